What follows belongs to an exercise in optimizing a design on an open flow for small area; a production flow would make more cautious choices. The RTL was checked by simulation tests, not by an equivalence proof against the original design. Runs are listed by start time; runs that overlapped did not see each other's results, and the first one shown may already differ from the original design. The series may have gaps, and a smaller design here may also do less where the tests do not look. Power is estimated from default activity; no workload was simulated.

<file path="design/flow/run.sh">
#!/bin/bash
# synth_recipe.tcl (not shown) runs the flow's synth.tcl, then flattens the netlist and writes it again
# the make line also repeats each setting of config.mk as NAME=value (left out here)
make -C /OpenROAD-flow-scripts/flow DESIGN_CONFIG=/design/flow/config.mk WORK_HOME=/design/flow/orfs CLKGATE_MAP_FILE= SYNTH_SCRIPT=/design/flow/synth_recipe.tcl finish
</file>
<file path="design/flow/design.v">
`timescale 1ns/100ps
module cmn_uart #(
    parameter BAUD_RATE       = 115200,
    parameter CLOCK_FREQUENCY = 100000000
)(
    input               CLOCK,
    input               RESET,
    input               uart_active,
    input       [7:0]   DATA_STREAM_IN,
    input               DATA_STREAM_IN_STB,
    output              DATA_STREAM_IN_ACK,
    output              next_command_ready,
    output      [7:0]   DATA_STREAM_OUT,
    output              DATA_STREAM_OUT_STB,
    input               DATA_STREAM_OUT_ACK,
    output              TX,
    input               RX,
    output      [1:0]   debug_uart_phy
);
    localparam OVS_STEPS = CLOCK_FREQUENCY / (16 * BAUD_RATE) - 1;
    localparam OVS_BITS  = $clog2(OVS_STEPS);
    localparam TX_IDLE          = 3'd0;
    localparam TX_WAIT_FOR_TICK = 3'd1;
    localparam TX_START_BIT     = 3'd2;
    localparam TX_DATA          = 3'd3;
    localparam TX_STOP_BIT      = 3'd4;
    localparam RX_WAIT_START    = 2'd0;
    localparam RX_GET_START_BIT = 2'd1;
    localparam RX_GET_DATA      = 2'd2;
    localparam RX_GET_STOP_BIT  = 2'd3;
    reg [OVS_BITS-1:0] oversample_baud_counter;
    reg                oversample_baud_tick;
    reg [3:0]          baud_counter;
    wire               baud_tick;
    wire               uart_rx_sample_tick;
    reg [2:0]          uart_tx_state;
    reg [7:0]          uart_tx_data_block;
    reg                uart_tx_data;
    reg [2:0]          uart_tx_count;
    reg                uart_rx_data_in_ack;
    reg [1:0]          uart_rx_state;
    reg                uart_rx_bit;
    reg [7:0]          uart_rx_data_block;
    reg [1:0]          uart_rx_filter;
    reg [2:0]          uart_rx_count;
    reg                uart_rx_data_out_stb;
    reg [3:0]          uart_rx_sync_clock;
    reg                next_command_ready_r;
    assign TX = uart_tx_data;
    always @(posedge CLOCK or posedge RESET) begin
        if (RESET) begin
            baud_counter <= 4'hf;
        end else if (oversample_baud_tick) begin
            if (baud_counter == 4'd0)
                baud_counter <= 4'hf;
            else
                baud_counter <= baud_counter - 4'd1;
        end
    end
    assign baud_tick = ~RESET & oversample_baud_tick & (baud_counter == 4'd0);
    always @(posedge CLOCK or posedge RESET) begin
        if (RESET) begin
            uart_tx_data        <= 1'b1;
            uart_tx_data_block  <= 8'h00;
            uart_tx_count       <= 3'd0;
            uart_tx_state       <= TX_IDLE;
            uart_rx_data_in_ack <= 1'b0;
        end else begin
            uart_rx_data_in_ack <= 1'b0;
            case (uart_tx_state)
                TX_IDLE: begin
                    if (DATA_STREAM_IN_STB) begin
                        uart_tx_data_block  <= DATA_STREAM_IN;
                        uart_rx_data_in_ack <= 1'b1;
                        uart_tx_state       <= TX_WAIT_FOR_TICK;
                    end
                end
                TX_WAIT_FOR_TICK: begin
                    if (baud_tick)
                        uart_tx_state <= TX_START_BIT;
                end
                TX_START_BIT: begin
                    if (baud_tick) begin
                        uart_tx_data  <= 1'b0;
                        uart_tx_state <= TX_DATA;
                    end
                end
                TX_DATA: begin
                    if (baud_tick) begin
                        uart_tx_data       <= uart_tx_data_block[0];
                        uart_tx_data_block <= {1'b0, uart_tx_data_block[7:1]};
                        if (uart_tx_count == 3'd7) begin
                            uart_tx_state <= TX_STOP_BIT;
                            uart_tx_count <= 3'd0;
                        end else begin
                            uart_tx_state <= TX_DATA;
                            uart_tx_count <= uart_tx_count + 3'd1;
                        end
                    end
                end
                TX_STOP_BIT: begin
                    if (baud_tick) begin
                        uart_tx_data  <= 1'b1;
                        uart_tx_state <= TX_IDLE;
                    end
                end
                default: begin
                    uart_tx_data  <= 1'b1;
                    uart_tx_state <= TX_IDLE;
                end
            endcase
        end
    end
    assign DATA_STREAM_IN_ACK  = uart_rx_data_in_ack;
    assign DATA_STREAM_OUT     = uart_rx_data_block;
    assign DATA_STREAM_OUT_STB = uart_rx_data_out_stb;
    always @(posedge CLOCK or posedge RESET) begin
        if (RESET) begin
            oversample_baud_counter <= OVS_STEPS;
            oversample_baud_tick    <= 1'b0;
        end else begin
            if (oversample_baud_counter == 0) begin
                oversample_baud_counter <= OVS_STEPS;
                oversample_baud_tick    <= 1'b1;
            end else begin
                oversample_baud_counter <= oversample_baud_counter - 1'b1;
                oversample_baud_tick    <= 1'b0;
            end
        end
    end
    assign uart_rx_sample_tick = ~RESET & oversample_baud_tick & (uart_rx_sync_clock == baud_counter);
    always @(posedge CLOCK or posedge RESET) begin
        if (RESET) begin
            uart_rx_filter <= 2'b11;
            uart_rx_bit    <= 1'b1;
        end else if (oversample_baud_tick) begin
            if (RX && uart_rx_filter < 2'd3)
                uart_rx_filter <= uart_rx_filter + 2'd1;
            else if (!RX && uart_rx_filter > 2'd0)
                uart_rx_filter <= uart_rx_filter - 2'd1;
            if (uart_rx_filter == 2'd3)
                uart_rx_bit <= 1'b1;
            else if (uart_rx_filter == 2'd0)
                uart_rx_bit <= 1'b0;
        end
    end
    always @(posedge CLOCK or posedge RESET) begin
        if (RESET) begin
            uart_rx_state        <= RX_WAIT_START;
            uart_rx_data_block   <= 8'h00;
            uart_rx_count        <= 3'd0;
            uart_rx_data_out_stb <= 1'b0;
            uart_rx_sync_clock   <= 4'h0;
        end else begin
            case (uart_rx_state)
                RX_WAIT_START: begin
                    if (DATA_STREAM_OUT_ACK)
                        uart_rx_data_out_stb <= 1'b0;
                    if (oversample_baud_tick && !uart_rx_bit) begin
                        uart_rx_state      <= RX_GET_START_BIT;
                        uart_rx_sync_clock <= {~baud_counter[3], baud_counter[2:0]};
                    end
                end
                RX_GET_START_BIT: begin
                    if (DATA_STREAM_OUT_ACK)
                        uart_rx_data_out_stb <= 1'b0;
                    if (uart_rx_sample_tick) begin
                        if (!uart_rx_bit) begin
                            uart_rx_state        <= RX_GET_DATA;
                            uart_rx_data_out_stb <= 1'b0;
                        end else begin
                            uart_rx_state <= RX_WAIT_START;
                        end
                    end
                end
                RX_GET_DATA: begin
                    if (uart_rx_sample_tick) begin
                        uart_rx_data_block <= {uart_rx_bit, uart_rx_data_block[7:1]};
                        if (uart_rx_count == 3'd7) begin
                            uart_rx_state <= RX_GET_STOP_BIT;
                            uart_rx_count <= 3'd0;
                        end else begin
                            uart_rx_state <= RX_GET_DATA;
                            uart_rx_count <= uart_rx_count + 3'd1;
                        end
                    end
                end
                RX_GET_STOP_BIT: begin
                    if (uart_rx_sample_tick) begin
                        if (uart_rx_bit)
                            uart_rx_data_out_stb <= 1'b1;
                        uart_rx_state <= RX_WAIT_START;
                    end
                end
            endcase
        end
    end
    always @(posedge CLOCK or posedge RESET) begin
        if (RESET)
            next_command_ready_r <= 1'b0;
        else
            next_command_ready_r <= (uart_tx_state == TX_STOP_BIT) && baud_tick;
    end
    assign next_command_ready = next_command_ready_r;
    assign debug_uart_phy     = {uart_rx_sample_tick, baud_tick};
endmodule
`timescale 1ns / 100ps
module afifo #(
    parameter DSIZE = 16,
    parameter ASIZE = 8
)
(
    input               i_wclk,
    input               i_wrst_n,
    input               i_wr,
    input [DSIZE-1:0]   i_wdata,
    output reg          o_wfull,
    input               i_rclk,
    input               i_rrst_n,
    input               i_rd,
    output [DSIZE-1:0]  o_rdata,
    output reg          o_rempty
);
	localparam DW = DSIZE;
	localparam AW = ASIZE;
	wire	[AW-1:0]	waddr, raddr;
	wire			wfull_next, rempty_next;
	reg	[AW:0]		wgray, wbin, wq2_rgray, wq1_rgray,
				rgray, rbin, rq2_wgray, rq1_wgray;
	wire	[AW:0]		wgraynext, wbinnext;
	wire	[AW:0]		rgraynext, rbinnext;
	reg	[DW-1:0]	mem	[0:((1<<AW)-1)];
	always @(posedge i_wclk or negedge i_wrst_n)
	if (!i_wrst_n)
		{ wq2_rgray, wq1_rgray } <= 0;
	else
		{ wq2_rgray, wq1_rgray } <= { wq1_rgray, rgray };
	assign	wbinnext  = wbin + { {(AW){1'b0}}, ((i_wr) && (!o_wfull)) };
	assign	wgraynext = (wbinnext >> 1) ^ wbinnext;
	assign	waddr = wbin[AW-1:0];
	always @(posedge i_wclk or negedge i_wrst_n)
	if (!i_wrst_n)
		{ wbin, wgray } <= 0;
	else
		{ wbin, wgray } <= { wbinnext, wgraynext };
	assign	wfull_next = (wgraynext == { ~wq2_rgray[AW:AW-1],
				wq2_rgray[AW-2:0] });
	always @(posedge i_wclk or negedge i_wrst_n)
	if (!i_wrst_n)
		o_wfull <= 1'b0;
	else
		o_wfull <= wfull_next;
	always @(posedge i_wclk)
	if ((i_wr)&&(!o_wfull))
		mem[waddr] <= i_wdata;
	always @(posedge i_rclk or negedge i_rrst_n)
	if (!i_rrst_n)
		{ rq2_wgray, rq1_wgray } <= 0;
	else
		{ rq2_wgray, rq1_wgray } <= { rq1_wgray, wgray };
	assign	rbinnext  = rbin + { {(AW){1'b0}}, ((i_rd)&&(!o_rempty)) };
	assign	rgraynext = (rbinnext >> 1) ^ rbinnext;
	always @(posedge i_rclk or negedge i_rrst_n)
	if (!i_rrst_n)
		{ rbin, rgray } <= 0;
	else
		{ rbin, rgray } <= { rbinnext, rgraynext };
	assign	raddr = rbin[AW-1:0];
	assign	rempty_next = (rgraynext == rq2_wgray);
	always @(posedge i_rclk or negedge i_rrst_n)
	if (!i_rrst_n)
		o_rempty <= 1'b1;
	else
		o_rempty <= rempty_next;
	assign	o_rdata = mem[raddr];
endmodule
`timescale 1ns/100ps
module msg_buffer
(
    input           OPB_CLK,
    input           OPB_RST,
    input   [7:0]   DATA_STREAM_OUT,
    input           DATA_STREAM_OUT_STB,
    output  reg     DATA_STREAM_OUT_ACK,
    output  [7:0]   DATA_STREAM_IN,
    output          DATA_STREAM_IN_STB,
    input           DATA_STREAM_IN_ACK,
    input           RX_FIFO_RD,
    output  [7:0]   RX_FIFO_DATA,
    output          RX_FIFO_EMPTY,
    input           TX_FIFO_WR,
    input   [7:0]   TX_FIFO_DATA,
    output          TX_FIFO_FULL
);
    wire            rx_fifo_wr;
    wire            rx_fifo_full;
    wire            tx_fifo_empty;
    wire            tx_fifo_rd;
    afifo #(
        .DSIZE(8),
        .ASIZE(4)
    )rx_fifo_inst(
        .i_wclk(OPB_CLK),
        .i_wrst_n(~OPB_RST),
        .i_wr(rx_fifo_wr),
        .i_wdata(DATA_STREAM_OUT),
        .o_wfull(rx_fifo_full),
		.i_rclk(OPB_CLK),
        .i_rrst_n(~OPB_RST),
        .i_rd(RX_FIFO_RD),
        .o_rdata(RX_FIFO_DATA),
        .o_rempty(RX_FIFO_EMPTY)
    );
    assign rx_fifo_wr = DATA_STREAM_OUT_STB && DATA_STREAM_OUT_ACK;
    always @(posedge OPB_CLK or posedge OPB_RST) begin
        if (OPB_RST) begin
            DATA_STREAM_OUT_ACK <= 1'b0;
        end else if (DATA_STREAM_OUT_STB && (~rx_fifo_full)) begin
            DATA_STREAM_OUT_ACK <= 1'b1;
        end else begin
            DATA_STREAM_OUT_ACK <= 1'b0;
        end
    end
    afifo #(
        .DSIZE(8),
        .ASIZE(4)
    )tx_fifo_inst(
        .i_wclk(OPB_CLK),
        .i_wrst_n(~OPB_RST),
        .i_wr(TX_FIFO_WR),
        .i_wdata(TX_FIFO_DATA),
        .o_wfull(TX_FIFO_FULL),
		.i_rclk(OPB_CLK),
        .i_rrst_n(~OPB_RST),
        .i_rd(tx_fifo_rd),
        .o_rdata(DATA_STREAM_IN),
        .o_rempty(tx_fifo_empty)
    );
    assign DATA_STREAM_IN_STB = ~tx_fifo_empty; 
    assign tx_fifo_rd = DATA_STREAM_IN_ACK && (~tx_fifo_empty);
endmodule
`timescale 1ns / 1ps
module CLOCK_DIV_EN(
	CLK_DIV,
	CLK_IN,
	CLK_EN,
	CLK_OUT,
    RST
);
	input   [15:0]  CLK_DIV;		 
	input           CLK_IN;
	input           CLK_EN;
    input           RST;
	output          CLK_OUT;
	reg             clkout;
	reg     [15:0]  cntr;
	always@(posedge CLK_IN or posedge RST) begin
        if(RST) begin
            cntr    <= 1;
            clkout  <= 1'b0;
        end
		else if(CLK_EN) begin
            if(CLK_DIV > 0) begin
                if(cntr >= CLK_DIV) begin
                    cntr    <= 1;
                    clkout  <= ~clkout;
                end
                else
                    cntr    <= cntr + 1;
            end
            else begin
                cntr    <= 1;
                clkout  <= 1'b0;
            end
        end
	end
	assign CLK_OUT = clkout;
endmodule
`timescale 1ns/1ps
module msg_read(
    input               OPB_CLK,
    input               OPB_RST,
    input               PULSE_2KHZ,
    output              RX_FIFO_RD,
    input       [7:0]   RX_FIFO_DATA,
    input               RX_FIFO_EMPTY,
    output  reg [31:0]  OPB_DO,
    output  reg [31:0]  OPB_ADDR,
    output  reg         OPB_RE,
    output  reg         OPB_WE,
    output              error_flag
);
    parameter IDLE = 8'h00;  
    parameter HEAD = 8'h01;  
    parameter ADDR = 8'h02;  
    parameter DATA = 8'h03;  
    parameter TAIL = 8'h04;  
    parameter DONE = 8'h05;  
    parameter ERROR = 8'h06;  
    reg [7:0]   state;  
    reg [7:0]   next_state;  
    reg [3:0]   byte_cnt;  
    reg [15:0]   timeout_cnt;  
    parameter TIMEOUT_LIMIT = 16'd200;  
    parameter ERROR_NONE = 8'h00;  
    parameter ERROR_TAIL = 8'h01;  
    parameter ERROR_TIMEOUT = 8'h02;  
    reg [7:0] byte_header;  
    reg [7:0] byte_tail;  
    always @(posedge OPB_CLK or posedge OPB_RST) begin
        if (OPB_RST) begin
            state <= IDLE;
        end else begin
            state <= next_state;
        end
    end
    always @(*) begin
        case(state)
            IDLE: begin
                if (byte_cnt > 0) begin
                    next_state = HEAD;  
                end else begin
                    next_state = IDLE;  
                end
            end
            HEAD: begin
                if( timeout_cnt < TIMEOUT_LIMIT) begin
                    if (byte_header == 8'h5A || byte_header == 8'h5B) begin
                        next_state = ADDR;  
                    end else begin
                        next_state = HEAD;  
                    end
                end else begin
                    next_state = ERROR;  
                end
            end
            ADDR: begin
                if (timeout_cnt < TIMEOUT_LIMIT) begin
                    if(byte_cnt == 4'd5) begin
                        next_state = DATA;  
                    end else begin
                        next_state = ADDR;  
                    end
                end else begin
                    next_state = ERROR;  
                end
            end
            DATA: begin
                if (timeout_cnt < TIMEOUT_LIMIT) begin
                    if(byte_cnt == 4'd9) begin
                        next_state = TAIL;  
                    end else begin
                        next_state = DATA;  
                    end
                end else begin
                    next_state = ERROR;  
                end
            end
            TAIL: begin
                if(timeout_cnt < TIMEOUT_LIMIT) begin
                    if (byte_cnt == 4'd10)begin
                        if(byte_tail == ~byte_header)begin
                            next_state = DONE;  
                        end else begin
                            next_state = ERROR;  
                        end
                    end else begin
                        next_state = TAIL;  
                    end
                end else begin
                    next_state = ERROR;  
                end
            end
            DONE: begin 
                next_state = IDLE;  
            end
            ERROR: begin 
                next_state = IDLE;  
            end
            default: begin 
                next_state = IDLE;  
            end 
        endcase 
    end
    assign RX_FIFO_RD = (state == IDLE || state == HEAD || state == ADDR || state == DATA || state == TAIL) ? (!RX_FIFO_EMPTY) : 1'b0;  
    always @(posedge OPB_CLK or posedge OPB_RST) begin
        if (OPB_RST) begin
            byte_cnt <= 4'b0000;  
        end else begin
            if(RX_FIFO_RD) begin
                byte_cnt <= byte_cnt + 1;  
            end else if(state == DONE || state == ERROR) begin
                byte_cnt <= 4'b0000;  
            end
        end
    end
    always @(posedge OPB_CLK or posedge OPB_RST) begin
        if (OPB_RST) begin
            timeout_cnt <= 16'd0;  
        end else if (PULSE_2KHZ) begin  
            if (state == IDLE) begin
                timeout_cnt <= 16'd0;  
            end else if (state == HEAD || state == ADDR || state == DATA || state == TAIL) begin
                if (timeout_cnt < TIMEOUT_LIMIT) begin
                    timeout_cnt <= timeout_cnt + 1;  
                end
            end else begin
                timeout_cnt <= timeout_cnt;  
            end
        end
    end
    assign error_flag = (state == ERROR);  
    always @(posedge OPB_CLK or posedge OPB_RST) begin
        if (OPB_RST) begin
            byte_header <= 8'b0;  
        end else begin
            if ((state == IDLE) && (byte_cnt == 0) && RX_FIFO_RD) begin
                byte_header <= RX_FIFO_DATA;  
            end else if(state == DONE || state == ERROR) begin
                    byte_header <= 8'b0;  
            end
        end
    end
    always @(posedge OPB_CLK or posedge OPB_RST) begin
        if (OPB_RST) begin
            byte_tail <= 8'b0;  
        end else begin
            if (byte_cnt == 9) begin
                byte_tail <= RX_FIFO_DATA;  
            end else if(state == DONE || state == ERROR) begin
                byte_tail <= 8'b0;  
            end
        end
    end
    always @(posedge OPB_CLK or posedge OPB_RST) begin
        if (OPB_RST) begin
            OPB_DO <= 32'b0;  
        end else begin
            if (byte_cnt == 8'd5) begin
                OPB_DO[31:24] <= RX_FIFO_DATA;
            end else if (byte_cnt == 8'd6) begin
                OPB_DO[23:16] <= RX_FIFO_DATA;
            end else if (byte_cnt == 8'd7) begin
                OPB_DO[15:8] <= RX_FIFO_DATA;
            end else if (byte_cnt == 8'd8) begin
                OPB_DO[7:0] <= RX_FIFO_DATA;
            end else if (state == IDLE) begin
                OPB_DO <= 32'b0;  
            end 
        end
    end
    always @(posedge OPB_CLK or posedge OPB_RST) begin
        if (OPB_RST) begin
            OPB_ADDR <= 32'b0;  
        end else begin
            if (byte_cnt == 8'd1) begin
                OPB_ADDR[31:24] <= RX_FIFO_DATA;
            end else if (byte_cnt == 8'd2) begin
                OPB_ADDR[23:16] <= RX_FIFO_DATA;
            end else if (byte_cnt == 8'd3) begin
                OPB_ADDR[15:8] <= RX_FIFO_DATA;
            end else if (byte_cnt == 8'd4) begin
                OPB_ADDR[7:0] <= RX_FIFO_DATA;
            end else if (state == IDLE) begin
                OPB_ADDR <= 32'b0;  
            end 
        end
    end
    always @(posedge OPB_CLK or posedge OPB_RST) begin
        if (OPB_RST) begin
            OPB_RE <= 1'b0;  
            OPB_WE <= 1'b0;  
        end else begin
            if (next_state == DONE) begin
                OPB_WE <= (byte_header == 8'h5A) ? 1'b1 : 1'b0;  
                OPB_RE <= (byte_header == 8'h5B) ? 1'b1 : 1'b0;  
            end else begin
                OPB_RE <= 1'b0;  
                OPB_WE <= 1'b0;  
            end 
        end
    end
endmodule
`timescale 1ns/1ps
module msg_write(
    input               OPB_CLK,
    input               OPB_RST,
    input               PULSE_2KHZ,
    output  reg         TX_FIFO_WR,
    output  reg [7:0]   TX_FIFO_DATA,
    input               TX_FIFO_FULL,
    input       [31:0]  OPB_DI,
    input       [31:0]  OPB_DO,
    input       [31:0]  OPB_ADDR,
    input               OPB_RE,
    input               OPB_WE,
    output              error_flag
);
    parameter IDLE_STATE = 8'h00;  
    parameter HEAD_STATE = 8'h01;  
    parameter ADDR_STATE = 8'h02;  
    parameter DATA_STATE = 8'h03;  
    parameter TAIL_STATE = 8'h04;  
    parameter DONE_STATE = 8'h05;  
    parameter ERROR_STATE = 8'h06; 
    reg [7:0] state;  
    reg [7:0] next_state;  
    reg [7:0] tx_header;  
    reg [7:0] tx_tail;  
    reg [31:0] tx_addr;  
    reg [31:0] tx_data;  
    reg [3:0] byte_cnt;  
    reg [15:0] timeout_cnt;  
    parameter TIMEOUT_LIMIT = 16'd200;  
    wire timeout_flag;  
    always @(posedge OPB_CLK or posedge OPB_RST) begin
        if (OPB_RST) begin
            state <= IDLE_STATE;
        end else begin
            state <= next_state;
        end
    end
    always @(*) begin
        case(state)
            IDLE_STATE: begin
                if (OPB_RE||OPB_WE) begin
                    next_state = HEAD_STATE;
                end else begin
                    next_state = IDLE_STATE;
                end
            end
            HEAD_STATE: begin
                if(timeout_flag) begin
                    next_state = ERROR_STATE;  
                end else if (!TX_FIFO_FULL) begin
                    next_state = ADDR_STATE;
                end else begin
                    next_state = HEAD_STATE;
                end
            end
            ADDR_STATE: begin
                if(timeout_flag) begin
                    next_state = ERROR_STATE;  
                end else if (!TX_FIFO_FULL && (byte_cnt == 4)) begin
                    next_state = DATA_STATE;
                end else begin
                    next_state = ADDR_STATE;
                end
            end
            DATA_STATE: begin
                if(timeout_flag) begin
                    next_state = ERROR_STATE;  
                end else if (!TX_FIFO_FULL && (byte_cnt == 8)) begin
                    next_state = TAIL_STATE;
                end else begin
                    next_state = DATA_STATE;
                end
            end
            TAIL_STATE: begin
                next_state = DONE_STATE;
            end
            DONE_STATE: begin
                next_state = IDLE_STATE;
            end
            ERROR_STATE: begin
                next_state = IDLE_STATE;
            end
            default: begin
                next_state = ERROR_STATE;
            end
        endcase
    end
    always @(posedge OPB_CLK or posedge OPB_RST) begin
        if (OPB_RST) begin
            byte_cnt <= 0;
        end else begin
            if (state == HEAD_STATE || state == ADDR_STATE || state == DATA_STATE || state == TAIL_STATE) begin
                if(!TX_FIFO_FULL) begin
                    byte_cnt <= byte_cnt + 1;  
                end else begin
                    byte_cnt <= byte_cnt;  
                end
            end else begin
                byte_cnt <= 0;
            end
        end
    end
    always @(posedge OPB_CLK or posedge OPB_RST) begin
        if (OPB_RST) begin
            tx_header <= 8'h5A;  
            tx_tail <= 8'hA5;  
        end else begin
            if(OPB_WE) begin
                tx_header <= 8'h5A;  
                tx_tail <= 8'hA5;  
            end else if (OPB_RE) begin
                tx_header <= 8'h5B;  
                tx_tail <= 8'hA4;  
            end else begin
                tx_header <= tx_header;  
                tx_tail <= tx_tail;  
            end
        end
    end
    always @(posedge OPB_CLK or posedge OPB_RST) begin
        if (OPB_RST) begin
            tx_addr <= 32'b0;  
        end else begin
            if(OPB_WE || OPB_RE) begin
                tx_addr <= OPB_ADDR;  
            end else if (state == ADDR_STATE) begin
                tx_addr <= {tx_addr[23:0], 8'h00};  
            end else begin
                tx_addr <= tx_addr;  
            end
        end
    end
    always @(posedge OPB_CLK or posedge OPB_RST) begin
        if (OPB_RST) begin
            tx_data <= 32'b0;  
        end else begin
            if(OPB_WE) begin
                tx_data <= OPB_DO;  
            end else if (OPB_RE) begin
                tx_data <= OPB_DI;  
            end else if (state == DATA_STATE) begin
                tx_data <= {tx_data[23:0], 8'h00};  
            end else begin
                tx_data <= tx_data;  
            end
        end
    end
    always @(posedge OPB_CLK or posedge OPB_RST) begin
        if (OPB_RST) begin
            TX_FIFO_DATA <= 8'h00;  
        end else begin
            if (state == HEAD_STATE) begin
                TX_FIFO_DATA <= tx_header;  
            end else if (state == ADDR_STATE) begin
                TX_FIFO_DATA <= tx_addr[31:24];  
            end else if (state == DATA_STATE) begin
                TX_FIFO_DATA <= tx_data[31:24];  
            end else if (state == TAIL_STATE) begin
                TX_FIFO_DATA <= tx_tail;  
            end else begin
                TX_FIFO_DATA <= 8'h00;  
            end
        end
    end
    always @(posedge OPB_CLK or posedge OPB_RST) begin
        if (OPB_RST) begin
            TX_FIFO_WR <= 1'b0;  
        end else begin
            if (state == HEAD_STATE || state == ADDR_STATE || state == DATA_STATE || state == TAIL_STATE) begin
                TX_FIFO_WR <= (!TX_FIFO_FULL) ? 1'b1 : 1'b0;  
            end else begin
                TX_FIFO_WR <= 1'b0;  
            end
        end
    end
    always @(posedge OPB_CLK or posedge OPB_RST) begin
        if (OPB_RST) begin
            timeout_cnt <= 16'b0;  
        end else if (PULSE_2KHZ) begin  
            if (state == IDLE_STATE) begin
                timeout_cnt <= 16'b0;  
            end else if (state == HEAD_STATE || state == ADDR_STATE || state == DATA_STATE || state == TAIL_STATE) begin
                if (timeout_cnt < TIMEOUT_LIMIT) begin
                    timeout_cnt <= timeout_cnt + 1;  
                end
            end else begin
                timeout_cnt <= timeout_cnt;  
            end
        end
    end
    assign timeout_flag = (timeout_cnt >= TIMEOUT_LIMIT) ? 1'b1 : 1'b0;  
    assign error_flag = (state == ERROR_STATE) ? 1'b1 : 1'b0;  
endmodule
`timescale 1ns/100ps
module opb_emu_target(
    input               SYS_CLK,
    input               SYS_RST,
    input               PULSE_2KHZ,
    output              RX_FIFO_RD,
    input       [7:0]   RX_FIFO_DATA,
    input               RX_FIFO_EMPTY,
    output              TX_FIFO_WR,
    output      [7:0]   TX_FIFO_DATA,
    input               TX_FIFO_FULL,
    output              OPB_CLK,
    output              OPB_RST,
    input       [31:0]  OPB_DI,
    output      [31:0]  OPB_DO,
    output      [31:0]  OPB_ADDR,
    output              OPB_RE,
    output              OPB_WE,
    output              error_flag
);
    parameter PING_LENGTH = 10;
    parameter IDLE = 2'h0;
    parameter PING = 2'h1;
    parameter OPB = 2'h2;
    reg     [1:0] state;
    reg     ping_mode;
    reg     [3:0] ping_counter;
    wire    trigger_per1s;  
    wire    PULSE_1HZ;
    reg     pulse_1hz_r;
    wire    TX_FIFO_WR_FROM_OPB;
    wire    [7:0] TX_FIFO_DATA_FROM_OPB;
    reg     OPB_RE_d1;  
    wire    error_flag_msg_read;
    wire    error_flag_msg_write;
    assign error_flag = error_flag_msg_read | error_flag_msg_write;
    assign OPB_CLK = SYS_CLK;
    assign OPB_RST = SYS_RST;
    msg_read msg_read_inst(
        .OPB_CLK(SYS_CLK),
        .OPB_RST(SYS_RST),
        .PULSE_2KHZ(PULSE_2KHZ),
        .RX_FIFO_RD(RX_FIFO_RD),
        .RX_FIFO_DATA(RX_FIFO_DATA),
        .RX_FIFO_EMPTY(RX_FIFO_EMPTY),
        .OPB_DO(OPB_DO),
        .OPB_ADDR(OPB_ADDR),
        .OPB_RE(OPB_RE),
        .OPB_WE(OPB_WE),
        .error_flag(error_flag_msg_read)
    );
    msg_write msg_write_inst(
        .OPB_CLK(SYS_CLK),
        .OPB_RST(SYS_RST),
        .PULSE_2KHZ(PULSE_2KHZ),
        .TX_FIFO_WR(TX_FIFO_WR_FROM_OPB),
        .TX_FIFO_DATA(TX_FIFO_DATA_FROM_OPB),
        .TX_FIFO_FULL(TX_FIFO_FULL),
        .OPB_DI(OPB_DI),
        .OPB_DO(OPB_DO),
        .OPB_ADDR(OPB_ADDR),
        .OPB_RE(OPB_RE_d1),
        .OPB_WE(OPB_WE),
        .error_flag(error_flag_msg_write)
    );
    always @(posedge SYS_CLK or posedge SYS_RST) begin
        if(SYS_RST) begin
            OPB_RE_d1 <= 1'b0;
        end else begin
            OPB_RE_d1 <= OPB_RE;
        end
    end
    always @(posedge SYS_CLK or posedge SYS_RST) begin
        if(SYS_RST) begin
            ping_mode <= 1'b1;
        end else if(OPB_WE || OPB_RE) begin
            ping_mode <= 1'b0;
        end
    end
	CLOCK_DIV_EN clkgen_1hz(
		.CLK_DIV(16'd250),
		.CLK_IN(SYS_CLK),
		.CLK_EN(PULSE_2KHZ),
        .RST(SYS_RST),
		.CLK_OUT(PULSE_1HZ)
	);
    always @(posedge SYS_CLK) begin
        pulse_1hz_r <= PULSE_1HZ;
    end
    assign trigger_per1s = PULSE_1HZ && ~pulse_1hz_r;
    always @(posedge SYS_CLK or posedge SYS_RST) begin
        if(SYS_RST) begin
            state <= IDLE;
        end else begin
            case(state)
                IDLE: begin
                    if(ping_mode) begin
                        if(trigger_per1s) begin
                            state <= PING;
                        end else begin
                            state <= IDLE;
                        end
                    end else begin
                        state <= OPB;
                    end
                end
                PING: begin  
                    if(ping_counter < PING_LENGTH+1) begin
                        state <= PING;
                    end else begin
                        state <= IDLE;
                    end
                end
                OPB: begin
                    state <= OPB;
                end
            endcase
        end
    end
    always @(posedge SYS_CLK or posedge SYS_RST) begin
        if (SYS_RST) begin
            ping_counter <= 0;
        end else if(state == PING) begin
            if (ping_counter < PING_LENGTH+1) begin
                ping_counter <= ping_counter + 1;
            end else begin
                ping_counter <= 0;
            end
        end
    end
    assign TX_FIFO_WR   =   (ping_counter > 0 && ping_counter < 11) ? 1: TX_FIFO_WR_FROM_OPB;
    assign TX_FIFO_DATA =   (ping_counter == 1) ? 8'h5A :
                            (ping_counter == 2) ? 8'hAA :
                            (ping_counter == 3) ? 8'hBB :
                            (ping_counter == 4) ? 8'hCC :
                            (ping_counter == 5) ? 8'hDD :
                            (ping_counter == 6) ? 8'h11 :
                            (ping_counter == 7) ? 8'h22 :
                            (ping_counter == 8) ? 8'h33 :
                            (ping_counter == 9) ? 8'h44 :
                            (ping_counter == 10) ? 8'hA5 : TX_FIFO_DATA_FROM_OPB;
endmodule
`timescale 1ns/100ps
module cmd_server(
    input               SYS_CLK,
    input               SYS_RST,
    input               PULSE_2KHZ,
    input       [31:0]  OPB_DI,
    output      [31:0]  OPB_DO,
    output      [31:0]  OPB_ADDR,
    output              OPB_RE,
    output              OPB_WE,
    output              UART_TXD,
    input               UART_RXD
);
    parameter BAUD_RATE = 115200;  
    parameter CLOCK_FREQUENCY = 100000000;  
    wire       [7:0]    DATA_STREAM_OUT;
    wire                DATA_STREAM_OUT_STB;
    wire                DATA_STREAM_OUT_ACK;
    wire       [7:0]    DATA_STREAM_IN;
    wire                DATA_STREAM_IN_STB;
    wire                DATA_STREAM_IN_ACK;
    wire                rx_fifo_rd;
    wire        [7:0]   rx_fifo_data;
    wire                rx_fifo_empty;
    wire                tx_fifo_wr;
    wire        [7:0]   tx_fifo_data;
    wire                tx_fifo_full;
    reg                 pulse_2khz_q;
    wire                pulse_2khz_tick;
    always @(posedge SYS_CLK or posedge SYS_RST) begin
        if (SYS_RST) begin
            pulse_2khz_q <= 1'b1;
        end else begin
            pulse_2khz_q <= PULSE_2KHZ;
        end
    end
    assign pulse_2khz_tick = PULSE_2KHZ & ~pulse_2khz_q;
    cmn_uart #(
        .BAUD_RATE(BAUD_RATE),
        .CLOCK_FREQUENCY(CLOCK_FREQUENCY)
    ) cmn_uart_inst (
        .CLOCK(SYS_CLK),
        .RESET(SYS_RST),
        .uart_active(1'b1),
        .DATA_STREAM_IN(DATA_STREAM_IN),
        .DATA_STREAM_IN_STB(DATA_STREAM_IN_STB),
        .DATA_STREAM_IN_ACK(DATA_STREAM_IN_ACK),
        .next_command_ready(),
        .DATA_STREAM_OUT(DATA_STREAM_OUT),
        .DATA_STREAM_OUT_STB(DATA_STREAM_OUT_STB),
        .DATA_STREAM_OUT_ACK(DATA_STREAM_OUT_ACK),
        .TX(UART_TXD),
        .RX(UART_RXD),
        .debug_uart_phy()
    );
    msg_buffer msg_buffer_inst(
        .OPB_CLK(SYS_CLK),
        .OPB_RST(SYS_RST),
        .DATA_STREAM_OUT(DATA_STREAM_OUT),
        .DATA_STREAM_OUT_STB(DATA_STREAM_OUT_STB),
        .DATA_STREAM_OUT_ACK(DATA_STREAM_OUT_ACK),
        .DATA_STREAM_IN(DATA_STREAM_IN),
        .DATA_STREAM_IN_STB(DATA_STREAM_IN_STB),
        .DATA_STREAM_IN_ACK(DATA_STREAM_IN_ACK),
        .RX_FIFO_RD(rx_fifo_rd),
        .RX_FIFO_DATA(rx_fifo_data),
        .RX_FIFO_EMPTY(rx_fifo_empty),
        .TX_FIFO_WR(tx_fifo_wr),
        .TX_FIFO_DATA(tx_fifo_data),
        .TX_FIFO_FULL(tx_fifo_full)
    );
    opb_emu_target opb_emu_target_inst(
        .SYS_CLK(SYS_CLK),
        .SYS_RST(SYS_RST),
        .PULSE_2KHZ(pulse_2khz_tick),
        .RX_FIFO_RD(rx_fifo_rd),
        .RX_FIFO_DATA(rx_fifo_data),
        .RX_FIFO_EMPTY(rx_fifo_empty),
        .TX_FIFO_WR(tx_fifo_wr),
        .TX_FIFO_DATA(tx_fifo_data),
        .TX_FIFO_FULL(tx_fifo_full),
        .OPB_CLK(),
        .OPB_RST(),
        .OPB_DI(OPB_DI),
        .OPB_DO(OPB_DO),
        .OPB_ADDR(OPB_ADDR),
        .OPB_RE(OPB_RE),
        .OPB_WE(OPB_WE),
        .error_flag()
    );
endmodule
</file>
<file path="design/flow/constraint.sdc">
create_clock -name core_clock -period 10.0 [get_ports {SYS_CLK}]
set_input_delay 2.0000 -clock core_clock [delete_from_list [all_inputs] [get_ports {SYS_CLK}]]
set_output_delay 2.0000 -clock core_clock [all_outputs]
set_load 0.01 [all_outputs]
</file>
<file path="design/flow/config.mk">
export PLATFORM = sky130hd
export DESIGN_NAME = cmd_server
export DESIGN_NICKNAME = cmd_server
export VERILOG_FILES = /design/flow/design.v
export SDC_FILE = /design/flow/constraint.sdc
export NUM_CORES = 4
export LEC_CHECK = 0
export CAP_MARGIN = 20
export CORE_MARGIN = 2
export CORE_UTILIZATION = 40
export SLEW_MARGIN = 20
</file>
==> impl_metrics.env, run 1 <==
export IMPL_outcome="finished clean"
export IMPL_drc_errors=0
export IMPL_setup_ws_ps=6130
export IMPL_fin_util_pct=47.0
export IMPL_yosysUniqueCellTypes=76
export IMPL_die_area_sq_um=67600
export IMPL_worst_slew_pin_slew_ps=996
export IMPL_grt_max_degree=187
export IMPL_place_area_sq_um=28100
export IMPL_n_antenna_cell=0
export IMPL_cp_end_kind="primary output"
export IMPL_htreeDepth=3
export IMPL_yosysSeqAreaShare_pct=63.7
export IMPL_cp_slowest_cell="clkdlybuf4s50_1"
export IMPL_finalMaxSlewViolations=0
export IMPL_synthCells=2021
export IMPL_routed_wl_um=62500
export IMPL_reg2reg_depth=12
export IMPL_clkLatencyLatePin_ps=620
export IMPL_vdd_drop_max_mv=0.168
export IMPL_synth_ff_type="dfrtp_1"
export IMPL_ant_nets=0
export IMPL_fin_area_sq_um=30400
export IMPL_drive_gt1_share_pct=12.9
export IMPL_cts_resized_gates=0
export IMPL_num_rows=93
export IMPL_firstDrtPassIters=5
export IMPL_clockBufferDepth=3
export IMPL_min_path_cells=0
export IMPL_clockRootBuffer="clkbuf_16"
export IMPL_critPathMaxFanout=3
export IMPL_path_class="reg -> out"
export IMPL_power_density_nw_per_um2=227
export IMPL_coreArea_sq_um=64600
export IMPL_dpl_worst_slack_ps=5170
export IMPL_worst_clock_skew_ps=26.5
export IMPL_die_w_um=260
export IMPL_rsz0062_at_grt="false"
export IMPL_hold_path_class="reg -> reg"
export IMPL_required_ps=8000
export IMPL_ios=103
export IMPL_nets=2192
export IMPL_grt_usage_pct=18.7
export IMPL_path_clk_slew_ps=60
export IMPL_worst_path_buf_inv=1
export IMPL_critPathLaunchType="flip-flop"
export IMPL_syn2layout_area_growth_pct=15.9
export IMPL_grt_pass1_wl_um=97100
export IMPL_drtIter0Drc=1564
export IMPL_port_buffers=102
export IMPL_die_height_um=260
export IMPL_grt_pass1_vias=16270
export IMPL_maxCapViolations=0
export IMPL_cpLargestDelayFamily="buffers and inverters"
export IMPL_avgSynthCellArea_sq_um=13.0
export IMPL_antenna_found_initial=0
export IMPL_initial_utilization_pct=40.6
export IMPL_slew_limit_headroom_pct=33.5
export IMPL_fin_crit_ps=3870
export IMPL_final_hold_violation_count=0
export IMPL_ys_async_sr_fraction_pct=58.2
export IMPL_fmax_mhz=258
export IMPL_cp_depth=1
export IMPL_synth_cell_area_sq_um=26200
export IMPL_cts_inserted_buffers=66
export IMPL_viasPerCell=5.43
export IMPL_place_congestion=0.845
export IMPL_path_cells="clkdlybuf4s50_1"
export IMPL_tritoncts="yes"
export IMPL_final_setup_tns_ps=0
export IMPL_synth_seq_cells=615
export IMPL_wl_per_cell_um=20.7
export IMPL_dp_final_hpwl_um=41800
export IMPL_setup_viol=0
export IMPL_syn_num_nets=2096
export IMPL_cts_sinks=615
export IMPL_period_share_pct=38.7
export IMPL_p_leak_uw=0.0120
export IMPL_overflow=0
export IMPL_vias=16440
export IMPL_hold_buffers=0
export IMPL_yosysWarnings=8
export IMPL_hold_ws_ps=333
export IMPL_synth_edf_count=256
export IMPL_cpPeakStageDelay_ps=640
export IMPL_worstPathArrival_ps=1870
export IMPL_cts_setup_buffers=0
-- state kept, by name (all words and copies together) (netlist names), 32 cells and up, named ones only --
name and count:
msg_buffer_inst.tx_fifo_inst.mem 128, opb_emu_target_inst.msg_write_inst.tx_addr 32, opb_emu_target_inst.msg_write_inst.tx_data 32, opb_emu_target_inst.msg_read_inst.OPB_DO 32, opb_emu_target_inst.msg_read_inst.OPB_ADDR 32, msg_buffer_inst.rx_fifo_inst.mem 128
-- report_power, final --
part | internal (uW) | switching [uW]
sequential | 2850 | 377
combinational | 574 | 596
clock | 1470 | 1030
total | 4890 | 2000
-- metal layers --
| layer | GRT usage, % | wire (um) | vias up |
|---|---|---|---|
| met4 | 5.11 | 1290 | 0 |
| met5 | 0 | 0 | - |
| met3 | 2.78 | 2880 | 89 |
| li1 | - | - | 7550 |
| met2 | 29.4 | 29300 | 402 |
| met1 | 27.2 | 29000 | 8399 |
-- cell usage after synthesis (all sizes together), types with 24 or more instances --
cell    instances  share of area (%)
edfxtp        256                 29
and2           24               0.57
o21ai         141                2.7
mux2i          64                2.4
nor3           35               0.69
nand2         242                3.5
mux2           33                1.4
nor2          125                1.8
xor2           45                1.5
xnor2          38                1.3
nand3          34               0.67
a22oi          36                1.0
mux4           65                5.6
buf            30               0.66
ha             39                1.9
a21oi          69                1.3
nor2b          34               0.81
dfrtp         340                 32
inv            74                1.1
clkbuf         69               0.99
-- through the flow --
step	instances	total power, uW
2_1_floorplan	2021	3900
3_3_place_gp	2901	4410
3_5_place_dp	2901	4430
4_1_cts	3023	6950
5_1_grt	3026	7190
6_report	3026	6890
-- area by class of cell --
class / instances / area, sq um
fill: 5689 / 34200
sequential: 615 / 16700
multi-input combinational: 1233 / 8810
clock buffer: 90 / 1840
timing repair buffer: 127 / 1270
tap: 855 / 1070
clock inverter: 32 / 407
inverter: 74 / 282
-- path summary, 6_finish.rpt --
check	startpoint	to	slack [ps]
max in group asynchronous	SYS_RST	opb_emu_target_inst.msg_read_inst.OPB_ADDR[23]	6220
worst min-delay path	msg_buffer_inst.tx_fifo_inst.rq1_wgray[4]	msg_buffer_inst.tx_fifo_inst.rq2_wgray[4]	330
worst max register to register	opb_emu_target_inst.ping_counter[0]	msg_buffer_inst.tx_fifo_inst.o_wfull	6670
worst max-delay path	opb_emu_target_inst.msg_read_inst.OPB_DO[4]	OPB_DO[4]	6130
worst min register to register	msg_buffer_inst.tx_fifo_inst.rq1_wgray[4]	msg_buffer_inst.tx_fifo_inst.rq2_wgray[4]	330
min in group asynchronous	SYS_RST	cmn_uart_inst.oversample_baud_counter[3]	1910
-- layout by cell type (no fill, tap or decap), types with 8 or more instances in the layout --
cell type,n
inv_1,66
nand2b_1,16
edfxtp_1,256
nand4_1,8
clkbuf_16,66
dfstp_2,18
clkdlybuf4s50_1,102
a211oi_1,17
clkinv_2,13
o21ai_0,138
nand2_1,242
a21oi_1,69
nor3_1,34
clkbuf_1,14
mux4_2,65
xor2_1,45
mux2_2,33
a221o_1,9
and2_1,24
a21o_1,10
buf_4,20
nand3_1,33
nor4_1,8
ha_1,39
mux2i_1,64
o221ai_1,10
xnor2_1,38
nor2b_1,34
a222oi_1,17
a22oi_1,36
dfrtp_1,333
nor2_1,124
clkbuf_8,9
-- cells by family (layout without fill, tap and decap cells) --
logic type | count (synthesis) | after routing | synth area share (%)
AO/OA/AOI/OAI | 369 | 369 | 9.01
XOR/XNOR | 83 | 83 | 2.77
adder cells (fa/ha/maj) | 40 | 40 | 1.91
buffers and inverters | 173 | 323 | 2.71
flip-flops | 615 | 615 | 63.7
multiplexers | 162 | 162 | 9.45
AND/OR/NAND/NOR | 579 | 579 | 10.5
==> run 2: changes to the inputs <==
==> design/flow/design.v (replaced) <==
`timescale 1ns/100ps
module cmd_server(
    input               SYS_CLK,
    input               SYS_RST,
    input               PULSE_2KHZ,
    input       [31:0]  OPB_DI,
    output      [31:0]  OPB_DO,
    output      [31:0]  OPB_ADDR,
    output              OPB_RE,
    output              OPB_WE,
    output              UART_TXD,
    input               UART_RXD
);
    reg  [4:0]  c_lo;
    reg  [4:0]  c_hi;
    wire        lo_end  = &c_lo;
    wire        hi_last = c_hi[4] & c_hi[3] & c_hi[1];      
    wire        bit_end = lo_end & hi_last;
    always @(posedge SYS_CLK or posedge SYS_RST) begin
        if (SYS_RST) begin
            c_lo <= 5'd0;
            c_hi <= 5'd0;
        end else begin
            c_lo <= c_lo + 5'd1;
            if (lo_end)
                c_hi <= hi_last ? 5'd0 : c_hi + 5'd1;
        end
    end
    reg         pulse_q;
    always @(posedge SYS_CLK)
        pulse_q <= PULSE_2KHZ;
    wire        tick = PULSE_2KHZ & ~pulse_q;
    reg  [3:0]  rx_ph;
    reg  [3:0]  rx_byte;
    reg         rx_sel;
    reg         typ;             
    reg         bad;
    reg  [7:0]  tcnt;
    wire        rx_idle  = (rx_ph == 4'd14);
    wire        rx_data  = ~rx_ph[3];
    wire        win      = rx_sel ? (c_hi == 5'd0) : (c_hi == 5'd13);
    wire        win_end  = win & lo_end;
    wire        in_hdr   = (rx_byte == 4'd15);
    wire        in_tail  = (rx_byte == 4'd8);
    wire [7:0]  HDR      = 8'h5A;
    wire        mism     = (rx_ph[2:0] == 3'd0) ? (in_tail & (UART_RXD == typ))
                                                : (UART_RXD ^ HDR[rx_ph[2:0]] ^ in_tail);
    wire        bad_now  = bad | ((in_hdr | in_tail) & mism);
    wire        byte_end = win_end & (rx_ph == 4'd7);
    wire        tmo      = tcnt[7] & tcnt[6] & tcnt[3];     
    wire        fire     = byte_end & in_tail & ~bad_now;
    always @(posedge SYS_CLK or posedge SYS_RST) begin
        if (SYS_RST) begin
            rx_ph   <= 4'd14;
            rx_byte <= 4'd15;
        end else begin
            if (rx_idle) begin
                if (!UART_RXD)
                    rx_ph <= 4'd15;
            end else if (win_end) begin
                rx_ph <= (rx_ph == 4'd8) ? 4'd14 : rx_ph + 4'd1;
            end
            if (tmo)
                rx_byte <= 4'd15;
            else if (byte_end) begin
                if (in_hdr)
                    rx_byte <= bad_now ? 4'd14 : 4'd0;
                else if (in_tail)
                    rx_byte <= 4'd15;
                else if (rx_byte != 4'd14)
                    rx_byte <= rx_byte + 4'd1;
            end
        end
    end
    always @(posedge SYS_CLK) begin
        if (rx_idle && !UART_RXD)
            rx_sel <= (c_hi >= 5'd7) && (c_hi <= 5'd20);
        if (win_end) begin
            if (rx_ph == 4'd15)
                bad <= 1'b0;
            else if (rx_data)
                bad <= bad_now;
            if (in_hdr && rx_ph == 4'd0)
                typ <= UART_RXD;
        end
        if (in_hdr)
            tcnt <= 8'd0;
        else if (tick)
            tcnt <= tcnt + 8'd1;
    end
    assign OPB_WE = fire & ~typ;
    assign OPB_RE = fire & typ;
    reg         re_d;
    always @(posedge SYS_CLK)
        re_d <= OPB_RE;
    reg  [3:0]  tx_byte;
    reg  [3:0]  tx_ph;
    reg  [31:0] ra;
    reg  [31:0] rd;
    wire [4:0]  j   = in_hdr ? {tx_byte[1:0], tx_ph[2:0]} : {rx_byte[1:0], rx_ph[2:0]};
    wire        jm  = (c_lo == j);
    wire        wr  = win & jm & rx_data & ~rx_byte[3];
    wire [31:0] a_out;
    wire [31:0] d_out;
    wire [31:0] di_ring;
    genvar g;
    generate
        for (g = 0; g < 32; g = g + 1) begin : map
            localparam integer JO = (62 - g) % 32;
            localparam integer JL = (32 - g) % 32;
            assign a_out[8 * (3 - JO / 8) + JO % 8]   = ra[g];
            assign d_out[8 * (3 - JO / 8) + JO % 8]   = rd[g];
            assign di_ring[g] = OPB_DI[8 * (3 - JL / 8) + JL % 8];
        end
    endgenerate
    assign OPB_ADDR = a_out;
    assign OPB_DO   = d_out;
    always @(posedge SYS_CLK) begin
        ra <= {ra[30:0], (wr & ~rx_byte[2]) ? UART_RXD : ra[31]};
        rd <= {rd[30:0], (wr & rx_byte[2]) ? (UART_RXD & ~typ) : rd[31]} | (di_ring & {32{re_d}});
    end
    reg  [8:0]  pcnt;
    reg         ping_mode;
    reg         ping_pend;
    reg         ans_pend;
    wire        ping_due = tick & ping_mode & (pcnt[7:0] == 8'd249);
    always @(posedge SYS_CLK or posedge SYS_RST) begin
        if (SYS_RST) begin
            pcnt      <= 9'd0;
            ping_mode <= 1'b1;
        end else begin
            if (tick)
                pcnt <= (pcnt == 9'd499) ? 9'd0 : pcnt + 9'd1;
            if (fire)
                ping_mode <= 1'b0;
        end
    end
    reg         src_ping;
    reg         txd;
    reg         pf;
    wire        tx_idle = (tx_byte == 4'd9);
    wire [2:0]  k       = tx_ph[2:0];
    wire        eff_typ = typ & ~src_ping;
    wire [7:0]  TAIL    = 8'hA5;
    reg  [7:0]  ping_b;
    always @(*) begin
        case (tx_byte[2:0])
            3'd0:    ping_b = 8'hAA;
            3'd1:    ping_b = 8'hBB;
            3'd2:    ping_b = 8'hCC;
            3'd3:    ping_b = 8'hDD;
            3'd4:    ping_b = 8'h11;
            3'd5:    ping_b = 8'h22;
            3'd6:    ping_b = 8'h33;
            default: ping_b = 8'h44;
        endcase
    end
    wire        dbit = (tx_byte == 4'd15) ? (HDR[k] | ((k == 3'd0) & eff_typ)) :
                       (tx_byte == 4'd8)  ? (TAIL[k] & ~((k == 3'd0) & eff_typ)) :
                       src_ping           ? ping_b[k] : pf;
    wire        nbit = (tx_ph == 4'd15) ? 1'b0 : tx_ph[3] ? 1'b1 : dbit;
    always @(posedge SYS_CLK)
        if (jm)
            pf <= tx_byte[2] ? rd[31] : ra[31];
    always @(posedge SYS_CLK or posedge SYS_RST) begin
        if (SYS_RST) begin
            tx_byte   <= 4'd9;
            tx_ph     <= 4'd15;
            txd       <= 1'b1;
            ping_pend <= 1'b0;
            ans_pend  <= 1'b0;
        end else begin
            if (ping_due)
                ping_pend <= 1'b1;
            if (fire)
                ans_pend <= 1'b1;
            if (bit_end) begin
                if (tx_idle) begin
                    if (ping_pend || ans_pend) begin
                        tx_byte <= 4'd15;
                        if (ping_pend)
                            ping_pend <= 1'b0;
                        else
                            ans_pend <= 1'b0;
                    end
                end else begin
                    txd <= nbit;
                    if (tx_ph == 4'd8) begin
                        tx_ph   <= 4'd15;
                        tx_byte <= (tx_byte == 4'd8) ? 4'd9 : tx_byte + 4'd1;
                    end else begin
                        tx_ph <= tx_ph + 4'd1;
                    end
                end
            end
        end
    end
    always @(posedge SYS_CLK)
        if (bit_end && tx_idle && (ping_pend || ans_pend))
            src_ping <= ping_pend;
    assign UART_TXD = txd;
endmodule
==> run 2 against run 1 <==
  * First-iteration DRC count fell by 88%
  * Core utilization rose by 7.9 points
  * Via count fell by 77%
  * Clock skew fell by 21 ps
  * Maximum frequency fell by 39%
  * Critical path depth rose by 6
  * Critical path type is now in -> out
==> impl_metrics.env, run 2 <==
export IMPL_synth_area_leaders="dfxtp_1, dfrtp_1, dfstp_2, ha_1, a21o_1"
export IMPL_r2r_start="c_lo[1]"
export IMPL_finalMaxSlewViolations=0
export IMPL_avgSynthCellArea_sq_um=10.4
export IMPL_grt_usage_pct=17.6
export IMPL_fin_area_sq_um=6540
export IMPL_routed_wl_um=10800
export IMPL_critPathMaxFanout=7
export IMPL_coreArea_sq_um=11900
export IMPL_r2r_end="rx_byte[1]"
export IMPL_die_area_sq_um=13000
export IMPL_initial_utilization_pct=40.5
export IMPL_cts_sinks=118
export IMPL_grt_max_degree=40
export IMPL_antenna_found_initial=0
export IMPL_final_cell_mix="clkdlybuf4s50_1, dfxtp_1, nor2_1"
export IMPL_clockBufferDepth=2
export IMPL_worst_slew_pin_slew_ps=863
export IMPL_fmax_mhz=157
export IMPL_startpoint="UART_RXD"
export IMPL_place_congestion=0.852
export IMPL_viasPerCell=5.08
export IMPL_ant_nets=0
export IMPL_synth_top_area_cell="dfxtp_1"
export IMPL_die_w_um=114
export IMPL_outcome="finished clean"
export IMPL_cts_setup_buffers=0
export IMPL_fin_crit_ps=6370
export IMPL_final_common_cell="clkdlybuf4s50_1"
export IMPL_drive_gt1_share_pct=10.8
export IMPL_path_class="in -> out"
export IMPL_final_hold_violation_count=0
export IMPL_cts_inserted_buffers=17
export IMPL_final_cells=729
export IMPL_grt_pass1_vias=3710
export IMPL_port_buffers=102
export IMPL_worstPathArrival_ps=4370
export IMPL_r2r_slack_ps=7260
export IMPL_syn2layout_area_growth_pct=35.5
export IMPL_drtIter0Drc=185
export IMPL_syn_num_nets=521
export IMPL_ios=103
export IMPL_synth_edf_count=5
export IMPL_hp_start="ra[29]"
export IMPL_required_ps=8000
export IMPL_setup_ws_ps=3630
export IMPL_nets=628
export IMPL_tritoncts="yes"
export IMPL_drc_errors=0
export IMPL_power_density_nw_per_um2=180
export IMPL_n_antenna_cell=0
export IMPL_rsz0062_at_grt="false"
export IMPL_synthCells=462
export IMPL_fillers=1052
export IMPL_dpl_worst_slack_ps=3660
export IMPL_vias=3703
export IMPL_dp_final_hpwl_um=7790
export IMPL_min_path_cells=0
export IMPL_endpoint="OPB_RE"
export IMPL_hold_path_class="reg -> reg"
export IMPL_worst_clock_skew_ps=5.28
export IMPL_synth_ff_type="dfxtp_1"
export IMPL_num_rows=40
export IMPL_yosysTopAreaCellShare_pct=30.7
export IMPL_hold_buffers=0
export IMPL_synthTopCellsByCount="dfxtp_1, nor2_1, a21o_1"
export IMPL_largestRegisters="ra (32), rd (32), pcnt (9)"
export IMPL_clockRootBuffer="clkbuf_16"
export IMPL_path_clk_slew_ps=50
export IMPL_place_area_sq_um=5970
export IMPL_yosysUniqueCellTypes=57
export IMPL_period_share_pct=63.7
export IMPL_die_height_um=114
export IMPL_yosysWarnings=1
export IMPL_wl_per_cell_um=14.8
export IMPL_yosysSeqAreaShare_pct=54.4
export IMPL_placedCellCount=697
export IMPL_reg2reg_depth=8
export IMPL_overflow=0
export IMPL_p_leak_uw=0.00280
export IMPL_firstDrtPassIters=4
export IMPL_clkLatencyLatePin_ps=410
export IMPL_slew_limit_headroom_pct=42.0
export IMPL_final_setup_tns_ps=0
export IMPL_synth_cell_area_sq_um=4830
export IMPL_ys_async_sr_fraction_pct=33.1
export IMPL_cp_end_kind="primary output"
export IMPL_critPathLaunchType="primary input"
export IMPL_maxCapViolations=0
export IMPL_htreeDepth=4
export IMPL_setup_viol=0
export IMPL_yosysMostFrequentCell="dfxtp_1"
export IMPL_cts_resized_gates=0
export IMPL_vdd_drop_max_mv=0.128
export IMPL_grt_pass1_wl_um=17900
export IMPL_synth_seq_cells=118
run 2: cell types whose count changed after synthesis, moves of 73 or more:
cell and delta:
dfrtp_1 -316, edfxtp_1 -251, nand2_1 -214, o21ai_0 -116, nor2_1 -89, dfxtp_1 +73
run 2: how the worst min path moves through the flow:
stage              to
2_1_floorplan  ra[10]
3_3_place_gp   ra[11]
3_5_place_dp   ra[30]
4_1_cts        ra[30]
5_1_grt        ra[13]
6_report       ra[30]
run 2: kinds of logic (layout without fill, tap and decap cells):
kind of cell,count (synthesis),count (layout),share of synthesized area [%]
buffers and inverters,39,159,3.29
XOR/XNOR,21,21,3.81
AND/OR/NAND/NOR,141,141,15.1
flip-flops,118,118,54.4
AO/OA/AOI/OAI,110,110,15.2
adder cells (fa/ha/maj),23,23,5.96
multiplexers,10,10,2.20
run 2: critical path: stages:
cell and delay, ps:
clkdlybuf4s50_1 550, xnor2_1 190, o21a_1 170, o21ai_0 400
a21oi_1 220, nor3_1 250, clkdlybuf4s50_1 600
run 2: layout make-up:
| type | instances | area (sq um) | area share [%] |
|---|---|---|---|
| clock inverters | 13 | 111 | 1.70 |
| multi-input cells | 305 | 2040 | 31.2 |
| flip-flops and latches | 118 | 2630 | 40.2 |
| well taps | 147 | 184 | 2.81 |
| repair buffers | 104 | 1040 | 15.8 |
| inverters | 23 | 86.3 | 1.32 |
| clock buffers | 19 | 454 | 6.94 |
run 2: power by group:
part           total, uW  switching (uW)  internal [uW]  leakage [uW]
clock network        570             230            339      0.000279
registers            529            26.4            503       0.00111
logic               77.3            31.4           45.9       0.00141
run 2: layer usage:
layer	up-vias	global-route usage [%]	routed length [um]
li1	1855	-	-
met1	1771	20.9	4800
met2	62	29.4	5400
met3	15	6.11	428
met4	0	6.50	191
met5	-	0	0
run 2: through the flow:
step / utilization (%) / total power, uW / hold slack, ps
finish: 54.9 / 1180 / 346
global route: 54.9 / 1230 / 351
CTS: 54.9 / 1190 / 348
detailed placement: 50.1 / 616 / 335
global placement: 50.1 / 613 / 334
floorplan: - / 574 / 382
==> run 3: changes to the inputs <==
--- a/design/flow/config.mk
+++ b/design/flow/config.mk
@@ -7,5 +7,9 @@
 export LEC_CHECK = 0
 export CAP_MARGIN = 20
 export CORE_MARGIN = 2
-export CORE_UTILIZATION = 40
+export CORE_UTILIZATION = 75
+export CTS_BUF_LIST = sky130_fd_sc_hd__clkbuf_4
+export CTS_CLUSTER_DIAMETER = 100
+export CTS_CLUSTER_SIZE = 40
+export PLACE_DENSITY = 0.85
 export SLEW_MARGIN = 20
==> run 3 against run 2 <==
  * Synthesized cell count did not move
  * The flow now stops in global placement
  * Synthesized area stayed put
==> impl_metrics.env, run 3 <==
export IMPL_synth_edf_count=5
export IMPL_synth_top_area_cell="dfxtp_1"
export IMPL_stop_error="[ERROR GPL-0301] Utilization 100.202 % exceeds 100%."
export IMPL_failing_step="global placement"
export IMPL_synth_xor_area_share_pct=3.81
export IMPL_ys_async_sr_fraction_pct=33.1
export IMPL_ios=103
export IMPL_die_height_um=84.2
export IMPL_synth_simple_area_share_pct=15.1
export IMPL_synth_cell_area_sq_um=4830
export IMPL_yosysMostFrequentCell="dfxtp_1"
export IMPL_syn_num_nets=521
export IMPL_synth_compound_area_share_pct=15.2
export IMPL_yosysTopAreaCellShare_pct=30.7
export IMPL_synth_seq_cells=118
export IMPL_yosysWarnings=1
export IMPL_initial_utilization_pct=76.9
export IMPL_synthTopCellsByCount="dfxtp_1, nor2_1, a21o_1"
export IMPL_synth_ff_type="dfxtp_1"
export IMPL_num_rows=29
export IMPL_outcome="aborted with a tool error"
export IMPL_synthCells=462
export IMPL_yosysUniqueCellTypes=57
export IMPL_die_w_um=84.2
export IMPL_yosysSeqAreaShare_pct=54.4
export IMPL_avgSynthCellArea_sq_um=10.4
export IMPL_synth_area_leaders="dfxtp_1, dfrtp_1, dfstp_2, ha_1, a21o_1"
export IMPL_port_buffers=102
export IMPL_synthMuxAreaShare_pct=2.20
export IMPL_synth_top_family_by_area="compound AO/OA/AOI/OAI gates"
export IMPL_synth_fa_ha_area_share_pct=5.96
run 3: cell counts after synthesis:
Identical to the previous run, type by type.
run 3: cell families after synthesis:
| kind of cell | after synthesis |
|---|---|
| flip-flops | 118 |
| AND/OR/NAND/NOR | 141 |
| XOR/XNOR | 21 |
| adder cells (fa/ha/maj) | 23 |
| buffers and inverters | 39 |
| multiplexers | 10 |
| AO/OA/AOI/OAI | 110 |
==> run 4: changes to the inputs <==
--- a/design/flow/config.mk
+++ b/design/flow/config.mk
@@ -7,9 +7,6 @@
 export LEC_CHECK = 0
 export CAP_MARGIN = 20
 export CORE_MARGIN = 2
-export CORE_UTILIZATION = 75
+export CORE_UTILIZATION = 60
 export CTS_BUF_LIST = sky130_fd_sc_hd__clkbuf_4
-export CTS_CLUSTER_DIAMETER = 100
-export CTS_CLUSTER_SIZE = 40
-export PLACE_DENSITY = 0.85
 export SLEW_MARGIN = 20
==> run 4 against run 3 <==
  * Now clean on timing, DRC and antenna
  * Synthesized area did not move
  * Synthesized cell count did not move
==> impl_metrics.env, run 4 <==
export IMPL_outcome="finished clean"
export IMPL_nets=627
export IMPL_slew_limit_headroom_pct=40.6
export IMPL_final_common_cell="clkdlybuf4s50_1"
export IMPL_grt_max_degree=34
export IMPL_synth_seq_cells=118
export IMPL_critPathLaunchType="primary input"
export IMPL_worst_path_buf_inv=2
export IMPL_power_density_nw_per_um2=150
export IMPL_yosysMostFrequentCell="dfxtp_1"
export IMPL_antenna_found_initial=0
export IMPL_coreArea_sq_um=7770
export IMPL_tritoncts="yes"
export IMPL_path_class="in -> out"
export IMPL_routed_wl_um=10200
export IMPL_fin_util_pct=79.5
export IMPL_final_cell_mix="clkdlybuf4s50_1, dfxtp_1, nor2_1"
export IMPL_synthCells=462
export IMPL_rsz0062_at_grt="false"
export IMPL_grt_pass1_vias=3653
export IMPL_wl_per_cell_um=15.0
export IMPL_synth_xor_area_share_pct=3.81
export IMPL_placedCellCount=651
export IMPL_overflow=0
export IMPL_hold_buffers=0
export IMPL_num_rows=32
export IMPL_syn2layout_area_growth_pct=27.9
export IMPL_yosysTopAreaCellShare_pct=30.7
export IMPL_synthTopCellsByCount="dfxtp_1, nor2_1, a21o_1"
export IMPL_die_w_um=93.7
export IMPL_cts_resized_gates=0
export IMPL_largestRegisters="ra (32), rd (32), pcnt (9)"
export IMPL_synthMuxAreaShare_pct=2.20
export IMPL_grt_usage_pct=24.1
export IMPL_synth_top_family_by_area="compound AO/OA/AOI/OAI gates"
export IMPL_critPathMostFrequentCell="clkdlybuf4s50_1"
export IMPL_clockBufferDepth=2
export IMPL_place_congestion=0.881
export IMPL_avgSynthCellArea_sq_um=10.4
export IMPL_syn_num_nets=521
export IMPL_worst_clock_skew_ps=24.4
export IMPL_yosysUniqueCellTypes=57
export IMPL_synth_ff_type="dfxtp_1"
export IMPL_port_buffers=102
export IMPL_worstPathArrival_ps=4330
export IMPL_synth_fa_ha_area_share_pct=5.96
export IMPL_cp_slowest_cell="clkdlybuf4s50_1"
export IMPL_die_area_sq_um=8780
export IMPL_cts_setup_buffers=0
export IMPL_grt_pass1_wl_um=16600
export IMPL_path_clk_slew_ps=120
export IMPL_p_leak_uw=0.00265
export IMPL_worst_slew_pin_slew_ps=889
export IMPL_finalMaxSlewViolations=0
export IMPL_firstDrtPassIters=4
export IMPL_ant_nets=0
export IMPL_drtIter0Drc=250
export IMPL_maxCapViolations=0
export IMPL_critPathMaxFanout=7
export IMPL_vdd_drop_max_mv=0.108
export IMPL_synth_cell_area_sq_um=4830
export IMPL_initial_utilization_pct=62.1
export IMPL_setup_viol=0
export IMPL_fin_crit_ps=6330
export IMPL_yosysSeqAreaShare_pct=54.4
export IMPL_ios=103
export IMPL_cpPeakStageDelay_ps=580
export IMPL_cts_sinks=118
export IMPL_htreeDepth=4
export IMPL_yosysWarnings=1
export IMPL_synth_edf_count=5
export IMPL_clockRootBuffer="clkbuf_4"
export IMPL_period_share_pct=63.3
export IMPL_vias=3755
export IMPL_ys_async_sr_fraction_pct=33.1
export IMPL_final_cells=683
export IMPL_cts_inserted_buffers=17
export IMPL_required_ps=8000
export IMPL_cp_end_kind="primary output"
export IMPL_synth_top_area_cell="dfxtp_1"
export IMPL_fmax_mhz=158
export IMPL_drc_errors=0
export IMPL_n_antenna_cell=0
export IMPL_drive_gt1_share_pct=10.5
export IMPL_final_hold_violation_count=0
export IMPL_cpLargestDelayFamily="buffers and inverters"
export IMPL_clkLatencyLatePin_ps=520
export IMPL_die_height_um=93.7
export IMPL_synth_compound_area_share_pct=15.2
export IMPL_dp_final_hpwl_um=7450
export IMPL_synth_area_leaders="dfxtp_1, dfrtp_1, dfstp_2, ha_1, a21o_1"
export IMPL_path_cells="clkdlybuf4s50_1, xnor2_1, o21a_1, o21ai_0, a21oi_1, nor3_1, clkdlybuf4s50_1"
export IMPL_synth_simple_area_share_pct=15.1
export IMPL_viasPerCell=5.50
export IMPL_hold_path_class="reg -> reg"
export IMPL_final_setup_tns_ps=0
-- run 4: cell counts after synthesis --
Identical to the previous run, type by type.
-- run 4: cell families after synthesis --
family	count (synthesis)
AOI/OAI and AO/OA	110
buffers and inverters	39
adders and majority gates	23
muxes	10
xor gates and xnor gates	21
DFF	118
and+or+nand+nor	141
-- run 4: worst paths after layout --
path	to	cells past startpoint	slack, ps	startpoint
max in group asynchronous	ping_mode	3	7380	SYS_RST
max	OPB_RE	7	3670	UART_RXD
min in group asynchronous	c_hi[0]	2	1820	SYS_RST
max reg2reg	rx_byte[1]	8	7240	c_lo[1]
min reg2reg	ra[24]	0	340	ra[23]
min	ra[24]	0	340	ra[23]
-- run 4: routing by layer --
| layer | wire length [um] | up-vias | global-route usage, % |
|---|---|---|---|
| met5 | 0 | - | 0 |
| met4 | 135 | 0 | 8.45 |
| met3 | 641 | 14 | 7.38 |
| met2 | 4970 | 106 | 39.4 |
| met1 | 4470 | 1785 | 30.3 |
| li1 | - | 1850 | - |
-- run 4: where the power goes --
part / leakage (uW) / internal, uW / switching [uW]
logic: 0.00141 / 45.7 / 30.7
registers: 0.00111 / 502 / 25.7
clock network: 0.000139 / 128 / 191
total: 0.00265 / 676 / 247
-- run 4: final cells by class --
class / count / area, sq um
inverter: 23 / 86.3
clock inverter: 14 / 128
tap: 102 / 128
clock buffer: 18 / 135
sequential: 118 / 2630
multi-input combinational: 305 / 2040
timing repair buffer: 103 / 1030
fill: 531 / 1590
-- run 4: metrics by stage --
stage	hold WS (ps)	instance area [sq um]	setup WS, ps	total power, uW
2_1_floorplan	382	4830	4930	574
3_3_place_gp	333	5910	3760	610
3_5_place_dp	338	5910	3700	613
4_1_cts	345	6170	3690	929
5_1_grt	363	6170	3540	962
6_report	343	6170	3670	923
==> run 5: changes to the inputs <==
--- a/design/flow/config.mk
+++ b/design/flow/config.mk
@@ -7,6 +7,6 @@
 export LEC_CHECK = 0
 export CAP_MARGIN = 20
 export CORE_MARGIN = 2
-export CORE_UTILIZATION = 60
-export CTS_BUF_LIST = sky130_fd_sc_hd__clkbuf_4
+export CORE_UTILIZATION = 65
+export CTS_BUF_LIST = sky130_fd_sc_hd__clkbuf_8
 export SLEW_MARGIN = 20
==> run 5 against run 4 <==
  * Final area grew 2.8%
  * Combinational power up 6.0%
  * Largest cell class unchanged
  * Wire length grew 30%
  * Maximum frequency fell by 1.7%
  * First-iteration DRC count up 33%
  * Critical endpoint unchanged
  * Die area fell by 7.4%
  * Power up 19%
==> impl_metrics.env, run 5 <==
export IMPL_critPathLaunchType="primary input"
export IMPL_grtUsageMet3_pct=11.9
export IMPL_place_congestion=0.882
export IMPL_synth_edf_count=5
export IMPL_fin_crit_ps=6440
export IMPL_clkLatencyLatePin_ps=430
export IMPL_cp_end_kind="primary output"
export IMPL_synth_ff_type="dfxtp_1"
export IMPL_synth_compound_area_share_pct=15.2
export IMPL_routed_wl_um=13300
export IMPL_dp_final_hpwl_um=8280
export IMPL_synth_area_leaders="dfxtp_1, dfrtp_1, dfstp_2, ha_1, a21o_1"
export IMPL_synth_seq_cells=118
export IMPL_tritoncts="yes"
export IMPL_fillers=328
export IMPL_avgSynthCellArea_sq_um=10.4
export IMPL_period_share_pct=64.4
export IMPL_finalMaxSlewViolations=0
export IMPL_synth_top_family_by_area="compound AO/OA/AOI/OAI gates"
export IMPL_syn2layout_area_growth_pct=31.6
export IMPL_ant_nets=0
export IMPL_die_height_um=90.2
export IMPL_synth_xor_area_share_pct=3.81
export IMPL_worst_clock_skew_ps=11.0
export IMPL_synthTopCellsByCount="dfxtp_1, nor2_1, a21o_1"
export IMPL_top_usage_layer="met2"
export IMPL_yosysUniqueCellTypes=57
export IMPL_synth_fa_ha_area_share_pct=5.96
export IMPL_final_common_cell="clkdlybuf4s50_1"
export IMPL_die_w_um=90.2
export IMPL_hold_buffers=0
export IMPL_syn_num_nets=521
export IMPL_rsz0062_at_grt="false"
export IMPL_outcome="finished clean"
export IMPL_grt_max_degree=40
export IMPL_ios=103
export IMPL_synthCells=462
export IMPL_overflow=0
export IMPL_wl_per_cell_um=19.6
export IMPL_slew_limit_headroom_pct=37.1
export IMPL_cts_inserted_buffers=17
export IMPL_required_ps=8000
export IMPL_critPathMaxFanout=7
export IMPL_vdd_drop_max_mv=0.126
export IMPL_power_density_nw_per_um2=173
export IMPL_worst_slew_pin_slew_ps=941
export IMPL_synth_cell_area_sq_um=4830
export IMPL_die_area_sq_um=8130
export IMPL_clockBufferDepth=2
export IMPL_grt_pass1_vias=4192
export IMPL_dpl_worst_slack_ps=3580
export IMPL_firstDrtPassIters=5
export IMPL_clockRootBuffer="clkbuf_8"
export IMPL_vias=3978
export IMPL_hold_ws_ps=346
export IMPL_cts_resized_gates=0
export IMPL_seq_area_sq_um=2630
export IMPL_cts_sinks=118
export IMPL_final_cell_mix="clkdlybuf4s50_1, dfxtp_1, nor2_1"
export IMPL_synth_top_area_cell="dfxtp_1"
export IMPL_setup_ws_ps=3560
export IMPL_ys_async_sr_fraction_pct=33.1
export IMPL_yosysMostFrequentCell="dfxtp_1"
export IMPL_largestRegisters="ra (32), rd (32), pcnt (9)"
export IMPL_initial_utilization_pct=66.9
export IMPL_coreArea_sq_um=7210
export IMPL_placedCellCount=648
export IMPL_yosysTopAreaCellShare_pct=30.7
export IMPL_path_class="in -> out"
export IMPL_yosysWarnings=1
export IMPL_final_cells=680
export IMPL_final_hold_violation_count=0
export IMPL_synth_simple_area_share_pct=15.1
export IMPL_multiInputGateArea_sq_um=2040
export IMPL_grt_met2_usage_pct=57.2
export IMPL_grt_pass1_wl_um=21500
export IMPL_viasPerCell=5.85
export IMPL_worstPathArrival_ps=4440
export IMPL_nets=627
export IMPL_yosysSeqAreaShare_pct=54.4
export IMPL_path_clk_slew_ps=80
export IMPL_maxCapViolations=0
export IMPL_port_buffers=102
export IMPL_drc_errors=0
export IMPL_final_setup_tns_ps=0
export IMPL_num_rows=31
export IMPL_setup_viol=0
export IMPL_drive_gt1_share_pct=10.5
export IMPL_antenna_found_initial=0
export IMPL_htreeDepth=4
export IMPL_p_leak_uw=0.00274
export IMPL_synthMuxAreaShare_pct=2.20
export IMPL_drtIter0Drc=332
export IMPL_cts_setup_buffers=0
export IMPL_hold_path_class="reg -> reg"
export IMPL_use_met1_pct=39.3
export IMPL_grt_usage_pct=33.6
export IMPL_fmax_mhz=155
export IMPL_n_antenna_cell=0
==> run 5: cell counts after synthesis <==
Identical to the previous run, type by type.
==> run 5: critical path, stage by stage <==
cell	delay, ps
clkdlybuf4s50_1	540
xnor2_1	180
o21a_1	170
o21ai_0	490
a21oi_1	240
nor3_1	240
clkdlybuf4s50_1	580
==> run 5: cell families (layout without fill, tap and decap cells) <==
| group | count (synthesis) | count (layout) |
|---|---|---|
| AO/OA/AOI/OAI | 110 | 110 |
| XOR/XNOR | 21 | 21 |
| adder cells (fa/ha/maj) | 23 | 23 |
| buffers and inverters | 39 | 158 |
| flip-flops | 118 | 118 |
| multiplexers | 10 | 10 |
| AND/OR/NAND/NOR | 141 | 141 |
==> run 5: where the power goes <==
part	internal [uW]	leakage [uW]	switching [uW]
Clock	284	0.000229	202
Sequential	502	0.00111	28.9
Combinational	46.0	0.00141	35.0
Total	832	0.00274	266
==> run 5: metrics by stage <==
stage / cell area (sq um) / power (uW) / util, %
after global placement: 5910 / 610 / 81.9
final: 6350 / 1100 / 88.0
after CTS: 6350 / 1100 / 88.0
after global routing: 6350 / 1140 / 88.0
after detailed placement: 5910 / 617 / 81.9
after floorplan: 4830 / 574 / -
==> run 5: area by class of cell <==
class	instances	share of cell area (%)
flip-flops and latches	118	41.4
multi-input cells	305	32.1
repair buffers	103	16.2
clock buffers	19	4.12
clock inverters	13	2.84
well taps	99	1.95
inverters	23	1.36
==> run 5: path summary, 6_finish.rpt <==
check	from	endpoint	slack [ps]	cells after the start
max	UART_RXD	OPB_RE	3560	7
min	ra[30]	ra[31]	350	0
max reg2reg	rx_byte[1]	ra[0]	7230	6
min reg2reg	ra[30]	ra[31]	350	0
max in group asynchronous	SYS_RST	txd	7620	3
min in group asynchronous	SYS_RST	pcnt[5]	2000	3
==> run 5: per-layer routing <==
| layer | vias to the layer above | part of all wire [%] |
|---|---|---|
| li1 | 1848 | - |
| met1 | 1902 | 39 |
| met2 | 199 | 50 |
| met3 | 29 | 8.8 |
| met4 | 0 | 2.1 |
| met5 | - | 0 |
==> run 6: changes to the inputs <==
==> design/flow/flow/run.sh (new file) <==
#!/bin/bash
# Own layout flow: the standard flow (standard.sh, unchanged synthesis), with
# - port buffers of the smallest buffer cell (buf_1) instead of the default pick;
# - a clock tree of clkbuf_4 buffers without dummy loads.
# Each tool's full output is in the ORFS logs under orfs/logs; make's own output in flow_make.log.
set -euo pipefail
bash standard.sh \
  "BUFFER_PORTS_ARGS=-buffer_cell sky130_fd_sc_hd__buf_1" \
  "CTS_ARGS=-sink_clustering_enable -repair_clock_nets -buf_list sky130_fd_sc_hd__clkbuf_4 -dont_use_dummy_load" \
  finish > flow_make.log 2>&1
==> design/flow/standard.sh (new file) <==
#!/bin/bash
# synth_recipe.tcl (not shown) runs the flow's synth.tcl, then flattens the netlist and writes it again
# the make line also repeats each setting of config.mk as NAME=value (left out here)
make -C /OpenROAD-flow-scripts/flow DESIGN_CONFIG=/design/flow/config.mk WORK_HOME=/design/flow/orfs CLKGATE_MAP_FILE= SYNTH_SCRIPT=/design/flow/synth_recipe.tcl "${@:-finish}"
--- a/design/flow/config.mk
+++ b/design/flow/config.mk
@@ -7,6 +7,5 @@
 export LEC_CHECK = 0
 export CAP_MARGIN = 20
 export CORE_MARGIN = 2
-export CORE_UTILIZATION = 65
-export CTS_BUF_LIST = sky130_fd_sc_hd__clkbuf_8
+export CORE_UTILIZATION = 60
 export SLEW_MARGIN = 20
removed: design/flow/run.sh
==> run 6 against run 5 <==
  * Non-clock buffer count unchanged
  * Clock-buffer cell count is 2 lower
  * Synthesized area is the same
  * Setup slack improved by 850 ps
  * First-iteration DRC count down 29%
  * Critical path depth is the same
  * Sequential power hardly changed
  * Synthesized cell count unchanged
  * Register-to-register slack better by 30 ps
  * Largest cell class unchanged
==> impl_metrics.env, run 6 <==
export IMPL_outcome="finished clean"
export IMPL_wl_per_cell_um=14.2
export IMPL_place_area_sq_um=5270
export IMPL_firstDrtPassIters=4
export IMPL_cts_setup_buffers=0
export IMPL_worst_clock_skew_ps=38.7
export IMPL_synth_fa_ha_area_share_pct=5.96
export IMPL_port_buffers=102
export IMPL_fin_util_pct=69.5
export IMPL_dp_final_hpwl_um=6950
export IMPL_synth_top_area_cell="dfxtp_1"
export IMPL_n_antenna_cell=0
export IMPL_grt_pass1_vias=3385
export IMPL_overflow=0
export IMPL_total_power_uw=804
export IMPL_final_hold_violation_count=0
export IMPL_path_class="in -> out"
export IMPL_ant_nets=0
export IMPL_antenna_found_initial=0
export IMPL_syn_num_nets=521
export IMPL_rsz0062_at_grt="false"
export IMPL_nets=627
export IMPL_die_area_sq_um=8780
export IMPL_power_density_nw_per_um2=149
export IMPL_p_leak_uw=0.00234
export IMPL_grt_max_degree=34
export IMPL_period_share_pct=55.8
export IMPL_final_setup_tns_ps=0
export IMPL_yosysWarnings=1
export IMPL_worst_slew_pin_slew_ps=928
export IMPL_ys_async_sr_fraction_pct=33.1
export IMPL_hold_path_class="reg -> reg"
export IMPL_vias=3701
export IMPL_ios=103
export IMPL_htreeDepth=4
export IMPL_synth_top_family_by_area="compound AO/OA/AOI/OAI gates"
export IMPL_vdd_drop_max_mv=0.121
export IMPL_drive_gt1_share_pct=8.48
export IMPL_final_cell_mix="buf_1, dfxtp_1, nor2_1"
export IMPL_dpl_worst_slack_ps=4440
export IMPL_synthCells=462
export IMPL_die_w_um=93.7
export IMPL_fmax_mhz=179
export IMPL_routed_wl_um=9510
export IMPL_slew_limit_headroom_pct=37.6
export IMPL_grt_usage_pct=22.4
export IMPL_synth_ff_type="dfxtp_1"
export IMPL_setup_ws_ps=4420
export IMPL_yosysSeqAreaShare_pct=54.4
export IMPL_worstPathArrival_ps=3580
export IMPL_synth_simple_area_share_pct=15.1
export IMPL_synthMuxAreaShare_pct=2.20
export IMPL_tritoncts="yes"
export IMPL_avgSynthCellArea_sq_um=10.4
export IMPL_clockRootBuffer="clkbuf_4"
export IMPL_viasPerCell=5.54
export IMPL_hold_buffers=0
export IMPL_grt_pass1_wl_um=15400
export IMPL_synth_cell_area_sq_um=4830
export IMPL_synth_seq_cells=118
export IMPL_synth_edf_count=5
export IMPL_synth_compound_area_share_pct=15.2
export IMPL_cts_resized_gates=0
export IMPL_finalMaxSlewViolations=0
export IMPL_final_common_cell="buf_1"
export IMPL_fin_area_sq_um=5400
export IMPL_critPathMaxFanout=7
export IMPL_coreArea_sq_um=7770
export IMPL_cts_sinks=118
export IMPL_yosysTopAreaCellShare_pct=30.7
export IMPL_maxCapViolations=0
export IMPL_drc_errors=0
export IMPL_num_rows=32
export IMPL_largestRegisters="ra (32), rd (32), pcnt (9)"
export IMPL_syn2layout_area_growth_pct=11.9
export IMPL_yosysMostFrequentCell="dfxtp_1"
export IMPL_place_congestion=0.916
export IMPL_critPathLaunchType="primary input"
export IMPL_clkLatencyLatePin_ps=500
export IMPL_yosysUniqueCellTypes=57
export IMPL_cts_inserted_buffers=17
export IMPL_clockBufferDepth=2
export IMPL_required_ps=8000
export IMPL_synth_xor_area_share_pct=3.81
export IMPL_synth_area_leaders="dfxtp_1, dfrtp_1, dfstp_2, ha_1, a21o_1"
export IMPL_die_height_um=93.7
export IMPL_path_clk_slew_ps=120
export IMPL_fin_crit_ps=5580
export IMPL_cp_end_kind="primary output"
export IMPL_fillers=633
export IMPL_drtIter0Drc=237
export IMPL_setup_viol=0
export IMPL_initial_utilization_pct=62.1
export IMPL_synthTopCellsByCount="dfxtp_1, nor2_1, a21o_1"
## run 6: worst paths after layout
| check | to | start | depth (start not counted) | slack (ps) |
|---|---|---|---|---|
| hold / removal | ra[22] | ra[21] | 0 | 330 |
| setup / recovery | OPB_RE | UART_RXD | 7 | 4420 |
| min in group asynchronous | tx_byte[2] | SYS_RST | 2 | 1490 |
| setup reg to reg | rx_byte[1] | c_lo[1] | 8 | 7260 |
| hold reg to reg | ra[22] | ra[21] | 0 | 330 |
| max in group asynchronous | rx_ph[2] | SYS_RST | 3 | 7720 |
## run 6: cells by family (layout without fill, tap and decap cells)
kind of cell / count (synthesis) / in the layout
flip-flops: 118 / 118
AND/OR/NAND/NOR: 141 / 141
AO/OA/AOI/OAI: 110 / 110
buffers and inverters: 39 / 143
XOR/XNOR: 21 / 21
adder cells (fa/ha/maj): 23 / 23
multiplexers: 10 / 10
## run 6: layer usage
metal / part of all wire, % / global-route usage (%) / vias up
li1: - / - / 1835
met1: 46 / 29.4 / 1749
met2: 48 / 35.4 / 106
met3: 5.3 / 6.98 / 11
met4: 1.2 / 7.73 / 0
met5: 0 / 0 / -
## run 6: report_power, final
part	switching [uW]	leakage, uW	total (uW)	internal, uW
sequential	26.3	0.00111	528	502
combinational	31.1	0.00115	59.8	28.7
clock	139	0.0000782	216	77.6
## run 6: final cells by class
cell class | count | area, sq um | share of cell area [%]
repair buffers | 103 | 390 | 7.23
clock buffers | 17 | 128 | 2.36
inverters | 23 | 86.3 | 1.60
well taps | 102 | 128 | 2.36
flip-flops and latches | 118 | 2630 | 48.7
multi-input cells | 305 | 2040 | 37.8
## run 6: critical path, cell delays in order
cell	delay, ps
buf_1	270
xnor2_1	110
o21a_1	170
o21ai_0	400
a21oi_1	230
nor3_1	230
buf_1	180
## run 6: metrics by stage
step                hold WS (ps)  instances
floorplan                    382        462
detailed placement           335        651
finish                       328        668
global placement             333        651
CTS                          326        668
global route                 340        668
==> run 7: changes to the inputs <==
--- a/design/flow/flow/run.sh
+++ b/design/flow/flow/run.sh
@@ -6,5 +6,5 @@
 set -euo pipefail
 bash standard.sh \
   "BUFFER_PORTS_ARGS=-buffer_cell sky130_fd_sc_hd__buf_1" \
-  "CTS_ARGS=-sink_clustering_enable -repair_clock_nets -buf_list sky130_fd_sc_hd__clkbuf_4 -dont_use_dummy_load" \
+  "CTS_ARGS=-sink_clustering_enable -repair_clock_nets -buf_list sky130_fd_sc_hd__clkbuf_8 -sink_clustering_size 40 -sink_clustering_max_diameter 150 -dont_use_dummy_load" \
   finish > flow_make.log 2>&1
==> run 7 against run 6 <==
  * Maximum frequency shrank 0.26%
  * Combinational power barely moved
  * Via count rose by 0.22%
  * Critical path type unchanged
  * Non-clock buffer count unchanged
  * Die area unchanged
  * Clock-buffer cell count stayed put
  * Critical path depth is the same
  * Core utilization is 1.4 points higher
  * Power up 10%
  * Largest cell class unchanged
  * Largest power group unchanged
  * Hold slack better by 8.0 ps
  * Synthesized area is the same
==> impl_metrics.env, run 7 <==
export IMPL_fmax_mhz=179
export IMPL_final_cell_mix="buf_1, dfxtp_1, nor2_1"
export IMPL_cts_setup_buffers=0
export IMPL_grt_max_degree=34
export IMPL_yosysUniqueCellTypes=57
export IMPL_period_share_pct=56.0
export IMPL_cp_slowest_cell="o21ai_0"
export IMPL_grt_pass1_wl_um=15400
export IMPL_placedCellCount=651
export IMPL_critPathMaxFanout=7
export IMPL_path_class="in -> out"
export IMPL_syn_num_nets=521
export IMPL_setup_viol=0
export IMPL_ys_async_sr_fraction_pct=33.1
export IMPL_drc_errors=0
export IMPL_maxCapViolations=0
export IMPL_num_rows=32
export IMPL_syn2layout_area_growth_pct=14.1
export IMPL_ios=103
export IMPL_vias=3709
export IMPL_antenna_found_initial=0
export IMPL_hold_buffers=0
export IMPL_fin_crit_ps=5600
export IMPL_grt_usage_pct=22.6
export IMPL_finalMaxSlewViolations=0
export IMPL_place_congestion=0.916
export IMPL_required_ps=8000
export IMPL_outcome="finished clean"
export IMPL_coreArea_sq_um=7770
export IMPL_synth_seq_cells=118
export IMPL_worst_path_buf_inv=2
export IMPL_yosysSeqAreaShare_pct=54.4
export IMPL_rsz0062_at_grt="false"
export IMPL_n_antenna_cell=0
export IMPL_drtIter0Drc=218
export IMPL_synthTopCellsByCount="dfxtp_1, nor2_1, a21o_1"
export IMPL_path_cells="buf_1, xnor2_1, o21a_1, o21ai_0, a21oi_1, nor3_1, buf_1"
export IMPL_nets=627
export IMPL_cp_end_kind="primary output"
export IMPL_worst_clock_skew_ps=24.2
export IMPL_yosysTopAreaCellShare_pct=30.7
export IMPL_clockBufferDepth=2
export IMPL_final_hold_violation_count=0
export IMPL_synth_ff_type="dfxtp_1"
export IMPL_tritoncts="yes"
export IMPL_final_setup_tns_ps=0
export IMPL_clockRootBuffer="clkbuf_8"
export IMPL_synth_cell_area_sq_um=4830
export IMPL_routed_wl_um=9630
export IMPL_yosysWarnings=1
export IMPL_final_common_cell="buf_1"
export IMPL_die_w_um=93.7
export IMPL_total_power_uw=886
export IMPL_port_buffers=102
export IMPL_yosysMostFrequentCell="dfxtp_1"
export IMPL_fin_util_pct=70.9
export IMPL_largestRegisters="ra (32), rd (32), pcnt (9)"
export IMPL_grt_pass1_vias=3388
export IMPL_synth_edf_count=5
export IMPL_worstPathArrival_ps=3600
export IMPL_dp_final_hpwl_um=6950
export IMPL_cts_inserted_buffers=17
export IMPL_critPathMostFrequentCell="buf_1"
export IMPL_die_height_um=93.7
export IMPL_cpPeakStageDelay_ps=400
export IMPL_final_cells=668
export IMPL_clkLatencyLatePin_ps=410
export IMPL_cts_resized_gates=0
export IMPL_slew_limit_headroom_pct=37.3
export IMPL_cpLargestDelayFamily="compound AO/OA/AOI/OAI gates"
export IMPL_hold_ws_ps=336
export IMPL_path_clk_slew_ps=60
export IMPL_synth_area_leaders="dfxtp_1, dfrtp_1, dfstp_2, ha_1, a21o_1"
export IMPL_wl_per_cell_um=14.4
export IMPL_critPathLaunchType="primary input"
export IMPL_avgSynthCellArea_sq_um=10.4
export IMPL_worst_slew_pin_slew_ps=933
export IMPL_drive_gt1_share_pct=8.48
export IMPL_p_leak_uw=0.00239
export IMPL_synthCells=462
export IMPL_vdd_drop_max_mv=0.140
export IMPL_die_area_sq_um=8780
export IMPL_viasPerCell=5.55
export IMPL_cts_sinks=118
export IMPL_synth_top_area_cell="dfxtp_1"
export IMPL_ant_nets=0
export IMPL_firstDrtPassIters=5
export IMPL_power_density_nw_per_um2=161
export IMPL_initial_utilization_pct=62.1
export IMPL_hold_path_class="reg -> reg"
export IMPL_overflow=0
export IMPL_htreeDepth=4
## run 7: per-stage QoR
step | worst slack (ps) | area [sq um]
floorplan | 4930 | 4830
global route | 4190 | 5510
finish | 4400 | 5510
CTS | 4430 | 5510
global placement | 4510 | 5270
detailed placement | 4440 | 5270
## run 7: area by class of cell
type,instances,area [sq um]
fillers,613,2260
inverters,23,86.3
clock buffers,17,234
flip-flops and latches,118,2630
well taps,102,128
multi-input cells,305,2040
repair buffers,103,390
## run 7: power by group
group          total, uW  leakage [uW]  switching [uW]  internal (uW)
clock                297      0.000122             149            149
combinational       60.0       0.00115            31.2           28.7
sequential           529       0.00111            26.1            503
## run 7: cell families (layout without fill, tap and decap cells)
group           after synthesis  after routing  share of synthesized area, %
simple gates                141            141                          15.1
flops                       118            118                          54.4
fa+ha+maj                    23             23                          5.96
buf+inv                      39            143                          3.29
compound gates              110            110                          15.2
mux                          10             10                          2.20
xor+xnor                     21             21                          3.81
## run 7: final timing paths
check	start	to	cells after the start	slack [ps]
min in group asynchronous	SYS_RST	tx_byte[2]	2	1580
setup reg to reg	c_lo[1]	rx_byte[3]	7	7290
hold reg to reg	ra[29]	ra[30]	0	340
setup / recovery	UART_RXD	OPB_RE	7	4400
max in group asynchronous	SYS_RST	rx_ph[2]	3	7640
hold / removal	ra[29]	ra[30]	0	340
## run 7: metal layers
metal	vias to the layer above	track usage [%]	wire [um]
li1	1832	-	-
met1	1752	29.5	4440
met2	110	35.8	4560
met3	15	6.66	501
met4	0	8.09	127
met5	-	0	0
==> run 8: changes to the inputs <==
--- a/design/flow/flow/run.sh
+++ b/design/flow/flow/run.sh
@@ -6,5 +6,5 @@
 set -euo pipefail
 bash standard.sh \
   "BUFFER_PORTS_ARGS=-buffer_cell sky130_fd_sc_hd__buf_1" \
-  "CTS_ARGS=-sink_clustering_enable -repair_clock_nets -buf_list sky130_fd_sc_hd__clkbuf_8 -sink_clustering_size 40 -sink_clustering_max_diameter 150 -dont_use_dummy_load" \
+  "CTS_ARGS=-sink_clustering_enable -repair_clock_nets -buf_list sky130_fd_sc_hd__clkbuf_4 -sink_clustering_size 25 -sink_clustering_max_diameter 100 -dont_use_dummy_load" \
   finish > flow_make.log 2>&1
--- a/design/flow/config.mk
+++ b/design/flow/config.mk
@@ -7,5 +7,5 @@
 export LEC_CHECK = 0
 export CAP_MARGIN = 20
 export CORE_MARGIN = 2
-export CORE_UTILIZATION = 60
+export CORE_UTILIZATION = 75
 export SLEW_MARGIN = 20
==> run 8 against run 7 <==
  * Still clean
  * Wire length rose by 20%
  * Core utilization is 15 points higher
  * Clock skew up 27 ps
  * Synthesized area unchanged
==> impl_metrics.env, run 8 <==
export IMPL_outcome="finished clean"
export IMPL_path_clk_slew_ps=100
export IMPL_syn_num_nets=521
export IMPL_worst_path_buf_inv=2
export IMPL_drtIter0Drc=257
export IMPL_setup_ws_ps=4470
export IMPL_avgSynthCellArea_sq_um=10.4
export IMPL_synth_ff_type="dfxtp_1"
export IMPL_worst_clock_skew_ps=51.5
export IMPL_min_path_cells=0
export IMPL_setup_viol=0
export IMPL_initial_utilization_pct=76.9
export IMPL_ant_nets=0
export IMPL_tritoncts="yes"
export IMPL_required_ps=8000
export IMPL_hold_end="ra[3]"
export IMPL_p_leak_uw=0.00234
export IMPL_synthTopCellsByCount="dfxtp_1, nor2_1, a21o_1"
export IMPL_yosysMostFrequentCell="dfxtp_1"
export IMPL_synth_seq_cells=118
export IMPL_synthCells=462
export IMPL_finalMaxSlewViolations=0
export IMPL_path_cells="buf_1, xnor2_1, o21a_1, o21ai_0, a21oi_1, nor3_1, buf_1"
export IMPL_final_cell_mix="buf_1, dfxtp_1, nor2_1"
export IMPL_hp_start="ra[2]"
export IMPL_r2r_slack_ps=7180
export IMPL_dp_final_hpwl_um=8180
export IMPL_drive_gt1_share_pct=8.48
export IMPL_ys_async_sr_fraction_pct=33.1
export IMPL_cp_depth=7
export IMPL_clkLatencyLatePin_ps=520
export IMPL_die_height_um=84.2
export IMPL_htreeDepth=4
export IMPL_viasPerCell=6.10
export IMPL_place_congestion=0.901
export IMPL_final_common_cell="buf_1"
export IMPL_rsz0062_at_grt="false"
export IMPL_port_buffers=102
export IMPL_reg2reg_depth=8
export IMPL_num_rows=29
export IMPL_coreArea_sq_um=6280
export IMPL_critPathLaunchType="primary input"
export IMPL_synth_area_leaders="dfxtp_1, dfrtp_1, dfstp_2, ha_1, a21o_1"
export IMPL_grt_pass1_wl_um=18400
export IMPL_overflow=0
export IMPL_clockRootBuffer="clkbuf_4"
export IMPL_yosysSeqAreaShare_pct=54.4
export IMPL_largestRegisters="ra (32), rd (32), pcnt (9)"
export IMPL_firstDrtPassIters=5
export IMPL_hold_buffers=0
export IMPL_fin_crit_ps=5530
export IMPL_cts_setup_buffers=0
export IMPL_final_hold_violation_count=0
export IMPL_worst_slew_pin_slew_ps=943
export IMPL_fin_area_sq_um=5370
export IMPL_cts_inserted_buffers=17
export IMPL_r2r_start="c_lo[1]"
export IMPL_critPathMaxFanout=7
export IMPL_vias=3921
export IMPL_synth_cell_area_sq_um=4830
export IMPL_hold_path_class="reg -> reg"
export IMPL_routed_wl_um=11500
export IMPL_vdd_drop_max_mv=0.151
export IMPL_cts_resized_gates=0
export IMPL_clockBufferDepth=2
export IMPL_r2r_end="rx_byte[1]"
export IMPL_cts_sinks=118
export IMPL_final_setup_tns_ps=0
export IMPL_die_w_um=84.2
export IMPL_cp_end_kind="primary output"
export IMPL_die_area_sq_um=7090
export IMPL_ios=103
export IMPL_path_class="in -> out"
export IMPL_cp_slowest_cell="o21ai_0"
export IMPL_slew_limit_headroom_pct=36.7
export IMPL_yosysTopAreaCellShare_pct=30.7
export IMPL_dpl_worst_slack_ps=4520
export IMPL_grt_max_degree=34
export IMPL_grt_usage_pct=33.2
export IMPL_antenna_found_initial=0
export IMPL_nets=627
export IMPL_maxCapViolations=0
export IMPL_cpLargestDelayFamily="compound AO/OA/AOI/OAI gates"
export IMPL_wl_per_cell_um=17.9
export IMPL_critPathMostFrequentCell="buf_1"
export IMPL_worstPathArrival_ps=3530
export IMPL_period_share_pct=55.3
export IMPL_yosysWarnings=1
export IMPL_place_area_sq_um=5240
export IMPL_synth_top_area_cell="dfxtp_1"
export IMPL_synth_edf_count=5
export IMPL_fmax_mhz=181
export IMPL_yosysUniqueCellTypes=57
export IMPL_cpPeakStageDelay_ps=380
export IMPL_drc_errors=0
export IMPL_syn2layout_area_growth_pct=11.3
export IMPL_power_density_nw_per_um2=151
export IMPL_grt_pass1_vias=3930
export IMPL_fillers=342
export IMPL_n_antenna_cell=0
## run 8: changes by cell type in the layout (fill, tap and decap cells not counted)
cell / previous run / this run
clkbuf_4: 0 / 17
clkbuf_8: 17 / 0
## run 8: cell families after synthesis
| group | Yosys count | synth area share [%] |
|---|---|---|
| muxes | 10 | 2.20 |
| AOI/OAI and AO/OA | 110 | 15.2 |
| and+or+nand+nor | 141 | 15.1 |
| xor gates and xnor gates | 21 | 3.81 |
| adders and majority gates | 23 | 5.96 |
| DFF | 118 | 54.4 |
| buffers and inverters | 39 | 3.29 |
## run 8: worst max path at each step
stage	startpoint	end	slack [ps]
5_1_grt	UART_RXD	OPB_RE	4260
3_5_place_dp	UART_RXD	OPB_RE	4520
3_3_place_gp	UART_RXD	OPB_RE	4590
4_1_cts	UART_RXD	OPB_RE	4500
6_report	UART_RXD	OPB_RE	4470
2_1_floorplan	UART_RXD	OPB_RE	4930
## run 8: metrics by stage
stage / instances / total power (uW) / hold slack, ps / util [%]
3_3_place_gp: 626 / 592 / 335 / 83.5
4_1_cts: 643 / 810 / 321 / 85.5
3_5_place_dp: 626 / 598 / 334 / 83.5
2_1_floorplan: 462 / 574 / 382 / -
6_report: 643 / 810 / 321 / 85.5
5_1_grt: 643 / 844 / 318 / 85.5
## run 8: cell type report
cell class              instances  area (sq um)  share of cell area (%)
clock buffers                  17           128                    2.38
inverters                      23          86.3                    1.61
multi-input cells             305          2040                    38.0
flip-flops and latches        118          2630                    48.9
well taps                      77          96.3                    1.79
repair buffers                103           390                    7.27
## run 8: routing by layer
layer / GRT usage [%] / share of wire, % / up-vias
li1: - / - / 1845
met1: 40.1 / 40 / 1861
met2: 56.2 / 50 / 189
met3: 10.1 / 7.7 / 26
met4: 12.8 / 2.2 / 0
met5: 0 / 0 / -
## run 8: report_power, final
group / switching [uW] / leakage [uW] / total, uW / internal, uW
Clock: 142 / 0.0000782 / 220 / 77.5
Combinational: 33.5 / 0.00115 / 62.0 / 28.5
Sequential: 26.5 / 0.00111 / 528 / 502
==> run 9: changes to the inputs <==
--- a/design/flow/design.v
+++ b/design/flow/design.v
@@ -35,10 +35,10 @@
     reg         rx_sel;
     reg         typ;             
     reg         bad;
-    reg  [7:0]  tcnt;
+    reg  [7:0]  tcnt;            
     wire        rx_idle  = (rx_ph == 4'd14);
     wire        rx_data  = ~rx_ph[3];
-    wire        win      = rx_sel ? (c_hi == 5'd0) : (c_hi == 5'd13);
+    wire        win      = (c_hi[3:0] == 4'd5) & (c_hi[4] ^ rx_sel);    
     wire        win_end  = win & lo_end;
     wire        in_hdr   = (rx_byte == 4'd15);
     wire        in_tail  = (rx_byte == 4'd8);
@@ -47,7 +47,7 @@
                                                 : (UART_RXD ^ HDR[rx_ph[2:0]] ^ in_tail);
     wire        bad_now  = bad | ((in_hdr | in_tail) & mism);
     wire        byte_end = win_end & (rx_ph == 4'd7);
-    wire        tmo      = tcnt[7] & tcnt[6] & tcnt[3];     
+    wire        tmo      = (tcnt == 8'd11);     
     wire        fire     = byte_end & in_tail & ~bad_now;
     always @(posedge SYS_CLK or posedge SYS_RST) begin
         if (SYS_RST) begin
@@ -74,7 +74,7 @@
     end
     always @(posedge SYS_CLK) begin
         if (rx_idle && !UART_RXD)
-            rx_sel <= (c_hi >= 5'd7) && (c_hi <= 5'd20);
+            rx_sel <= c_hi[4];
         if (win_end) begin
             if (rx_ph == 4'd15)
                 bad <= 1'b0;
@@ -86,7 +86,7 @@
         if (in_hdr)
             tcnt <= 8'd0;
         else if (tick)
-            tcnt <= tcnt + 8'd1;
+            tcnt <= {tcnt[6:0], ~(tcnt[7] ^ tcnt[5] ^ tcnt[4] ^ tcnt[3])};
     end
     assign OPB_WE = fire & ~typ;
     assign OPB_RE = fire & typ;
@@ -123,14 +123,15 @@
     reg         ping_mode;
     reg         ping_pend;
     reg         ans_pend;
-    wire        ping_due = tick & ping_mode & (pcnt[7:0] == 8'd249);
-    always @(posedge SYS_CLK or posedge SYS_RST) begin
-        if (SYS_RST) begin
-            pcnt      <= 9'd0;
+    wire        ptrig    = (pcnt == 9'd33);
+    wire        ping_due = tick & ping_mode & ptrig;
+    always @(posedge SYS_CLK or posedge SYS_RST) begin
+        if (SYS_RST) begin
+            pcnt      <= 9'd358;
             ping_mode <= 1'b1;
         end else begin
             if (tick)
-                pcnt <= (pcnt == 9'd499) ? 9'd0 : pcnt + 9'd1;
+                pcnt <= ptrig ? 9'd0 : {pcnt[7:0], ~(pcnt[8] ^ pcnt[4])};
             if (fire)
                 ping_mode <= 1'b0;
         end
--- a/design/flow/flow/run.sh
+++ b/design/flow/flow/run.sh
@@ -6,5 +6,5 @@
 set -euo pipefail
 bash standard.sh \
   "BUFFER_PORTS_ARGS=-buffer_cell sky130_fd_sc_hd__buf_1" \
-  "CTS_ARGS=-sink_clustering_enable -repair_clock_nets -buf_list sky130_fd_sc_hd__clkbuf_4 -sink_clustering_size 25 -sink_clustering_max_diameter 100 -dont_use_dummy_load" \
+  "CTS_ARGS=-sink_clustering_enable -repair_clock_nets -buf_list sky130_fd_sc_hd__clkbuf_4 -dont_use_dummy_load" \
   finish > flow_make.log 2>&1
--- a/design/flow/config.mk
+++ b/design/flow/config.mk
@@ -7,5 +7,5 @@
 export LEC_CHECK = 0
 export CAP_MARGIN = 20
 export CORE_MARGIN = 2
-export CORE_UTILIZATION = 75
+export CORE_UTILIZATION = 70
 export SLEW_MARGIN = 20
==> run 9 against run 8 <==
  * Core utilization fell by 4.3 points
  * Clock-buffer cell count did not move
  * Die area rose by 2.2%
  * Combinational power rose by 54%
  * Final cell count fell by 3.9%
  * Synthesized cell count fell by 5.6%
  * Critical path type unchanged
  * Largest power group unchanged
==> impl_metrics.env, run 9 <==
export IMPL_die_area_sq_um=7250
export IMPL_yosysWarnings=1
export IMPL_vias=3557
export IMPL_n_antenna_cell=0
export IMPL_synth_edf_count=5
export IMPL_coreArea_sq_um=6350
export IMPL_min_path_cells=0
export IMPL_finalMaxSlewViolations=0
export IMPL_seq_area_sq_um=2630
export IMPL_yosysMostFrequentCell="dfxtp_1"
export IMPL_routed_wl_um=9450
export IMPL_total_power_uw=833
export IMPL_hold_buffers=0
export IMPL_final_cell_mix="buf_1, dfxtp_1, nand2_1"
export IMPL_wl_per_cell_um=15.3
export IMPL_final_hold_violation_count=0
export IMPL_htreeDepth=4
export IMPL_multiInputGateArea_sq_um=1850
export IMPL_die_height_um=85.1
export IMPL_clockBufferDepth=2
export IMPL_yosysTopAreaCellShare_pct=32.1
export IMPL_setup_viol=0
export IMPL_port_buffers=102
export IMPL_cts_resized_gates=0
export IMPL_initial_utilization_pct=72.6
export IMPL_synthMuxAreaShare_pct=2.69
export IMPL_synth_compound_area_share_pct=14.8
export IMPL_avgSynthCellArea_sq_um=10.6
export IMPL_rsz0062_at_grt="false"
export IMPL_worst_clock_skew_ps=47.5
export IMPL_fin_crit_ps=5780
export IMPL_tritoncts="yes"
export IMPL_required_ps=8000
export IMPL_largestRegisters="ra (32), rd (32), pcnt (9)"
export IMPL_synthCells=436
export IMPL_grt_pass1_vias=3582
export IMPL_ys_async_sr_fraction_pct=33.1
export IMPL_clockRootBuffer="clkbuf_4"
export IMPL_nets=598
export IMPL_ios=103
export IMPL_p_leak_uw=0.00230
export IMPL_fin_util_pct=81.2
export IMPL_ant_nets=0
export IMPL_worstPathArrival_ps=3780
export IMPL_yosysUniqueCellTypes=54
export IMPL_cts_setup_buffers=0
export IMPL_num_rows=29
export IMPL_yosysSeqAreaShare_pct=57.1
export IMPL_fmax_mhz=173
export IMPL_dp_final_hpwl_um=6930
export IMPL_synth_ff_type="dfxtp_1"
export IMPL_synth_cell_area_sq_um=4610
export IMPL_synth_top_area_cell="dfxtp_1"
export IMPL_drtIter0Drc=188
export IMPL_synthTopCellsByCount="dfxtp_1, nand2_1, a21o_1"
export IMPL_drive_gt1_share_pct=8.69
export IMPL_cts_sinks=118
export IMPL_drc_errors=0
export IMPL_outcome="finished clean"
export IMPL_grt_max_degree=34
export IMPL_antenna_found_initial=0
export IMPL_grt_pass1_wl_um=15800
export IMPL_synth_fa_ha_area_share_pct=5.16
export IMPL_synth_seq_cells=118
export IMPL_overflow=0
export IMPL_syn_num_nets=491
export IMPL_final_common_cell="buf_1"
export IMPL_fillers=415
export IMPL_die_w_um=85.1
export IMPL_period_share_pct=57.8
export IMPL_place_congestion=0.910
export IMPL_synth_simple_area_share_pct=14.0
export IMPL_vdd_drop_max_mv=0.195
export IMPL_firstDrtPassIters=5
export IMPL_maxCapViolations=0
export IMPL_grt_usage_pct=27.9
export IMPL_synth_xor_area_share_pct=3.39
export IMPL_slew_limit_headroom_pct=34.4
export IMPL_power_density_nw_per_um2=162
export IMPL_cts_inserted_buffers=17
export IMPL_synth_top_family_by_area="compound AO/OA/AOI/OAI gates"
export IMPL_final_setup_tns_ps=0
export IMPL_path_class="in -> out"
export IMPL_reg2reg_depth=7
export IMPL_critPathLaunchType="primary input"
export IMPL_hold_path_class="reg -> reg"
export IMPL_viasPerCell=5.76
export IMPL_cp_end_kind="primary output"
export IMPL_clkLatencyLatePin_ps=500
export IMPL_worst_slew_pin_slew_ps=982
export IMPL_syn2layout_area_growth_pct=11.9
export IMPL_critPathMaxFanout=8
export IMPL_path_clk_slew_ps=110
export IMPL_synth_area_leaders="dfxtp_1, dfstp_2, dfrtp_1, a21o_1, ha_1"
## run 9: logic make-up (layout without fill, tap and decap cells)
kind of cell | Yosys count | count (layout)
xor gates and xnor gates | 17 | 17
AOI/OAI and AO/OA | 102 | 102
muxes | 12 | 12
adders and majority gates | 19 | 19
and+or+nand+nor | 136 | 136
DFF | 118 | 118
buffers and inverters | 32 | 137
## run 9: worst paths after layout
kind / startpoint / to / slack, ps
worst min-delay path: ra[0] / ra[1] / 340
worst min register to register: ra[0] / ra[1] / 340
worst max-delay path: UART_RXD / OPB_RE / 4220
worst max register to register: rx_byte[1] / rd[0] / 7160
min in group asynchronous: SYS_RST / pcnt[0] / 1430
max in group asynchronous: SYS_RST / ping_mode / 7810
## run 9: per-layer routing
layer | vias up | part of all wire [%] | global-route usage (%)
met5 | - | 0 | 0
met4 | 0 | 2.0 | 11.4
met3 | 17 | 6.4 | 10.6
met2 | 111 | 51 | 47.4
met1 | 1702 | 41 | 31.7
li1 | 1727 | - | -
## run 9: metrics by stage
step / area [sq um] / worst slack (ps) / hold WS, ps / cells
after detailed placement: 5030 / 4230 / 337 / 601
final: 5160 / 4220 / 336 / 618
after global routing: 5160 / 3940 / 342 / 618
after global placement: 5030 / 4340 / 332 / 601
after CTS: 5160 / 4230 / 327 / 618
after floorplan: 4610 / 4820 / 382 / 436
## run 9: layout make-up
| class | count | share of cell area (%) |
|---|---|---|
| timing repair buffer | 103 | 7.57 |
| tap | 77 | 1.87 |
| clock buffer | 17 | 2.47 |
| multi-input combinational | 286 | 35.8 |
| inverter | 17 | 1.24 |
| sequential | 118 | 51.1 |
## run 9: report_power, final
| group | leakage [uW] | switching [uW] | internal, uW |
|---|---|---|---|
| combinational | 0.00113 | 53.3 | 42.0 |
| sequential | 0.00110 | 20.3 | 505 |
| clock | 0.0000782 | 135 | 77.5 |
| total | 0.00230 | 209 | 625 |
## run 9: worst max-delay path: stages
cell     delay [ps]
buf_1           290
xnor2_1         110
o21a_1          170
o21ai_0         390
nand2_1         120
a211o_1         370
nor2_1          160
buf_1           170
==> run 10: changes to the inputs <==
--- a/design/flow/design.v
+++ b/design/flow/design.v
@@ -35,10 +35,10 @@
     reg         rx_sel;
     reg         typ;             
     reg         bad;
-    reg  [7:0]  tcnt;            
+    reg  [7:0]  tcnt;
     wire        rx_idle  = (rx_ph == 4'd14);
     wire        rx_data  = ~rx_ph[3];
-    wire        win      = (c_hi[3:0] == 4'd5) & (c_hi[4] ^ rx_sel);    
+    wire        win      = rx_sel ? (c_hi == 5'd0) : (c_hi == 5'd13);
     wire        win_end  = win & lo_end;
     wire        in_hdr   = (rx_byte == 4'd15);
     wire        in_tail  = (rx_byte == 4'd8);
@@ -47,7 +47,7 @@
                                                 : (UART_RXD ^ HDR[rx_ph[2:0]] ^ in_tail);
     wire        bad_now  = bad | ((in_hdr | in_tail) & mism);
     wire        byte_end = win_end & (rx_ph == 4'd7);
-    wire        tmo      = (tcnt == 8'd11);     
+    wire        tmo      = tcnt[7] & tcnt[6] & tcnt[3];     
     wire        fire     = byte_end & in_tail & ~bad_now;
     always @(posedge SYS_CLK or posedge SYS_RST) begin
         if (SYS_RST) begin
@@ -74,7 +74,7 @@
     end
     always @(posedge SYS_CLK) begin
         if (rx_idle && !UART_RXD)
-            rx_sel <= c_hi[4];
+            rx_sel <= (c_hi >= 5'd7) && (c_hi <= 5'd20);
         if (win_end) begin
             if (rx_ph == 4'd15)
                 bad <= 1'b0;
@@ -86,7 +86,7 @@
         if (in_hdr)
             tcnt <= 8'd0;
         else if (tick)
-            tcnt <= {tcnt[6:0], ~(tcnt[7] ^ tcnt[5] ^ tcnt[4] ^ tcnt[3])};
+            tcnt <= tcnt + 8'd1;
     end
     assign OPB_WE = fire & ~typ;
     assign OPB_RE = fire & typ;
@@ -123,15 +123,14 @@
     reg         ping_mode;
     reg         ping_pend;
     reg         ans_pend;
-    wire        ptrig    = (pcnt == 9'd33);
-    wire        ping_due = tick & ping_mode & ptrig;
-    always @(posedge SYS_CLK or posedge SYS_RST) begin
-        if (SYS_RST) begin
-            pcnt      <= 9'd358;
+    wire        ping_due = tick & ping_mode & (pcnt[7:0] == 8'd249);
+    always @(posedge SYS_CLK or posedge SYS_RST) begin
+        if (SYS_RST) begin
+            pcnt      <= 9'd0;
             ping_mode <= 1'b1;
         end else begin
             if (tick)
-                pcnt <= ptrig ? 9'd0 : {pcnt[7:0], ~(pcnt[8] ^ pcnt[4])};
+                pcnt <= (pcnt == 9'd499) ? 9'd0 : pcnt + 9'd1;
             if (fire)
                 ping_mode <= 1'b0;
         end
--- a/design/flow/flow/run.sh
+++ b/design/flow/flow/run.sh
@@ -6,5 +6,5 @@
 set -euo pipefail
 bash standard.sh \
   "BUFFER_PORTS_ARGS=-buffer_cell sky130_fd_sc_hd__buf_1" \
-  "CTS_ARGS=-sink_clustering_enable -repair_clock_nets -buf_list sky130_fd_sc_hd__clkbuf_4 -dont_use_dummy_load" \
+  "CTS_ARGS=-repair_clock_nets -buf_list sky130_fd_sc_hd__clkbuf_8 -dont_use_dummy_load" \
   finish > flow_make.log 2>&1
--- a/design/flow/config.mk
+++ b/design/flow/config.mk
@@ -7,5 +7,5 @@
 export LEC_CHECK = 0
 export CAP_MARGIN = 20
 export CORE_MARGIN = 2
-export CORE_UTILIZATION = 70
+export CORE_UTILIZATION = 60
 export SLEW_MARGIN = 20
==> run 10 against run 9 <==
  * Synthesized cell count up 6.0%
  * Global-route usage down 5.4 points
  * Clock power grew about 40%
  * First-iteration DRC count rose by 16%
  * Via count rose by 4.3%
  * Combinational power fell by 37%
  * Die area increased by 21%
  * Critical endpoint unchanged
  * Critical path depth is 1 lower
  * Sequential cell count did not move
  * Largest power group unchanged
  * Setup slack improved by 180 ps
  * Sequential share of layout area decreased by 3.4 points
==> impl_metrics.env, run 10 <==
export IMPL_outcome="finished clean"
export IMPL_worstPathArrival_ps=3600
export IMPL_hold_buffers=0
export IMPL_clkLatencyLatePin_ps=410
export IMPL_die_w_um=93.7
export IMPL_synth_edf_count=5
export IMPL_yosysMostFrequentCell="dfxtp_1"
export IMPL_period_share_pct=56.0
export IMPL_n_antenna_cell=0
export IMPL_required_ps=8000
export IMPL_coreArea_sq_um=7770
export IMPL_final_hold_violation_count=0
export IMPL_synth_ff_type="dfxtp_1"
export IMPL_final_cell_mix="buf_1, dfxtp_1, nor2_1"
export IMPL_vias=3709
export IMPL_endpoint="OPB_RE"
export IMPL_synth_cell_area_sq_um=4830
export IMPL_r2r_start="c_lo[1]"
export IMPL_ys_async_sr_fraction_pct=33.1
export IMPL_r2r_end="rx_byte[3]"
export IMPL_synthCells=462
export IMPL_drtIter0Drc=218
export IMPL_critPathLaunchType="primary input"
export IMPL_port_buffers=102
export IMPL_synth_fa_ha_area_share_pct=5.96
export IMPL_power_net_switching_uw=206
export IMPL_reg2reg_depth=7
export IMPL_power_density_nw_per_um2=161
export IMPL_placedCellCount=651
export IMPL_place_congestion=0.916
export IMPL_num_rows=32
export IMPL_routed_wl_um=9630
export IMPL_final_cells=668
export IMPL_yosysTopAreaCellShare_pct=30.7
export IMPL_cts_resized_gates=0
export IMPL_p_leak_uw=0.00239
export IMPL_cts_inserted_buffers=17
export IMPL_maxCapViolations=0
export IMPL_synth_xor_area_share_pct=3.81
export IMPL_initial_utilization_pct=62.1
export IMPL_grt_pass1_wl_um=15400
export IMPL_antenna_found_initial=0
export IMPL_startpoint="UART_RXD"
export IMPL_drc_errors=0
export IMPL_cts_setup_buffers=0
export IMPL_die_area_sq_um=8780
export IMPL_dpl_worst_slack_ps=4440
export IMPL_clockBufferDepth=2
export IMPL_synth_top_family_by_area="compound AO/OA/AOI/OAI gates"
export IMPL_yosysSeqAreaShare_pct=54.4
export IMPL_synth_simple_area_share_pct=15.1
export IMPL_wl_per_cell_um=14.4
export IMPL_critPathMaxFanout=7
export IMPL_rsz0062_at_grt="false"
export IMPL_path_class="in -> out"
export IMPL_viasPerCell=5.55
export IMPL_worst_clock_skew_ps=24.2
export IMPL_yosysUniqueCellTypes=57
export IMPL_syn_num_nets=521
export IMPL_synth_compound_area_share_pct=15.2
export IMPL_yosysWarnings=1
export IMPL_hold_path_class="reg -> reg"
export IMPL_final_common_cell="buf_1"
export IMPL_htreeDepth=4
export IMPL_clkPwrFrac_pct=33.6
export IMPL_grt_max_degree=34
export IMPL_grt_usage_pct=22.6
export IMPL_clockRootBuffer="clkbuf_8"
export IMPL_largestRegisters="ra (32), rd (32), pcnt (9)"
export IMPL_setup_ws_ps=4400
export IMPL_r2r_slack_ps=7290
export IMPL_sw_frac_of_total_pct=23.2
export IMPL_tritoncts="yes"
export IMPL_synth_area_leaders="dfxtp_1, dfrtp_1, dfstp_2, ha_1, a21o_1"
export IMPL_drive_gt1_share_pct=8.48
export IMPL_synthTopCellsByCount="dfxtp_1, nor2_1, a21o_1"
export IMPL_final_setup_tns_ps=0
export IMPL_ant_nets=0
export IMPL_setup_viol=0
export IMPL_overflow=0
export IMPL_p_int_uw=680
export IMPL_fin_crit_ps=5600
export IMPL_grt_pass1_vias=3388
export IMPL_vdd_drop_max_mv=0.140
export IMPL_ios=103
export IMPL_finalMaxSlewViolations=0
export IMPL_die_height_um=93.7
export IMPL_slew_limit_headroom_pct=37.3
export IMPL_syn2layout_area_growth_pct=14.1
export IMPL_cp_end_kind="primary output"
export IMPL_dp_final_hpwl_um=6950
export IMPL_worst_slew_pin_slew_ps=933
export IMPL_cts_sinks=118
export IMPL_nets=627
export IMPL_path_clk_slew_ps=60
export IMPL_synth_top_area_cell="dfxtp_1"
export IMPL_firstDrtPassIters=5
export IMPL_synth_seq_cells=118
export IMPL_fillers=613
export IMPL_comb_power_share_pct=6.8
export IMPL_avgSynthCellArea_sq_um=10.4
export IMPL_fmax_mhz=179
export IMPL_p_seq_share_pct=59.7
export IMPL_synthMuxAreaShare_pct=2.20
-- run 10: cell count changes in the layout (fill, tap and decap cells not counted), moves of 4 or more --
cell	delta
nand2_1	-33
o21a_1	+4
mux2i_1	-4
dfrtp_1	+5
ha_1	+4
clkbuf_8	+17
clkbuf_4	-17
nor2_1	+14
xor2_1	+5
dfstp_2	-5
nand4_1	+7
inv_1	+6
-- run 10: area by class of cell --
class	count	area, sq um	area share [%]
Multi-Input combinational cell	305	2040	37.1
Inverter	23	86.3	1.57
Timing Repair Buffer	103	390	7.09
Clock buffer	17	234	4.25
Tap cell	102	128	2.32
Sequential cell	118	2630	47.7
-- run 10: how the worst min path moves through the flow --
stage	slack, ps	start	endpoint	depth (start not counted)
after global placement	330	ra[12]	ra[13]	0
after global routing	340	ra[2]	ra[3]	0
after CTS	340	ra[24]	ra[25]	0
after detailed placement	340	ra[12]	ra[13]	0
after floorplan	380	ra[9]	ra[10]	0
final	340	ra[29]	ra[30]	0
-- run 10: logic make-up (layout without fill, tap and decap cells) --
kind of cell,count (synthesis),after routing
compound gates,110,110
xor+xnor,21,21
fa+ha+maj,23,23
buf+inv,39,143
flops,118,118
mux,10,10
simple gates,141,141
-- run 10: stage by stage --
| stage | instance area [sq um] | power (uW) | util, % | hold slack [ps] |
|---|---|---|---|---|
| 2_1_floorplan | 4830 | 574 | - | 382 |
| 3_3_place_gp | 5270 | 593 | 67.9 | 333 |
| 3_5_place_dp | 5270 | 598 | 67.9 | 335 |
| 4_1_cts | 5510 | 895 | 70.9 | 337 |
| 5_1_grt | 5510 | 925 | 70.9 | 342 |
| 6_report | 5510 | 886 | 70.9 | 336 |
-- run 10: routing by layer --
metal	share of wire, %	global-route usage, %	wire [um]	up-vias
met4	1.3	8.09	127	0
met5	0	0	0	-
li1	-	-	-	1832
met1	46	29.5	4440	1752
met3	5.2	6.66	501	15
met2	47	35.8	4560	110
-- run 10: worst max-delay path: stages --
cell and delay (ps):
buf_1 270, xnor2_1 110, o21a_1 170, o21ai_0 400
a21oi_1 230, nor3_1 230, buf_1 180
-- run 10: power groups by stage --
stage               clock network [uW]  registers, uW  logic [uW]
floorplan                            0            535        38.4
global placement                     0            536        57.2
detailed placement                   0            537        60.8
CTS                                305            528        61.1
global route                       324            533        68.4
finish                             297            529        60.0
==> run 11: changes to the inputs <==
--- a/design/flow/flow/run.sh
+++ b/design/flow/flow/run.sh
@@ -6,5 +6,5 @@
 set -euo pipefail
 bash standard.sh \
   "BUFFER_PORTS_ARGS=-buffer_cell sky130_fd_sc_hd__buf_1" \
-  "CTS_ARGS=-repair_clock_nets -buf_list sky130_fd_sc_hd__clkbuf_8 -dont_use_dummy_load" \
+  "CTS_ARGS=-sink_clustering_enable -sink_clustering_size 40 -sink_clustering_max_diameter 300 -sink_clustering_levels 1 -repair_clock_nets -buf_list sky130_fd_sc_hd__clkbuf_8 -dont_use_dummy_load" \
   finish > flow_make.log 2>&1
==> run 11 against run 10 <==
  * Sequential cell count unchanged
  * Critical path depth did not move
  * Maximum frequency unchanged
  * First-iteration DRC count unchanged
  * Critical endpoint unchanged
  * Largest power group unchanged
==> impl_metrics.env, run 11 <==
export IMPL_worstPathArrival_ps=3600
export IMPL_fin_area_sq_um=5510
export IMPL_routed_wl_um=9630
export IMPL_yosysWarnings=1
export IMPL_num_rows=32
export IMPL_fillers=613
export IMPL_synth_ff_type="dfxtp_1"
export IMPL_final_setup_tns_ps=0
export IMPL_drive_gt1_share_pct=8.48
export IMPL_die_w_um=93.7
export IMPL_ant_nets=0
export IMPL_fmax_mhz=179
export IMPL_synthTopCellsByCount="dfxtp_1, nor2_1, a21o_1"
export IMPL_clkPwrFrac_pct=33.6
export IMPL_synthCells=462
export IMPL_worst_slew_pin_slew_ps=933
export IMPL_drc_errors=0
export IMPL_cts_setup_buffers=0
export IMPL_die_height_um=93.7
export IMPL_grt_pass1_wl_um=15400
export IMPL_port_buffers=102
export IMPL_yosysUniqueCellTypes=57
export IMPL_comb_power_share_pct=6.8
export IMPL_final_hold_violation_count=0
export IMPL_coreArea_sq_um=7770
export IMPL_yosysTopAreaCellShare_pct=30.7
export IMPL_yosysSeqAreaShare_pct=54.4
export IMPL_hold_path_class="reg -> reg"
export IMPL_wl_met3_um=501
export IMPL_vdd_drop_max_mv=0.140
export IMPL_p_leak_uw=0.00239
export IMPL_synth_edf_count=5
export IMPL_sw_frac_of_total_pct=23.2
export IMPL_wl_met1_um=4440
export IMPL_nets=627
export IMPL_wl_per_cell_um=14.4
export IMPL_die_area_sq_um=8780
export IMPL_drtIter0Drc=218
export IMPL_critPathMaxFanout=7
export IMPL_critPathLaunchType="primary input"
export IMPL_finalMaxSlewViolations=0
export IMPL_avgSynthCellArea_sq_um=10.4
export IMPL_overflow=0
export IMPL_synth_top_area_cell="dfxtp_1"
export IMPL_htreeDepth=4
export IMPL_period_share_pct=56.0
export IMPL_yosysMostFrequentCell="dfxtp_1"
export IMPL_syn_num_nets=521
export IMPL_top_layer="met4"
export IMPL_maxCapViolations=0
export IMPL_power_density_nw_per_um2=161
export IMPL_path_clk_slew_ps=60
export IMPL_p_int_uw=680
export IMPL_synth_cell_area_sq_um=4830
export IMPL_synth_seq_cells=118
export IMPL_grt_max_degree=34
export IMPL_worst_clock_skew_ps=24.2
export IMPL_tritoncts="yes"
export IMPL_cts_resized_gates=0
export IMPL_clkLatencyLatePin_ps=410
export IMPL_setup_viol=0
export IMPL_grt_pass1_vias=3388
export IMPL_largestRegisters="ra (32), rd (32), pcnt (9)"
export IMPL_slew_limit_headroom_pct=37.3
export IMPL_initial_utilization_pct=62.1
export IMPL_path_class="in -> out"
export IMPL_synth_area_leaders="dfxtp_1, dfrtp_1, dfstp_2, ha_1, a21o_1"
export IMPL_viasPerCell=5.55
export IMPL_final_common_cell="buf_1"
export IMPL_cp_end_kind="primary output"
export IMPL_ys_async_sr_fraction_pct=33.1
export IMPL_dr_wl_met2_um=4560
export IMPL_rsz0062_at_grt="false"
export IMPL_place_congestion=0.916
export IMPL_firstDrtPassIters=5
export IMPL_antenna_found_initial=0
export IMPL_grt_usage_pct=22.6
export IMPL_cts_sinks=118
export IMPL_outcome="finished clean"
export IMPL_ios=103
export IMPL_n_antenna_cell=0
export IMPL_clockBufferDepth=2
export IMPL_dp_final_hpwl_um=6950
export IMPL_required_ps=8000
export IMPL_vias=3709
export IMPL_power_net_switching_uw=206
export IMPL_cts_inserted_buffers=17
export IMPL_p_seq_share_pct=59.7
export IMPL_place_area_sq_um=5270
export IMPL_clockRootBuffer="clkbuf_8"
export IMPL_hold_buffers=0
export IMPL_final_cell_mix="buf_1, dfxtp_1, nor2_1"
export IMPL_syn2layout_area_growth_pct=14.1
export IMPL_fin_crit_ps=5600
## run 11: cell counts after synthesis
No cell type changed its count.
## run 11: power groups by stage
| stage | Sequential [uW] | Clock (uW) | Combinational, uW |
|---|---|---|---|
| 5_1_grt | 533 | 324 | 68.4 |
| 2_1_floorplan | 535 | 0 | 38.4 |
| 3_5_place_dp | 537 | 0 | 60.8 |
| 3_3_place_gp | 536 | 0 | 57.2 |
| 4_1_cts | 528 | 305 | 61.1 |
| 6_report | 529 | 297 | 60.0 |
## run 11: per-stage QoR
step	std cells	hold slack, ps	worst slack, ps	util [%]	power [uW]
final	668	336	4400	70.9	886
after global routing	668	342	4190	70.9	925
after CTS	668	337	4430	70.9	895
after detailed placement	651	335	4440	67.9	598
after global placement	651	333	4510	67.9	593
after floorplan	462	382	4930	-	574
## run 11: worst paths after layout
check / startpoint / end / slack, ps / cells after the start
max reg2reg: c_lo[1] / rx_byte[3] / 7290 / 7
max in group asynchronous: SYS_RST / rx_ph[2] / 7640 / 3
min: ra[29] / ra[30] / 340 / 0
max: UART_RXD / OPB_RE / 4400 / 7
min in group asynchronous: SYS_RST / tx_byte[2] / 1580 / 2
min reg2reg: ra[29] / ra[30] / 340 / 0
## run 11: layout make-up
cell class              count  area (sq um)  area share (%)
well taps                 102           128            2.32
flip-flops and latches    118          2630            47.7
repair buffers            103           390            7.09
clock buffers              17           234            4.25
multi-input cells         305          2040            37.1
inverters                  23          86.3            1.57
## run 11: layer usage
layer / vias to the layer above / track usage (%)
li1: 1832 / -
met1: 1752 / 29.5
met4: 0 / 8.09
met5: - / 0
met2: 110 / 35.8
met3: 15 / 6.66
## run 11: critical path, cell delays in order
cell and delay [ps]:
buf_1 270, xnor2_1 110, o21a_1 170, o21ai_0 400, a21oi_1 230, nor3_1 230, buf_1 180
## run 11: cell families after synthesis
family | synth area share [%]
AO/OA/AOI/OAI | 15.2
buffers and inverters | 3.29
multiplexers | 2.20
adder cells (fa/ha/maj) | 5.96
XOR/XNOR | 3.81
AND/OR/NAND/NOR | 15.1
flip-flops | 54.4
==> run 12: changes to the inputs <==
--- a/design/flow/design.v
+++ b/design/flow/design.v
@@ -35,19 +35,19 @@
     reg         rx_sel;
     reg         typ;             
     reg         bad;
-    reg  [7:0]  tcnt;
-    wire        rx_idle  = (rx_ph == 4'd14);
+    reg  [7:0]  tcnt;            
+    wire        rx_idle  = rx_ph[3] & rx_ph[2] & ~rx_ph[0];     
     wire        rx_data  = ~rx_ph[3];
-    wire        win      = rx_sel ? (c_hi == 5'd0) : (c_hi == 5'd13);
+    wire        win      = (c_hi[3:0] == 4'd5) & (c_hi[4] ^ rx_sel);    
     wire        win_end  = win & lo_end;
-    wire        in_hdr   = (rx_byte == 4'd15);
-    wire        in_tail  = (rx_byte == 4'd8);
+    wire        in_hdr   = rx_byte[3] & rx_byte[0];        
+    wire        in_tail  = rx_byte[3] & ~rx_byte[1];       
     wire [7:0]  HDR      = 8'h5A;
     wire        mism     = (rx_ph[2:0] == 3'd0) ? (in_tail & (UART_RXD == typ))
                                                 : (UART_RXD ^ HDR[rx_ph[2:0]] ^ in_tail);
     wire        bad_now  = bad | ((in_hdr | in_tail) & mism);
     wire        byte_end = win_end & (rx_ph == 4'd7);
-    wire        tmo      = tcnt[7] & tcnt[6] & tcnt[3];     
+    wire        tmo      = (tcnt == 8'd11);     
     wire        fire     = byte_end & in_tail & ~bad_now;
     always @(posedge SYS_CLK or posedge SYS_RST) begin
         if (SYS_RST) begin
@@ -58,7 +58,7 @@
                 if (!UART_RXD)
                     rx_ph <= 4'd15;
             end else if (win_end) begin
-                rx_ph <= (rx_ph == 4'd8) ? 4'd14 : rx_ph + 4'd1;
+                rx_ph <= (rx_ph[3] & ~rx_ph[2]) ? 4'd14 : rx_ph + 4'd1;    
             end
             if (tmo)
                 rx_byte <= 4'd15;
@@ -67,16 +67,16 @@
                     rx_byte <= bad_now ? 4'd14 : 4'd0;
                 else if (in_tail)
                     rx_byte <= 4'd15;
-                else if (rx_byte != 4'd14)
+                else if (!rx_byte[3])
                     rx_byte <= rx_byte + 4'd1;
             end
         end
     end
     always @(posedge SYS_CLK) begin
         if (rx_idle && !UART_RXD)
-            rx_sel <= (c_hi >= 5'd7) && (c_hi <= 5'd20);
+            rx_sel <= c_hi[4];
         if (win_end) begin
-            if (rx_ph == 4'd15)
+            if (rx_ph[3] & rx_ph[0])         
                 bad <= 1'b0;
             else if (rx_data)
                 bad <= bad_now;
@@ -86,7 +86,7 @@
         if (in_hdr)
             tcnt <= 8'd0;
         else if (tick)
-            tcnt <= tcnt + 8'd1;
+            tcnt <= {tcnt[6:0], ~(tcnt[7] ^ tcnt[5] ^ tcnt[4] ^ tcnt[3])};
     end
     assign OPB_WE = fire & ~typ;
     assign OPB_RE = fire & typ;
@@ -123,24 +123,24 @@
     reg         ping_mode;
     reg         ping_pend;
     reg         ans_pend;
-    wire        ping_due = tick & ping_mode & (pcnt[7:0] == 8'd249);
+    wire        ptrig    = (pcnt == 9'd33);
+    wire        ping_due = tick & ping_mode & ptrig;
     always @(posedge SYS_CLK or posedge SYS_RST) begin
         if (SYS_RST) begin
-            pcnt      <= 9'd0;
+            pcnt      <= 9'd358;
             ping_mode <= 1'b1;
         end else begin
             if (tick)
-                pcnt <= (pcnt == 9'd499) ? 9'd0 : pcnt + 9'd1;
+                pcnt <= ptrig ? 9'd0 : {pcnt[7:0], ~(pcnt[8] ^ pcnt[4])};
             if (fire)
                 ping_mode <= 1'b0;
         end
     end
-    reg         src_ping;
     reg         txd;
     reg         pf;
-    wire        tx_idle = (tx_byte == 4'd9);
+    wire        tx_idle = tx_byte[3] & ~tx_byte[2] & tx_byte[0];    
     wire [2:0]  k       = tx_ph[2:0];
-    wire        eff_typ = typ & ~src_ping;
+    wire        eff_typ = typ & ~ping_pend;
     wire [7:0]  TAIL    = 8'hA5;
     reg  [7:0]  ping_b;
     always @(*) begin
@@ -155,10 +155,9 @@
             default: ping_b = 8'h44;
         endcase
     end
-    wire        dbit = (tx_byte == 4'd15) ? (HDR[k] | ((k == 3'd0) & eff_typ)) :
-                       (tx_byte == 4'd8)  ? (TAIL[k] & ~((k == 3'd0) & eff_typ)) :
-                       src_ping           ? ping_b[k] : pf;
-    wire        nbit = (tx_ph == 4'd15) ? 1'b0 : tx_ph[3] ? 1'b1 : dbit;
+    wire        hbit = (k == 3'd0) ? eff_typ : (k[0] ^ k[2]);
+    wire        dbit = tx_byte[3] ? (hbit ^ ~tx_byte[0]) : ping_pend ? ping_b[k] : pf;
+    wire        nbit = tx_ph[3] ? ~tx_ph[0] : dbit;      
     always @(posedge SYS_CLK)
         if (jm)
             pf <= tx_byte[2] ? rd[31] : ra[31];
@@ -178,16 +177,16 @@
                 if (tx_idle) begin
                     if (ping_pend || ans_pend) begin
                         tx_byte <= 4'd15;
-                        if (ping_pend)
-                            ping_pend <= 1'b0;
-                        else
+                        if (!ping_pend)
                             ans_pend <= 1'b0;
                     end
                 end else begin
                     txd <= nbit;
-                    if (tx_ph == 4'd8) begin
+                    if (tx_ph[3] & ~tx_ph[0]) begin
                         tx_ph   <= 4'd15;
-                        tx_byte <= (tx_byte == 4'd8) ? 4'd9 : tx_byte + 4'd1;
+                        tx_byte <= tx_byte + 4'd1;      
+                        if (tx_byte[3] & ~tx_byte[0])
+                            ping_pend <= 1'b0;
                     end else begin
                         tx_ph <= tx_ph + 4'd1;
                     end
@@ -195,8 +194,5 @@
             end
         end
     end
-    always @(posedge SYS_CLK)
-        if (bit_end && tx_idle && (ping_pend || ans_pend))
-            src_ping <= ping_pend;
     assign UART_TXD = txd;
 endmodule
--- a/design/flow/flow/run.sh
+++ b/design/flow/flow/run.sh
@@ -6,5 +6,5 @@
 set -euo pipefail
 bash standard.sh \
   "BUFFER_PORTS_ARGS=-buffer_cell sky130_fd_sc_hd__buf_1" \
-  "CTS_ARGS=-sink_clustering_enable -sink_clustering_size 40 -sink_clustering_max_diameter 300 -sink_clustering_levels 1 -repair_clock_nets -buf_list sky130_fd_sc_hd__clkbuf_8 -dont_use_dummy_load" \
+  "CTS_ARGS=-sink_clustering_enable -repair_clock_nets -buf_list sky130_fd_sc_hd__clkbuf_4 -dont_use_dummy_load" \
   finish > flow_make.log 2>&1
--- a/design/flow/config.mk
+++ b/design/flow/config.mk
@@ -7,5 +7,5 @@
 export LEC_CHECK = 0
 export CAP_MARGIN = 20
 export CORE_MARGIN = 2
-export CORE_UTILIZATION = 60
+export CORE_UTILIZATION = 70
 export SLEW_MARGIN = 20
==> run 12 against run 11 <==
  * Synthesized area shrank 7.7%
  * Critical endpoint unchanged
  * Die area shrank 20%
  * Highest routed layer unchanged
  * Final cell count shrank 10%
  * Clock power shrank 29%
  * Core utilization grew 9.2 points
  * Critical path type unchanged
==> impl_metrics.env, run 12 <==
export IMPL_syn2layout_area_growth_pct=12.2
export IMPL_placedCellCount=581
export IMPL_synth_edf_count=4
export IMPL_r2r_slack_ps=7430
export IMPL_clockRootBuffer="clkbuf_4"
export IMPL_n_antenna_cell=0
export IMPL_drive_gt1_share_pct=9.21
export IMPL_cts_resized_gates=0
export IMPL_initial_utilization_pct=71.4
export IMPL_synth_ff_type="dfxtp_1"
export IMPL_port_buffers=102
export IMPL_ys_async_sr_fraction_pct=33.3
export IMPL_path_clk_slew_ps=110
export IMPL_yosysMostFrequentCell="dfxtp_1"
export IMPL_synth_seq_cells=117
export IMPL_synth_cell_area_sq_um=4450
export IMPL_startpoint="UART_RXD"
export IMPL_setup_viol=0
export IMPL_fin_crit_ps=5870
export IMPL_syn_num_nets=469
export IMPL_fmax_mhz=170
export IMPL_drc_errors=0
export IMPL_grt_pass1_wl_um=14800
export IMPL_cts_sinks=117
export IMPL_min_path_cells=0
export IMPL_maxCapViolations=0
export IMPL_outcome="finished clean"
export IMPL_r2r_end="txd"
export IMPL_clkLatencyLatePin_ps=490
export IMPL_yosysSeqAreaShare_pct=58.4
export IMPL_p_leak_uw=0.00221
export IMPL_synthTopCellsByCount="dfxtp_1, nand2_1, a21o_1"
export IMPL_cp_end_kind="primary output"
export IMPL_die_w_um=83.8
export IMPL_grt_usage_pct=26.4
export IMPL_final_setup_tns_ps=0
export IMPL_avgSynthCellArea_sq_um=10.7
export IMPL_viasPerCell=5.66
export IMPL_clockBufferDepth=2
export IMPL_worstPathArrival_ps=3870
export IMPL_tritoncts="yes"
export IMPL_nets=575
export IMPL_largestRegisters="ra (32), rd (32), pcnt (9)"
export IMPL_synth_top_area_cell="dfxtp_1"
export IMPL_reg2reg_depth=8
export IMPL_num_rows=29
export IMPL_grt_pass1_vias=3320
export IMPL_hold_path_class="reg -> reg"
export IMPL_power_density_nw_per_um2=161
export IMPL_grt_max_degree=40
export IMPL_wl_per_cell_um=14.5
export IMPL_coreArea_sq_um=6240
export IMPL_cts_inserted_buffers=17
export IMPL_routed_wl_um=8690
export IMPL_synth_area_leaders="dfxtp_1, dfstp_2, dfrtp_1, a21o_1, nand2_1"
export IMPL_final_common_cell="buf_1"
export IMPL_critPathMaxFanout=6
export IMPL_firstDrtPassIters=5
export IMPL_antenna_found_initial=0
export IMPL_worst_slew_pin_slew_ps=1040
export IMPL_yosysUniqueCellTypes=55
export IMPL_die_height_um=83.8
export IMPL_yosysTopAreaCellShare_pct=33.3
export IMPL_ant_nets=0
export IMPL_synthCells=417
export IMPL_yosysWarnings=1
export IMPL_r2r_start="c_lo[1]"
export IMPL_final_cell_mix="buf_1, dfxtp_1, nand2_1"
export IMPL_period_share_pct=58.7
export IMPL_hp_start="ra[11]"
export IMPL_required_ps=8000
export IMPL_htreeDepth=4
export IMPL_final_hold_violation_count=0
export IMPL_vdd_drop_max_mv=0.150
export IMPL_slew_limit_headroom_pct=30.8
export IMPL_overflow=0
export IMPL_vias=3387
export IMPL_hold_buffers=0
export IMPL_worst_clock_skew_ps=46.3
export IMPL_drtIter0Drc=156
export IMPL_path_class="in -> out"
export IMPL_final_cells=598
export IMPL_dp_final_hpwl_um=6410
export IMPL_rsz0062_at_grt="false"
export IMPL_ios=103
export IMPL_place_congestion=0.887
export IMPL_finalMaxSlewViolations=0
export IMPL_die_area_sq_um=7020
export IMPL_critPathLaunchType="primary input"
export IMPL_cts_setup_buffers=0
export IMPL_hold_end="ra[12]"
-- run 12: cell types whose count changed after synthesis, sizes merged, moves of 6 or more --
cell and delta:
nand2 +31, a21oi +6, o21ai -11, nand4 -10
ha -7, nor2 -20, nand3 -7
-- run 12: area by class of cell --
cell class / count / area (sq um)
Sequential cell: 117 / 2600
Multi-Input combinational cell: 264 / 1700
Fill cell: 410 / 1240
Timing Repair Buffer: 103 / 390
Inverter: 20 / 75.1
Clock buffer: 17 / 128
Tap cell: 77 / 96.3
-- run 12: cell families after synthesis --
kind of cell / after synthesis / share of synthesized area (%)
buf+inv: 36 / 3.31
xor+xnor: 20 / 3.93
fa+ha+maj: 16 / 4.49
compound gates: 99 / 15.0
simple gates: 122 / 13.1
mux: 7 / 1.66
flops: 117 / 58.4
-- run 12: worst max-delay path by stage --
stage              to  slack [ps]  cells after the start
2_1_floorplan  OPB_RE        4620                      6
3_3_place_gp   OPB_RE        4200                      8
3_5_place_dp   OPB_RE        4130                      8
4_1_cts        OPB_RE        4120                      8
5_1_grt        OPB_RE        3960                      8
6_report       OPB_RE        4130                      8
-- run 12: stage by stage --
step,total power (uW),instance area [sq um],utilization [%],hold slack (ps),setup slack (ps)
after floorplan,583,4450,-,382,4620
after global placement,601,4870,78.0,333,4200
after detailed placement,605,4870,78.0,335,4130
after CTS,812,5000,80.1,313,4120
after global routing,844,5000,80.1,328,3960
final,806,5000,80.1,312,4130
-- run 12: worst max-delay path: stages --
cell and delay (ps):
buf_1 220, inv_1 90, or4_1 400, o311ai_1 120
mux2i_1 180, or4_4 540, nor2_1 130, buf_1 190
-- run 12: per-layer routing --
metal / up-vias / share of wire (%) / track usage, %
met5: - / 0 / 0
li1: 1650 / - / -
met1: 1604 / 42 / 32.7
met3: 12 / 6.1 / 6.63
met2: 121 / 51 / 44.4
met4: 0 / 1.3 / 10.3
-- run 12: power by group --
group          total (uW)  internal [uW]  switching, uW
Sequential            517            498           19.5
Combinational        78.7           35.0           43.7
Clock                 210           77.5            133
==> run 13: changes to the inputs <==
==> design/flow/flow/run.sh (replaced) <==
#!/bin/bash
# Own layout flow: the standard flow (standard.sh) with
# - synthesis: synth_recipe.tcl unchanged, but its abc technology mapping runs the area-oriented
#   script flow/area.abc (abc_wrap.tcl); registers are mapped before abc, so they are the same;
# - port buffers of the smallest buffer cell (buf_1) instead of the default pick;
# - a clock tree of clkbuf_4 buffers without dummy loads.
# Each tool's full output is in the ORFS logs under orfs/logs; make's own output in flow_make.log.
set -euo pipefail
cat flow/abc_wrap.tcl synth_recipe.tcl > area_synth.tcl
export AREA_ABC_SCRIPT="$PWD/flow/area.abc"
bash standard.sh \
  "SYNTH_SCRIPT=$PWD/area_synth.tcl" \
  "BUFFER_PORTS_ARGS=-buffer_cell sky130_fd_sc_hd__buf_1" \
  "CTS_ARGS=-sink_clustering_enable -repair_clock_nets -buf_list sky130_fd_sc_hd__clkbuf_4 -dont_use_dummy_load" \
  finish > flow_make.log 2>&1
==> design/flow/flow/abc_wrap.tcl (new file) <==
# Put before synth_recipe.tcl: the synthesis's technology mapping (abc) uses the area-oriented
# script flow/area.abc instead of ORFS's delay-oriented one. Everything else is the standard
# synthesis: the registers are mapped (dfflibmap) before abc, so they are the same.
proc abc {args} {
  set i [lsearch -exact $args -script]
  if { $i >= 0 } { lset args [expr { $i + 1 }] $::env(AREA_ABC_SCRIPT) }
  yosys abc {*}$args
}
==> design/flow/flow/area.abc (new file) <==
strash
dc2
dch -f
amap
topo
==> run 13 against run 12 <==
  * Sequential cell count stayed put
  * Final cell count is 0.84% lower
  * Still clean on timing, DRC and antenna
  * Clock-buffer cell count stayed put
  * Combinational power is about 10% higher
  * Final area is 2.7% lower
  * Critical path depth stayed put
  * First-iteration DRC count is 15% higher
==> impl_metrics.env, run 13 <==
export IMPL_outcome="finished clean"
export IMPL_vdd_drop_max_mv=0.171
export IMPL_grt_usage_pct=28.7
export IMPL_sw_frac_of_total_pct=25.3
export IMPL_final_setup_tns_ps=0
export IMPL_syn2layout_area_growth_pct=14.6
export IMPL_cts_resized_gates=0
export IMPL_synth_seq_cells=117
export IMPL_critPathMaxFanout=4
export IMPL_clockRootBuffer="clkbuf_4"
export IMPL_place_congestion=0.915
export IMPL_die_height_um=81.9
export IMPL_dpl_worst_slack_ps=4270
export IMPL_slew_limit_headroom_pct=30.9
export IMPL_synthCells=397
export IMPL_required_ps=8000
export IMPL_finalMaxSlewViolations=0
export IMPL_clkPwrFrac_pct=25.8
export IMPL_drc_errors=0
export IMPL_yosysUniqueCellTypes=41
export IMPL_p_leak_uw=0.00210
export IMPL_synthTopCellsByCount="dfxtp_1, clkinv_1, nor2_1"
export IMPL_fin_crit_ps=5780
export IMPL_dp_final_hpwl_um=6940
export IMPL_cts_setup_buffers=0
export IMPL_clockBufferDepth=2
export IMPL_final_common_cell="buf_1"
export IMPL_drtIter0Drc=180
export IMPL_hold_path_class="reg -> reg"
export IMPL_worstPathArrival_ps=3780
export IMPL_setup_ws_ps=4220
export IMPL_fin_util_pct=82.6
export IMPL_worst_slew_pin_slew_ps=1040
export IMPL_yosysMostFrequentCell="dfxtp_1"
export IMPL_grt_pass1_wl_um=14200
export IMPL_synth_top_area_cell="dfxtp_1"
export IMPL_htreeDepth=4
export IMPL_path_clk_slew_ps=110
export IMPL_critPathLaunchType="primary input"
export IMPL_fmax_mhz=173
export IMPL_yosysTopAreaCellShare_pct=34.9
export IMPL_cp_end_kind="primary output"
export IMPL_viasPerCell=5.81
export IMPL_final_cell_mix="buf_1, dfxtp_1, clkinv_1"
export IMPL_maxCapViolations=0
export IMPL_clkLatencyLatePin_ps=500
export IMPL_p_seq_share_pct=63.6
export IMPL_coreArea_sq_um=5890
export IMPL_period_share_pct=57.8
export IMPL_num_rows=28
export IMPL_avgSynthCellArea_sq_um=10.7
export IMPL_nets=572
export IMPL_vias=3446
export IMPL_yosysWarnings=1
export IMPL_synth_edf_count=4
export IMPL_routed_wl_um=9210
export IMPL_grt_pass1_vias=3134
export IMPL_tritoncts="yes"
export IMPL_wl_per_cell_um=15.5
export IMPL_power_density_nw_per_um2=169
export IMPL_ios=103
export IMPL_fin_area_sq_um=4860
export IMPL_synth_area_leaders="dfxtp_1, dfstp_2, dfrtp_1, a21o_1, ha_1"
export IMPL_p_int_uw=614
export IMPL_ant_nets=0
export IMPL_setup_viol=0
export IMPL_cts_inserted_buffers=17
export IMPL_n_antenna_cell=0
export IMPL_grt_max_degree=33
export IMPL_overflow=0
export IMPL_comb_power_share_pct=10.6
export IMPL_yosysSeqAreaShare_pct=61.3
export IMPL_drive_gt1_share_pct=7.53
export IMPL_die_w_um=81.9
export IMPL_power_net_switching_uw=208
export IMPL_r2r_slack_ps=6070
export IMPL_synth_ff_type="dfxtp_1"
export IMPL_hold_buffers=0
export IMPL_port_buffers=102
export IMPL_largestRegisters="ra (32), rd (32), pcnt (9)"
export IMPL_final_hold_violation_count=0
export IMPL_initial_utilization_pct=72.1
export IMPL_die_area_sq_um=6700
export IMPL_place_area_sq_um=4740
export IMPL_antenna_found_initial=0
export IMPL_syn_num_nets=449
export IMPL_cts_sinks=117
export IMPL_fillers=386
export IMPL_path_class="in -> out"
export IMPL_synth_cell_area_sq_um=4240
export IMPL_worst_clock_skew_ps=49.1
export IMPL_ys_async_sr_fraction_pct=33.3
export IMPL_rsz0062_at_grt="false"
export IMPL_hold_ws_ps=317
export IMPL_firstDrtPassIters=4
-- run 13: cell types whose count changed after synthesis, sizes merged, moves of 14 or more --
cell / delta
clkinv: +45
nor2: +25
nand2: -42
o21ai: +15
xnor2: -14
inv: -20
-- run 13: path summary, 6_finish.rpt --
kind	startpoint	endpoint	depth (start not counted)
setup / recovery	UART_RXD	OPB_RE	8
hold / removal	ra[22]	ra[23]	0
setup reg to reg	rx_byte[3]	ra[0]	11
hold reg to reg	ra[22]	ra[23]	0
max in group asynchronous	SYS_RST	tx_byte[0]	3
min in group asynchronous	SYS_RST	pcnt[3]	2
-- run 13: kinds of logic (layout without fill, tap and decap cells) --
family	count (synthesis)	after routing	share of synthesized area, %
buffers and inverters	45	166	3.98
AO/OA/AOI/OAI	127	127	20.2
AND/OR/NAND/NOR	92	92	9.82
adder cells (fa/ha/maj)	16	16	4.72
flip-flops	117	117	61.3
-- run 13: power by group through the flow --
| stage | logic [uW] | clock network, uW | registers [uW] |
|---|---|---|---|
| 6_report | 86.7 | 212 | 523 |
| 5_1_grt | 97.1 | 236 | 526 |
| 4_1_cts | 85.9 | 216 | 522 |
| 3_5_place_dp | 85.8 | 0 | 530 |
| 3_3_place_gp | 79.6 | 0 | 528 |
| 2_1_floorplan | 62.6 | 0 | 524 |
-- run 13: final cells by class --
class	instances	area, sq um	share of cell area [%]
multi-input combinational	235	1470	30.3
timing repair buffer	104	398	8.18
inverter	45	169	3.47
clock buffer	17	128	2.62
sequential	117	2600	53.5
tap	75	93.8	1.93
-- run 13: metrics by stage --
stage                     cells  total power, uW
after floorplan             397              586
after global placement      576              608
after detailed placement    576              616
after CTS                   593              823
after global routing        593              859
final                       593              822
-- run 13: worst max-delay path: stages --
cell and delay, ps:
buf_1 140, clkinv_1 140, a221oi_1 350, nor4_1 80, a311oi_1 390, nand4_1 250, nor2_1 240, buf_1 180
-- run 13: metal layers --
layer | vias up | wire length, um | GRT usage (%)
li1 | 1671 | - | -
met1 | 1609 | 3600 | 32.9
met2 | 147 | 4850 | 49.0
met3 | 19 | 574 | 9.34
met4 | 0 | 188 | 12.3
met5 | - | 0 | 0
==> run 14: changes to the inputs <==
==> design/flow/flow/run.sh (replaced) <==
#!/bin/bash
# Own layout flow: the standard flow (standard.sh) with
# - synthesis: synth_recipe.tcl unchanged, but its abc technology mapping runs the area-oriented
#   script flow/area.abc (abc_wrap.tcl), and adders are left to abc instead of being mapped to
#   half/full adder cells first (ADDER_MAP_FILE empty); registers are mapped before abc and
#   are the same as the standard synthesis's;
# - port buffers of the smallest buffer cell (buf_1) instead of the default pick;
# - a clock tree of clkbuf_4 buffers without dummy loads.
# Each tool's full output is in the ORFS logs under orfs/logs; make's own output in flow_make.log.
set -euo pipefail
cat flow/abc_wrap.tcl synth_recipe.tcl > area_synth.tcl
export AREA_ABC_SCRIPT="$PWD/flow/area.abc"
bash standard.sh \
  "SYNTH_SCRIPT=$PWD/area_synth.tcl" \
  "ADDER_MAP_FILE=" \
  "BUFFER_PORTS_ARGS=-buffer_cell sky130_fd_sc_hd__buf_1" \
  "CTS_ARGS=-sink_clustering_enable -repair_clock_nets -buf_list sky130_fd_sc_hd__clkbuf_4 -dont_use_dummy_load" \
  finish > flow_make.log 2>&1
==> design/flow/flow/area.abc (replaced) <==
&get -n
&st
&deepsyn -T 30
&put
dch -f
amap
topo
==> run 14 against run 13 <==
  * Still clean
  * Synthesized cell count shrank 7.1%
  * Via count down 7.8%
  * Die area shrank 6.4%
  * Setup slack lost 71 ps
  * Clock skew shrank 18 ps
  * Power shrank 3.3%
  * Maximum frequency down 1.2%
  * Hold slack improved by 5.9 ps
  * Clock power about the same
  * Core utilization increased by 0.82 points
  * Critical endpoint unchanged
  * Highest routed layer unchanged
==> impl_metrics.env, run 14 <==
export IMPL_outcome="finished clean"
export IMPL_coreArea_sq_um=5470
export IMPL_p_int_uw=599
export IMPL_final_hold_violation_count=0
export IMPL_yosysWarnings=1
export IMPL_synth_area_leaders="dfxtp_1, dfstp_2, dfrtp_1, a21o_1, clkinv_1"
export IMPL_cts_resized_gates=0
export IMPL_ant_nets=0
export IMPL_rsz0062_at_grt="false"
export IMPL_drtIter0Drc=205
export IMPL_ys_async_sr_fraction_pct=33.3
export IMPL_p_seq_share_pct=63.8
export IMPL_grt_pass1_vias=3188
export IMPL_firstDrtPassIters=5
export IMPL_clockRootBuffer="clkbuf_4"
export IMPL_die_area_sq_um=6270
export IMPL_power_net_switching_uw=195
export IMPL_cts_setup_buffers=0
export IMPL_cts_inserted_buffers=17
export IMPL_setup_viol=0
export IMPL_die_height_um=79.2
export IMPL_tritoncts="yes"
export IMPL_p_leak_uw=0.00198
export IMPL_sw_frac_of_total_pct=24.5
export IMPL_synth_cell_area_sq_um=3960
export IMPL_worstPathArrival_ps=3850
export IMPL_path_clk_slew_ps=110
export IMPL_grt_met2_usage_pct=51.4
export IMPL_min_path_cells=0
export IMPL_final_cell_mix="buf_1, dfxtp_1, clkinv_1"
export IMPL_critPathLaunchType="flip-flop"
export IMPL_r2r_slack_ps=6540
export IMPL_viasPerCell=5.66
export IMPL_synth_top_area_cell="dfxtp_1"
export IMPL_fmax_mhz=171
export IMPL_period_share_pct=58.5
export IMPL_synth_seq_cells=117
export IMPL_die_w_um=79.2
export IMPL_maxCapViolations=0
export IMPL_multiInputGateArea_sq_um=1170
export IMPL_grtUsageMet3_pct=10.5
export IMPL_clkLatencyLatePin_ps=510
export IMPL_hp_start="ra[12]"
export IMPL_antenna_found_initial=0
export IMPL_r2r_end="ra[0]"
export IMPL_critPathMaxFanout=5
export IMPL_drive_gt1_share_pct=7.77
export IMPL_dp_final_hpwl_um=6480
export IMPL_vdd_drop_max_mv=0.143
export IMPL_place_congestion=0.905
export IMPL_hold_path_class="reg -> reg"
export IMPL_synthCells=369
export IMPL_power_density_nw_per_um2=174
export IMPL_top_usage_layer="met2"
export IMPL_htreeDepth=4
export IMPL_avgSynthCellArea_sq_um=10.7
export IMPL_synth_ff_type="dfxtp_1"
export IMPL_clkPwrFrac_pct=26.8
export IMPL_port_buffers=102
export IMPL_ios=103
export IMPL_wl_per_cell_um=15.3
export IMPL_largestRegisters="ra (32), rd (32), pcnt (9)"
export IMPL_finalMaxSlewViolations=0
export IMPL_seq_area_sq_um=2600
export IMPL_nets=527
export IMPL_syn2layout_area_growth_pct=15.4
export IMPL_final_common_cell="buf_1"
export IMPL_startpoint="c_lo[0]"
export IMPL_final_setup_tns_ps=0
export IMPL_fillers=324
export IMPL_yosysUniqueCellTypes=39
export IMPL_fin_crit_ps=5850
export IMPL_hold_buffers=0
export IMPL_fin_util_pct=83.4
export IMPL_routed_wl_um=8590
export IMPL_grt_usage_pct=29.4
export IMPL_synth_edf_count=4
export IMPL_vias=3177
export IMPL_cts_sinks=117
export IMPL_comb_power_share_pct=9.4
export IMPL_hold_end="ra[13]"
export IMPL_yosysTopAreaCellShare_pct=37.4
export IMPL_grt_max_degree=40
export IMPL_syn_num_nets=405
export IMPL_r2r_start="rx_byte[3]"
export IMPL_synthTopCellsByCount="dfxtp_1, clkinv_1, nor2_1"
export IMPL_cp_end_kind="primary output"
export IMPL_overflow=0
export IMPL_slew_limit_headroom_pct=28.9
export IMPL_num_rows=27
export IMPL_path_class="reg -> out"
export IMPL_required_ps=8000
export IMPL_yosysSeqAreaShare_pct=65.7
export IMPL_yosysMostFrequentCell="dfxtp_1"
export IMPL_worst_slew_pin_slew_ps=1070
export IMPL_drc_errors=0
export IMPL_n_antenna_cell=0
export IMPL_grt_pass1_wl_um=13800
export IMPL_reg2reg_depth=11
export IMPL_worst_clock_skew_ps=30.9
export IMPL_use_met1_pct=31.5
export IMPL_initial_utilization_pct=72.3
export IMPL_clockBufferDepth=2
[run 14: changes by cell type in the layout (fill, tap and decap cells not counted), sizes merged, moves of 6 or more]
cell | before | now
ha | 16 | 0
a21oi | 24 | 18
o21ai | 26 | 15
o22ai | 9 | 16
nor3 | 9 | 2
[run 14: metrics by stage]
stage | instances | instance area, sq um | hold WS, ps | total power (uW) | setup WS (ps)
after floorplan | 369 | 3960 | 382 | 564 | 5050
after global placement | 544 | 4440 | 332 | 583 | 4600
after detailed placement | 544 | 4440 | 335 | 590 | 4450
after CTS | 561 | 4570 | 330 | 798 | 4160
after global routing | 561 | 4570 | 330 | 825 | 3720
final | 561 | 4570 | 323 | 794 | 4150
[run 14: power groups by stage]
stage,clock [uW],combinational (uW),sequential (uW)
finish,213,74.5,507
global route,235,81.4,509
CTS,217,74.5,506
detailed placement,0,73.9,517
global placement,0,67.9,515
floorplan,0,51.3,512
[run 14: how the worst max path moves through the flow]
stage / end / depth (start not counted)
2_1_floorplan: OPB_RE / 4
3_3_place_gp: OPB_RE / 6
3_5_place_dp: OPB_RE / 6
4_1_cts: OPB_RE / 16
5_1_grt: OPB_RE / 16
6_report: OPB_RE / 16
[run 14: cell families after synthesis]
logic type                synth area share, %
DFF                                      65.7
buffers and inverters                    4.74
and+or+nand+nor                          9.45
AOI/OAI and AO/OA                        19.6
xor gates and xnor gates                0.443
[run 14: metal layers]
metal / wire (um) / up-vias
li1: - / 1523
met1: 3280 / 1501
met2: 4510 / 128
met3: 587 / 25
met4: 216 / 0
met5: 0 / -
[run 14: cell type report]
type	instances	share of cell area [%]
clock buffer	17	2.79
multi-input combinational	202	25.6
tap	72	1.97
sequential	117	57.0
timing repair buffer	103	8.55
inverter	50	4.11
[run 14: critical path, stage by stage (launching register included)]
cell      delay [ps]
dfrtp_1          380
clkinv_1         100
nor2_1           130
clkinv_1          90
nor2_1           140
clkinv_1         100
nor2_1           130
clkinv_1         120
or3_1            400
nor2_1           210
nand2_1          120
nor2_1           160
nand2_1          150
nor4b_1          590
clkinv_1         200
nor2_1           150
buf_1            200
==> run 15: changes to the inputs <==
--- a/design/flow/design.v
+++ b/design/flow/design.v
@@ -30,59 +30,56 @@
     always @(posedge SYS_CLK)
         pulse_q <= PULSE_2KHZ;
     wire        tick = PULSE_2KHZ & ~pulse_q;
-    reg  [3:0]  rx_ph;
-    reg  [3:0]  rx_byte;
+    reg  [3:0]  rx_ph_r;    
+    wire  [3:0]  rx_ph = rx_ph_r ^ 4'd14;
+    reg  [3:0]  rx_byte_r;    
+    wire  [3:0]  rx_byte = rx_byte_r ^ 4'd15;
     reg         rx_sel;
     reg         typ;             
-    reg         bad;
     reg  [7:0]  tcnt;            
     wire        rx_idle  = rx_ph[3] & rx_ph[2] & ~rx_ph[0];     
     wire        rx_data  = ~rx_ph[3];
     wire        win      = (c_hi[3:0] == 4'd5) & (c_hi[4] ^ rx_sel);    
     wire        win_end  = win & lo_end;
-    wire        in_hdr   = rx_byte[3] & rx_byte[0];        
-    wire        in_tail  = rx_byte[3] & ~rx_byte[1];       
+    wire        in_hdr   = rx_byte[3] & rx_byte[1] & rx_byte[0];    
+    wire        in_tail  = rx_byte[3] & ~rx_byte[2];                
     wire [7:0]  HDR      = 8'h5A;
     wire        mism     = (rx_ph[2:0] == 3'd0) ? (in_tail & (UART_RXD == typ))
                                                 : (UART_RXD ^ HDR[rx_ph[2:0]] ^ in_tail);
-    wire        bad_now  = bad | ((in_hdr | in_tail) & mism);
+    wire        chk_bad  = win_end & rx_data & (in_hdr | in_tail) & mism;
     wire        byte_end = win_end & (rx_ph == 4'd7);
     wire        tmo      = (tcnt == 8'd11);     
-    wire        fire     = byte_end & in_tail & ~bad_now;
+    wire        fire     = byte_end & in_tail & ~mism;
     always @(posedge SYS_CLK or posedge SYS_RST) begin
         if (SYS_RST) begin
-            rx_ph   <= 4'd14;
-            rx_byte <= 4'd15;
+            rx_ph_r   <= 4'd0;
+            rx_byte_r <= 4'd0;
         end else begin
             if (rx_idle) begin
                 if (!UART_RXD)
-                    rx_ph <= 4'd15;
+                    rx_ph_r <= 4'd1;
             end else if (win_end) begin
-                rx_ph <= (rx_ph[3] & ~rx_ph[2]) ? 4'd14 : rx_ph + 4'd1;    
+                rx_ph_r <= ((rx_ph[3] & ~rx_ph[2]) ? 4'd14 : rx_ph + 4'd1) ^ 4'd14;    
             end
             if (tmo)
-                rx_byte <= 4'd15;
+                rx_byte_r <= 4'd0;
             else if (byte_end) begin
                 if (in_hdr)
-                    rx_byte <= bad_now ? 4'd14 : 4'd0;
-                else if (in_tail)
-                    rx_byte <= 4'd15;
+                    rx_byte_r <= (mism ? 4'd14 : 4'd0) ^ 4'd15;
+                else if (in_tail || rx_byte == 4'd13)
+                    rx_byte_r <= 4'd0;
                 else if (!rx_byte[3])
-                    rx_byte <= rx_byte + 4'd1;
+                    rx_byte_r <= (rx_byte + 4'd1) ^ 4'd15;
+            end else if (chk_bad) begin
+                rx_byte_r <= (in_hdr ? 4'd14 : 4'd13) ^ 4'd15;
             end
         end
     end
     always @(posedge SYS_CLK) begin
         if (rx_idle && !UART_RXD)
             rx_sel <= c_hi[4];
-        if (win_end) begin
-            if (rx_ph[3] & rx_ph[0])         
-                bad <= 1'b0;
-            else if (rx_data)
-                bad <= bad_now;
-            if (in_hdr && rx_ph == 4'd0)
-                typ <= UART_RXD;
-        end
+        if (win_end && in_hdr && rx_ph == 4'd0)
+            typ <= UART_RXD;
         if (in_hdr)
             tcnt <= 8'd0;
         else if (tick)
@@ -93,8 +90,10 @@
     reg         re_d;
     always @(posedge SYS_CLK)
         re_d <= OPB_RE;
-    reg  [3:0]  tx_byte;
-    reg  [3:0]  tx_ph;
+    reg  [3:0]  tx_byte_r;    
+    wire  [3:0]  tx_byte = tx_byte_r ^ 4'd9;
+    reg  [3:0]  tx_ph_r;    
+    wire  [3:0]  tx_ph = tx_ph_r ^ 4'd15;
     reg  [31:0] ra;
     reg  [31:0] rd;
     wire [4:0]  j   = in_hdr ? {tx_byte[1:0], tx_ph[2:0]} : {rx_byte[1:0], rx_ph[2:0]};
@@ -119,21 +118,23 @@
         ra <= {ra[30:0], (wr & ~rx_byte[2]) ? UART_RXD : ra[31]};
         rd <= {rd[30:0], (wr & rx_byte[2]) ? (UART_RXD & ~typ) : rd[31]} | (di_ring & {32{re_d}});
     end
-    reg  [8:0]  pcnt;
-    reg         ping_mode;
+    reg  [8:0]  pcnt_r;    
+    wire  [8:0]  pcnt = pcnt_r ^ 9'd358;
+    reg         ping_mode_r;         
+    wire         ping_mode = ~ping_mode_r;
     reg         ping_pend;
     reg         ans_pend;
     wire        ptrig    = (pcnt == 9'd33);
     wire        ping_due = tick & ping_mode & ptrig;
     always @(posedge SYS_CLK or posedge SYS_RST) begin
         if (SYS_RST) begin
-            pcnt      <= 9'd358;
-            ping_mode <= 1'b1;
+            pcnt_r      <= 9'd0;
+            ping_mode_r <= 1'b0;
         end else begin
             if (tick)
-                pcnt <= ptrig ? 9'd0 : {pcnt[7:0], ~(pcnt[8] ^ pcnt[4])};
+                pcnt_r <= (ptrig ? 9'd0 : {pcnt[7:0], ~(pcnt[8] ^ pcnt[4])}) ^ 9'd358;
             if (fire)
-                ping_mode <= 1'b0;
+                ping_mode_r <= 1'b1;
         end
     end
     reg         txd;
@@ -163,8 +164,8 @@
             pf <= tx_byte[2] ? rd[31] : ra[31];
     always @(posedge SYS_CLK or posedge SYS_RST) begin
         if (SYS_RST) begin
-            tx_byte   <= 4'd9;
-            tx_ph     <= 4'd15;
+            tx_byte_r   <= 4'd0;
+            tx_ph_r     <= 4'd0;
             txd       <= 1'b1;
             ping_pend <= 1'b0;
             ans_pend  <= 1'b0;
@@ -176,19 +177,19 @@
             if (bit_end) begin
                 if (tx_idle) begin
                     if (ping_pend || ans_pend) begin
-                        tx_byte <= 4'd15;
+                        tx_byte_r <= 4'd6;
                         if (!ping_pend)
                             ans_pend <= 1'b0;
                     end
                 end else begin
                     txd <= nbit;
                     if (tx_ph[3] & ~tx_ph[0]) begin
-                        tx_ph   <= 4'd15;
-                        tx_byte <= tx_byte + 4'd1;      
+                        tx_ph_r   <= 4'd0;
+                        tx_byte_r <= (tx_byte + 4'd1) ^ 4'd9;      
                         if (tx_byte[3] & ~tx_byte[0])
                             ping_pend <= 1'b0;
                     end else begin
-                        tx_ph <= tx_ph + 4'd1;
+                        tx_ph_r <= (tx_ph + 4'd1) ^ 4'd15;
                     end
                 end
             end
==> design/flow/flow/area.abc (replaced) <==
&get -n
&st
&deepsyn -T 30
&put
dch -f
amap -F 2
topo
==> run 15 against run 14 <==
  * Global-route usage increased by 0.33 points
  * Clock power is essentially flat
  * Synthesized area fell by 0.79%
  * Non-clock buffer count up 1
  * Critical path type unchanged
  * Largest power group unchanged
==> impl_metrics.env, run 15 <==
export IMPL_outcome="finished clean"
export IMPL_largestRegisters="ra (32), rd (32), pcnt_r (9)"
export IMPL_grt_pass1_vias=3130
export IMPL_antenna_found_initial=0
export IMPL_yosysUniqueCellTypes=34
export IMPL_routed_wl_um=8530
export IMPL_synthTopCellsByCount="dfxtp_1, clkinv_1, nor2_1"
export IMPL_synth_ff_type="dfxtp_1"
export IMPL_viasPerCell=5.50
export IMPL_yosysMostFrequentCell="dfxtp_1"
export IMPL_drtIter0Drc=195
export IMPL_avgSynthCellArea_sq_um=10.2
export IMPL_power_net_switching_uw=203
export IMPL_clkLatencyLatePin_ps=500
export IMPL_initial_utilization_pct=71.8
export IMPL_cts_sinks=116
export IMPL_setup_viol=0
export IMPL_synth_cell_area_sq_um=3930
export IMPL_slew_limit_headroom_pct=45.5
export IMPL_grt_pass1_wl_um=13900
export IMPL_finalMaxSlewViolations=0
export IMPL_overflow=0
export IMPL_critPathLaunchType="flip-flop"
export IMPL_sw_frac_of_total_pct=25.5
export IMPL_syn_num_nets=421
export IMPL_fin_util_pct=83.0
export IMPL_p_seq_share_pct=63.1
export IMPL_fmax_mhz=177
export IMPL_worstPathArrival_ps=3640
export IMPL_yosysTopAreaCellShare_pct=37.7
export IMPL_clockRootBuffer="clkbuf_4"
export IMPL_synthCells=385
export IMPL_worst_slew_pin_slew_ps=812
export IMPL_cts_inserted_buffers=17
export IMPL_drive_gt1_share_pct=4.15
export IMPL_final_hold_violation_count=0
export IMPL_syn2layout_area_growth_pct=15.7
export IMPL_multiInputGateArea_sq_um=1160
export IMPL_critPathMaxFanout=5
export IMPL_vias=3180
export IMPL_yosysWarnings=1
export IMPL_ios=103
export IMPL_n_antenna_cell=0
export IMPL_grt_max_degree=40
export IMPL_worst_clock_skew_ps=48.2
export IMPL_fillers=328
export IMPL_path_clk_slew_ps=120
export IMPL_final_common_cell="buf_1"
export IMPL_path_class="reg -> out"
export IMPL_period_share_pct=56.4
export IMPL_seq_area_sq_um=2550
export IMPL_fin_crit_ps=5640
export IMPL_final_cell_mix="buf_1, dfxtp_1, clkinv_1"
export IMPL_grt_usage_pct=29.7
export IMPL_cts_resized_gates=0
export IMPL_power_density_nw_per_um2=175
export IMPL_htreeDepth=4
export IMPL_rsz0062_at_grt="false"
export IMPL_p_leak_uw=0.00201
export IMPL_synth_seq_cells=116
export IMPL_final_setup_tns_ps=0
export IMPL_clkPwrFrac_pct=27.0
export IMPL_place_congestion=0.922
export IMPL_clockBufferDepth=2
export IMPL_hold_path_class="reg -> reg"
export IMPL_p_int_uw=593
export IMPL_die_area_sq_um=6230
export IMPL_port_buffers=102
export IMPL_required_ps=8000
export IMPL_comb_power_share_pct=9.9
export IMPL_hold_buffers=0
export IMPL_coreArea_sq_um=5470
export IMPL_die_w_um=78.9
export IMPL_ys_async_sr_fraction_pct=33.6
export IMPL_num_rows=27
export IMPL_dp_final_hpwl_um=6390
export IMPL_synth_top_area_cell="dfxtp_1"
export IMPL_vdd_drop_max_mv=0.155
export IMPL_synth_edf_count=3
export IMPL_synth_area_leaders="dfxtp_1, dfrtp_1, a21o_1, clkinv_1, nor2_1"
export IMPL_cp_end_kind="primary output"
export IMPL_drc_errors=0
export IMPL_ant_nets=0
export IMPL_firstDrtPassIters=5
export IMPL_cts_setup_buffers=0
export IMPL_wl_per_cell_um=14.8
export IMPL_yosysSeqAreaShare_pct=64.9
export IMPL_nets=544
export IMPL_maxCapViolations=0
export IMPL_die_height_um=78.9
export IMPL_tritoncts="yes"
run 15: cell types whose count changed in the layout (fill, tap and decap cells not counted), sizes merged, moves of 5 or more:
cell    before  now
clkinv      50   59
dfrtp       19   38
dfstp       20    1
nor2        46   51
nor3         2   12
o21ai       15   20
run 15: cell families after synthesis:
logic type	Yosys count	synth area share, %
xor+xnor	1	0.223
simple gates	95	10.4
buf+inv	59	5.64
flops	116	64.9
compound gates	114	18.9
run 15: cell type report:
cell class / count / share of cell area [%]
multi-input combinational: 210 / 25.5
clock buffer: 17 / 2.81
sequential: 116 / 56.1
tap: 72 / 1.98
inverter: 59 / 4.87
timing repair buffer: 104 / 8.76
run 15: critical path, cell delays in order, from the launching register on:
cell,delay [ps]
dfrtp_1,330
clkinv_1,130
nor2_1,170
clkinv_1,100
nor2_1,140
clkinv_1,90
nor2_1,140
clkinv_1,110
or3_1,400
nor2_1,190
nand2_1,120
nor2_1,270
nand2_1,160
nor2_1,250
nand3_1,200
nor2_1,210
buf_1,180
run 15: worst paths after layout:
path,to,slack [ps],start,depth (start not counted)
setup / recovery,OPB_RE,4360,c_lo[0],16
setup reg to reg,rx_byte_r[1],6520,c_lo[0],17
max in group asynchronous,rx_ph_r[2],8040,SYS_RST,3
hold reg to reg,ra[6],330,ra[5],0
hold / removal,ra[6],330,ra[5],0
min in group asynchronous,c_hi[0],1570,SYS_RST,3
run 15: layer usage:
metal | global-route usage [%] | vias up | share of wire (%)
li1 | - | 1567 | -
met1 | 34.7 | 1444 | 40
met2 | 49.5 | 148 | 50
met3 | 9.66 | 21 | 7.5
met4 | 14.7 | 0 | 2.5
met5 | 0 | - | 0
run 15: power by group through the flow:
| stage | Clock [uW] | Sequential, uW | Combinational [uW] |
|---|---|---|---|
| after floorplan | 0 | 508 | 55.5 |
| after CTS | 220 | 502 | 77.5 |
| after detailed placement | 0 | 512 | 77.3 |
| after global placement | 0 | 511 | 72.8 |
| after global routing | 238 | 504 | 87.8 |
| final | 215 | 502 | 79.1 |
run 15: per-stage QoR:
step                area [sq um]  power (uW)  worst slack, ps  instances  hold WS [ps]
floorplan                   3930         564             5450        385           382
global placement            4420         584             5050        561           332
detailed placement          4420         589             4870        561           336
CTS                         4540         799             4340        578           328
global route                4540         830             3900        578           334
finish                      4540         796             4360        578           332

[separate check: timing with driven ports]
In the flow no input, the clock included, has a driving cell. The finished layouts below were timed again as built, in two steps.
Step 1 (the two cells are an assumption about what drives the block):
set clk [get_ports {SYS_CLK}]
set_driving_cell -lib_cell sky130_fd_sc_hd__clkbuf_16 $clk
set_driving_cell -lib_cell sky130_fd_sc_hd__buf_2 [delete_from_list [all_inputs] $clk]
Step 2 moves the port delays by t, midway between the first and last clock arrival at a register: inputs arrive t later, outputs are due t later. That takes back most of the time a late clock gives input paths.
Three values: no drivers, after step 1, after step 2; two values: the first two.
run	t, ns	setup slack, ns	latest minus earliest clock arrival (ns)	worst data-port slew with drivers (ns)
run 1	0.669	6.128 / 6.069 / 5.575	0.027 / 0.028	0.06
run 2	0.446	3.631 / 3.609 / 3.609	0.006 / 0.007	0.05
run 4	0.538	3.673 / 3.646 / 3.646	0.027 / 0.026	0.04
run 5	0.457	3.563 / 3.539 / 3.539	0.011 / 0.011	0.05
run 6	0.508	4.415 / 4.378 / 4.378	0.048 / 0.047	0.04
run 7	0.432	4.400 / 4.364 / 4.364	0.027 / 0.027	0.04
run 8	0.524	4.475 / 4.451 / 4.451	0.052 / 0.052	0.05
run 9	0.506	4.221 / 4.184 / 4.184	0.048 / 0.048	0.04
run 10	0.432	4.400 / 4.364 / 4.364	0.027 / 0.027	0.04
run 11	0.432	4.400 / 4.364 / 4.364	0.027 / 0.027	0.04
run 12	0.493	4.129 / 4.091 / 4.091	0.051 / 0.050	0.04
run 13	0.507	4.218 / 4.193 / 4.193	0.062 / 0.062	0.04
run 14	0.516	4.147 / 4.117 / 4.388	0.039 / 0.039	0.04
run 15	0.506	4.357 / 4.329 / 4.835	0.048 / 0.048	0.04
After both steps setup and hold are still met in every run listed. For run 1, which loses most, drivers alone change the setup slack by -0.059 ns; drivers and shift together by -0.553 ns. The worst setup slack also covers recovery checks on asynchronous resets.
